Source: an optimization exercise on an open RTL-to-GDS flow (aim: small area, a short achievable clock period and few clock cycles). Production flows keep margins and buffers that such runs may drop. At most, simulation tests tie the RTL to the original design; equivalence was not proved. Order is by start time. A run may have started before the one above it ended, and the first run may already hold edits. Some runs may be left out. An edit can pass the tests and still lose a function that they never use. No functional check of the RTL was part of runs 12 to 17, 27 and 28. The clock cells of runs 8 to 35 come from the design's own scripts or RTL, not from TritonCTS. The flow treats the clock pin as an ideal source. Dropping or thinning the clock tree relies on that and would not hold on a real chip. Power is estimated from default activity; no workload was simulated.

<file path="constraint.sdc">
create_clock -name core_clock -period 5.0 [get_ports {clk}]
set_input_delay 1.0000 -clock core_clock [delete_from_list [all_inputs] [get_ports {clk}]]
set_output_delay 1.0000 -clock core_clock [all_outputs]
set_load 0.01 [all_outputs]
</file>
<file path="design.v">
`timescale 1ns / 1ps
module bridge(
input clk,arvalid,res_n,
input [1:0]arburst,
input [3:0]arlen,
input [4:0]araddr,
output arready,
output reg [15:0]rdata,
output rresp,rlast,
input rready,
output rvalid,
output [2:0]PADDR,
input [15:0]PRDATA,
output PWRITE,PENABLE,PSEL1,PSEL2,PSEL3,PSEL4,
input PREADY
    );
    parameter IDLE = 3'b000,SETUP_M = 3'b001,SETUP_S = 3'b010,
              ACCESS_S = 3'b011,PREACCESS_M = 3'b100,ACCESS_M = 3'b101;
    reg [2:0]current_state;
    reg [1:0]burst;
    reg [3:0]lenS;           
    reg [3:0]lenM;           
    reg [4:0]addr;
    reg [15:0]DDATA[15:0];   
    reg [2:0]DADDR;
    reg [3:0]wi;             
    reg [3:0]ri;             
    reg last;
    always@(posedge clk,negedge res_n)
    begin
      if(!res_n)
        current_state <= IDLE;
      else
        case(current_state)
          IDLE : if(arvalid)
                   current_state <= SETUP_M;
          SETUP_M : current_state <= SETUP_S;
          SETUP_S : current_state <= ACCESS_S;
          ACCESS_S : if(PREADY)
                       current_state <= (lenS != 0) ? SETUP_S : PREACCESS_M;
          PREACCESS_M : current_state <= ACCESS_M;
          ACCESS_M : if(rready)
                       current_state <= last ? IDLE : PREACCESS_M;
          default : current_state <= IDLE;
        endcase
    end
    always@(posedge clk)
    begin
      case(current_state)
        SETUP_M : begin
                    addr <= araddr;
                    burst <= arburst;
                    lenS <= arlen;
                    lenM <= arlen;
                    DADDR <= araddr[2:0];
                    wi <= 4'd0;
                    ri <= 4'd0;
                  end
        ACCESS_S : if(PREADY)
                     begin
                       DDATA[wi] <= PRDATA;
                       if(lenS != 0)
                         begin
                           if(burst == 2'b01)
                             DADDR <= DADDR + 3'd1;
                           lenS <= lenS - 4'd1;
                           wi <= wi + 4'd1;
                         end
                     end
        PREACCESS_M : begin
                        rdata <= DDATA[ri];
                        last <= (lenM == 4'd0);
                      end
        ACCESS_M : if(rready && !last)
                     begin
                       ri <= ri + 4'd1;
                       lenM <= lenM - 4'd1;
                     end
        default : ;
      endcase
    end
    wire apb_phase = (current_state == SETUP_S || current_state == ACCESS_S);
    assign arready = (current_state == SETUP_M);
    assign PADDR = DADDR;
    assign PSEL1 = apb_phase && (addr[4:3] == 2'b00);
    assign PSEL2 = apb_phase && (addr[4:3] == 2'b01);
    assign PSEL3 = apb_phase && (addr[4:3] == 2'b10);
    assign PSEL4 = apb_phase && (addr[4:3] == 2'b11);
    assign PWRITE = 1'b0;
    assign PENABLE = (current_state == ACCESS_S);
    assign rvalid = (current_state == ACCESS_M);
    assign rresp = rvalid;
    assign rlast = (rvalid && last);
endmodule
</file>
<file path="config.mk">
export PLATFORM = sky130hd
export DESIGN_NAME = bridge
export DESIGN_NICKNAME = bridge
export VERILOG_FILES = /design/flow/design.v
export SDC_FILE = /design/flow/constraint.sdc
export NUM_CORES = 4
export LEC_CHECK = 0
export CAP_MARGIN = 20
export CORE_MARGIN = 2
export CORE_UTILIZATION = 40
export PLACE_DENSITY = 0.6
export SLEW_MARGIN = 20
</file>
<file path="run.sh">
#!/bin/bash
# synth_recipe.tcl (not shown) runs the flow's synth.tcl, then flattens the netlist and writes it again
# the make line also repeats each setting of config.mk as NAME=value (left out here)
make -C /OpenROAD-flow-scripts/flow DESIGN_CONFIG=/design/flow/config.mk WORK_HOME=/design/flow/orfs CLKGATE_MAP_FILE= SYNTH_SCRIPT=/design/flow/synth_recipe.tcl finish
</file>
==> results.json, run 1 <==
{
  "status": "complete, no violations",
  "cts_root_buffer": "clkbuf_16",
  "min_period_ps": 3566,
  "final_cell_area_sq_um": 13550,
  "grt_max_degree": 66,
  "rsz0062_at_grt": "no",
  "synth_warnings": 1,
  "cpPeakStageDelay_ps": 600,
  "synth_area_sq_um": 11580,
  "synth_xor_area_frac": 0.006806,
  "p_leak_nw": 4.312,
  "synth_adder_area_share": 0.008642,
  "cp-end-kind": "output pin",
  "final_antenna_net_count": 0,
  "die_h_um": 174.2,
  "grt_usage": 0.1631,
  "layout.nets": 674,
  "critPathKind": "reg2out",
  "core_area_sq_um": 28630,
  "hold_depth": 1,
  "top_usage_layer": "met2",
  "io_pins": 61,
  "required_ps": 4000,
  "nFillCells": 2385,
  "grt_use_met2": 0.2777,
  "clkTransAtPathRegs_ps": 60,
  "vias_per_cell": 5.311,
  "synth-seq-cells": 299,
  "synth_top_family_by_area": "multiplexers",
  "multi_input_area_sq_um": 2472,
  "synth_cell_types": 33,
  "dr_total_vias": 5529,
  "yosys.cell_count.top_type": "edfxtp_1",
  "cts-buffers-inserted": 30,
  "worstPathArrival_ps": 2570,
  "crit-reg2reg-launch": "current_state[1]",
  "drc": 0,
  "synth_area_per_cell_sq_um": 20.57,
  "final_core_util": 0.4733,
  "r2r-end": "DDATA[1][12]",
  "dp_hpwl_mm": 15.13,
  "yosysTopAreaCell": "edfxtp_1",
  "ys.flop_type": "edfxtp_1",
  "wl_mm": 24.19,
  "cts_sinks": 299,
  "finalHoldViolations": 0,
  "tns_ps": 0,
  "ir_drop_mv": 0.2570,
  "synth-compound-area-share": 0.02906,
  "syn-num-nets": 603,
  "grt_overflow": 0,
  "row_count": 62,
  "post_dp_cell_area_sq_um": 12610,
  "drive_above_1_share": 0.1933,
  "crit_slowest_cell": "clkdlybuf4s50_1",
  "pwr_density_cell_nw_per_um2": 454.3,
  "clockBufferDepth": 3,
  "synth_mux_area_frac": 0.1267,
  "whs_endpoint": "last",
  "async_flop_share": 0.01003,
  "tightest_slew_ps": 1063,
  "pre_cts_ws_ps": 1808,
  "gp_congestion": 0.8247,
  "grt_pass1_vias": 5876,
  "synth_common_cells": "edfxtp_1 (296), mux4_2 (57), nand2_1 (35), a22oi_1 (32), nor2_1 (24)",
  "maxSlewHeadroom": 0.2914,
  "clkLatencyLatePin_ps": 550,
  "cap_violations": 0,
  "tritoncts": "yes",
  "drv_slew": 0,
  "cts-hold-fix-buffers": 0,
  "drtIter0Drc": 387,
  "seq_area_sq_um": 8964,
  "synth_edf_count": 296,
  "antenna_found_initial": 0,
  "wl_per_cell_um": 23.24,
  "whs_ps": 605.0,
  "critPathLaunchType": "flop",
  "r2r_slack_ps": 2080,
  "die_width_um": 174.2,
  "drtPass1Iterations": 5,
  "cts_setup_buffers": 0,
  "syn_inst": 563,
  "met3_usage": 0.02800,
  "syn2layout_area_growth_pct": 16.97,
  "crit_chain": "nand3b_1 > inv_1 > clkdlybuf4s50_1",
  "path_max_fanout": 17,
  "grt_pass1_wl_mm": 36.97,
  "yosysSeqAreaShare": 0.7739,
  "ff2ff_path_depth": 5,
  "diodes": 0,
  "grtUsageMet1": 0.2236,
  "dieArea_sq_um": 30330,
  "place.port_buffers": 59,
  "ys_top_cells_by_area": "edfxtp_1 (77%), mux4_2 (11%), a22oi_1 (2.1%), mux4_1 (1.6%), nand2_1 (1.1%)",
  "start_util": 0.4046,
  "hold_class": "reg2reg",
  "worst-path-buf-inv": 2,
  "synth-simple-area-share": 0.03716,
  "period_share": 0.7132,
  "max_freq_mhz": 280.4,
  "fin_ws_ps": 1434,
  "fin_skew_ps": 11.35,
  "ctsResizeCount": 0,
  "finalSetupViolCount": 0,
  "yosys.area.top_type_share": 0.7674,
  "htree_num_levels": 1,
  "min_from": "lenM[3]",
  "path_delay_family": "buffers and inverters"
}
## worst max path at each step
stage / slack (ps) / cells past startpoint / endpoint / start
floorplan: 2320 / 2 / DDATA[3][0] / PREADY
global placement: 1870 / 3 / DDATA[8][8] / PREADY
detailed placement: 1810 / 3 / DDATA[14][3] / PREADY
CTS: 1430 / 3 / PENABLE / current_state[2]
global route: 1230 / 3 / PENABLE / current_state[1]
finish: 1430 / 3 / PENABLE / current_state[1]
## power by group
group          leakage [nW]  internal (mW)  switching (mW)
registers              2.71           3.03           0.118
logic                  1.14          0.350           0.530
clock network         0.458           1.24           0.890
## layer usage
metal / routed length (um) / up-vias
li1: - / 2433
met5: 0 / -
met4: 414 / 0
met3: 1255 / 28
met1: 10410 / 2892
met2: 12110 / 176
## final cells by class
class                      count  area share
clock buffer                  42     0.06031
clock inverter                13    0.008496
inverter                       9    0.002494
multi-input combinational    225      0.1825
sequential                   299      0.6616
tap                          384     0.03546
timing repair buffer          69     0.04913
## state kept, by name (all words and copies together), names as in the netlist
register,cells
DDATA,256
last,1
burst,2
rdata,16
ri,4
current_state,3
wi,4
DADDR,3
lenM,4
addr,2
lenS,4
## per-stage QoR
step                std cells  power, mW
floorplan                 563      3.727
global placement          986      4.046
detailed placement        986      4.090
CTS                      1041      6.209
global route             1041      6.414
finish                   1041      6.155
## cell families (layout without fill, tap and decap cells)
logic type,Yosys count,after routing
AND/OR/NAND/NOR,93,93
buffers and inverters,39,133
flip-flops,299,299
adder cells (fa/ha/maj),8,8
multiplexers,64,64
other,1,1
XOR/XNOR,9,9
AO/OA/AOI/OAI,50,50
## cells in the final DEF, fill, tap and decap left out, types with 3 or more instances in the layout
cell,n
edfxtp_1,296
clkdlybuf4s50_1,59
mux4_2,57
nand2_1,35
a22oi_1,32
clkbuf_16,31
nor2_1,12
nor2_2,12
o21ai_0,11
clkbuf_1,11
buf_4,10
inv_1,9
ha_1,8
clkinv_2,8
xnor2_1,7
mux4_1,7
and2_1,6
nand3_1,6
nand2b_1,4
nor3_2,4
a21oi_1,4
nor2b_1,3
nor3b_1,3
dfrtp_1,3
Testbench counts, summed over its fixed seeds: cycles 15,137.
==> inputs of run 2 (changes only) <==
==> design.v (replaced) <==
`timescale 1ns / 1ps
module bridge(
input clk,arvalid,res_n,
input [1:0]arburst,
input [3:0]arlen,
input [4:0]araddr,
output arready,
output reg [15:0]rdata,
output rresp,rlast,
input rready,
output rvalid,
output reg [2:0]PADDR,
input [15:0]PRDATA,
output PWRITE,PENABLE,PSEL1,PSEL2,PSEL3,PSEL4,
input PREADY
    );
    reg        empty;        
    reg [1:0]  sel;
    reg [2:0]  addr;         
    reg        incr;
    reg [3:0]  cnt;          
    reg        setup;        
    reg        enable;       
    reg [3:0]  psel;
    reg        tlast;        
    reg        valid;
    reg        rlast_q;
    reg        skid;
    reg [15:0] sdata;
    reg        slast;
    wire done  = enable & PREADY;               
    wire take  = valid & rready;                
    wire accept = arvalid & empty;
    wire room  = ~valid | (~skid & (~done | rready)) | (rready & ~done);
    wire free  = ~setup & (~enable | PREADY);
    wire issue = ~empty & free & room;
    always @(posedge clk, negedge res_n)
      if (!res_n) begin
        empty  <= 1'b1;
        setup  <= 1'b0;
        enable <= 1'b0;
        psel   <= 4'd0;
        valid  <= 1'b0;
        skid   <= 1'b0;
      end else begin
        if (accept)
          empty <= 1'b0;
        else if (issue && cnt == 4'd0)
          empty <= 1'b1;
        setup  <= issue;
        enable <= setup | (enable & ~PREADY);
        if (issue)
          psel <= 4'd1 << sel;
        else if (done)
          psel <= 4'd0;
        valid <= skid | done | (valid & ~rready);
        skid  <= (skid | (done & valid)) & ~rready;
      end
    always @(posedge clk) begin
      if (accept) begin
        sel  <= araddr[4:3];
        addr <= araddr[2:0];
        incr <= (arburst == 2'b01);
        cnt  <= arlen;
      end else if (issue) begin
        if (incr)
          addr <= addr + 3'd1;
        cnt <= cnt - 4'd1;
      end
      if (~setup & ~(enable & ~PREADY)) begin
        PADDR <= addr;
        tlast <= (cnt == 4'd0);
      end
      if (~valid | rready) begin
        rdata   <= skid ? sdata : PRDATA;
        rlast_q <= skid ? slast : tlast;
      end
      if (~skid) begin
        sdata <= PRDATA;
        slast <= tlast;
      end
    end
    assign arready = empty;
    assign PSEL1 = psel[0];
    assign PSEL2 = psel[1];
    assign PSEL3 = psel[2];
    assign PSEL4 = psel[3];
    assign PENABLE = enable;
    assign PWRITE = 1'b0;
    assign rvalid = valid;
    assign rresp = valid;
    assign rlast = rlast_q;
endmodule
==> run 2 against run 1 <==
  * Still clean on timing, DRC and antenna
  * Worst setup slack improved by 1100 ps
  * Synthesized area decreased by 82%
  * Register-to-register slack improved by 900 ps
  * Synthesized cell count decreased by 75%
  * Critical path depth increased by 1
  * Global-route usage decreased by 2.4 points
  * Cell area decreased by 79%
  * Utilization increased by 9.6 points
  * Highest routed layer unchanged
==> results.json, run 2 <==
{
  "yosys.area.top_type_share": 0.4455,
  "worstPathArrival_ps": 2480,
  "grt_pass1_wl_mm": 6.072,
  "fin_skew_ps": 6.135,
  "syn-num-nets": 173,
  "die_h_um": 76.28,
  "cts-hold-fix-buffers": 0,
  "core_area_sq_um": 5075,
  "dpl.cell_count": 262,
  "clkLatencyLatePin_ps": 320,
  "cts_setup_buffers": 0,
  "wl_mm": 3.691,
  "final_cell_mix": "clkdlybuf4s50_1 (59), edfxtp_1 (31), mux2_2 (18)",
  "finalSetupViolCount": 0,
  "yosysSeqAreaShare": 0.7168,
  "seq_area_sq_um": 1498,
  "clkTransAtPathRegs_ps": 60,
  "switchingPower_mw": 0.4513,
  "critPathKind": "in2reg",
  "drtIter0Drc": 39,
  "cap_violations": 0,
  "dp_hpwl_mm": 2.598,
  "die_width_um": 76.28,
  "diodes": 0,
  "reg_top3": "rdata (16), sdata (16)",
  "start_util": 0.4117,
  "final_common_cell": "clkdlybuf4s50_1",
  "drc": 0,
  "syn_inst": 138,
  "swShare": 0.2872,
  "period_share": 0.5008,
  "place.port_buffers": 59,
  "yosysTopAreaCell": "edfxtp_1",
  "ys.flop_type": "edfxtp_1",
  "vias_per_cell": 4.486,
  "dr_total_vias": 1247,
  "synth_cell_types": 26,
  "synth_common_cells": "edfxtp_1 (31), mux2_2 (18), dfxtp_1 (17), nand2_1 (10), nor2_1 (9)",
  "comb_power_share": 0.293,
  "grt_pass1_vias": 1330,
  "io_pins": 61,
  "min_period_ps": 2504,
  "grt_max_degree": 21,
  "synth_area_per_cell_sq_um": 15.14,
  "whs_ps": 466.4,
  "yosys.cell_count.top_type": "edfxtp_1",
  "pwr-share-seq": 0.489,
  "clockBufferDepth": 2,
  "required_ps": 4980,
  "dieArea_sq_um": 5818,
  "tritoncts": "yes",
  "synth_edf_count": 31,
  "drtPass1Iterations": 4,
  "syn2layout_area_growth_pct": 38.20,
  "rsz0062_at_grt": "no",
  "gp_congestion": 0.7807,
  "grt_usage": 0.1394,
  "wl_per_cell_um": 13.28,
  "cts_sinks": 57,
  "pwr_density_cell_nw_per_um2": 544.2,
  "critPathLaunchType": "input pin",
  "tns_ps": 0,
  "ys_top_cells_by_area": "edfxtp_1 (45%), dfxtp_1 (16%), mux2_2 (9.7%), dfrtp_1 (9.6%), mux2i_1 (1.9%)",
  "ctsResizeCount": 0,
  "async_flop_share": 0.1579,
  "cp-end-kind": "flop",
  "cts_root_buffer": "clkbuf_8",
  "clkPwrFrac": 0.218,
  "synth-seq-cells": 57,
  "hold_class": "reg2reg",
  "synth_warnings": 1,
  "cts-buffers-inserted": 9,
  "final_antenna_net_count": 0,
  "status": "complete, no violations",
  "tightest_slew_ps": 815.7,
  "nFillCells": 451,
  "ir_drop_mv": 0.2948,
  "antenna_found_initial": 0,
  "internal-power_mw": 1.120,
  "layout.nets": 238,
  "layout.cells.non_filler": 278,
  "row_count": 26,
  "finalHoldViolations": 0,
  "htree_num_levels": 3,
  "synth_area_sq_um": 2090,
  "drive_above_1_share": 0.1731,
  "p_leak_nw": 1.131,
  "grt_overflow": 0,
  "multi_input_area_sq_um": 526.8,
  "path_max_fanout": 19,
  "drv_slew": 0,
  "max_freq_mhz": 399.4,
  "maxSlewHeadroom": 0.4562
}
run 2: cell count changes in the layout (fill, tap and decap cells not counted), moves of 7 or more:
| cell | before | now |
|---|---|---|
| mux2_2 | 0 | 18 |
| clkbuf_16 | 31 | 0 |
| mux4_2 | 57 | 0 |
| nor2_2 | 12 | 0 |
| o21ai_0 | 11 | 1 |
| nand2_1 | 35 | 10 |
| dfxtp_1 | 0 | 17 |
| buf_4 | 10 | 0 |
| clkbuf_8 | 0 | 9 |
| mux4_1 | 7 | 0 |
| a22oi_1 | 32 | 0 |
| clkbuf_1 | 11 | 3 |
| edfxtp_1 | 296 | 31 |
run 2: cells by family (layout without fill, tap and decap cells):
group / after synthesis / in the layout / synth area share
buf+inv: 13 / 83 / 0.03114
other cells: 1 / 1 / 0.001795
mux: 22 / 22 / 0.1162
xor+xnor: 3 / 3 / 0.01258
compound gates: 11 / 11 / 0.03953
simple gates: 28 / 28 / 0.06407
fa+ha+maj: 3 / 3 / 0.01797
flops: 57 / 57 / 0.7168
run 2: final cells by class:
type                    instances  share of cell area
clock buffers                  12             0.04679
clock inverters                 4            0.006932
inverters                       8             0.01040
multi-input cells              68              0.1824
flip-flops and latches         57              0.5186
well taps                      70             0.03033
repair buffers                 59              0.2045
run 2: metal layers:
metal	share of wire	routed length [um]	up-vias	track usage
met3	0.073	269	6	0.05806
met2	0.51	1867	45	0.2274
met4	0.021	78	0	0.08182
met5	0	0	-	0
met1	0.40	1476	588	0.1522
li1	-	-	608	-
run 2: power groups by stage:
stage / clock network [mW] / logic, mW / registers, mW
floorplan: 0 / 0.226 / 0.789
global placement: 0 / 0.452 / 0.773
global route: 0.375 / 0.502 / 0.788
CTS: 0.354 / 0.469 / 0.773
detailed placement: 0 / 0.466 / 0.778
finish: 0.343 / 0.460 / 0.769
run 2: stage by stage:
step | util | power [mW] | setup WS, ps | cell area, sq um
floorplan | - | 1.015 | 2867 | 2090
global placement | 0.5385 | 1.226 | 2239 | 2733
detailed placement | 0.5385 | 1.244 | 2119 | 2733
CTS | 0.5690 | 1.596 | 2479 | 2888
global route | 0.5690 | 1.665 | 2393 | 2888
finish | 0.5690 | 1.571 | 2496 | 2888
run 2: path summary, 6_finish.rpt:
| kind | end | from | depth (start not counted) | slack, ps |
|---|---|---|---|---|
| worst max-delay path | addr[1] | rready | 4 | 2500 |
| worst min-delay path | PADDR[1] | addr[1] | 0 | 470 |
| worst max register to register | addr[1] | skid | 3 | 2980 |
| worst min register to register | PADDR[1] | addr[1] | 0 | 470 |
| max in group asynchronous | empty | res_n | 1 | 3710 |
| min in group asynchronous | psel[2] | res_n | 1 | 970 |
run 2: worst max-delay path, cell delays in order:
cell	delay [ps]
clkdlybuf4s50_1	480
nand2b_4	300
o2111ai_4	260
o21ai_0	440
Testbench counts for the RTL of run 2, summed over its fixed seeds: cycles 7,350.
==> inputs of run 3 (changes only) <==
==> flow/run.sh (new file) <==
#!/bin/bash
set -euo pipefail
export BUFFER_PORTS_ARGS="-buffer_cell sky130_fd_sc_hd__buf_1"
bash standard.sh finish > flow_standard.log 2>&1
==> standard.sh (new file) <==
#!/bin/bash
# synth_recipe.tcl (not shown) runs the flow's synth.tcl, then flattens the netlist and writes it again
# the make line also repeats each setting of config.mk as NAME=value (left out here)
make -C /OpenROAD-flow-scripts/flow DESIGN_CONFIG=/design/flow/config.mk WORK_HOME=/design/flow/orfs CLKGATE_MAP_FILE= SYNTH_SCRIPT=/design/flow/synth_recipe.tcl "${@:-finish}"
removed: run.sh
==> run 3 against run 2 <==
  * Still clean on timing, DRC and antenna
  * Via count shrank 0.96%
  * Non-clock buffer count is the same
  * Clock skew shrank 1.5 ps
  * Worst setup slack gained 380 ps
  * Cell area shrank 11%
  * Utilization shrank 6.2 points
  * Die area is the same
  * Critical path type unchanged
  * Highest routed layer unchanged
==> results.json, run 3 <==
{
  "status": "complete, no violations",
  "ys_top_cells_by_area": "edfxtp_1 (45%), dfxtp_1 (16%), mux2_2 (9.7%), dfrtp_1 (9.6%), mux2i_1 (1.9%)",
  "clkLatencyLatePin_ps": 320,
  "cts_setup_buffers": 0,
  "syn-num-nets": 173,
  "io_pins": 61,
  "cp-endpoint": "addr[1]",
  "cts-hold-fix-buffers": 0,
  "min_period_ps": 2127,
  "row_count": 26,
  "worstPathArrival_ps": 2090,
  "gp_congestion": 0.6859,
  "syn_inst": 138,
  "reg_top3": "rdata (16), sdata (16)",
  "r2r_slack_ps": 2960,
  "core_area_sq_um": 5075,
  "synth_common_cells": "edfxtp_1 (31), mux2_2 (18), dfxtp_1 (17), nand2_1 (10), nor2_1 (9)",
  "drive_above_1_share": 0.1827,
  "ir_drop_mv": 0.2884,
  "tns_ps": 0,
  "crit_chain": "buf_1 > nand2b_4 > o2111ai_4 > o21ai_0",
  "required_ps": 4960,
  "die_h_um": 76.28,
  "tightest_slew_ps": 809.4,
  "crit-reg2reg-launch": "skid",
  "max_freq_mhz": 470.2,
  "cpPeakStageDelay_ps": 460,
  "yosysSeqAreaShare": 0.7168,
  "final_cell_mix": "buf_1 (59), edfxtp_1 (31), mux2_2 (18)",
  "finalSetupViolCount": 0,
  "clkTransAtPathRegs_ps": 60,
  "place.port_buffers": 59,
  "ff2ff_path_depth": 3,
  "maxSlewHeadroom": 0.4604,
  "async_flop_share": 0.1579,
  "cts_root_buffer": "clkbuf_8",
  "yosysTopAreaCell": "edfxtp_1",
  "final_core_util": 0.5072,
  "final_antenna_net_count": 0,
  "wl_per_cell_um": 12.09,
  "tritoncts": "yes",
  "drc": 0,
  "crit_path_start": "rready",
  "htree_num_levels": 3,
  "grt_pass1_vias": 1294,
  "antenna_found_initial": 0,
  "yosys.cell_count.top_type": "edfxtp_1",
  "rsz0062_at_grt": "no",
  "cp-end-kind": "flop",
  "drtPass1Iterations": 4,
  "min_from": "addr[1]",
  "ctsResizeCount": 0,
  "synth-seq-cells": 57,
  "drtIter0Drc": 42,
  "crit_slowest_cell": "o21ai_0",
  "ys.flop_type": "edfxtp_1",
  "cts_sinks": 57,
  "p_leak_nw": 0.9937,
  "grt_overflow": 0,
  "layout.nets": 238,
  "vias_per_cell": 4.442,
  "grt_usage": 0.1259,
  "finalHoldViolations": 0,
  "synth_edf_count": 31,
  "whs_ps": 450.6,
  "final_common_cell": "buf_1",
  "fin_skew_ps": 4.593,
  "dp_hpwl_mm": 2.450,
  "synth_cell_types": 26,
  "synth_warnings": 1,
  "diodes": 0,
  "synth_area_sq_um": 2090,
  "syn2layout_area_growth_pct": 23.17,
  "path_max_fanout": 19,
  "path_delay_family": "compound AO/OA/AOI/OAI gates",
  "cts-buffers-inserted": 9,
  "dieArea_sq_um": 5818,
  "start_util": 0.4117,
  "cp.depth": 4,
  "die_width_um": 76.28,
  "critPathLaunchType": "input pin",
  "wl_mm": 3.362,
  "critPathKind": "in2reg",
  "pwr_density_cell_nw_per_um2": 606.3,
  "grt_pass1_wl_mm": 5.485,
  "worst-path-buf-inv": 1,
  "hold_class": "reg2reg",
  "r2r-end": "addr[1]",
  "cap_violations": 0,
  "dr_total_vias": 1235,
  "period_share": 0.4254,
  "drv_slew": 0,
  "clockBufferDepth": 2,
  "synth_area_per_cell_sq_um": 15.14,
  "yosys.area.top_type_share": 0.4455,
  "grt_max_degree": 21
}
[run 3: cell counts after synthesis]
Identical to the previous run, type by type.
[run 3: cell families (layout without fill, tap and decap cells)]
kind of cell             after synthesis  count (layout)  share of synthesized area
flip-flops                            57              57                     0.7168
AND/OR/NAND/NOR                       28              28                    0.06407
multiplexers                          22              22                     0.1162
buffers and inverters                 13              83                    0.03114
AO/OA/AOI/OAI                         11              11                    0.03953
adder cells (fa/ha/maj)                3               3                    0.01797
XOR/XNOR                               3               3                    0.01258
other                                  1               1                   0.001795
[run 3: power by group]
group	switching [mW]	internal, mW
logic	0.199	0.148
clock network	0.170	0.278
registers	0.0817	0.684
[run 3: worst min-delay path by stage]
stage | slack (ps) | end | depth (start not counted)
after floorplan | 430 | PADDR[1] | 0
after global placement | 450 | PADDR[1] | 0
after detailed placement | 440 | PADDR[1] | 0
after CTS | 450 | PADDR[1] | 0
after global routing | 470 | PADDR[1] | 0
final | 450 | PADDR[1] | 0
[run 3: cell type report]
type                       instances  area, sq um
fill                             491         2501
multi-input combinational         68        526.8
inverter                           8        30.03
clock inverter                     6        82.58
sequential                        57         1498
timing repair buffer              59        221.5
clock buffer                      10        127.6
tap                               70        87.58
[run 3: metrics by stage]
| stage | area [sq um] | worst slack [ps] | std cells | power [mW] |
|---|---|---|---|---|
| 2_1_floorplan | 2090 | 2867 | 138 | 1.015 |
| 3_3_place_gp | 2364 | 2629 | 262 | 1.112 |
| 3_5_place_dp | 2364 | 2526 | 262 | 1.132 |
| 4_1_cts | 2574 | 2878 | 278 | 1.589 |
| 5_1_grt | 2574 | 2780 | 278 | 1.654 |
| 6_report | 2574 | 2873 | 278 | 1.560 |
[run 3: metal layers]
metal,global-route usage,part of all wire,up-vias
li1,-,-,612
met1,0.1208,0.39,572
met2,0.2230,0.53,46
met3,0.04621,0.068,5
met4,0.08545,0.012,0
met5,0,0,-
==> inputs of run 4 (changes only) <==
--- a/design.v
+++ b/design.v
@@ -28,12 +28,11 @@
     reg        skid;
     reg [15:0] sdata;
     reg        slast;
-    wire done  = enable & PREADY;               
-    wire take  = valid & rready;                
+    wire done   = enable & PREADY;              
     wire accept = arvalid & empty;
-    wire room  = ~valid | (~skid & (~done | rready)) | (rready & ~done);
-    wire free  = ~setup & (~enable | PREADY);
-    wire issue = ~empty & free & room;
+    wire idle   = ~setup & ~enable;
+    wire issue  = ~empty & ((idle & (~skid | rready)) |
+                            (done & (~valid | (~skid & rready))));
     always @(posedge clk, negedge res_n)
       if (!res_n) begin
         empty  <= 1'b1;
@@ -62,7 +61,7 @@
         addr <= araddr[2:0];
         incr <= (arburst == 2'b01);
         cnt  <= arlen;
-      end else if (issue) begin
+      end else if (setup) begin
         if (incr)
           addr <= addr + 3'd1;
         cnt <= cnt - 4'd1;
==> run 4 against run 3 <==
  * First-iteration DRC count is 48% lower
  * Count of clock-buffer cells in the layout is 2 higher
  * Sequential share of layout area is 0.085 points higher
  * Global-route usage is 0.68 points higher
==> results.json, run 4 <==
{
  "dpl.cell_count": 264,
  "clockBufferDepth": 2,
  "seq_area_sq_um": 1498,
  "power_mw": 1.551,
  "yosysSeqAreaShare": 0.7151,
  "cpPeakStageDelay_ps": 540,
  "layout.nets": 240,
  "grt_pass1_vias": 1358,
  "synth_area_per_cell_sq_um": 14.96,
  "syn-num-nets": 175,
  "ys.flop_type": "edfxtp_1",
  "dp_hpwl_mm": 2.673,
  "ys_top_cells_by_area": "edfxtp_1 (44%), dfxtp_1 (16%), dfrtp_1 (9.6%), mux2_2 (5.4%), mux2_1 (4.3%)",
  "cts_setup_buffers": 0,
  "pwr_density_cell_nw_per_um2": 603.6,
  "critPathLaunchType": "flop",
  "wl_mm": 3.596,
  "p_leak_nw": 0.9932,
  "yosys.cell_count.top_type": "edfxtp_1",
  "drv_slew": 0,
  "die_h_um": 76.36,
  "status": "complete, no violations",
  "drtIter0Drc": 22,
  "antenna_found_initial": 0,
  "synth_warnings": 1,
  "wl_per_cell_um": 12.89,
  "dr_total_vias": 1268,
  "tightest_slew_ps": 801.0,
  "synth_xor_area_frac": 0.01254,
  "grt_max_degree": 21,
  "synth_edf_count": 31,
  "ctsResizeCount": 0,
  "cts_root_buffer": "clkbuf_8",
  "synth-simple-area-share": 0.06631,
  "layout.cells.non_filler": 279,
  "core_area_sq_um": 5075,
  "worst-path-buf-inv": 1,
  "cts-hold-fix-buffers": 0,
  "vias_per_cell": 4.545,
  "io_pins": 61,
  "drc": 0,
  "synth-seq-cells": 57,
  "synth_cell_types": 33,
  "synth_mux_area_frac": 0.1159,
  "synth-compound-area-share": 0.04241,
  "tritoncts": "yes",
  "nFillCells": 466,
  "ff2ff_path_depth": 3,
  "fin_ws_ps": 2995,
  "period_share": 0.4009,
  "synth_common_cells": "edfxtp_1 (31), dfxtp_1 (17), nand2_1 (11), mux2_2 (10)",
  "synth_top_family_by_area": "multiplexers",
  "syn_inst": 140,
  "dieArea_sq_um": 5831,
  "synth_adder_area_share": 0.01792,
  "path_max_fanout": 3,
  "crit_slowest_cell": "dfstp_2",
  "worstPathArrival_ps": 1000,
  "cap_violations": 0,
  "final_common_cell": "buf_1",
  "drive_above_1_share": 0.1531,
  "gp_congestion": 0.6915,
  "hold_depth": 0,
  "finalSetupViolCount": 0,
  "cp-end-kind": "output pin",
  "hold_class": "reg2reg",
  "final_cell_mix": "buf_1 (59), edfxtp_1 (31), dfxtp_1 (17)",
  "grt_overflow": 0,
  "syn2layout_area_growth_pct": 22.70,
  "cts_sinks": 57,
  "crit_chain": "buf_1",
  "clkLatencyLatePin_ps": 320,
  "rsz0062_at_grt": "no",
  "pre_cts_ws_ps": 2821,
  "die_width_um": 76.36,
  "async_flop_share": 0.1579,
  "finalHoldViolations": 0,
  "maxSlewHeadroom": 0.4660,
  "cts-buffers-inserted": 9,
  "place.port_buffers": 59,
  "required_ps": 4000,
  "row_count": 26,
  "grt_usage": 0.1327,
  "final_antenna_net_count": 0,
  "fin_skew_ps": 5.421,
  "cp.depth": 1,
  "drtPass1Iterations": 4,
  "grt_pass1_wl_mm": 5.934,
  "htree_num_levels": 3,
  "path_delay_family": "flip-flops",
  "max_freq_mhz": 498.8,
  "start_util": 0.4127,
  "min_period_ps": 2005,
  "critPathKind": "reg2out",
  "synth_area_sq_um": 2095,
  "yosys.area.top_type_share": 0.4444,
  "clkTransAtPathRegs_ps": 60,
  "reg_top3": "rdata (16), sdata (16)",
  "yosysTopAreaCell": "edfxtp_1",
  "multi_input_area_sq_um": 538.0,
  "ir_drop_mv": 0.2659,
  "tns_ps": 0,
  "diodes": 0
}
run 4: worst paths after layout:
| kind | endpoint | from | slack (ps) |
|---|---|---|---|
| hold / removal | PADDR[1] | addr[1] | 460 |
| max in group asynchronous | empty | res_n | 3990 |
| setup / recovery | arready | empty | 3000 |
| setup reg to reg | psel[0] | skid | 3410 |
| min in group asynchronous | psel[1] | res_n | 640 |
| hold reg to reg | PADDR[1] | addr[1] | 460 |
run 4: power breakdown:
part / switching, mW / internal [mW]
sequential: 0.0818 / 0.684
clock: 0.164 / 0.253
combinational: 0.211 / 0.158
total: 0.456 / 1.09
run 4: cell type report:
class,count,area share
tap,70,0.03408
timing repair buffer,59,0.08617
clock inverter,3,0.01558
clock buffer,12,0.06037
inverter,8,0.01168
sequential,57,0.5828
multi-input combinational,70,0.2093
run 4: per-stage QoR:
step / hold slack [ps] / utilization / area [sq um]
5_1_grt: 479.2 / 0.5064 / 2570
4_1_cts: 461.9 / 0.5064 / 2570
6_report: 461.2 / 0.5064 / 2570
2_1_floorplan: 430.7 / - / 2095
3_5_place_dp: 448.7 / 0.4679 / 2375
3_3_place_gp: 441.9 / 0.4679 / 2375
run 4: worst reg2reg max path, cell delays in order (launching register included):
cell and delay (ps):
dfrtp_1 860, a21oi_2 110, o21ai_4 290, mux2i_1 240
run 4: cell families after synthesis:
group                    Yosys count
flip-flops                        57
AND/OR/NAND/NOR                   29
multiplexers                      22
buffers and inverters             13
AO/OA/AOI/OAI                     12
adder cells (fa/ha/maj)            3
XOR/XNOR                           3
other                              1
run 4: routing by layer:
| layer | track usage | share of wire |
|---|---|---|
| met1 | 0.1370 | 0.40 |
| met2 | 0.2221 | 0.51 |
| met3 | 0.04384 | 0.064 |
| met4 | 0.1018 | 0.032 |
| met5 | 0 | 0 |
Testbench counts for the RTL of run 4, summed over its fixed seeds: cycles 7,350.
==> inputs of run 5 (changes only) <==
==> flow/run.sh (replaced) <==
#!/bin/bash
set -euo pipefail
export BUFFER_PORTS_ARGS="-buffer_cell sky130_fd_sc_hd__buf_1"
export CTS_ARGS="-sink_clustering_enable -repair_clock_nets -dont_use_dummy_load -buf_list sky130_fd_sc_hd__clkbuf_4 -root_buf sky130_fd_sc_hd__clkbuf_4"
bash standard.sh finish > flow_standard.log 2>&1
==> run 5 against run 4 <==
  * Synthesized area unchanged
  * Critical path depth unchanged
  * Routed wire length decreased by 0.86%
  * Clock skew increased by 15 ps
  * Critical endpoint unchanged
  * Largest power group unchanged
  * Highest routed layer unchanged
==> results.json, run 5 <==
{
  "die_h_um": 76.36,
  "drv_slew": 0,
  "cts_root_buffer": "clkbuf_4",
  "final_cell_mix": "buf_1 (59), edfxtp_1 (31), dfxtp_1 (17)",
  "layout.cells.non_filler": 273,
  "layout.nets": 240,
  "dp_hpwl_mm": 2.673,
  "hold_class": "reg2reg",
  "antenna_found_initial": 0,
  "cts-hold-fix-buffers": 0,
  "grt_overflow": 0,
  "core_area_sq_um": 5075,
  "crit_chain": "buf_1",
  "drc": 0,
  "grt_pass1_wl_mm": 5.830,
  "synth_area_per_cell_sq_um": 14.96,
  "final_core_util": 0.4813,
  "die_width_um": 76.36,
  "synth_edf_count": 31,
  "critPathKind": "reg2out",
  "wl_mm": 3.565,
  "tightest_slew_ps": 797.7,
  "min_from": "addr[1]",
  "max_freq_mhz": 485.3,
  "drtPass1Iterations": 4,
  "cts-buffers-inserted": 9,
  "p_leak_nw": 0.9324,
  "dr_total_vias": 1262,
  "drtIter0Drc": 24,
  "syn2layout_area_growth_pct": 16.61,
  "yosysSeqAreaShare": 0.7151,
  "hold_depth": 0,
  "seq_area_sq_um": 1498,
  "maxSlewHeadroom": 0.4682,
  "whs_ps": 462.3,
  "grt_max_degree": 21,
  "wl_per_cell_um": 13.06,
  "path_max_fanout": 3,
  "htree_num_levels": 3,
  "finalHoldViolations": 0,
  "ff2ff_path_depth": 3,
  "cts_setup_buffers": 0,
  "yosys.area.top_type_share": 0.4444,
  "synth_area_sq_um": 2095,
  "ys.flop_type": "edfxtp_1",
  "cpPeakStageDelay_ps": 550,
  "crit_path_start": "empty",
  "r2r_slack_ps": 3410,
  "cts_sinks": 57,
  "ys_top_cells_by_area": "edfxtp_1 (44%), dfxtp_1 (16%), dfrtp_1 (9.6%), mux2_2 (5.4%), mux2_1 (4.3%)",
  "dieArea_sq_um": 5831,
  "reg_top3": "rdata (16), sdata (16)",
  "pwr_density_cell_nw_per_um2": 553.4,
  "ir_drop_mv": 0.2029,
  "vias_per_cell": 4.623,
  "place.port_buffers": 59,
  "whs_endpoint": "PADDR[1]",
  "power_mw": 1.352,
  "clockBufferDepth": 2,
  "tns_ps": 0,
  "synth_warnings": 1,
  "worstPathArrival_ps": 1060,
  "grt_pass1_vias": 1345,
  "drive_above_1_share": 0.1330,
  "period_share": 0.4122,
  "clkLatencyLatePin_ps": 380,
  "yosys.cell_count.top_type": "edfxtp_1",
  "nFillCells": 478,
  "critPathLaunchType": "flop",
  "worst-path-buf-inv": 1,
  "cp-end-kind": "output pin",
  "crit-reg2reg-launch": "skid",
  "synth-seq-cells": 57,
  "syn-num-nets": 175,
  "status": "complete, no violations",
  "gp_congestion": 0.6915,
  "syn_inst": 140,
  "rsz0062_at_grt": "no",
  "tritoncts": "yes",
  "min_period_ps": 2061,
  "grt_usage": 0.1324,
  "clkTransAtPathRegs_ps": 80,
  "start_util": 0.4127,
  "required_ps": 4000,
  "ctsResizeCount": 0,
  "yosysTopAreaCell": "edfxtp_1",
  "synth_common_cells": "edfxtp_1 (31), dfxtp_1 (17), nand2_1 (11), mux2_2 (10)",
  "crit_slowest_cell": "dfstp_2",
  "final_common_cell": "buf_1",
  "cap_violations": 0,
  "synth_cell_types": 33,
  "diodes": 0,
  "final_antenna_net_count": 0,
  "row_count": 26,
  "dpl.cell_count": 264,
  "finalSetupViolCount": 0,
  "fin_skew_ps": 20.55,
  "io_pins": 61,
  "multi_input_area_sq_um": 538.0,
  "r2r-end": "psel[0]",
  "path_delay_family": "flip-flops",
  "async_flop_share": 0.1579
}
-- run 5: per-stage QoR --
stage	setup slack [ps]	area (sq um)
3_3_place_gp	2887	2375
5_1_grt	2875	2442
3_5_place_dp	2821	2375
4_1_cts	2898	2442
2_1_floorplan	3160	2095
6_report	2939	2442
-- run 5: cell families (layout without fill, tap and decap cells) --
family,after synthesis,count (layout),synth area share
mux,22,22,0.1159
flops,57,57,0.7151
xor+xnor,3,3,0.01255
buf+inv,13,76,0.02807
fa+ha+maj,3,3,0.01792
other cells,1,1,0.001790
simple gates,29,29,0.06631
compound gates,12,12,0.04242
-- run 5: cell type report --
class	instances	area share
clock buffers	9	0.02766
repair buffers	59	0.09068
well taps	70	0.03586
flip-flops and latches	57	0.6132
multi-input cells	70	0.2203
inverters	8	0.01230
-- run 5: per-layer routing --
layer,up-vias,global-route usage,share of wire
li1,613,-,-
met2,46,0.2195,0.52
met1,595,0.1339,0.39
met4,0,0.1073,0.024
met3,8,0.04739,0.072
met5,-,0,0
-- run 5: how the worst max path moves through the flow --
stage                      endpoint  slack [ps]  depth (start not counted)
after floorplan             addr[0]        3160                          3
after global placement    rdata[10]        2890                          3
after detailed placement   rdata[6]        2820                          3
after CTS                   arready        2900                          1
after global routing        arready        2880                          1
final                       arready        2940                          1
-- run 5: where the power goes --
group          switching, mW  internal, mW
combinational          0.211         0.158
sequential            0.0826         0.683
clock                  0.134        0.0835
==> inputs of run 6 (changes only) <==
==> flow/run.sh (replaced) <==
#!/bin/bash
set -euo pipefail
export BUFFER_PORTS_ARGS="-buffer_cell sky130_fd_sc_hd__buf_1"
export CTS_ARGS="-sink_clustering_enable -repair_clock_nets -dont_use_dummy_load -buf_list sky130_fd_sc_hd__clkbuf_16 -root_buf sky130_fd_sc_hd__clkbuf_16 -sink_clustering_size 64 -sink_clustering_max_diameter 500"
bash standard.sh finish > flow_standard.log 2>&1
==> run 6 against run 5 <==
  * Still clean
  * Worst setup slack improved by 71 ps
  * Utilization increased by 3.1 points
  * Clock power increased by 120%
  * Via count decreased by 0.71%
  * Routed wire length about the same
  * Sequential power about the same
==> results.json, run 6 <==
{
  "syn2layout_area_growth_pct": 24.13,
  "nFillCells": 454,
  "ctsResizeCount": 0,
  "grt_overflow": 0,
  "wl_mm": 3.563,
  "fin_skew_ps": 7.132,
  "dr_total_vias": 1253,
  "period_share": 0.3979,
  "yosysTopAreaCell": "edfxtp_1",
  "final_antenna_net_count": 0,
  "min_period_ps": 1990,
  "drc": 0,
  "drv_slew": 0,
  "dieArea_sq_um": 5831,
  "critPathKind": "reg2out",
  "cts_root_buffer": "clkbuf_16",
  "grt_usage": 0.1342,
  "crit_slowest_cell": "dfstp_2",
  "cp.depth": 1,
  "required_ps": 4000,
  "dpl.cell_count": 264,
  "synth_area_sq_um": 2095,
  "synth-seq-cells": 57,
  "drtPass1Iterations": 4,
  "final_cell_area_sq_um": 2600,
  "path_max_fanout": 3,
  "die_width_um": 76.36,
  "drive_above_1_share": 0.1330,
  "whs_ps": 459.3,
  "die_h_um": 76.36,
  "clkTransAtPathRegs_ps": 40,
  "antenna_found_initial": 0,
  "diodes": 0,
  "io_pins": 61,
  "syn_inst": 140,
  "rsz0062_at_grt": "no",
  "wl_met3_um": 233,
  "grt_max_degree": 21,
  "path_delay_family": "flip-flops",
  "tritoncts": "yes",
  "cap_violations": 0,
  "ys.flop_type": "edfxtp_1",
  "final_cell_mix": "buf_1 (59), edfxtp_1 (31), dfxtp_1 (17)",
  "met2_wirelength_mm": 1.867,
  "final_core_util": 0.5123,
  "syn-num-nets": 175,
  "clkLatencyLatePin_ps": 310,
  "status": "complete, no violations",
  "vias_per_cell": 4.590,
  "htree_num_levels": 3,
  "hold_depth": 0,
  "cts-hold-fix-buffers": 0,
  "start_util": 0.4127,
  "met1Wirelength_mm": 1.383,
  "cpPeakStageDelay_ps": 530,
  "wl_per_cell_um": 13.05,
  "tightest_slew_ps": 786.6,
  "drtIter0Drc": 35,
  "core_area_sq_um": 5075,
  "ir_drop_mv": 0.2406,
  "place.port_buffers": 59,
  "seq_area_sq_um": 1498,
  "clockBufferDepth": 2,
  "ys_top_cells_by_area": "edfxtp_1 (44%), dfxtp_1 (16%), dfrtp_1 (9.6%), mux2_2 (5.4%), mux2_1 (4.3%)",
  "grt_pass1_wl_mm": 5.899,
  "yosys.area.top_type_share": 0.4444,
  "highest_layer": "met4",
  "r2r_slack_ps": 3430,
  "finalSetupViolCount": 0,
  "synth_common_cells": "edfxtp_1 (31), dfxtp_1 (17), nand2_1 (11), mux2_2 (10)",
  "hold_class": "reg2reg",
  "row_count": 26,
  "cts_sinks": 57,
  "worstPathArrival_ps": 990,
  "synth_warnings": 1,
  "synth_edf_count": 31,
  "reg_top3": "rdata (16), sdata (16)",
  "crit_chain": "buf_1",
  "dp_hpwl_mm": 2.673,
  "ff2ff_path_depth": 3,
  "cts_setup_buffers": 0,
  "layout.nets": 240,
  "layout.cells.non_filler": 273,
  "yosys.cell_count.top_type": "edfxtp_1",
  "pwr_density_cell_nw_per_um2": 619.0,
  "worst-path-buf-inv": 1,
  "post_dp_cell_area_sq_um": 2375,
  "synth_cell_types": 33,
  "async_flop_share": 0.1579,
  "tns_ps": 0,
  "max_freq_mhz": 502.6,
  "critPathLaunchType": "flop",
  "p_leak_nw": 1.002,
  "finalHoldViolations": 0,
  "final_common_cell": "buf_1",
  "yosysSeqAreaShare": 0.7151,
  "grt_pass1_vias": 1339,
  "cp-end-kind": "output pin",
  "synth_area_per_cell_sq_um": 14.96,
  "gp_congestion": 0.6915,
  "cts-buffers-inserted": 9,
  "multi_input_area_sq_um": 538.0,
  "maxSlewHeadroom": 0.4756
}
## run 6: final cells by class
cell class / instances / share of cell area
tap: 70 / 0.03369
timing repair buffer: 59 / 0.08518
inverter: 8 / 0.01155
clock buffer: 9 / 0.08662
multi-input combinational: 70 / 0.2069
sequential: 57 / 0.5760
## run 6: worst reg2reg max path, cell delays in order (launching register included)
cell	delay, ps
dfrtp_1	850
a21oi_2	120
o21ai_4	290
mux2i_1	240
## run 6: power breakdown
group | switching, mW | total [mW] | internal (mW)
sequential | 0.0814 | 0.767 | 0.686
clock | 0.161 | 0.473 | 0.312
combinational | 0.211 | 0.370 | 0.158
total | 0.454 | 1.61 | 1.16
## run 6: kinds of logic (layout without fill, tap and decap cells)
| group | Yosys count | after routing | share of synthesized area |
|---|---|---|---|
| compound gates | 12 | 12 | 0.04242 |
| xor+xnor | 3 | 3 | 0.01255 |
| fa+ha+maj | 3 | 3 | 0.01792 |
| buf+inv | 13 | 76 | 0.02807 |
| flops | 57 | 57 | 0.7151 |
| mux | 22 | 22 | 0.1159 |
| other cells | 1 | 1 | 0.001790 |
| simple gates | 29 | 29 | 0.06631 |
## run 6: metrics by stage
stage          power, mW  setup WS, ps
2_1_floorplan      1.025          3160
3_3_place_gp       1.124          2887
3_5_place_dp       1.152          2821
4_1_cts            1.635          2988
5_1_grt            1.698          2968
6_report           1.609          3010
## run 6: worst paths after layout
path / from / endpoint
worst max-delay path: empty / arready
worst min-delay path: addr[1] / PADDR[1]
worst max register to register: skid / psel[0]
worst min register to register: addr[1] / PADDR[1]
max in group asynchronous: res_n / empty
min in group asynchronous: res_n / psel[1]
## run 6: per-layer routing
layer / GRT usage / up-vias
li1: - / 613
met1: 0.1369 / 591
met2: 0.2221 / 43
met3: 0.04739 / 6
met4: 0.1073 / 0
met5: 0 / -
==> inputs of run 7 (changes only) <==
==> flow/run.sh (replaced) <==
#!/bin/bash
set -euo pipefail
export BUFFER_PORTS_ARGS="-buffer_cell sky130_fd_sc_hd__buf_1"
export CTS_ARGS="-sink_clustering_enable -repair_clock_nets -dont_use_dummy_load -buf_list sky130_fd_sc_hd__clkbuf_8 -root_buf sky130_fd_sc_hd__clkbuf_8 -sink_clustering_size 64 -sink_clustering_max_diameter 500"
bash standard.sh finish > flow_standard.log 2>&1
==> run 7 against run 6 <==
  * Cell area fell by 3.9%
  * Power shrank 11%
  * Still clean on timing, DRC and antenna
  * Sequential share of layout area grew 2.3 points
  * Routed wire length down 0.11%
  * Largest cell class unchanged
  * Combinational power about the same
  * Count of clock-buffer cells in the layout unchanged
  * Cell count unchanged
  * Worst hold slack improved by 1.7 ps
  * Synthesized cell count did not move
  * First-iteration DRC count is 23% lower
  * Clock skew rose by 5.0 ps
==> results.json, run 7 <==
{
  "grt_overflow": 0,
  "cts-hold-fix-buffers": 0,
  "layout.nets": 240,
  "yosys.area.top_type_share": 0.4444,
  "critPathKind": "reg2out",
  "cp-end-kind": "output pin",
  "synth_area_sq_um": 2095,
  "dp_hpwl_mm": 2.673,
  "reg_top3": "rdata (16), sdata (16)",
  "critPathLaunchType": "flop",
  "syn2layout_area_growth_pct": 19.30,
  "synth_cell_types": 33,
  "required_ps": 4000,
  "dr_total_vias": 1254,
  "cap_violations": 0,
  "period_share": 0.4000,
  "yosys.cell_count.top_type": "edfxtp_1",
  "yosysSeqAreaShare": 0.7151,
  "p_leak_nw": 0.9557,
  "hold_depth": 0,
  "grt_pass1_wl_mm": 5.851,
  "status": "complete, no violations",
  "switchingPower_mw": 0.4337,
  "pwr-share-seq": 0.534,
  "cts_sinks": 57,
  "async_flop_share": 0.1579,
  "finalSetupViolCount": 0,
  "post_dp_cell_area_sq_um": 2375,
  "clkLatencyLatePin_ps": 310,
  "grt_usage": 0.1329,
  "cts_setup_buffers": 0,
  "wl_mm": 3.559,
  "syn_inst": 140,
  "ctsResizeCount": 0,
  "swShare": 0.3021,
  "synth_area_per_cell_sq_um": 14.96,
  "internal-power_mw": 1.002,
  "drc": 0,
  "drtIter0Drc": 27,
  "synth_warnings": 1,
  "dieArea_sq_um": 5831,
  "path_max_fanout": 3,
  "final_common_cell": "buf_1",
  "ys_top_cells_by_area": "edfxtp_1 (44%), dfxtp_1 (16%), dfrtp_1 (9.6%), mux2_2 (5.4%), mux2_1 (4.3%)",
  "drtPass1Iterations": 4,
  "vias_per_cell": 4.593,
  "crit-reg2reg-launch": "skid",
  "diodes": 0,
  "final_cell_area_sq_um": 2499,
  "crit_slowest_cell": "dfstp_2",
  "yosysTopAreaCell": "edfxtp_1",
  "whs_ps": 461.0,
  "maxSlewHeadroom": 0.4663,
  "final_cell_mix": "buf_1 (59), edfxtp_1 (31), dfxtp_1 (17)",
  "grt_max_degree": 21,
  "final_core_util": 0.4924,
  "start_util": 0.4127,
  "final_antenna_net_count": 0,
  "io_pins": 61,
  "gp_congestion": 0.6915,
  "tightest_slew_ps": 800.5,
  "die_h_um": 76.36,
  "synth-seq-cells": 57,
  "cpPeakStageDelay_ps": 540,
  "tritoncts": "yes",
  "syn-num-nets": 175,
  "htree_num_levels": 3,
  "min_period_ps": 2000,
  "cts-buffers-inserted": 9,
  "core_area_sq_um": 5075,
  "cts_root_buffer": "clkbuf_8",
  "r2r-end": "psel[0]",
  "fin_skew_ps": 12.12,
  "drv_slew": 0,
  "min_from": "addr[1]",
  "worstPathArrival_ps": 1000,
  "comb_power_share": 0.257,
  "antenna_found_initial": 0,
  "worst-path-buf-inv": 1,
  "finalHoldViolations": 0,
  "pwr_density_cell_nw_per_um2": 574.5,
  "hold_class": "reg2reg",
  "clkTransAtPathRegs_ps": 50,
  "ff2ff_path_depth": 3,
  "crit_chain": "buf_1",
  "clkPwrFrac": 0.209,
  "ir_drop_mv": 0.2037,
  "place.port_buffers": 59,
  "rsz0062_at_grt": "no",
  "synth_common_cells": "edfxtp_1 (31), dfxtp_1 (17), nand2_1 (11), mux2_2 (10)",
  "die_width_um": 76.36,
  "drive_above_1_share": 0.1330,
  "whs_endpoint": "PADDR[1]",
  "r2r_slack_ps": 3420,
  "clockBufferDepth": 2,
  "max_freq_mhz": 500.0,
  "path_delay_family": "flip-flops",
  "wl_per_cell_um": 13.04,
  "ys.flop_type": "edfxtp_1",
  "synth_edf_count": 31,
  "grt_pass1_vias": 1334,
  "row_count": 26,
  "tns_ps": 0
}
-- run 7: cell counts after synthesis --
No cell type changed its count.
-- run 7: how the worst max path moves through the flow --
stage	start	end	slack, ps	cells after the start
floorplan	arvalid	addr[0]	3160	3
global placement	rready	rdata[10]	2890	3
detailed placement	rready	rdata[6]	2820	3
CTS	empty	arready	2970	1
global route	empty	arready	2950	1
finish	empty	arready	3000	1
-- run 7: through the flow --
| stage | setup slack (ps) | std cells | total power [mW] |
|---|---|---|---|
| after CTS | 2973 | 273 | 1.460 |
| after floorplan | 3160 | 140 | 1.025 |
| after global placement | 2887 | 264 | 1.124 |
| final | 3000 | 273 | 1.435 |
| after global routing | 2948 | 273 | 1.521 |
| after detailed placement | 2821 | 264 | 1.152 |
-- run 7: final cells by class --
cell class	instances	area (sq um)
clock buffer	9	123.9
fill	469	2576
inverter	8	30.03
multi-input combinational	70	538.0
sequential	57	1498
tap	70	87.58
timing repair buffer	59	221.5
-- run 7: power groups by stage --
stage / sequential, mW / clock (mW) / combinational, mW
after floorplan: 0.787 / 0 / 0.238
after global placement: 0.768 / 0 / 0.356
after detailed placement: 0.777 / 0 / 0.374
after CTS: 0.769 / 0.314 / 0.376
after global routing: 0.784 / 0.330 / 0.408
final: 0.766 / 0.301 / 0.369
-- run 7: worst reg2reg max path: cells and delay by family, from the launching register on --
family             cells  cell delay, ps
muxes                  1             240
DFF                    1             860
AOI/OAI and AO/OA      2             410
-- run 7: cells by family after synthesis --
logic type                 Yosys count  synth area share
DFF                                 57            0.7151
and+or+nand+nor                     29           0.06631
muxes                               22            0.1159
buffers and inverters               13           0.02807
AOI/OAI and AO/OA                   12           0.04242
adders and majority gates            3           0.01792
xor gates and xnor gates             3           0.01255
other                                1          0.001790
-- run 7: per-layer routing --
| layer | vias up | share of wire | track usage |
|---|---|---|---|
| li1 | 607 | - | - |
| met1 | 590 | 0.39 | 0.1346 |
| met2 | 47 | 0.52 | 0.2204 |
| met3 | 10 | 0.066 | 0.05095 |
| met4 | 0 | 0.028 | 0.1018 |
| met5 | - | 0 | 0 |
==> inputs of run 8 (changes only) <==
==> flow/run.sh (replaced) <==
#!/bin/bash
set -euo pipefail
export BUFFER_PORTS_ARGS="-buffer_cell sky130_fd_sc_hd__buf_1"
export PRE_CTS_TCL="$PWD/flow/manclk.tcl"
bash standard.sh finish > flow_standard.log 2>&1
==> flow/manclk.tcl (new file) <==
# Clock distribution in place of the CTS H-tree: the clock port drives
# nbuf clock buffers, each driving the register clock pins of one vertical
# slice of the core, placed at that slice's centroid.
proc man_clock {bufmaster nbuf} {
  set db [ord::get_db]
  set block [ord::get_db_block]
  set clknet [$block findNet clk]
  set master [$db findMaster $bufmaster]
  set sinks {}
  foreach it [$clknet getITerms] {
    set loc [[$it getInst] getLocation]
    lappend sinks [list [lindex $loc 0] [lindex $loc 1] $it]
  }
  set sinks [lsort -integer -index 0 $sinks]
  set n [llength $sinks]
  for {set b 0} {$b < $nbuf} {incr b} {
    set lo [expr {$b * $n / $nbuf}]
    set hi [expr {($b + 1) * $n / $nbuf - 1}]
    set inst [odb::dbInst_create $block $master clkbuf_root_$b]
    set net [odb::dbNet_create $block clknet_root_$b]
    $net setSigType CLOCK
    set sx 0; set sy 0; set k 0
    foreach s [lrange $sinks $lo $hi] {
      set it [lindex $s 2]
      set sx [expr {$sx + [lindex $s 0]}]; set sy [expr {$sy + [lindex $s 1]}]; incr k
      $it disconnect
      $it connect $net
    }
    [$inst findITerm A] connect $clknet
    [$inst findITerm X] connect $net
    $inst setLocation [expr {$sx / $k}] [expr {$sy / $k}]
    $inst setPlacementStatus PLACED
    puts "man_clock: $k sinks on clknet_root_$b"
  }
}

# Sourced by ORFS's cts.tcl just before its clock_tree_synthesis call:
# replace that call with the distribution above.
rename clock_tree_synthesis orfs_clock_tree_synthesis
proc clock_tree_synthesis {args} {
  man_clock sky130_fd_sc_hd__clkbuf_8 4
}
==> run 8 against run 7 <==
  * Still clean on timing, DRC and antenna
  * Worst hold slack improved by 8.3 ps
  * Worst setup slack better by 5.3 ps
  * Clock skew about the same
  * Global-route usage down 1.8 points
  * Clock power down 41%
  * Critical endpoint is now rdata[4]
  * Largest cell class unchanged
  * Largest power group unchanged
==> results.json, run 8 <==
{
  "min_from": "sdata[10]",
  "drtPass1Iterations": 3,
  "p_leak_nw": 0.9198,
  "cts_setup_buffers": 0,
  "grt_pass1_wl_mm": 5.685,
  "synth_area_sq_um": 2095,
  "syn-num-nets": 175,
  "row_count": 26,
  "critPathLaunchType": "input pin",
  "hold_depth": 1,
  "layout.nets": 235,
  "required_ps": 4780,
  "final_cell_mix": "buf_1 (59), edfxtp_1 (31), dfxtp_1 (17)",
  "crit-reg2reg-launch": "skid",
  "dieArea_sq_um": 5831,
  "yosys.area.top_type_share": 0.4444,
  "clkLatencyLatePin_ps": 150,
  "maxSlewHeadroom": 0.4643,
  "clkTransAtPathRegs_ps": 80,
  "yosysTopAreaCell": "edfxtp_1",
  "rsz0062_at_grt": "no",
  "grt_overflow": 0,
  "multi_input_area_sq_um": 538.0,
  "whs_ps": 469.3,
  "tns_ps": 0,
  "die_h_um": 76.36,
  "yosysSeqAreaShare": 0.7151,
  "ir_drop_mv": 0.2476,
  "reg_top3": "rdata (16), sdata (16)",
  "hold_class": "reg2reg",
  "synth_warnings": 1,
  "cts-hold-fix-buffers": 0,
  "finalSetupViolCount": 0,
  "wl_mm": 3.421,
  "die_width_um": 76.36,
  "cp-end-kind": "flop",
  "nFillCells": 470,
  "cpPeakStageDelay_ps": 540,
  "yosys.cell_count.top_type": "edfxtp_1",
  "async_flop_share": 0.1579,
  "synth_edf_count": 31,
  "dr_total_vias": 1218,
  "ctsResizeCount": 0,
  "ys.flop_type": "edfxtp_1",
  "diodes": 0,
  "start_util": 0.4127,
  "drv_slew": 0,
  "critPathKind": "in2reg",
  "place.port_buffers": 59,
  "ff2ff_path_depth": 3,
  "max_freq_mhz": 501.3,
  "ys_top_cells_by_area": "edfxtp_1 (44%), dfxtp_1 (16%), dfrtp_1 (9.6%), mux2_2 (5.4%), mux2_1 (4.3%)",
  "drtIter0Drc": 17,
  "whs_endpoint": "sdata[10]",
  "cap_violations": 0,
  "gp_congestion": 0.6915,
  "crit_chain": "buf_1 > inv_1 > nand2_1",
  "synth_common_cells": "edfxtp_1 (31), dfxtp_1 (17), nand2_1 (11), mux2_2 (10)",
  "grt_max_degree": 21,
  "r2r_slack_ps": 3400,
  "drive_above_1_share": 0.1111,
  "fin_skew_ps": 11.63,
  "grt_usage": 0.1145,
  "synth_cell_types": 33,
  "core_area_sq_um": 5075,
  "dp_hpwl_mm": 2.673,
  "wl_per_cell_um": 12.76,
  "worstPathArrival_ps": 1770,
  "finalHoldViolations": 0,
  "status": "complete, no violations",
  "io_pins": 61,
  "min_period_ps": 1995,
  "drc": 0,
  "vias_per_cell": 4.545,
  "final_common_cell": "buf_1",
  "seq_area_sq_um": 1498,
  "final_antenna_net_count": 0,
  "synth-seq-cells": 57,
  "syn_inst": 140,
  "grt_pass1_vias": 1318,
  "crit_slowest_cell": "nand2_1",
  "synth_area_per_cell_sq_um": 14.96,
  "r2r-end": "psel[0]",
  "antenna_found_initial": 0,
  "syn2layout_area_growth_pct": 16.01,
  "period_share": 0.3989,
  "path_max_fanout": 18,
  "pwr_density_cell_nw_per_um2": 540.5,
  "tightest_slew_ps": 803.6
}
-- run 8: cell counts after synthesis --
Identical to the previous run, type by type.
-- run 8: worst max path at each step --
stage / end / depth (start not counted) / from
after floorplan: addr[0] / 3 / arvalid
after global placement: rdata[10] / 3 / rready
after detailed placement: rdata[6] / 3 / rready
after CTS: rdata[6] / 3 / rready
after global routing: rdata[4] / 3 / rready
final: rdata[4] / 3 / rready
-- run 8: cells by family after synthesis --
group	count (synthesis)	share of synthesized area
AO/OA/AOI/OAI	12	0.04242
buffers and inverters	13	0.02807
adder cells (fa/ha/maj)	3	0.01792
XOR/XNOR	3	0.01255
multiplexers	22	0.1159
AND/OR/NAND/NOR	29	0.06631
other	1	0.001790
flip-flops	57	0.7151
-- run 8: cell type report --
class / instances / share of cell area
sequential: 57 / 0.6164
multi-input combinational: 70 / 0.2214
tap: 70 / 0.03605
inverter: 8 / 0.01236
buffer: 4 / 0.02266
timing repair buffer: 59 / 0.09114
-- run 8: layer usage --
layer / wire [um] / track usage
met1: 1298 / 0.1213
met2: 1834 / 0.2327
met3: 224 / 0.02251
met4: 63 / 0.02000
met5: 0 / 0
-- run 8: critical path, delay by kind of cell --
| kind | cells | cell delay [ps] |
|---|---|---|
| buf+inv | 2 | 220 |
| simple gates | 1 | 540 |
-- run 8: stage by stage --
| stage | setup WS, ps | power, mW | instances | area (sq um) | util |
|---|---|---|---|---|---|
| floorplan | 3160 | 1.025 | 140 | 2095 | - |
| global placement | 2887 | 1.124 | 264 | 2375 | 0.4679 |
| detailed placement | 2821 | 1.152 | 264 | 2375 | 0.4679 |
| CTS | 2819 | 1.296 | 268 | 2430 | 0.4788 |
| global route | 2910 | 1.389 | 268 | 2430 | 0.4788 |
| finish | 3005 | 1.313 | 268 | 2430 | 0.4788 |
-- run 8: power by group --
| group | switching (mW) | total (mW) | internal (mW) |
|---|---|---|---|
| sequential | 0.0825 | 0.765 | 0.683 |
| clock | 0.106 | 0.179 | 0.0736 |
| combinational | 0.211 | 0.369 | 0.158 |
==> inputs of run 9 (changes only) <==
--- a/config.mk
+++ b/config.mk
@@ -9,4 +9,5 @@
 export CORE_MARGIN = 2
 export CORE_UTILIZATION = 40
 export PLACE_DENSITY = 0.6
+export SETUP_SLACK_MARGIN = 3.3
 export SLEW_MARGIN = 20
==> run 9 against run 8 <==
  * Power rose by 6.9%
  * Sequential share of layout area fell by 4.7 points
  * Clock skew is 5.8 ps lower
  * Largest power group unchanged
  * First-iteration DRC count increased by 29%
  * Critical endpoint is now arready
  * Via count rose by 4.7%
  * Largest cell class unchanged
  * Synthesized cell count stayed put
  * Synthesized area is the same
==> results.json, run 9 <==
{
  "worst-path-buf-inv": 1,
  "dieArea_sq_um": 5831,
  "grt_pass1_vias": 1329,
  "die_width_um": 76.36,
  "status": "complete, no violations",
  "clkTransAtPathRegs_ps": 90,
  "wl_met3_um": 217,
  "final_common_cell": "buf_1",
  "grt_pass1_wl_mm": 5.961,
  "row_count": 26,
  "wl_mm": 3.554,
  "drtIter0Drc": 22,
  "period_share": 0.3691,
  "required_ps": 4000,
  "yosysSeqAreaShare": 0.7151,
  "crit_chain": "buf_6",
  "io_pins": 61,
  "finalSetupViolCount": 0,
  "drive_above_1_share": 0.2816,
  "antenna_found_initial": 0,
  "core_area_sq_um": 5075,
  "finalHoldViolations": 0,
  "layout.nets": 243,
  "vias_per_cell": 4.620,
  "cp.depth": 1,
  "synth_area_sq_um": 2095,
  "dr_total_vias": 1275,
  "cpPeakStageDelay_ps": 590,
  "whs_ps": 469.2,
  "clkLatencyLatePin_ps": 150,
  "grt_overflow": 0,
  "synth-seq-cells": 57,
  "grt_usage": 0.1206,
  "cts-hold-fix-buffers": 0,
  "dp_hpwl_mm": 2.658,
  "multi_input_area_sq_um": 599.3,
  "drc": 0,
  "max_freq_mhz": 541.9,
  "yosysTopAreaCell": "edfxtp_1",
  "met2_wirelength_mm": 1.951,
  "synth_area_per_cell_sq_um": 14.96,
  "async_flop_share": 0.1579,
  "maxSlewHeadroom": 0.4340,
  "synth_cell_types": 33,
  "grt_max_degree": 21,
  "worstPathArrival_ps": 850,
  "drv_slew": 0,
  "synth_warnings": 1,
  "synth_edf_count": 31,
  "wl_per_cell_um": 12.88,
  "drtPass1Iterations": 2,
  "gp_congestion": 0.7321,
  "yosys.cell_count.top_type": "edfxtp_1",
  "final_antenna_net_count": 0,
  "path_max_fanout": 3,
  "start_util": 0.4127,
  "diodes": 0,
  "ys.flop_type": "edfxtp_1",
  "die_h_um": 76.36,
  "cap_violations": 0,
  "pwr_density_cell_nw_per_um2": 533.2,
  "final_cell_mix": "buf_1 (44), edfxtp_1 (31), dfxtp_1 (17)",
  "ff2ff_path_depth": 1,
  "place.port_buffers": 59,
  "critPathKind": "reg2out",
  "cp-end-kind": "output pin",
  "hold_depth": 1,
  "hold_class": "reg2reg",
  "met1Wirelength_mm": 1.339,
  "ys_top_cells_by_area": "edfxtp_1 (44%), dfxtp_1 (16%), dfrtp_1 (9.6%), mux2_2 (5.4%), mux2_1 (4.3%)",
  "tns_ps": 0,
  "path_delay_family": "flip-flops",
  "min_period_ps": 1845,
  "syn2layout_area_growth_pct": 25.69,
  "reg_top3": "rdata (16), sdata (16)",
  "highest_layer": "met4",
  "nFillCells": 467,
  "syn-num-nets": 175,
  "r2r_slack_ps": 3410,
  "synth_common_cells": "edfxtp_1 (31), dfxtp_1 (17), nand2_1 (11), mux2_2 (10)",
  "crit_slowest_cell": "dfstp_2",
  "seq_area_sq_um": 1500,
  "fin_skew_ps": 5.800,
  "tightest_slew_ps": 849.0,
  "p_leak_nw": 1.039,
  "ir_drop_mv": 0.2739,
  "yosys.area.top_type_share": 0.4444,
  "critPathLaunchType": "flop",
  "syn_inst": 140,
  "rsz0062_at_grt": "yes"
}
run 9: cell counts after synthesis:
No cell type changed its count.
run 9: area by class of cell:
cell class | count | share of cell area
inverter | 8 | 0.01236
multi-input combinational | 70 | 0.2277
timing repair buffer | 67 | 0.1359
tap | 70 | 0.03327
sequential | 57 | 0.5699
buffer | 4 | 0.02091
run 9: through the flow:
stage                     instances    util  worst slack, ps  power [mW]  cell area, sq um
after floorplan                 140       -             3308       1.038              2125
after global placement          264  0.4719             3062       1.137              2395
after detailed placement        264  0.4719             3036       1.158              2395
after CTS                       274  0.5086             3158       1.354              2581
after global routing            276  0.5187             3118       1.495              2633
final                           276  0.5187             3155       1.404              2633
run 9: path summary, 6_finish.rpt:
check / startpoint / endpoint
min: sdata[11] / sdata[11]
min in group asynchronous: res_n / skid
min reg2reg: sdata[11] / sdata[11]
max: empty / arready
max reg2reg: skid / rdata[3]
max in group asynchronous: res_n / valid
run 9: repair_timing:
item / CTS / global route
buffers inserted: 6 / 2
pin swaps: 4 / 1
resized for setup: 23 / 20
setup endpoints to repair: 45 / 17
cloned: 0 / 0
run 9: cell families (layout without fill, tap and decap cells):
family / Yosys count / after routing / synth area share
flops: 57 / 57 / 0.7151
simple gates: 29 / 29 / 0.06631
mux: 22 / 22 / 0.1159
buf+inv: 13 / 79 / 0.02807
compound gates: 12 / 12 / 0.04242
fa+ha+maj: 3 / 3 / 0.01792
xor+xnor: 3 / 3 / 0.01255
other cells: 1 / 1 / 0.001790
run 9: power by group:
group | total, mW | internal (mW) | leakage [nW] | switching (mW)
registers | 0.774 | 0.684 | 0.558 | 0.0903
logic | 0.450 | 0.227 | 0.452 | 0.224
clock network | 0.179 | 0.0736 | 0.0288 | 0.106
run 9: metal layers:
| layer | track usage | up-vias |
|---|---|---|
| met5 | 0 | - |
| met4 | 0.01636 | 0 |
| met3 | 0.02133 | 4 |
| met2 | 0.2451 | 42 |
| met1 | 0.1312 | 613 |
| li1 | - | 616 |
==> inputs of run 10 (changes only) <==
--- a/config.mk
+++ b/config.mk
@@ -9,5 +9,5 @@
 export CORE_MARGIN = 2
 export CORE_UTILIZATION = 40
 export PLACE_DENSITY = 0.6
-export SETUP_SLACK_MARGIN = 3.3
+export SETUP_SLACK_MARGIN = 3.2
 export SLEW_MARGIN = 20
==> run 10 against run 9 <==
  * Fmax rose by 2.6%
  * First-iteration DRC count grew 55%
  * Clock power rose by 3%
  * Worst setup slack better by 47 ps
  * Global-route usage fell by 0.36 points
  * Clock skew increased by 3.4 ps
  * Sequential cell count is the same
  * Worst hold slack worse by 1.7 ps
==> results.json, run 10 <==
{
  "final_cell_mix": "buf_1 (56), edfxtp_1 (31), dfxtp_1 (17)",
  "whs_ps": 467.5,
  "start_util": 0.4127,
  "cpPeakStageDelay_ps": 550,
  "crit_slowest_cell": "dfstp_2",
  "io_pins": 61,
  "ys.flop_type": "edfxtp_1",
  "synth_common_cells": "edfxtp_1 (31), dfxtp_1 (17), nand2_1 (11), mux2_2 (10)",
  "swShare": 0.3080,
  "die_h_um": 76.36,
  "grt_pass1_vias": 1344,
  "vias_per_cell": 4.604,
  "yosys.cell_count.top_type": "edfxtp_1",
  "status": "complete, no violations",
  "min_period_ps": 1799,
  "internal-power_mw": 0.9564,
  "finalHoldViolations": 0,
  "finalSetupViolCount": 0,
  "comb_power_share": 0.314,
  "path_delay_family": "flip-flops",
  "final_antenna_net_count": 0,
  "synth_edf_count": 31,
  "ys_top_cells_by_area": "edfxtp_1 (44%), dfxtp_1 (16%), dfrtp_1 (9.6%), mux2_2 (5.4%), mux2_1 (4.3%)",
  "drv_slew": 0,
  "drtIter0Drc": 34,
  "clkPwrFrac": 0.134,
  "critPathLaunchType": "flop",
  "diodes": 0,
  "synth_area_sq_um": 2095,
  "ir_drop_mv": 0.2824,
  "power_mw": 1.382,
  "fin_skew_ps": 9.244,
  "nFillCells": 457,
  "required_ps": 4000,
  "reg_top3": "rdata (16), sdata (16)",
  "worstPathArrival_ps": 800,
  "crit_chain": "buf_6",
  "yosysSeqAreaShare": 0.7151,
  "r2r-end": "rdata[15]",
  "critPathKind": "reg2out",
  "tightest_slew_ps": 871.8,
  "ff2ff_path_depth": 1,
  "multi_input_area_sq_um": 588.1,
  "min_from": "sdata[7]",
  "synth_cell_types": 33,
  "synth-seq-cells": 57,
  "clkTransAtPathRegs_ps": 90,
  "pwr-share-seq": 0.552,
  "grt_max_degree": 21,
  "hold_class": "reg2reg",
  "dr_total_vias": 1266,
  "cp-end-kind": "output pin",
  "grt_usage": 0.1169,
  "drive_above_1_share": 0.1902,
  "pre_cts_ws_ps": 2901,
  "synth_warnings": 1,
  "antenna_found_initial": 0,
  "drtPass1Iterations": 4,
  "syn_inst": 140,
  "layout.nets": 242,
  "p_leak_nw": 0.9864,
  "wl_mm": 3.528,
  "grt_overflow": 0,
  "dpl.cell_count": 264,
  "gp_congestion": 0.7237,
  "tns_ps": 0,
  "cp-endpoint": "arready",
  "cp.depth": 1,
  "core_area_sq_um": 5075,
  "grt_pass1_wl_mm": 5.865,
  "place.port_buffers": 59,
  "dp_hpwl_mm": 2.600,
  "synth_area_per_cell_sq_um": 14.96,
  "syn-num-nets": 175,
  "path_max_fanout": 2,
  "worst-path-buf-inv": 1,
  "cap_violations": 0,
  "rsz0062_at_grt": "yes",
  "yosys.area.top_type_share": 0.4444,
  "drc": 0,
  "switchingPower_mw": 0.4256,
  "max_freq_mhz": 556.0,
  "pwr_density_cell_nw_per_um2": 539.1,
  "die_width_um": 76.36,
  "period_share": 0.3597,
  "layout.cells.non_filler": 275,
  "seq_area_sq_um": 1500,
  "syn2layout_area_growth_pct": 22.40,
  "async_flop_share": 0.1579,
  "yosysTopAreaCell": "edfxtp_1",
  "final_common_cell": "buf_1",
  "r2r_slack_ps": 3410,
  "crit_path_start": "empty",
  "fin_ws_ps": 3201,
  "row_count": 26,
  "wl_per_cell_um": 12.83,
  "dieArea_sq_um": 5831,
  "clkLatencyLatePin_ps": 150,
  "maxSlewHeadroom": 0.4188,
  "crit-reg2reg-launch": "skid"
}
-- run 10: logic make-up after synthesis --
kind of cell,after synthesis,synth area share
xor+xnor,3,0.01255
compound gates,12,0.04242
other cells,1,0.001790
mux,22,0.1159
fa+ha+maj,3,0.01792
flops,57,0.7151
buf+inv,13,0.02807
simple gates,29,0.06631
-- run 10: timing repair --
action | 4_1_cts | 5_1_grt
buffers inserted | 2 | 5
pin swaps | 4 | 0
hold buffers | 0 | 0
endpoints found under the setup margin | 45 | 4
resized for setup | 17 | 5
-- run 10: power groups by stage --
stage                     Sequential [mW]  Combinational [mW]  Clock [mW]
after floorplan                     0.787               0.239           0
after global placement              0.768               0.355           0
after detailed placement            0.776               0.370           0
after CTS                           0.786               0.396       0.141
after global routing                0.780               0.475       0.208
final                               0.764               0.433       0.185
-- run 10: layer usage --
metal | global-route usage | vias up | part of all wire
li1 | - | 611 | -
met1 | 0.1247 | 600 | 0.38
met2 | 0.2327 | 46 | 0.52
met3 | 0.02014 | 9 | 0.062
met4 | 0.03273 | 0 | 0.029
met5 | 0 | - | 0
-- run 10: cell type report --
| type | count | area share |
|---|---|---|
| multi-input combinational | 70 | 0.2294 |
| sequential | 57 | 0.5852 |
| buffer | 4 | 0.02147 |
| tap | 70 | 0.03416 |
| timing repair buffer | 66 | 0.1171 |
| inverter | 8 | 0.01269 |
-- run 10: per-stage QoR --
stage	util	area [sq um]
2_1_floorplan	-	2098
3_3_place_gp	0.4684	2377
3_5_place_dp	0.4684	2377
4_1_cts	0.4958	2516
5_1_grt	0.5052	2564
6_report	0.5052	2564
-- run 10: worst min path at each step --
stage | cells past startpoint | slack (ps) | end
after floorplan | 0 | 430 | PADDR[1]
after global placement | 1 | 440 | sdata[14]
after detailed placement | 1 | 450 | sdata[11]
after CTS | 1 | 450 | sdata[11]
after global routing | 0 | 490 | PADDR[1]
final | 1 | 470 | sdata[7]
==> inputs of run 11 (changes only) <==
--- a/config.mk
+++ b/config.mk
@@ -9,5 +9,5 @@
 export CORE_MARGIN = 2
 export CORE_UTILIZATION = 40
 export PLACE_DENSITY = 0.6
-export SETUP_SLACK_MARGIN = 3.2
+export SETUP_SLACK_MARGIN = 3.1
 export SLEW_MARGIN = 20
==> run 11 against run 10 <==
  * Still clean on timing, DRC and antenna
  * Synthesized cell count unchanged
  * Sequential power grew 0.5%
  * Via count fell by 2.3%
  * Largest cell class unchanged
  * Synthesized area stayed put
==> results.json, run 11 <==
{
  "clkTransAtPathRegs_ps": 90,
  "cpPeakStageDelay_ps": 490,
  "critPathKind": "reg2out",
  "synth_warnings": 1,
  "ir_drop_mv": 0.2556,
  "grt_overflow": 0,
  "vias_per_cell": 4.565,
  "synth-seq-cells": 57,
  "yosysTopAreaCell": "edfxtp_1",
  "gp_congestion": 0.6915,
  "cp-end-kind": "output pin",
  "finalHoldViolations": 0,
  "yosysSeqAreaShare": 0.7151,
  "crit_slowest_cell": "dfrtp_1",
  "syn2layout_area_growth_pct": 18.46,
  "die_width_um": 76.36,
  "wl_per_cell_um": 12.81,
  "final_core_util": 0.4889,
  "dieArea_sq_um": 5831,
  "antenna_found_initial": 0,
  "critPathLaunchType": "flop",
  "final_cell_area_sq_um": 2481,
  "max_freq_mhz": 545.1,
  "ys.flop_type": "edfxtp_1",
  "tns_ps": 0,
  "drive_above_1_share": 0.1592,
  "maxSlewHeadroom": 0.4715,
  "tightest_slew_ps": 792.7,
  "start_util": 0.4127,
  "reg_top3": "rdata (16), sdata (16)",
  "finalSetupViolCount": 0,
  "synth_area_per_cell_sq_um": 14.96,
  "drtPass1Iterations": 4,
  "synth_area_sq_um": 2095,
  "min_period_ps": 1834,
  "multi_input_area_sq_um": 563.0,
  "rsz0062_at_grt": "no",
  "syn_inst": 140,
  "path_delay_family": "flip-flops",
  "hold_class": "reg2reg",
  "post_dp_cell_area_sq_um": 2375,
  "syn-num-nets": 175,
  "required_ps": 4000,
  "pre_cts_ws_ps": 2821,
  "p_leak_nw": 0.9552,
  "dr_total_vias": 1237,
  "final_common_cell": "buf_1",
  "status": "complete, no violations",
  "die_h_um": 76.36,
  "crit_chain": "buf_1",
  "cap_violations": 0,
  "seq_area_sq_um": 1498,
  "met1Wirelength_mm": 1.334,
  "core_area_sq_um": 5075,
  "wl_met3_um": 224,
  "yosys.cell_count.top_type": "edfxtp_1",
  "ys_top_cells_by_area": "edfxtp_1 (44%), dfxtp_1 (16%), dfrtp_1 (9.6%), mux2_2 (5.4%), mux2_1 (4.3%)",
  "synth_cell_types": 33,
  "met2_wirelength_mm": 1.849,
  "final_antenna_net_count": 0,
  "place.port_buffers": 59,
  "wl_mm": 3.472,
  "row_count": 26,
  "fin_ws_ps": 3166,
  "drtIter0Drc": 15,
  "clkLatencyLatePin_ps": 150,
  "grt_usage": 0.1158,
  "grt_max_degree": 21,
  "drv_slew": 0,
  "period_share": 0.3669,
  "worst-path-buf-inv": 1,
  "highest_layer": "met4",
  "diodes": 0,
  "final_cell_mix": "buf_1 (56), edfxtp_1 (31), dfxtp_1 (17)",
  "pwr_density_cell_nw_per_um2": 541.2,
  "layout.nets": 238,
  "dp_hpwl_mm": 2.673,
  "io_pins": 61,
  "fin_skew_ps": 8.096,
  "drc": 0,
  "async_flop_share": 0.1579,
  "grt_pass1_wl_mm": 5.761,
  "grt_pass1_vias": 1320,
  "worstPathArrival_ps": 830,
  "synth_common_cells": "edfxtp_1 (31), dfxtp_1 (17), nand2_1 (11), mux2_2 (10)",
  "nFillCells": 465,
  "path_max_fanout": 6,
  "yosys.area.top_type_share": 0.4444,
  "synth_edf_count": 31
}
[run 11: per-stage QoR]
step | hold WS (ps) | std cells | power, mW
2_1_floorplan | 430.7 | 140 | 1.025
6_report | 469.4 | 271 | 1.343
5_1_grt | 489.3 | 271 | 1.420
4_1_cts | 448.7 | 270 | 1.322
3_5_place_dp | 448.7 | 264 | 1.152
3_3_place_gp | 441.9 | 264 | 1.124
[run 11: layout make-up]
type	instances	area share
flip-flops and latches	57	0.6036
plain buffers	4	0.02219
inverters	8	0.01210
multi-input cells	70	0.2269
well taps	70	0.03530
repair buffers	62	0.09985
[run 11: worst paths after layout]
check	to	from	slack, ps	cells after the start
worst max-delay path	PENABLE	enable	3170	1
worst min-delay path	sdata[10]	sdata[10]	470	1
worst max register to register	psel[0]	skid	3450	3
worst min register to register	sdata[10]	sdata[10]	470	1
max in group asynchronous	empty	res_n	3850	1
min in group asynchronous	enable	res_n	790	1
[run 11: per-layer routing]
layer	vias up	global-route usage
met1	586	0.1252
met5	-	0
met3	5	0.02133
met2	41	0.2345
li1	605	-
met4	0	0.01818
[run 11: logic make-up (layout without fill, tap and decap cells)]
| group | Yosys count | count (layout) | synth area share |
|---|---|---|---|
| other cells | 1 | 1 | 0.001790 |
| mux | 22 | 22 | 0.1159 |
| fa+ha+maj | 3 | 3 | 0.01792 |
| xor+xnor | 3 | 3 | 0.01255 |
| simple gates | 29 | 29 | 0.06631 |
| flops | 57 | 57 | 0.7151 |
| compound gates | 12 | 12 | 0.04242 |
| buf+inv | 13 | 74 | 0.02807 |
[run 11: where the power goes]
group / total [mW] / leakage [nW] / internal [mW] / switching, mW
logic: 0.398 / 0.367 / 0.178 / 0.220
clock network: 0.178 / 0.0288 / 0.0735 / 0.104
registers: 0.768 / 0.560 / 0.682 / 0.0856
total: 1.34 / 0.955 / 0.933 / 0.410
[run 11: repair_timing]
action                                  in CTS  in global routing
cloned                                       0                  0
hold buffers                                 0                  0
pin swaps                                    3                  0
endpoints found under the setup margin      37                  1
gates resized for setup                      9                  1
setup buffers                                2                  1
==> inputs of run 12 (changes only) <==
--- a/design.v
+++ b/design.v
@@ -56,7 +56,7 @@
         skid  <= (skid | (done & valid)) & ~rready;
       end
     always @(posedge clk) begin
-      if (accept) begin
+      if (empty) begin
         sel  <= araddr[4:3];
         addr <= araddr[2:0];
         incr <= (arburst == 2'b01);
==> run 12 against run 11 <==
  * Worst hold slack improved by 9.6 ps
  * Sequential cell count stayed put
  * Register-to-register slack got worse by 180 ps
  * Routed wire length is 5.6% higher
  * Largest power group unchanged
==> results.json, run 12 <==
{
  "status": "complete, no violations",
  "start_util": 0.4093,
  "drv_slew": 0,
  "synth_warnings": 1,
  "yosys.area.top_type_share": 0.4482,
  "yosys.cell_count.top_type": "edfxtp_1",
  "ys.flop_type": "edfxtp_1",
  "clkTransAtPathRegs_ps": 90,
  "drive_above_1_share": 0.2233,
  "cts-hold-fix-buffers": 0,
  "reg_top3": "rdata (16), sdata (16)",
  "final_antenna_net_count": 0,
  "place.port_buffers": 59,
  "die_width_um": 76.06,
  "cpPeakStageDelay_ps": 660,
  "dp_hpwl_mm": 2.584,
  "vias_per_cell": 4.529,
  "drtPass1Iterations": 3,
  "row_count": 26,
  "synth_area_per_cell_sq_um": 15.16,
  "drc": 0,
  "hold_class": "reg2reg",
  "dr_total_vias": 1250,
  "tns_ps": 0,
  "grt_pass1_vias": 1308,
  "period_share": 0.3836,
  "io_pins": 61,
  "ir_drop_mv": 0.3183,
  "drtIter0Drc": 14,
  "ys_top_cells_by_area": "edfxtp_1 (45%), dfxtp_1 (16%), mux2_2 (10%), dfrtp_1 (9.6%), nand2_1 (2.7%)",
  "final_cell_mix": "buf_1 (57), edfxtp_1 (31), mux2_2 (19)",
  "finalSetupViolCount": 0,
  "synth_common_cells": "edfxtp_1 (31), mux2_2 (19), dfxtp_1 (17), nand2_1 (15), dfrtp_1 (8)",
  "grt_overflow": 0,
  "synth-seq-cells": 57,
  "p_leak_nw": 0.9680,
  "finalHoldViolations": 0,
  "grt_max_degree": 23,
  "syn_inst": 137,
  "grt_usage": 0.1178,
  "gp_congestion": 0.7604,
  "synth_cell_types": 30,
  "yosysTopAreaCell": "edfxtp_1",
  "worstPathArrival_ps": 920,
  "syn-num-nets": 172,
  "dieArea_sq_um": 5785,
  "maxSlewHeadroom": 0.4079,
  "diodes": 0,
  "rsz0062_at_grt": "yes",
  "required_ps": 4000,
  "wl_mm": 3.668,
  "critPathKind": "reg2out",
  "core_area_sq_um": 5075,
  "synth_edf_count": 31,
  "die_h_um": 76.06,
  "cp-end-kind": "output pin",
  "critPathLaunchType": "flop",
  "synth_area_sq_um": 2077,
  "grt_pass1_wl_mm": 5.837,
  "max_freq_mhz": 521.3,
  "tightest_slew_ps": 888.1,
  "fin_skew_ps": 3.104,
  "clkLatencyLatePin_ps": 150,
  "crit_chain": "buf_6",
  "layout.cells.non_filler": 276,
  "path_delay_family": "flip-flops",
  "final_common_cell": "buf_1",
  "pwr_density_cell_nw_per_um2": 550.6,
  "wl_per_cell_um": 13.29,
  "dpl.cell_count": 261,
  "worst-path-buf-inv": 1,
  "path_max_fanout": 6,
  "cap_violations": 0,
  "yosysSeqAreaShare": 0.7211,
  "syn2layout_area_growth_pct": 21.63,
  "crit_slowest_cell": "dfstp_4",
  "layout.nets": 243,
  "antenna_found_initial": 0,
  "min_period_ps": 1918,
  "async_flop_share": 0.1579
}
[run 12: cell types whose count changed in the layout (fill, tap and decap cells not counted), moves of 2 or more]
| cell | previous run | this run |
|---|---|---|
| mux2_2 | 10 | 19 |
| mux2_1 | 8 | 0 |
| a21oi_1 | 6 | 0 |
| buf_4 | 3 | 9 |
| nor2_1 | 8 | 2 |
| nand2_1 | 8 | 13 |
| o21ai_0 | 0 | 5 |
| buf_6 | 0 | 2 |
| inv_2 | 2 | 0 |
| or2b_1 | 2 | 0 |
[run 12: cells by family (layout without fill, tap and decap cells)]
kind of cell,count (synthesis),in the layout,share of synthesized area
muxes,23,23,0.1223
xor gates and xnor gates,3,3,0.01265
adders and majority gates,3,3,0.01807
and+or+nand+nor,25,25,0.05663
DFF,57,57,0.7211
other,1,1,0.001805
buffers and inverters,12,81,0.02650
AOI/OAI and AO/OA,13,13,0.04097
[run 12: cell type report]
class	instances	area, sq um
tap	70	87.58
timing repair buffer	70	314.1
fill	470	2549
sequential	57	1503
multi-input combinational	68	538.0
buffer	4	55.05
inverter	7	28.78
[run 12: final timing paths]
kind / depth (start not counted) / startpoint / slack (ps) / end
worst max-delay path: 1 / empty / 3080 / arready
worst min-delay path: 1 / sdata[6] / 480 / sdata[6]
worst max register to register: 4 / skid / 3270 / psel[3]
worst min register to register: 1 / sdata[6] / 480 / sdata[6]
max in group asynchronous: 1 / res_n / 3860 / enable
min in group asynchronous: 1 / res_n / 780 / setup
[run 12: stage by stage]
stage | cell area [sq um] | setup slack (ps) | util | power (mW) | hold WS (ps)
3_3_place_gp | 2357 | 2883 | 0.4645 | 1.144 | 441.9
3_5_place_dp | 2357 | 2823 | 0.4645 | 1.169 | 459.5
4_1_cts | 2467 | 3094 | 0.4862 | 1.341 | 462.3
6_report | 2526 | 3082 | 0.4978 | 1.391 | 479.1
2_1_floorplan | 2077 | 3170 | - | 1.038 | 430.7
5_1_grt | 2526 | 3050 | 0.4978 | 1.483 | 494.1
[run 12: what timing repair did]
item	CTS	global route
pin swaps	2	0
gates resized for setup	10	4
buffers inserted	4	7
setup endpoints to repair	24	2
hold endpoints to repair	0	0
[run 12: report_power, final]
group	internal [mW]	total (mW)	leakage (nW)	switching, mW
clock	0.0737	0.182	0.0288	0.108
combinational	0.198	0.420	0.378	0.222
sequential	0.696	0.789	0.562	0.0930
total	0.967	1.39	0.968	0.424
[run 12: layer usage]
layer | global-route usage | part of all wire
met1 | 0.1357 | 0.42
met2 | 0.2357 | 0.52
met3 | 0.01659 | 0.057
met4 | 0.01455 | 0.011
met5 | 0 | 0
==> inputs of run 13 (changes only) <==
--- a/config.mk
+++ b/config.mk
@@ -9,5 +9,5 @@
 export CORE_MARGIN = 2
 export CORE_UTILIZATION = 40
 export PLACE_DENSITY = 0.6
-export SETUP_SLACK_MARGIN = 3.1
+export SETUP_SLACK_MARGIN = 3.0
 export SLEW_MARGIN = 20
==> run 13 against run 12 <==
  * Critical endpoint unchanged
  * Fmax down 2.0%
  * Clock skew is 0.94 ps higher
  * Sequential power fell by 0.5%
  * Via count down 1.3%
==> results.json, run 13 <==
{
  "status": "complete, no violations",
  "final_core_util": 0.4879,
  "grt_pass1_vias": 1281,
  "swShare": 0.3033,
  "max_freq_mhz": 510.8,
  "drive_above_1_share": 0.1823,
  "rsz0062_at_grt": "no",
  "yosys.cell_count.top_type": "edfxtp_1",
  "grt_max_degree": 23,
  "synth-seq-cells": 57,
  "synth_area_per_cell_sq_um": 15.16,
  "path_max_fanout": 6,
  "grt_overflow": 0,
  "yosysSeqAreaShare": 0.7211,
  "syn_inst": 137,
  "p_leak_nw": 0.9413,
  "row_count": 26,
  "worstPathArrival_ps": 960,
  "required_ps": 4000,
  "period_share": 0.3915,
  "place.port_buffers": 59,
  "finalHoldViolations": 0,
  "synth_cell_types": 30,
  "crit_chain": "buf_1",
  "vias_per_cell": 4.520,
  "dpl.cell_count": 261,
  "start_util": 0.4093,
  "critPathKind": "reg2out",
  "final_common_cell": "buf_1",
  "tns_ps": 0,
  "pre_cts_ws_ps": 2823,
  "nFillCells": 471,
  "diodes": 0,
  "cap_violations": 0,
  "core_area_sq_um": 5075,
  "syn2layout_area_growth_pct": 19.22,
  "antenna_found_initial": 0,
  "drtIter0Drc": 20,
  "hold_class": "reg2reg",
  "grt_pass1_wl_mm": 5.671,
  "async_flop_share": 0.1579,
  "ir_drop_mv": 0.3210,
  "fin_skew_ps": 4.049,
  "clkTransAtPathRegs_ps": 90,
  "drtPass1Iterations": 4,
  "layout.nets": 240,
  "crit_slowest_cell": "dfstp_4",
  "final_cell_mix": "buf_1 (59), edfxtp_1 (31), mux2_2 (19)",
  "yosys.area.top_type_share": 0.4482,
  "comb_power_share": 0.291,
  "grt_usage": 0.1134,
  "wl_mm": 3.566,
  "cts-hold-fix-buffers": 0,
  "synth_edf_count": 31,
  "clkLatencyLatePin_ps": 150,
  "io_pins": 61,
  "whs_ps": 479.3,
  "final_antenna_net_count": 0,
  "maxSlewHeadroom": 0.4308,
  "cp-end-kind": "output pin",
  "dr_total_vias": 1234,
  "die_h_um": 76.06,
  "synth_area_sq_um": 2077,
  "pwr_density_cell_nw_per_um2": 551.2,
  "clkPwrFrac": 0.134,
  "yosysTopAreaCell": "edfxtp_1",
  "switchingPower_mw": 0.4140,
  "gp_congestion": 0.7604,
  "internal-power_mw": 0.9509,
  "syn-num-nets": 172,
  "worst-path-buf-inv": 1,
  "dieArea_sq_um": 5785,
  "ys.flop_type": "edfxtp_1",
  "pwr-share-seq": 0.575,
  "ys_top_cells_by_area": "edfxtp_1 (45%), dfxtp_1 (16%), mux2_2 (10%), dfrtp_1 (9.6%), nand2_1 (2.7%)",
  "die_width_um": 76.06,
  "tightest_slew_ps": 853.8,
  "critPathLaunchType": "flop",
  "finalSetupViolCount": 0,
  "layout.cells.non_filler": 273,
  "drv_slew": 0,
  "reg_top3": "rdata (16), sdata (16)",
  "synth_warnings": 1,
  "synth_common_cells": "edfxtp_1 (31), mux2_2 (19), dfxtp_1 (17), nand2_1 (15), dfrtp_1 (8)",
  "path_delay_family": "flip-flops",
  "min_period_ps": 1958,
  "cpPeakStageDelay_ps": 660,
  "wl_per_cell_um": 13.06,
  "dp_hpwl_mm": 2.584,
  "drc": 0,
  "fin_ws_ps": 3042
}
[run 13: power by group through the flow]
stage	Combinational, mW	Sequential (mW)	Clock (mW)
floorplan	0.231	0.807	0
global placement	0.349	0.795	0
detailed placement	0.365	0.804	0
CTS	0.375	0.805	0.141
global route	0.445	0.804	0.206
finish	0.397	0.785	0.182
[run 13: routing by layer]
metal	track usage	part of all wire	vias to the layer above	wire length (um)
met1	0.1334	0.42	580	1492
met2	0.2232	0.51	42	1820
li1	-	-	608	-
met3	0.01659	0.059	4	212
met4	0.01455	0.011	0	41
met5	0	0	-	0
[run 13: kinds of logic after synthesis]
kind of cell / synth area share
xor+xnor: 0.01265
simple gates: 0.05663
mux: 0.1223
buf+inv: 0.02650
fa+ha+maj: 0.01807
flops: 0.7211
compound gates: 0.04097
other cells: 0.001805
[run 13: repair_timing]
item | CTS | global route
setup buffers | 1 | 7
gates resized for setup | 2 | 1
pin swaps | 1 | 0
gates cloned | 0 | 0
setup endpoints to repair | 22 | 1
[run 13: cell type report]
type	instances	area, sq um	share of cell area
Multi-Input combinational cell	68	526.8	0.2127
Buffer	4	55.05	0.02223
Tap cell	70	87.58	0.03537
Sequential cell	57	1501	0.6064
Inverter	7	26.28	0.01061
Timing Repair Buffer	67	279.0	0.1127
[run 13: through the flow]
step | power, mW | area [sq um]
after global placement | 1.144 | 2357
after floorplan | 1.038 | 2077
after CTS | 1.321 | 2422
final | 1.365 | 2476
after detailed placement | 1.169 | 2357
after global routing | 1.455 | 2476
[run 13: final timing paths]
check                               from  endpoint  slack [ps]  cells after the start
max in group asynchronous          res_n     empty        3870                      1
worst max-delay path               empty   arready        3040                      1
worst max register to register      skid   psel[3]        3290                      4
min in group asynchronous          res_n     setup         780                      1
worst min register to register  sdata[9]  sdata[9]         480                      1
worst min-delay path            sdata[9]  sdata[9]         480                      1
[run 13: worst register-to-register path, delay by kind of cell (launching register included)]
kind            cells  cell delay [ps]
compound gates      2              370
buf+inv             1              160
flops               1              900
mux                 1              200
==> inputs of run 14 (changes only) <==
--- a/design.v
+++ b/design.v
@@ -14,7 +14,7 @@
 output PWRITE,PENABLE,PSEL1,PSEL2,PSEL3,PSEL4,
 input PREADY
     );
-    reg        empty;        
+    reg        full;         
     reg [1:0]  sel;
     reg [2:0]  addr;         
     reg        incr;
@@ -29,13 +29,14 @@
     reg [15:0] sdata;
     reg        slast;
     wire done   = enable & PREADY;              
+    wire empty  = ~full;
     wire accept = arvalid & empty;
     wire idle   = ~setup & ~enable;
-    wire issue  = ~empty & ((idle & (~skid | rready)) |
+    wire issue  = full & ((idle & (~skid | rready)) |
                             (done & (~valid | (~skid & rready))));
     always @(posedge clk, negedge res_n)
       if (!res_n) begin
-        empty  <= 1'b1;
+        full   <= 1'b0;
         setup  <= 1'b0;
         enable <= 1'b0;
         psel   <= 4'd0;
@@ -43,9 +44,9 @@
         skid   <= 1'b0;
       end else begin
         if (accept)
-          empty <= 1'b0;
+          full <= 1'b1;
         else if (issue && cnt == 4'd0)
-          empty <= 1'b1;
+          full <= 1'b0;
         setup  <= issue;
         enable <= setup | (enable & ~PREADY);
         if (issue)
--- a/config.mk
+++ b/config.mk
@@ -9,5 +9,5 @@
 export CORE_MARGIN = 2
 export CORE_UTILIZATION = 40
 export PLACE_DENSITY = 0.6
-export SETUP_SLACK_MARGIN = 3.0
+export SETUP_SLACK_MARGIN = 3.2
 export SLEW_MARGIN = 20
==> run 14 against run 13 <==
  * Routed wire length fell by 4.1%
  * Clock power barely moved
  * Fmax rose by 6.1%
  * Worst hold slack got worse by 12 ps
  * Via count rose by 0.16%
  * Sequential power fell by 0.8%
  * Critical path depth rose by 1
  * Largest cell class unchanged
  * Highest routed layer unchanged
==> results.json, run 14 <==
{
  "status": "complete, no violations",
  "async_flop_share": 0.1579,
  "grt_pass1_vias": 1234,
  "drc": 0,
  "layout.nets": 240,
  "worst-path-buf-inv": 2,
  "final_antenna_net_count": 0,
  "tightest_slew_ps": 508.1,
  "hold_class": "reg2reg",
  "cpPeakStageDelay_ps": 450,
  "drv_slew": 0,
  "row_count": 26,
  "ys.flop_type": "edfxtp_1",
  "finalHoldViolations": 0,
  "core_area_sq_um": 5075,
  "drive_above_1_share": 0.2414,
  "wl_per_cell_um": 12.53,
  "period_share": 0.3689,
  "cap_violations": 0,
  "cp-end-kind": "output pin",
  "yosys.area.top_type_share": 0.4458,
  "synth_cell_types": 26,
  "rsz0062_at_grt": "yes",
  "seq_area_sq_um": 1501,
  "dieArea_sq_um": 5815,
  "io_pins": 61,
  "dr_total_vias": 1236,
  "synth_common_cells": "edfxtp_1 (31), mux2_2 (19), dfxtp_1 (17), nand2_1 (12), dfrtp_1 (9)",
  "dp_hpwl_mm": 2.480,
  "worstPathArrival_ps": 840,
  "synth_warnings": 1,
  "crit_slowest_cell": "dfrtp_2",
  "path_max_fanout": 6,
  "synth_area_sq_um": 2088,
  "grt_max_degree": 22,
  "min_period_ps": 1844,
  "clkLatencyLatePin_ps": 150,
  "synth-seq-cells": 57,
  "nFillCells": 461,
  "drtIter0Drc": 34,
  "whs_ps": 467.6,
  "grt_usage": 0.1154,
  "crit_chain": "clkinvlp_4 > clkbuf_2",
  "vias_per_cell": 4.527,
  "tns_ps": 0,
  "syn_inst": 135,
  "fin_skew_ps": 4.649,
  "p_leak_nw": 0.9585,
  "start_util": 0.4115,
  "final_cell_mix": "buf_1 (56), edfxtp_1 (31), mux2_2 (19)",
  "die_width_um": 76.26,
  "maxSlewHeadroom": 0.6613,
  "max_freq_mhz": 542.2,
  "syn2layout_area_growth_pct": 21.69,
  "required_ps": 4000,
  "critPathLaunchType": "flop",
  "cts-hold-fix-buffers": 0,
  "ys_top_cells_by_area": "edfxtp_1 (45%), dfxtp_1 (16%), dfrtp_1 (11%), mux2_2 (10%), nand2_1 (2.2%)",
  "place.port_buffers": 59,
  "multi_input_area_sq_um": 545.5,
  "synth_edf_count": 31,
  "finalSetupViolCount": 0,
  "critPathKind": "reg2out",
  "yosysSeqAreaShare": 0.7166,
  "ir_drop_mv": 0.2460,
  "syn-num-nets": 170,
  "path_delay_family": "flip-flops",
  "die_h_um": 76.26,
  "reg_top3": "rdata (16), sdata (16)",
  "r2r_slack_ps": 3520,
  "antenna_found_initial": 0,
  "synth_area_per_cell_sq_um": 15.47,
  "pwr_density_cell_nw_per_um2": 544.4,
  "drtPass1Iterations": 4,
  "diodes": 0,
  "grt_overflow": 0,
  "grt_pass1_wl_mm": 5.775,
  "wl_mm": 3.421,
  "yosys.cell_count.top_type": "edfxtp_1",
  "yosysTopAreaCell": "edfxtp_1",
  "final_common_cell": "buf_1",
  "gp_congestion": 0.7340,
  "clkTransAtPathRegs_ps": 90
}
==> run 14: cell count changes in the layout (fill, tap and decap cells not counted), sizes merged, moves of 2 or more <==
| cell | before | now |
|---|---|---|
| o21ai | 6 | 3 |
| nor2 | 2 | 5 |
| nand2 | 15 | 12 |
| a21oi | 1 | 3 |
==> run 14: cell families after synthesis <==
group / count (synthesis) / synth area share
AO/OA/AOI/OAI: 11 / 0.04434
adder cells (fa/ha/maj): 3 / 0.01798
multiplexers: 23 / 0.1216
other: 1 / 0.001796
XOR/XNOR: 3 / 0.01258
flip-flops: 57 / 0.7166
buffers and inverters: 13 / 0.03236
AND/OR/NAND/NOR: 24 / 0.05273
==> run 14: power by group <==
| group | switching (mW) | total, mW | internal (mW) | leakage [nW] |
|---|---|---|---|---|
| Clock | 0.107 | 0.181 | 0.0736 | 0.0288 |
| Combinational | 0.224 | 0.423 | 0.199 | 0.373 |
| Sequential | 0.0870 | 0.779 | 0.692 | 0.556 |
| Total | 0.419 | 1.38 | 0.965 | 0.958 |
==> run 14: layout make-up <==
type,instances,area share
timing repair buffer,69,0.1221
tap,70,0.03447
sequential,57,0.5908
multi-input combinational,65,0.2147
inverter,8,0.01625
buffer,4,0.02166
==> run 14: routing by layer <==
| layer | global-route usage | share of wire | vias up |
|---|---|---|---|
| met5 | 0 | 0 | - |
| met4 | 0.01091 | 0.0099 | 0 |
| met3 | 0.01777 | 0.060 | 5 |
| met2 | 0.2035 | 0.50 | 40 |
| met1 | 0.1569 | 0.43 | 588 |
| li1 | - | - | 603 |
==> run 14: worst paths after layout <==
| path | from | end | cells past startpoint |
|---|---|---|---|
| setup / recovery | full | arready | 2 |
| hold / removal | addr[1] | PADDR[1] | 0 |
| setup reg to reg | skid | psel[0] | 3 |
| hold reg to reg | addr[1] | PADDR[1] | 0 |
| max in group asynchronous | res_n | enable | 1 |
| min in group asynchronous | res_n | psel[2] | 1 |
==> run 14: through the flow <==
stage	power (mW)	cell area [sq um]	cells	worst slack, ps	util
2_1_floorplan	1.043	2091	135	3208	-
3_3_place_gp	1.140	2362	259	3002	0.4655
3_5_place_dp	1.163	2362	259	2967	0.4655
4_1_cts	1.327	2469	264	3094	0.4864
5_1_grt	1.483	2541	273	3115	0.5007
6_report	1.383	2541	273	3156	0.5007
==> run 14: repair_timing <==
item                                    CTS  global route
setup buffers                             1             9
pin swaps                                 2             1
gates cloned                              0             0
gates resized for setup                  14             4
endpoints found under the setup margin   29             9
==> inputs of run 15 (changes only) <==
--- a/config.mk
+++ b/config.mk
@@ -9,5 +9,5 @@
 export CORE_MARGIN = 2
 export CORE_UTILIZATION = 40
 export PLACE_DENSITY = 0.6
-export SETUP_SLACK_MARGIN = 3.2
+export SETUP_SLACK_MARGIN = 3.1
 export SLEW_MARGIN = 20
==> run 15 against run 14 <==
  * Synthesized area did not move
  * Global-route usage grew 0.31 points
  * Fmax decreased by 1.6%
  * Clock power barely moved
  * Worst setup slack lost 29 ps
  * Cell count is 1.5% lower
==> results.json, run 15 <==
{
  "io_pins": 61,
  "cp-end-kind": "output pin",
  "reg_top3": "rdata (16), sdata (16)",
  "worstPathArrival_ps": 870,
  "ys_top_cells_by_area": "edfxtp_1 (45%), dfxtp_1 (16%), dfrtp_1 (11%), mux2_2 (10%), nand2_1 (2.2%)",
  "fin_skew_ps": 5.443,
  "drv_slew": 0,
  "final_antenna_net_count": 0,
  "row_count": 26,
  "crit-reg2reg-launch": "full",
  "required_ps": 4000,
  "layout.cells.non_filler": 269,
  "critPathKind": "reg2out",
  "min_from": "addr[1]",
  "tns_ps": 0,
  "final_common_cell": "buf_1",
  "syn-num-nets": 170,
  "crit_slowest_cell": "dfrtp_2",
  "finalHoldViolations": 0,
  "period_share": 0.3748,
  "crit_path_start": "full",
  "dpl.cell_count": 259,
  "synth_area_sq_um": 2088,
  "yosysTopAreaCell": "edfxtp_1",
  "async_flop_share": 0.1579,
  "clkTransAtPathRegs_ps": 90,
  "synth_cell_types": 26,
  "dr_total_vias": 1202,
  "synth_edf_count": 31,
  "grt_max_degree": 22,
  "drtPass1Iterations": 4,
  "synth_area_per_cell_sq_um": 15.47,
  "vias_per_cell": 4.468,
  "grt_use_met2": 0.2292,
  "start_util": 0.4115,
  "maxSlewHeadroom": 0.6571,
  "layout.nets": 236,
  "top_usage_layer": "met2",
  "tightest_slew_ps": 514.3,
  "drc": 0,
  "antenna_found_initial": 0,
  "final_cell_mix": "buf_1 (58), edfxtp_1 (31), mux2_2 (19)",
  "rsz0062_at_grt": "yes",
  "grtUsageMet1": 0.1430,
  "drtIter0Drc": 15,
  "cts-hold-fix-buffers": 0,
  "cap_violations": 0,
  "wl_per_cell_um": 13.09,
  "place.port_buffers": 59,
  "syn2layout_area_growth_pct": 19.71,
  "yosysSeqAreaShare": 0.7166,
  "cpPeakStageDelay_ps": 480,
  "syn_inst": 135,
  "ir_drop_mv": 0.3299,
  "finalSetupViolCount": 0,
  "whs_ps": 472.5,
  "gp_congestion": 0.7348,
  "path_max_fanout": 8,
  "status": "complete, no violations",
  "core_area_sq_um": 5075,
  "die_width_um": 76.26,
  "synth-seq-cells": 57,
  "yosys.cell_count.top_type": "edfxtp_1",
  "yosys.area.top_type_share": 0.4458,
  "path_delay_family": "flip-flops",
  "grt_usage": 0.1185,
  "grt_pass1_wl_mm": 5.844,
  "grt_overflow": 0,
  "crit_chain": "clkinvlp_4 > buf_1",
  "die_h_um": 76.26,
  "synth_common_cells": "edfxtp_1 (31), mux2_2 (19), dfxtp_1 (17), nand2_1 (12), dfrtp_1 (9)",
  "min_period_ps": 1874,
  "drive_above_1_share": 0.2060,
  "hold_class": "reg2reg",
  "wl_mm": 3.522,
  "p_leak_nw": 0.9342,
  "dp_hpwl_mm": 2.647,
  "pwr_density_cell_nw_per_um2": 545.0,
  "clkLatencyLatePin_ps": 150,
  "synth_warnings": 1,
  "ys.flop_type": "edfxtp_1",
  "diodes": 0,
  "worst-path-buf-inv": 2,
  "dieArea_sq_um": 5815,
  "grt_pass1_vias": 1239,
  "critPathLaunchType": "flop",
  "max_freq_mhz": 533.7,
  "met3_usage": 0.01896
}
[run 15: changes by cell type in the layout (fill, tap and decap cells not counted), sizes merged]
cell / before / now
clkbuf: 5 / 4
buf: 68 / 65
[run 15: logic make-up (layout without fill, tap and decap cells)]
group           count (synthesis)  after routing  share of synthesized area
buf+inv                        13             77                    0.03236
fa+ha+maj                       3              3                    0.01798
simple gates                   24             24                    0.05273
compound gates                 11             11                    0.04434
xor+xnor                        3              3                    0.01258
mux                            23             23                     0.1216
flops                          57             57                     0.7166
other cells                     1              1                   0.001796
[run 15: worst paths after layout]
kind,slack (ps),cells after the start,endpoint
worst max-delay path,3130,2,arready
worst min-delay path,470,0,PADDR[1]
worst max register to register,3470,5,psel[2]
worst min register to register,470,0,PADDR[1]
max in group asynchronous,3840,1,enable
min in group asynchronous,790,1,psel[2]
[run 15: what timing repair did]
| action | in CTS | in global routing |
|---|---|---|
| setup endpoints to repair | 24 | 3 |
| pin swaps | 2 | 0 |
| setup buffers | 1 | 5 |
| hold endpoints to repair | 0 | 0 |
| gates resized for setup | 12 | 2 |
[run 15: layer usage]
| metal | part of all wire | vias up |
|---|---|---|
| li1 | - | 593 |
| met3 | 0.062 | 5 |
| met2 | 0.53 | 40 |
| met1 | 0.40 | 564 |
| met5 | 0 | - |
| met4 | 0.0097 | 0 |
[run 15: metrics by stage]
step	util	worst slack [ps]	power, mW	instance area [sq um]
after floorplan	-	3178	1.042	2088
after global placement	0.4650	2892	1.137	2360
after detailed placement	0.4650	2856	1.167	2360
after CTS	0.4847	3045	1.328	2460
after global routing	0.4926	3076	1.450	2500
final	0.4926	3126	1.362	2500
[run 15: area by class of cell]
class                   count  area [sq um]
multi-input cells          65         538.0
flip-flops and latches     57          1500
plain buffers               4         55.05
fillers                   488          2575
inverters                   8         41.29
well taps                  70         87.58
repair buffers             65         277.8
[run 15: power by group]
group | total, mW | internal (mW) | switching [mW]
clock | 0.180 | 0.0736 | 0.106
sequential | 0.783 | 0.691 | 0.0917
combinational | 0.400 | 0.180 | 0.219
total | 1.36 | 0.945 | 0.417
==> inputs of run 16 (changes only) <==
--- a/design.v
+++ b/design.v
@@ -49,10 +49,7 @@
           full <= 1'b0;
         setup  <= issue;
         enable <= setup | (enable & ~PREADY);
-        if (issue)
-          psel <= 4'd1 << sel;
-        else if (done)
-          psel <= 4'd0;
+        psel <= ({4{issue}} & (4'd1 << sel)) | (psel & {4{~done}});
         valid <= skid | done | (valid & ~rready);
         skid  <= (skid | (done & valid)) & ~rready;
       end
@@ -67,7 +64,7 @@
           addr <= addr + 3'd1;
         cnt <= cnt - 4'd1;
       end
-      if (~setup & ~(enable & ~PREADY)) begin
+      if (~enable | PREADY) begin
         PADDR <= addr;
         tlast <= (cnt == 4'd0);
       end
==> run 16 against run 15 <==
  * Still clean
  * Critical path depth unchanged
  * Sequential share of layout area grew 1.5 points
  * Worst hold slack improved by 3.7 ps
  * Register-to-register slack worse by 60 ps
  * Power fell by 0.61%
  * First-iteration DRC count rose to 4.1 times the previous value
  * Clock skew rose by 1.6 ps
  * Cell area shrank 2.6%
  * Utilization down 0.95 points
  * Fmax hardly changed
  * Synthesized cell count fell by 3.0%
  * Sequential power rose by 0.6%
  * Largest power group unchanged
==> results.json, run 16 <==
{
  "cap_violations": 0,
  "rsz0062_at_grt": "yes",
  "ff2ff_path_depth": 1,
  "antenna_found_initial": 0,
  "final_core_util": 0.4831,
  "drtIter0Drc": 61,
  "fin_skew_ps": 7.093,
  "p_leak_nw": 0.8920,
  "synth_warnings": 1,
  "drtPass1Iterations": 4,
  "die_width_um": 75.60,
  "required_ps": 4000,
  "start_util": 0.4067,
  "hold_depth": 1,
  "dieArea_sq_um": 5715,
  "row_count": 26,
  "critPathLaunchType": "flop",
  "core_area_sq_um": 5042,
  "clkLatencyLatePin_ps": 150,
  "drive_above_1_share": 0.1947,
  "maxSlewHeadroom": 0.4357,
  "synth_area_sq_um": 2051,
  "final_antenna_net_count": 0,
  "dr_total_vias": 1203,
  "finalSetupViolCount": 0,
  "tightest_slew_ps": 846.5,
  "vias_per_cell": 4.627,
  "io_pins": 61,
  "cts-hold-fix-buffers": 0,
  "finalHoldViolations": 0,
  "max_freq_mhz": 533.5,
  "syn2layout_area_growth_pct": 18.79,
  "dp_hpwl_mm": 2.542,
  "grt_overflow": 0,
  "final_cell_mix": "buf_1 (57), edfxtp_1 (31), mux2_2 (18)",
  "tns_ps": 0,
  "cpPeakStageDelay_ps": 470,
  "period_share": 0.3749,
  "grt_usage": 0.1161,
  "wl_mm": 3.389,
  "crit_slowest_cell": "dfrtp_2",
  "pwr_density_cell_nw_per_um2": 555.8,
  "place.port_buffers": 59,
  "nFillCells": 452,
  "min_period_ps": 1875,
  "yosys.cell_count.top_type": "edfxtp_1",
  "syn-num-nets": 166,
  "drv_slew": 0,
  "synth_common_cells": "edfxtp_1 (31), mux2_2 (18), dfxtp_1 (17), dfrtp_1 (9), nor2_1 (8)",
  "wl_per_cell_um": 13.03,
  "die_h_um": 75.60,
  "path_max_fanout": 7,
  "gp_congestion": 0.6726,
  "async_flop_share": 0.1579,
  "ir_drop_mv": 0.2870,
  "grt_pass1_wl_mm": 5.292,
  "final_common_cell": "buf_1",
  "synth_edf_count": 31,
  "layout.nets": 227,
  "reg_top3": "rdata (16), sdata (16)",
  "synth_area_per_cell_sq_um": 15.65,
  "syn_inst": 131,
  "cp-end-kind": "output pin",
  "ys_top_cells_by_area": "edfxtp_1 (45%), dfxtp_1 (17%), dfrtp_1 (11%), mux2_2 (9.9%), ha_1 (1.8%)",
  "ys.flop_type": "edfxtp_1",
  "yosysTopAreaCell": "edfxtp_1",
  "yosys.area.top_type_share": 0.4539,
  "critPathKind": "reg2out",
  "drc": 0,
  "worstPathArrival_ps": 870,
  "grt_pass1_vias": 1122,
  "clkTransAtPathRegs_ps": 90,
  "diodes": 0,
  "status": "complete, no violations",
  "hold_class": "reg2reg",
  "synth-seq-cells": 57,
  "crit_chain": "inv_4 > buf_1",
  "yosysSeqAreaShare": 0.7297,
  "grt_max_degree": 21,
  "synth_cell_types": 27
}
==> run 16: final timing paths <==
kind	startpoint	endpoint	slack (ps)
worst min register to register	sdata[6]	sdata[6]	480
min in group asynchronous	res_n	psel[2]	770
max in group asynchronous	res_n	enable	3880
worst max register to register	skid	rdata[10]	3410
worst min-delay path	sdata[6]	sdata[6]	480
worst max-delay path	full	arready	3130
==> run 16: power breakdown <==
part	internal [mW]	leakage, nW	switching [mW]
clock network	0.0737	0.0288	0.110
registers	0.692	0.558	0.0962
logic	0.177	0.305	0.204
total	0.943	0.892	0.411
==> run 16: cell families (layout without fill, tap and decap cells) <==
kind of cell / count (synthesis) / in the layout / synth area share
other: 1 / 1 / 0.001829
buffers and inverters: 10 / 69 / 0.02562
AOI/OAI and AO/OA: 14 / 14 / 0.05064
and+or+nand+nor: 25 / 25 / 0.06224
xor gates and xnor gates: 3 / 3 / 0.01282
muxes: 18 / 18 / 0.09884
adders and majority gates: 3 / 3 / 0.01831
DFF: 57 / 57 / 0.7297
==> run 16: area by class of cell <==
cell class                      instances  area, sq um  share of cell area
Sequential cell                        57         1499              0.6153
Multi-Input combinational cell         64        538.0              0.2209
Timing Repair Buffer                   61        239.0             0.09810
Tap cell                               70        87.58             0.03595
Buffer                                  4        55.05             0.02260
Inverter                                4        17.52            0.007191
==> run 16: timing repair <==
action	4_1_cts	5_1_grt
setup endpoints to repair	25	2
pin swaps	4	0
buffers inserted	0	2
gates resized for setup	9	3
==> run 16: stage by stage <==
stage          area [sq um]  hold WS (ps)  power, mW  setup WS, ps  instances
2_1_floorplan          2051         430.7      1.032          3148        131
3_3_place_gp           2322         441.2      1.130          2812        254
3_5_place_dp           2322         458.8      1.157          2757        254
4_1_cts                2417         458.8      1.322          3090        258
5_1_grt                2436         498.7      1.451          3090        260
6_report               2436         476.2      1.354          3125        260
==> run 16: routing by layer <==
| metal | GRT usage | vias to the layer above | routed length (um) |
|---|---|---|---|
| li1 | - | 586 | - |
| met1 | 0.1463 | 572 | 1331 |
| met2 | 0.2261 | 43 | 1850 |
| met3 | 0.01058 | 2 | 187 |
| met4 | 0.005848 | 0 | 19 |
| met5 | 0 | - | 0 |
==> run 16: worst max-delay path: cells and delay by family (launching register included) <==
| family | cells | cell delay, ps |
|---|---|---|
| buffers and inverters | 2 | 250 |
| DFF | 1 | 470 |
==> inputs of run 17 (changes only) <==
--- a/config.mk
+++ b/config.mk
@@ -9,5 +9,5 @@
 export CORE_MARGIN = 2
 export CORE_UTILIZATION = 40
 export PLACE_DENSITY = 0.6
-export SETUP_SLACK_MARGIN = 3.1
+export SETUP_SLACK_MARGIN = 3.2
 export SLEW_MARGIN = 20
==> run 17 against run 16 <==
  * Worst hold slack got worse by 4.6 ps
  * Sequential cell count is the same
  * Die area stayed put
  * Global-route usage fell by 0.73 points
  * Largest power group unchanged
  * Largest cell class unchanged
  * First-iteration DRC count shrank 69%
  * Clock skew fell by 2.8 ps
==> results.json, run 17 <==
{
  "critPathKind": "reg2out",
  "gp_congestion": 0.6837,
  "period_share": 0.3588,
  "p_leak_nw": 0.9401,
  "maxSlewHeadroom": 0.4432,
  "grt_pass1_wl_mm": 4.954,
  "tightest_slew_ps": 835.3,
  "die_h_um": 75.60,
  "crit_chain": "inv_4 > buf_2",
  "syn_inst": 131,
  "power_mw": 1.384,
  "tns_ps": 0,
  "drv_slew": 0,
  "cts-hold-fix-buffers": 0,
  "r2r_slack_ps": 3430,
  "synth_cell_types": 27,
  "final_common_cell": "buf_1",
  "dieArea_sq_um": 5715,
  "synth-seq-cells": 57,
  "yosys.cell_count.top_type": "edfxtp_1",
  "finalHoldViolations": 0,
  "min_period_ps": 1794,
  "cap_violations": 0,
  "required_ps": 4000,
  "max_freq_mhz": 557.4,
  "hold_class": "reg2reg",
  "die_width_um": 75.60,
  "dp_hpwl_mm": 2.476,
  "drtPass1Iterations": 2,
  "ir_drop_mv": 0.2894,
  "wl_mm": 3.342,
  "clkTransAtPathRegs_ps": 90,
  "final_cell_mix": "buf_1 (56), edfxtp_1 (31), mux2_2 (18)",
  "syn2layout_area_growth_pct": 22.64,
  "start_util": 0.4067,
  "worstPathArrival_ps": 790,
  "ys_top_cells_by_area": "edfxtp_1 (45%), dfxtp_1 (17%), dfrtp_1 (11%), mux2_2 (9.9%), ha_1 (1.8%)",
  "place.port_buffers": 59,
  "row_count": 26,
  "diodes": 0,
  "grt_max_degree": 21,
  "cpPeakStageDelay_ps": 450,
  "rsz0062_at_grt": "yes",
  "drtIter0Drc": 19,
  "yosysSeqAreaShare": 0.7297,
  "layout.nets": 235,
  "grt_pass1_vias": 1194,
  "vias_per_cell": 4.567,
  "cp-end-kind": "output pin",
  "synth_area_per_cell_sq_um": 15.65,
  "status": "complete, no violations",
  "grt_overflow": 0,
  "worst-path-buf-inv": 2,
  "grt_usage": 0.1087,
  "core_area_sq_um": 5042,
  "finalSetupViolCount": 0,
  "syn-num-nets": 166,
  "yosys.area.top_type_share": 0.4539,
  "final_antenna_net_count": 0,
  "synth_common_cells": "edfxtp_1 (31), mux2_2 (18), dfxtp_1 (17), dfrtp_1 (9), nor2_1 (8)",
  "synth_area_sq_um": 2051,
  "drive_above_1_share": 0.2374,
  "drc": 0,
  "synth_warnings": 1,
  "path_max_fanout": 5,
  "antenna_found_initial": 0,
  "async_flop_share": 0.1579,
  "pwr_density_cell_nw_per_um2": 550.4,
  "reg_top3": "rdata (16), sdata (16)",
  "clkLatencyLatePin_ps": 150,
  "ys.flop_type": "edfxtp_1",
  "path_delay_family": "flip-flops",
  "dr_total_vias": 1224,
  "fin_skew_ps": 4.303,
  "wl_per_cell_um": 12.47,
  "io_pins": 61,
  "synth_edf_count": 31,
  "critPathLaunchType": "flop",
  "yosysTopAreaCell": "edfxtp_1",
  "crit_slowest_cell": "dfrtp_2"
}
run 17: path summary, 6_finish.rpt:
check | start | endpoint | cells past startpoint
min in group asynchronous | res_n | full | 1
setup reg to reg | skid | rdata[11] | 1
hold reg to reg | addr[1] | PADDR[1] | 0
max in group asynchronous | res_n | valid | 1
setup / recovery | full | arready | 2
hold / removal | addr[1] | PADDR[1] | 0
run 17: per-stage QoR:
step	instances	area (sq um)	setup slack, ps	hold WS [ps]	util
5_1_grt	268	2515	3170	492.0	0.4988
3_3_place_gp	254	2325	2968	442.3	0.4610
6_report	268	2515	3206	471.6	0.4988
4_1_cts	258	2434	3162	451.3	0.4826
3_5_place_dp	254	2325	2902	451.3	0.4610
2_1_floorplan	131	2053	3285	430.7	-
run 17: where the power goes:
part	switching, mW	internal, mW
Clock	0.107	0.0736
Sequential	0.0874	0.693
Combinational	0.216	0.207
run 17: layout make-up:
class                   count  area [sq um]
plain buffers               4         55.05
fillers                   473          2527
inverters                   4         17.52
multi-input cells          64         538.0
flip-flops and latches     57          1500
well taps                  70         87.58
repair buffers             69         316.6
run 17: cell families (layout without fill, tap and decap cells):
family          Yosys count  count (layout)  synth area share
compound gates           14              14           0.05064
other cells               1               1          0.001829
flops                    57              57            0.7297
fa+ha+maj                 3               3           0.01831
xor+xnor                  3               3           0.01282
simple gates             25              25           0.06224
buf+inv                  10              77           0.02562
mux                      18              18           0.09884
run 17: repair_timing:
| item | CTS | global route |
|---|---|---|
| hold endpoints to repair | 0 | 0 |
| gates resized for setup | 14 | 5 |
| buffers inserted | 0 | 10 |
| pin swaps | 5 | 0 |
| endpoints found under the setup margin | 25 | 4 |
run 17: metal layers:
metal / share of wire / track usage / vias to the layer above / wire length [um]
met2: 0.54 / 0.2348 / 40 / 1819
li1: - / - / 600 / -
met5: 0 / 0 / - / 0
met1: 0.39 / 0.1159 / 582 / 1306
met3: 0.059 / 0.009259 / 2 / 196
met4: 0.0057 / 0.007797 / 0 / 19
==> inputs of run 18 (changes only) <==
--- a/design.v
+++ b/design.v
@@ -15,6 +15,7 @@
 input PREADY
     );
     reg        full;         
+    reg        ready;        
     reg [1:0]  sel;
     reg [2:0]  addr;         
     reg        incr;
@@ -30,23 +31,28 @@
     reg        slast;
     wire done   = enable & PREADY;              
     wire empty  = ~full;
-    wire accept = arvalid & empty;
+    wire accept = arvalid & ready;
     wire idle   = ~setup & ~enable;
     wire issue  = full & ((idle & (~skid | rready)) |
                             (done & (~valid | (~skid & rready))));
     always @(posedge clk, negedge res_n)
       if (!res_n) begin
         full   <= 1'b0;
+        ready  <= 1'b0;
         setup  <= 1'b0;
         enable <= 1'b0;
         psel   <= 4'd0;
         valid  <= 1'b0;
         skid   <= 1'b0;
       end else begin
-        if (accept)
-          full <= 1'b1;
-        else if (issue && cnt == 4'd0)
-          full <= 1'b0;
+        if (accept) begin
+          full  <= 1'b1;
+          ready <= 1'b0;
+        end else if (issue && cnt == 4'd0) begin
+          full  <= 1'b0;
+          ready <= 1'b1;
+        end else
+          ready <= ~full;
         setup  <= issue;
         enable <= setup | (enable & ~PREADY);
         psel <= ({4{issue}} & (4'd1 << sel)) | (psel & {4{~done}});
@@ -77,7 +83,7 @@
         slast <= tlast;
       end
     end
-    assign arready = empty;
+    assign arready = ready;
     assign PSEL1 = psel[0];
     assign PSEL2 = psel[1];
     assign PSEL3 = psel[2];
==> run 18 against run 17 <==
  * Fmax is 0.54% higher
  * Die area is 2.4% higher
  * Sequential share of layout area grew 1.4 points
  * Power decreased by 1.1%
  * Register-to-register slack worse by 50 ps
  * Synthesized cell count up 4.6%
  * Largest cell class unchanged
  * Largest power group unchanged
==> results.json, run 18 <==
{
  "status": "complete, no violations",
  "yosysTopAreaCell": "edfxtp_1",
  "required_ps": 4000,
  "cts-hold-fix-buffers": 0,
  "pwr-share-seq": 0.596,
  "p_leak_nw": 0.9080,
  "vias_per_cell": 4.620,
  "cap_violations": 0,
  "drtIter0Drc": 28,
  "gp_congestion": 0.7696,
  "comb_power_share": 0.274,
  "pwr_density_cell_nw_per_um2": 548.2,
  "critPathLaunchType": "flop",
  "die_h_um": 76.52,
  "drv_slew": 0,
  "maxSlewHeadroom": 0.6098,
  "clkLatencyLatePin_ps": 150,
  "grt_max_degree": 22,
  "worstPathArrival_ps": 780,
  "r2r_slack_ps": 3380,
  "place.port_buffers": 59,
  "ys.flop_type": "edfxtp_1",
  "syn2layout_area_growth_pct": 18.74,
  "fin_skew_ps": 8.569,
  "antenna_found_initial": 0,
  "path_delay_family": "flip-flops",
  "switchingPower_mw": 0.4229,
  "layout.nets": 233,
  "finalSetupViolCount": 0,
  "grt_overflow": 0,
  "internal-power_mw": 0.9461,
  "wl_per_cell_um": 13.35,
  "hold_class": "reg2reg",
  "rsz0062_at_grt": "yes",
  "min_period_ps": 1785,
  "drc": 0,
  "cp-end-kind": "output pin",
  "final_core_util": 0.4921,
  "grt_usage": 0.1194,
  "synth_cell_types": 32,
  "synth-seq-cells": 58,
  "diodes": 0,
  "clkPwrFrac": 0.130,
  "cp-endpoint": "PENABLE",
  "dp_hpwl_mm": 2.657,
  "synth_edf_count": 31,
  "dr_total_vias": 1229,
  "clkTransAtPathRegs_ps": 90,
  "r2r-end": "psel[0]",
  "start_util": 0.4144,
  "row_count": 26,
  "tightest_slew_ps": 585.3,
  "yosys.cell_count.top_type": "edfxtp_1",
  "crit_chain": "buf_1",
  "ff2ff_path_depth": 2,
  "synth_area_per_cell_sq_um": 15.35,
  "crit_path_start": "enable",
  "dieArea_sq_um": 5855,
  "final_cell_mix": "buf_1 (56), edfxtp_1 (31), mux2_2 (18)",
  "syn-num-nets": 172,
  "die_width_um": 76.52,
  "syn_inst": 137,
  "core_area_sq_um": 5075,
  "finalHoldViolations": 0,
  "reg_top3": "rdata (16), sdata (16)",
  "crit-reg2reg-launch": "full",
  "async_flop_share": 0.1724,
  "ys_top_cells_by_area": "edfxtp_1 (44%), dfxtp_1 (16%), dfrtp_1 (12%), mux2_2 (9.6%), buf_4 (1.8%)",
  "wl_mm": 3.550,
  "swShare": 0.3089,
  "period_share": 0.3569,
  "critPathKind": "reg2out",
  "synth_area_sq_um": 2103,
  "yosysSeqAreaShare": 0.7234,
  "cp.depth": 1,
  "tns_ps": 0,
  "synth_common_cells": "edfxtp_1 (31), mux2_2 (18), dfxtp_1 (17), dfrtp_1 (10), nand2_1 (10)",
  "grt_pass1_wl_mm": 5.892,
  "yosys.area.top_type_share": 0.4426,
  "crit_slowest_cell": "dfrtp_2",
  "final_antenna_net_count": 0,
  "synth_warnings": 1,
  "io_pins": 61,
  "drtPass1Iterations": 4,
  "ir_drop_mv": 0.2904,
  "drive_above_1_share": 0.1939,
  "cpPeakStageDelay_ps": 460,
  "max_freq_mhz": 560.3,
  "final_common_cell": "buf_1",
  "worst-path-buf-inv": 1,
  "grt_pass1_vias": 1311,
  "path_max_fanout": 6
}
run 18: changes by cell type in the layout (fill, tap and decap cells not counted), moves of 2 or more:
| cell | previous run | this run |
|---|---|---|
| buf_4 | 10 | 2 |
| o21ai_0 | 1 | 4 |
| a22o_2 | 2 | 0 |
| a32o_1 | 2 | 0 |
| and3_1 | 2 | 0 |
| nand2_1 | 4 | 9 |
run 18: cell families after synthesis:
logic type | synth area share
xor+xnor | 0.01249
compound gates | 0.05236
fa+ha+maj | 0.01785
buf+inv | 0.02736
other cells | 0.001783
simple gates | 0.06842
mux | 0.09637
flops | 0.7234
run 18: how the worst min path moves through the flow:
| stage | start | endpoint | cells past startpoint |
|---|---|---|---|
| floorplan | addr[1] | PADDR[1] | 0 |
| global placement | sdata[5] | sdata[5] | 1 |
| detailed placement | sdata[0] | sdata[0] | 1 |
| CTS | sdata[0] | sdata[0] | 1 |
| global route | sdata[9] | sdata[9] | 1 |
| finish | sdata[5] | sdata[5] | 1 |
run 18: power by group through the flow:
stage	Combinational (mW)	Clock, mW	Sequential, mW
after floorplan	0.236	0	0.812
after global placement	0.335	0	0.812
after detailed placement	0.356	0	0.820
after CTS	0.380	0.142	0.827
after global routing	0.420	0.201	0.836
final	0.375	0.178	0.816
run 18: layout make-up:
class,count,area [sq um]
multi-input cells,69,551.8
well taps,70,87.58
plain buffers,4,55.05
repair buffers,61,256.5
fillers,477,2577
inverters,4,21.27
flip-flops and latches,58,1525
run 18: repair_timing:
action,4_1_cts,5_1_grt
pin swaps,5,0
gates resized for setup,12,5
endpoints found under the setup margin,25,6
buffers inserted,2,0
gates cloned,0,0
run 18: layer usage:
metal  up-vias  part of all wire  track usage
met3         4             0.050      0.02014
met4         0             0.010      0.01818
li1        603                 -            -
met5         -                 0            0
met1       581              0.41       0.1339
met2        41              0.53       0.2381
run 18: per-stage QoR:
stage,hold WS (ps),cell area [sq um],setup WS [ps],power [mW],instances
final,474.3,2497,3215,1.369,266
after global routing,488.8,2497,3182,1.457,266
after global placement,450.9,2372,3038,1.147,260
after CTS,459.1,2489,3132,1.350,266
after detailed placement,459.1,2372,3031,1.176,260
after floorplan,430.7,2106,3233,1.048,137
Testbench counts for the RTL of run 18, summed over its fixed seeds: cycles 7,352.
==> inputs of run 19 (changes only) <==
--- a/config.mk
+++ b/config.mk
@@ -9,5 +9,5 @@
 export CORE_MARGIN = 2
 export CORE_UTILIZATION = 40
 export PLACE_DENSITY = 0.6
-export SETUP_SLACK_MARGIN = 3.2
+export SETUP_SLACK_MARGIN = 3.3
 export SLEW_MARGIN = 20
==> run 19 against run 18 <==
  * Highest routed layer unchanged
  * Clock power barely moved
  * Cell area rose by 1.1%
  * Worst hold slack improved by 3.4 ps
  * Sequential share of layout area fell by 0.59 points
  * Critical path depth did not move
  * Sequential cell count did not move
  * Synthesized cell count did not move
  * Critical endpoint is now rvalid
  * Sequential power fell by 2%
  * Still clean on timing, DRC and antenna
  * Die area did not move
==> results.json, run 19 <==
{
  "crit-reg2reg-launch": "skid",
  "ff2ff_path_depth": 4,
  "wl_per_cell_um": 13.51,
  "final_common_cell": "buf_1",
  "final_antenna_net_count": 0,
  "worstPathArrival_ps": 740,
  "period_share": 0.3472,
  "drtPass1Iterations": 4,
  "hold_depth": 1,
  "status": "complete, no violations",
  "yosys.area.top_type_share": 0.4426,
  "rsz0062_at_grt": "yes",
  "required_ps": 4000,
  "min_from": "sdata[5]",
  "drtIter0Drc": 26,
  "gp_congestion": 0.7269,
  "reg_top3": "rdata (16), sdata (16)",
  "post_dp_cell_area_sq_um": 2380,
  "r2r_slack_ps": 3500,
  "row_count": 26,
  "tns_ps": 0,
  "grt_pass1_vias": 1394,
  "r2r-end": "full",
  "maxSlewHeadroom": 0.6387,
  "syn2layout_area_growth_pct": 19.99,
  "clkTransAtPathRegs_ps": 90,
  "met3_usage": 0.01896,
  "async_flop_share": 0.1724,
  "crit_chain": "clkbuf_2",
  "whs_endpoint": "sdata[5]",
  "min_period_ps": 1736,
  "die_width_um": 76.52,
  "yosys.cell_count.top_type": "edfxtp_1",
  "layout.cells.non_filler": 267,
  "ys.flop_type": "edfxtp_1",
  "critPathKind": "reg2out",
  "grt_use_met2": 0.2566,
  "grt_overflow": 0,
  "ir_drop_mv": 0.3369,
  "synth_common_cells": "edfxtp_1 (31), mux2_2 (18), dfxtp_1 (17), dfrtp_1 (10), nand2_1 (10)",
  "pre_cts_ws_ps": 2932,
  "grtUsageMet1": 0.1305,
  "layout.nets": 234,
  "synth_warnings": 1,
  "fin_ws_ps": 3264,
  "hold_class": "reg2reg",
  "critPathLaunchType": "flop",
  "fin_skew_ps": 6.615,
  "drive_above_1_share": 0.2437,
  "yosysTopAreaCell": "edfxtp_1",
  "antenna_found_initial": 0,
  "cts-hold-fix-buffers": 0,
  "dp_hpwl_mm": 2.778,
  "syn-num-nets": 172,
  "crit_slowest_cell": "dfrtp_2",
  "path_delay_family": "flip-flops",
  "synth_edf_count": 31,
  "drc": 0,
  "finalSetupViolCount": 0,
  "grt_max_degree": 22,
  "clkLatencyLatePin_ps": 150,
  "pwr_density_cell_nw_per_um2": 549.0,
  "crit_path_start": "valid",
  "core_area_sq_um": 5075,
  "die_h_um": 76.52,
  "grt_pass1_wl_mm": 6.147,
  "io_pins": 61,
  "dr_total_vias": 1275,
  "drv_slew": 0,
  "synth-seq-cells": 58,
  "diodes": 0,
  "dpl.cell_count": 260,
  "final_cell_area_sq_um": 2524,
  "p_leak_nw": 0.9404,
  "wl_mm": 3.608,
  "max_freq_mhz": 576.1,
  "start_util": 0.4144,
  "vias_per_cell": 4.775,
  "finalHoldViolations": 0,
  "yosysSeqAreaShare": 0.7234,
  "synth_area_sq_um": 2103,
  "path_max_fanout": 5,
  "final_cell_mix": "buf_1 (48), edfxtp_1 (31), mux2_2 (18)",
  "dieArea_sq_um": 5855,
  "syn_inst": 137,
  "cap_violations": 0,
  "grt_usage": 0.1234,
  "cpPeakStageDelay_ps": 450,
  "worst-path-buf-inv": 1,
  "synth_cell_types": 32,
  "cp-end-kind": "output pin",
  "ys_top_cells_by_area": "edfxtp_1 (44%), dfxtp_1 (16%), dfrtp_1 (12%), mux2_2 (9.6%), buf_4 (1.8%)",
  "tightest_slew_ps": 542.0,
  "synth_area_per_cell_sq_um": 15.35,
  "place.port_buffers": 59,
  "top_usage_layer": "met2"
}
[run 19: changes by cell type in the layout (fill, tap and decap cells not counted), sizes merged]
cell | before | now
buf | 60 | 54
clkbuf | 5 | 12
[run 19: routing by layer]
metal,vias to the layer above,share of wire
li1,604,-
met2,46,0.57
met5,-,0
met4,0,0.012
met3,4,0.060
met1,621,0.36
[run 19: through the flow]
step / hold slack (ps) / power, mW / utilization
2_1_floorplan: 430.7 / 1.048 / -
3_3_place_gp: 441.0 / 1.143 / 0.4689
3_5_place_dp: 458.4 / 1.174 / 0.4689
4_1_cts: 459.5 / 1.339 / 0.4877
5_1_grt: 501.0 / 1.474 / 0.4973
6_report: 477.7 / 1.386 / 0.4973
[run 19: worst max path at each step]
stage	to	cells past startpoint
after global placement	full	5
after floorplan	full	4
final	rvalid	1
after detailed placement	full	5
after CTS	full	5
after global routing	rvalid	1
[run 19: final cells by class]
type	instances	area, sq um
Timing Repair Buffer	62	276.5
Sequential cell	58	1526
Tap cell	70	87.58
Multi-Input combinational cell	69	551.8
Buffer	4	55.05
Inverter	4	26.28
Fill cell	484	2551
[run 19: power breakdown]
group / switching (mW) / internal (mW)
registers: 0.0979 / 0.704
clock network: 0.107 / 0.0736
logic: 0.220 / 0.183
total: 0.425 / 0.961
[run 19: kinds of logic (layout without fill, tap and decap cells)]
kind of cell | after synthesis | count (layout) | synth area share
flops | 58 | 58 | 0.7234
simple gates | 29 | 29 | 0.06842
mux | 18 | 18 | 0.09637
compound gates | 15 | 15 | 0.05236
buf+inv | 10 | 70 | 0.02736
fa+ha+maj | 3 | 3 | 0.01785
xor+xnor | 3 | 3 | 0.01249
other cells | 1 | 1 | 0.001783
[run 19: what timing repair did]
item	CTS	global route
hold endpoints to repair	0	0
buffers inserted	0	3
endpoints found under the setup margin	29	19
pin swaps	6	4
gates resized for setup	10	16
==> inputs of run 20 (changes only) <==
--- a/config.mk
+++ b/config.mk
@@ -9,5 +9,5 @@
 export CORE_MARGIN = 2
 export CORE_UTILIZATION = 40
 export PLACE_DENSITY = 0.6
-export SETUP_SLACK_MARGIN = 3.3
+export SETUP_SLACK_MARGIN = 3.5
 export SLEW_MARGIN = 20
==> run 20 against run 19 <==
  * Cell count rose by 2.2%
  * Synthesized cell count did not move
  * Still clean
  * Critical path type unchanged
  * Sequential share of layout area fell by 4.4 points
  * Critical endpoint is now rresp
  * Largest cell class unchanged
  * Largest power group unchanged
  * Utilization rose by 4.0 points
  * Worst setup slack got worse by 54 ps
==> results.json, run 20 <==
{
  "status": "complete, no violations",
  "wl_mm": 3.821,
  "hold_class": "reg2reg",
  "ys.flop_type": "edfxtp_1",
  "ys_top_cells_by_area": "edfxtp_1 (44%), dfxtp_1 (16%), dfrtp_1 (12%), mux2_2 (9.6%), buf_4 (1.8%)",
  "p_leak_nw": 1.050,
  "final_core_util": 0.5375,
  "drtIter0Drc": 33,
  "finalHoldViolations": 0,
  "place.port_buffers": 59,
  "tightest_slew_ps": 571.7,
  "path_max_fanout": 3,
  "synth_area_sq_um": 2103,
  "synth-seq-cells": 58,
  "core_area_sq_um": 5075,
  "row_count": 26,
  "critPathKind": "reg2out",
  "synth_xor_area_frac": 0.01249,
  "worst-path-buf-inv": 1,
  "synth_area_per_cell_sq_um": 15.35,
  "dpl.cell_count": 260,
  "power_mw": 1.503,
  "synth_mux_area_frac": 0.09637,
  "drc": 0,
  "die_width_um": 76.52,
  "synth_adder_area_share": 0.01785,
  "wl_per_cell_um": 14.00,
  "async_flop_share": 0.1724,
  "io_pins": 61,
  "maxSlewHeadroom": 0.6189,
  "drtPass1Iterations": 4,
  "gp_congestion": 0.7670,
  "fin_ws_ps": 3210,
  "synth_warnings": 1,
  "crit_path_start": "valid",
  "cts-hold-fix-buffers": 0,
  "yosysTopAreaCell": "edfxtp_1",
  "cp-end-kind": "output pin",
  "min_from": "addr[1]",
  "cpPeakStageDelay_ps": 510,
  "reg_top3": "rdata (16), sdata (16)",
  "dp_hpwl_mm": 2.531,
  "min_period_ps": 1790,
  "post_dp_cell_area_sq_um": 2381,
  "start_util": 0.4144,
  "synth-simple-area-share": 0.06841,
  "synth_cell_types": 32,
  "antenna_found_initial": 0,
  "syn_inst": 137,
  "rsz0062_at_grt": "yes",
  "whs_ps": 468.6,
  "period_share": 0.3580,
  "pwr_density_cell_nw_per_um2": 551.1,
  "vias_per_cell": 4.626,
  "grt_pass1_vias": 1308,
  "required_ps": 4000,
  "crit_slowest_cell": "dfrtp_4",
  "synth_edf_count": 31,
  "pre_cts_ws_ps": 2955,
  "crit_chain": "buf_6",
  "nFillCells": 443,
  "final_common_cell": "buf_1",
  "syn2layout_area_growth_pct": 29.68,
  "grt_max_degree": 22,
  "fin_skew_ps": 11.19,
  "grt_pass1_wl_mm": 6.023,
  "layout.cells.non_filler": 273,
  "critPathLaunchType": "flop",
  "diodes": 0,
  "synth_top_family_by_area": "multiplexers",
  "drive_above_1_share": 0.3645,
  "tns_ps": 0,
  "final_antenna_net_count": 0,
  "grt_usage": 0.1238,
  "die_h_um": 76.52,
  "final_cell_area_sq_um": 2728,
  "yosysSeqAreaShare": 0.7234,
  "ir_drop_mv": 0.2679,
  "yosys.cell_count.top_type": "edfxtp_1",
  "finalSetupViolCount": 0,
  "yosys.area.top_type_share": 0.4426,
  "clkTransAtPathRegs_ps": 90,
  "crit-reg2reg-launch": "skid",
  "synth_common_cells": "edfxtp_1 (31), mux2_2 (18), dfxtp_1 (17), dfrtp_1 (10), nand2_1 (10)",
  "dr_total_vias": 1263,
  "final_cell_mix": "buf_1 (34), edfxtp_1 (31), clkbuf_2 (19)",
  "synth-compound-area-share": 0.05235,
  "dieArea_sq_um": 5855,
  "grt_overflow": 0,
  "max_freq_mhz": 558.7,
  "drv_slew": 0,
  "cap_violations": 0,
  "layout.nets": 240,
  "clkLatencyLatePin_ps": 150,
  "worstPathArrival_ps": 790,
  "syn-num-nets": 172,
  "path_delay_family": "flip-flops"
}
==> run 20: layout make-up <==
class | count | area (sq um) | area share
flip-flops and latches | 58 | 1529 | 0.5606
repair buffers | 65 | 365.4 | 0.1339
plain buffers | 4 | 55.05 | 0.02018
well taps | 70 | 87.58 | 0.03211
inverters | 4 | 23.77 | 0.008716
multi-input cells | 72 | 666.9 | 0.2445
==> run 20: final timing paths <==
check,endpoint,slack [ps],cells after the start
worst max-delay path,rresp,3210,1
worst min-delay path,PADDR[1],470,0
worst max register to register,psel[0],3470,5
worst min register to register,PADDR[1],470,0
max in group asynchronous,valid,3780,1
min in group asynchronous,valid,800,1
==> run 20: cells by family (layout without fill, tap and decap cells) <==
group / count (synthesis) / after routing
flip-flops: 58 / 58
other: 1 / 1
XOR/XNOR: 3 / 3
multiplexers: 18 / 18
AND/OR/NAND/NOR: 29 / 32
adder cells (fa/ha/maj): 3 / 3
AO/OA/AOI/OAI: 15 / 15
buffers and inverters: 10 / 73
==> run 20: what timing repair did <==
item	in CTS	in global routing
pin swaps	6	5
setup buffers	6	0
gates cloned	3	0
setup endpoints to repair	57	59
resized for setup	28	34
==> run 20: where the power goes <==
| group | switching, mW | total [mW] | internal (mW) |
|---|---|---|---|
| clock network | 0.110 | 0.183 | 0.0737 |
| logic | 0.265 | 0.513 | 0.248 |
| registers | 0.102 | 0.807 | 0.706 |
==> run 20: layer usage <==
layer  routed length (um)  vias up  part of all wire  track usage
li1                     -      624                 -            -
met1                 1488      595              0.39       0.1473
met2                 2089       41              0.55       0.2372
met3                  213        3             0.056      0.01896
met4                   31        0            0.0081      0.02182
met5                    0        -                 0            0
==> inputs of run 21 (changes only) <==
--- a/config.mk
+++ b/config.mk
@@ -7,7 +7,7 @@
 export LEC_CHECK = 0
 export CAP_MARGIN = 20
 export CORE_MARGIN = 2
-export CORE_UTILIZATION = 40
-export PLACE_DENSITY = 0.6
-export SETUP_SLACK_MARGIN = 3.5
+export CORE_UTILIZATION = 55
+export PLACE_DENSITY = 0.75
+export SETUP_SLACK_MARGIN = 3.3
 export SLEW_MARGIN = 20
==> run 21 against run 20 <==
  * Still clean on timing, DRC and antenna
  * Cell area is 4.9% lower
  * Via count is 2.3% higher
  * Worst setup slack better by 52 ps
  * Synthesized area stayed put
  * Synthesized cell count stayed put
  * Fmax is 3.0% higher
  * Largest cell class unchanged
  * Largest power group unchanged
==> results.json, run 21 <==
{
  "synth_edf_count": 31,
  "gp_congestion": 0.8025,
  "synth_common_cells": "edfxtp_1 (31), mux2_2 (18), dfxtp_1 (17), dfrtp_1 (10), nand2_1 (10)",
  "die_h_um": 65.84,
  "synth_warnings": 1,
  "grt_pass1_wl_mm": 5.637,
  "dr_total_vias": 1292,
  "vias_per_cell": 5.107,
  "fin_ws_ps": 3262,
  "path_max_fanout": 6,
  "internal-power_mw": 1.025,
  "required_ps": 5030,
  "yosysSeqAreaShare": 0.7234,
  "drtPass1Iterations": 4,
  "cts-hold-fix-buffers": 0,
  "tightest_slew_ps": 579.6,
  "wl_mm": 3.654,
  "yosys.cell_count.top_type": "edfxtp_1",
  "cap_violations": 0,
  "rsz0062_at_grt": "yes",
  "whs_ps": 477.5,
  "power_mw": 1.467,
  "worstPathArrival_ps": 1760,
  "comb_power_share": 0.331,
  "final_cell_mix": "buf_1 (49), edfxtp_1 (31), mux2_2 (18)",
  "tns_ps": 0,
  "switchingPower_mw": 0.4426,
  "ir_drop_mv": 0.3340,
  "ys_top_cells_by_area": "edfxtp_1 (44%), dfxtp_1 (16%), dfrtp_1 (12%), mux2_2 (9.6%), buf_4 (1.8%)",
  "final_antenna_net_count": 0,
  "grt_overflow": 0,
  "layout.nets": 242,
  "pwr_density_cell_nw_per_um2": 565.4,
  "grt_usage": 0.1641,
  "grt_max_degree": 22,
  "grt_pass1_vias": 1288,
  "drc": 0,
  "status": "complete, no violations",
  "crit_chain": "buf_8 > nand4b_1 > o21ai_4 > nor2_4 > buf_4 > o21ai_0",
  "async_flop_share": 0.1724,
  "finalHoldViolations": 0,
  "cpPeakStageDelay_ps": 200,
  "min_period_ps": 1738,
  "drtIter0Drc": 58,
  "period_share": 0.3476,
  "hold_class": "reg2reg",
  "start_util": 0.5745,
  "synth_cell_types": 32,
  "yosys.area.top_type_share": 0.4426,
  "ys.flop_type": "edfxtp_1",
  "maxSlewHeadroom": 0.6136,
  "finalSetupViolCount": 0,
  "core_area_sq_um": 3661,
  "synth_area_sq_um": 2103,
  "dp_hpwl_mm": 2.512,
  "dieArea_sq_um": 4335,
  "final_cell_area_sq_um": 2595,
  "ff2ff_path_depth": 6,
  "row_count": 22,
  "clkLatencyLatePin_ps": 150,
  "wl_per_cell_um": 14.44,
  "drv_slew": 0,
  "io_pins": 61,
  "antenna_found_initial": 0,
  "syn_inst": 137,
  "critPathLaunchType": "input pin",
  "synth-seq-cells": 58,
  "drive_above_1_share": 0.2780,
  "hold_depth": 1,
  "post_dp_cell_area_sq_um": 2352,
  "die_width_um": 65.84,
  "crit_slowest_cell": "nor2_4",
  "cp-end-kind": "flop",
  "place.port_buffers": 59,
  "final_common_cell": "buf_1",
  "p_leak_nw": 0.9874,
  "syn-num-nets": 172,
  "swShare": 0.3017,
  "max_freq_mhz": 575.4,
  "clkTransAtPathRegs_ps": 80,
  "reg_top3": "rdata (16), sdata (16)",
  "yosysTopAreaCell": "edfxtp_1",
  "syn2layout_area_growth_pct": 23.38,
  "diodes": 0,
  "pwr-share-seq": 0.549,
  "clkPwrFrac": 0.120,
  "pre_cts_ws_ps": 2918,
  "critPathKind": "in2reg",
  "synth_area_per_cell_sq_um": 15.35,
  "fin_skew_ps": 10.63
}
==> run 21: cell counts after synthesis <==
No cell type changed its count.
==> run 21: kinds of logic (layout without fill, tap and decap cells) <==
logic type	after synthesis	count (layout)	share of synthesized area
AO/OA/AOI/OAI	15	15	0.05236
XOR/XNOR	3	3	0.01249
adder cells (fa/ha/maj)	3	3	0.01785
buffers and inverters	10	78	0.02736
flip-flops	58	58	0.7234
multiplexers	18	18	0.09637
other	1	1	0.001783
AND/OR/NAND/NOR	29	29	0.06842
==> run 21: metrics by stage <==
stage | util | instances
CTS | 0.6794 | 246
global route | 0.7088 | 253
detailed placement | 0.6425 | 238
finish | 0.7088 | 253
global placement | 0.6425 | 238
floorplan | - | 137
==> run 21: what timing repair did <==
| item | CTS | global route |
|---|---|---|
| buffers inserted | 4 | 7 |
| endpoints found under the setup margin | 29 | 23 |
| pin swaps | 8 | 4 |
| hold endpoints to repair | 0 | 0 |
| gates resized for setup | 13 | 24 |
==> run 21: power by group through the flow <==
stage                     Combinational, mW  Clock (mW)  Sequential (mW)
final                                 0.486       0.176            0.805
after global routing                  0.541       0.203            0.827
after CTS                             0.407       0.142            0.820
after detailed placement              0.355           0            0.813
after global placement                0.334           0            0.803
after floorplan                       0.236           0            0.812
==> run 21: final timing paths <==
kind                           from  endpoint  slack, ps
max                          rready   psel[2]       3260
min reg2reg                sdata[4]  sdata[4]        480
max in group asynchronous     res_n    enable       3780
max reg2reg                  enable      full       3400
min in group asynchronous     res_n     ready        810
min                        sdata[4]  sdata[4]        480
==> run 21: final cells by class <==
class | count | area (sq um)
plain buffers | 4 | 55.05
fillers | 262 | 1066
flip-flops and latches | 58 | 1526
repair buffers | 70 | 366.6
inverters | 4 | 26.28
well taps | 48 | 60.06
multi-input cells | 69 | 560.5
==> run 21: layer usage <==
metal / routed length (um) / track usage
met1: 1346 / 0.1934
met2: 2045 / 0.3220
met3: 191 / 0.01704
met5: 0 / 0
met4: 70 / 0.02865
==> run 21: critical path, delay by kind of cell <==
family          cells  cell delay, ps
buf+inv             2             260
simple gates        2             340
compound gates      2             160
==> inputs of run 22 (changes only) <==
--- a/config.mk
+++ b/config.mk
@@ -7,7 +7,7 @@
 export LEC_CHECK = 0
 export CAP_MARGIN = 20
 export CORE_MARGIN = 2
-export CORE_UTILIZATION = 55
-export PLACE_DENSITY = 0.75
-export SETUP_SLACK_MARGIN = 3.3
+export CORE_UTILIZATION = 40
+export PLACE_DENSITY = 0.6
+export SETUP_SLACK_MARGIN = 3.25
 export SLEW_MARGIN = 20
==> run 22 against run 21 <==
  * Synthesized area unchanged
  * Cell count increased by 7.1%
  * Routed wire length increased by 1.1%
  * Clock power increased by 4%
  * Power decreased by 2.5%
  * Cell area decreased by 1.4%
  * Via count decreased by 2.2%
  * Synthesized cell count unchanged
  * First-iteration DRC count decreased by 43%
  * Sequential power increased by 0.6%
  * Fmax decreased by 0.78%
  * Highest routed layer unchanged
==> results.json, run 22 <==
{
  "status": "complete, no violations",
  "final_antenna_net_count": 0,
  "highest_layer": "met4",
  "drv_slew": 0,
  "crit_slowest_cell": "dfrtp_2",
  "nFillCells": 464,
  "maxSlewHeadroom": 0.6372,
  "tns_ps": 0,
  "drive_above_1_share": 0.2289,
  "synth_common_cells": "edfxtp_1 (31), mux2_2 (18), dfxtp_1 (17), dfrtp_1 (10), nand2_1 (10)",
  "critPathLaunchType": "flop",
  "p_leak_nw": 0.9411,
  "ys_top_cells_by_area": "edfxtp_1 (44%), dfxtp_1 (16%), dfrtp_1 (12%), mux2_2 (9.6%), buf_4 (1.8%)",
  "synth_edf_count": 31,
  "dieArea_sq_um": 5855,
  "worstPathArrival_ps": 750,
  "grt_usage": 0.1204,
  "final_cell_mix": "buf_1 (55), edfxtp_1 (31), mux2_2 (18)",
  "final_common_cell": "buf_1",
  "gp_congestion": 0.8185,
  "finalHoldViolations": 0,
  "critPathKind": "reg2out",
  "pwr_density_cell_nw_per_um2": 559.3,
  "required_ps": 4000,
  "grt_overflow": 0,
  "grt_max_degree": 22,
  "grt_pass1_wl_mm": 5.954,
  "ys.flop_type": "edfxtp_1",
  "start_util": 0.4144,
  "antenna_found_initial": 0,
  "path_delay_family": "flip-flops",
  "vias_per_cell": 4.664,
  "whs_ps": 467.3,
  "synth_cell_types": 32,
  "drtPass1Iterations": 4,
  "yosys.cell_count.top_type": "edfxtp_1",
  "synth_area_sq_um": 2103,
  "path_max_fanout": 5,
  "drtIter0Drc": 33,
  "crit_chain": "buf_6",
  "drc": 0,
  "place.port_buffers": 59,
  "diodes": 0,
  "die_width_um": 76.52,
  "syn-num-nets": 172,
  "yosysTopAreaCell": "edfxtp_1",
  "worst-path-buf-inv": 1,
  "period_share": 0.3503,
  "ir_drop_mv": 0.2514,
  "tightest_slew_ps": 544.2,
  "hold_class": "reg2reg",
  "clkTransAtPathRegs_ps": 90,
  "row_count": 26,
  "reg_top3": "rdata (16), sdata (16)",
  "async_flop_share": 0.1724,
  "clkLatencyLatePin_ps": 150,
  "cp-end-kind": "output pin",
  "yosysSeqAreaShare": 0.7234,
  "finalSetupViolCount": 0,
  "die_h_um": 76.52,
  "met2_wirelength_mm": 1.962,
  "synth-seq-cells": 58,
  "min_period_ps": 1752,
  "met1Wirelength_mm": 1.529,
  "grt_pass1_vias": 1313,
  "cap_violations": 0,
  "synth_area_per_cell_sq_um": 15.35,
  "wl_per_cell_um": 13.64,
  "dr_total_vias": 1264,
  "seq_area_sq_um": 1526,
  "fin_skew_ps": 9.107,
  "wl_met3_um": 173,
  "synth_warnings": 1,
  "syn2layout_area_growth_pct": 21.59,
  "syn_inst": 137,
  "yosys.area.top_type_share": 0.4426,
  "rsz0062_at_grt": "yes",
  "layout.nets": 238,
  "wl_mm": 3.696,
  "io_pins": 61,
  "max_freq_mhz": 570.9,
  "core_area_sq_um": 5075,
  "multi_input_area_sq_um": 555.5,
  "cpPeakStageDelay_ps": 460,
  "dp_hpwl_mm": 2.627
}
[run 22: layout make-up]
class,count,area share
buffer,4,0.02153
sequential,58,0.5969
timing repair buffer,66,0.1218
multi-input combinational,69,0.2172
tap,70,0.03425
inverter,4,0.008317
[run 22: power by group]
group	leakage [nW]	switching, mW	internal [mW]	total, mW
sequential	0.570	0.105	0.705	0.810
combinational	0.342	0.226	0.212	0.438
clock	0.0288	0.109	0.0737	0.183
[run 22: cells by family (layout without fill, tap and decap cells)]
group,Yosys count,after routing,synth area share
AO/OA/AOI/OAI,15,15,0.05236
XOR/XNOR,3,3,0.01249
adder cells (fa/ha/maj),3,3,0.01785
buffers and inverters,10,74,0.02736
flip-flops,58,58,0.7234
multiplexers,18,18,0.09637
other,1,1,0.001783
AND/OR/NAND/NOR,29,29,0.06842
[run 22: worst paths after layout]
check / start / depth (start not counted) / to / slack (ps)
max reg2reg: skid / 5 / psel[0] / 3500
max in group asynchronous: res_n / 1 / enable / 3810
min: addr[1] / 0 / PADDR[1] / 470
max: valid / 1 / rvalid / 3250
min in group asynchronous: res_n / 1 / setup / 790
min reg2reg: addr[1] / 0 / PADDR[1] / 470
[run 22: what timing repair did]
item / in CTS / in global routing
endpoints found under the setup margin: 29 / 11
gates resized for setup: 12 / 15
pin swaps: 5 / 4
setup buffers: 2 / 5
hold buffers: 0 / 0
[run 22: metrics by stage]
step,total power [mW],instance area (sq um),cells,utilization,setup slack [ps]
after detailed placement,1.171,2372,260,0.4675,3032
after global routing,1.516,2557,271,0.5039,3220
final,1.430,2557,271,0.5039,3248
after CTS,1.351,2485,266,0.4896,3083
after global placement,1.147,2372,260,0.4675,3073
after floorplan,1.048,2106,137,-,3274
[run 22: per-layer routing]
metal,track usage,up-vias
li1,-,610
met1,0.1448,608
met2,0.2310,41
met3,0.01659,5
met4,0.02000,0
met5,0,-
==> inputs of run 23 (changes only) <==
--- a/config.mk
+++ b/config.mk
@@ -9,5 +9,5 @@
 export CORE_MARGIN = 2
 export CORE_UTILIZATION = 40
 export PLACE_DENSITY = 0.6
-export SETUP_SLACK_MARGIN = 3.25
+export SETUP_SLACK_MARGIN = 3.35
 export SLEW_MARGIN = 20
==> run 23 against run 22 <==
  * Sequential cell count did not move
  * Utilization fell by 0.22 points
  * Power fell by 2.1%
  * Global-route usage rose by 0.30 points
  * Sequential share of layout area rose by 0.21 points
  * Critical path depth rose by 4
  * Sequential power fell by 1%
  * Fmax rose by 0.97%
  * Cell count fell by 1.5%
  * Largest cell class unchanged
==> results.json, run 23 <==
{
  "finalHoldViolations": 0,
  "tightest_slew_ps": 567.2,
  "wl_mm": 3.619,
  "maxSlewHeadroom": 0.6219,
  "required_ps": 5040,
  "cap_violations": 0,
  "finalSetupViolCount": 0,
  "reg_top3": "rdata (16), sdata (16)",
  "yosysTopAreaCell": "edfxtp_1",
  "path_max_fanout": 7,
  "fin_skew_ps": 6.187,
  "gp_congestion": 0.7269,
  "drtPass1Iterations": 4,
  "die_h_um": 76.52,
  "ys.flop_type": "edfxtp_1",
  "final_common_cell": "buf_1",
  "antenna_found_initial": 0,
  "drv_slew": 0,
  "min_period_ps": 1735,
  "grt_overflow": 0,
  "highest_layer": "met4",
  "whs_ps": 477.8,
  "grt_max_degree": 22,
  "comb_power_share": 0.298,
  "row_count": 26,
  "grt_usage": 0.1234,
  "synth_common_cells": "edfxtp_1 (31), mux2_2 (18), dfxtp_1 (17), dfrtp_1 (10), nand2_1 (10)",
  "met2_wirelength_mm": 2.060,
  "synth_area_sq_um": 2103,
  "p_leak_nw": 0.9847,
  "place.port_buffers": 59,
  "final_cell_mix": "buf_1 (37), edfxtp_1 (31), clkbuf_2 (19)",
  "layout.nets": 234,
  "ir_drop_mv": 0.3402,
  "wl_met3_um": 202,
  "die_width_um": 76.52,
  "dp_hpwl_mm": 2.778,
  "clkLatencyLatePin_ps": 150,
  "synth_cell_types": 32,
  "start_util": 0.4144,
  "status": "complete, no violations",
  "core_area_sq_um": 5075,
  "drc": 0,
  "synth_warnings": 1,
  "syn-num-nets": 172,
  "drtIter0Drc": 26,
  "power_mw": 1.400,
  "grt_pass1_vias": 1394,
  "swShare": 0.3064,
  "switchingPower_mw": 0.4288,
  "yosysSeqAreaShare": 0.7234,
  "pwr_density_cell_nw_per_um2": 549.7,
  "critPathKind": "in2reg",
  "synth_edf_count": 31,
  "synth_area_per_cell_sq_um": 15.35,
  "cp-end-kind": "flop",
  "period_share": 0.3469,
  "diodes": 0,
  "dr_total_vias": 1277,
  "clkPwrFrac": 0.129,
  "syn_inst": 137,
  "rsz0062_at_grt": "yes",
  "syn2layout_area_growth_pct": 21.06,
  "cts-hold-fix-buffers": 0,
  "yosys.area.top_type_share": 0.4426,
  "vias_per_cell": 4.783,
  "synth-seq-cells": 58,
  "pwr-share-seq": 0.573,
  "ys_top_cells_by_area": "edfxtp_1 (44%), dfxtp_1 (16%), dfrtp_1 (12%), mux2_2 (9.6%), buf_4 (1.8%)",
  "grt_pass1_wl_mm": 6.147,
  "dieArea_sq_um": 5855,
  "internal-power_mw": 0.9707,
  "hold_class": "reg2reg",
  "io_pins": 61,
  "async_flop_share": 0.1724,
  "critPathLaunchType": "input pin",
  "worstPathArrival_ps": 1770,
  "clkTransAtPathRegs_ps": 90,
  "met1Wirelength_mm": 1.313,
  "max_freq_mhz": 576.5,
  "yosys.cell_count.top_type": "edfxtp_1",
  "drive_above_1_share": 0.3046,
  "final_antenna_net_count": 0,
  "tns_ps": 0,
  "wl_per_cell_um": 13.55
}
## run 23: final cells by class
type / instances / area, sq um
fillers: 476 / 2529
flip-flops and latches: 58 / 1525
multi-input cells: 69 / 560.5
repair buffers: 62 / 294.0
well taps: 70 / 87.58
plain buffers: 4 / 55.05
inverters: 4 / 23.77
## run 23: path summary, 6_finish.rpt
path                           from        to  slack, ps  cells after the start
max                          rready      full       3270                      5
min                        sdata[4]  sdata[4]        480                      1
max reg2reg                    full   psel[0]       3440                      2
min reg2reg                sdata[4]  sdata[4]        480                      1
max in group asynchronous     res_n      skid       3820                      1
min in group asynchronous     res_n      full        800                      1
## run 23: metrics by stage
step | setup slack (ps) | cell area [sq um] | cells | util
floorplan | 3285 | 2113 | 137 | -
global placement | 2980 | 2380 | 260 | 0.4689
detailed placement | 2932 | 2380 | 260 | 0.4689
CTS | 3096 | 2477 | 264 | 0.4882
global route | 3239 | 2546 | 267 | 0.5017
finish | 3265 | 2546 | 267 | 0.5017
## run 23: per-layer routing
layer,vias up,global-route usage
met5,-,0
met4,0,0.01818
met3,4,0.01896
met2,42,0.2566
met1,627,0.1305
li1,604,-
## run 23: cells by family after synthesis
kind of cell | synth area share
other | 0.001783
DFF | 0.7234
AOI/OAI and AO/OA | 0.05236
muxes | 0.09637
and+or+nand+nor | 0.06842
xor gates and xnor gates | 0.01249
adders and majority gates | 0.01785
buffers and inverters | 0.02736
## run 23: power groups by stage
| stage | logic, mW | clock network, mW | registers (mW) |
|---|---|---|---|
| 2_1_floorplan | 0.236 | 0 | 0.812 |
| 3_3_place_gp | 0.338 | 0 | 0.805 |
| 3_5_place_dp | 0.358 | 0 | 0.816 |
| 4_1_cts | 0.373 | 0.142 | 0.825 |
| 5_1_grt | 0.463 | 0.207 | 0.819 |
| 6_report | 0.417 | 0.181 | 0.802 |
## run 23: critical path, stage by stage
cell and delay, ps:
buf_8 90, inv_8 30, a211oi_4 260, nor2_4 90, a221o_1 300
## run 23: what timing repair did
item	CTS	global route
gates resized for setup	12	29
buffers inserted	0	3
endpoints found under the setup margin	31	65
pin swaps	6	4
==> inputs of run 24 (changes only) <==
--- a/config.mk
+++ b/config.mk
@@ -9,5 +9,5 @@
 export CORE_MARGIN = 2
 export CORE_UTILIZATION = 40
 export PLACE_DENSITY = 0.6
-export SETUP_SLACK_MARGIN = 3.35
+export SETUP_SLACK_MARGIN = 3.4
 export SLEW_MARGIN = 20
==> run 24 against run 23 <==
  * Utilization rose by 0.81 points
  * Fmax down 0.42%
  * Global-route usage up 0.14 points
  * Worst setup slack lost 7.3 ps
  * Still clean on timing, DRC and antenna
  * Sequential power rose by 0.9%
  * Critical path type is now reg2out
  * Cell area is 1.6% higher
  * Clock skew about the same
  * Synthesized area is the same
  * Die area stayed put
  * Combinational power is 5.5% higher
  * Sequential cell count is the same
  * Via count fell by 0.47%
==> results.json, run 24 <==
{
  "required_ps": 4000,
  "finalHoldViolations": 0,
  "cp-end-kind": "output pin",
  "rsz0062_at_grt": "yes",
  "synth_warnings": 1,
  "grt_pass1_wl_mm": 6.175,
  "worst-path-buf-inv": 1,
  "ir_drop_mv": 0.2820,
  "drtIter0Drc": 31,
  "path_max_fanout": 5,
  "drive_above_1_share": 0.3266,
  "die_width_um": 76.52,
  "final_common_cell": "buf_1",
  "final_antenna_net_count": 0,
  "yosysSeqAreaShare": 0.7234,
  "io_pins": 61,
  "syn-num-nets": 172,
  "layout.nets": 236,
  "max_freq_mhz": 574.0,
  "cpPeakStageDelay_ps": 460,
  "syn2layout_area_growth_pct": 23.02,
  "synth-seq-cells": 58,
  "critPathLaunchType": "flop",
  "cts-hold-fix-buffers": 0,
  "yosysTopAreaCell": "edfxtp_1",
  "period_share": 0.3484,
  "reg_top3": "rdata (16), sdata (16)",
  "pwr_density_cell_nw_per_um2": 551.8,
  "syn_inst": 137,
  "maxSlewHeadroom": 0.6404,
  "gp_congestion": 0.6919,
  "drc": 0,
  "synth_common_cells": "edfxtp_1 (31), mux2_2 (18), dfxtp_1 (17), dfrtp_1 (10), nand2_1 (10)",
  "tns_ps": 0,
  "start_util": 0.4144,
  "grt_pass1_vias": 1323,
  "drtPass1Iterations": 4,
  "wl_mm": 3.665,
  "crit_slowest_cell": "dfrtp_2",
  "die_h_um": 76.52,
  "synth_cell_types": 32,
  "place.port_buffers": 59,
  "synth_edf_count": 31,
  "row_count": 26,
  "finalSetupViolCount": 0,
  "p_leak_nw": 1.011,
  "dp_hpwl_mm": 2.644,
  "ys.flop_type": "edfxtp_1",
  "grt_overflow": 0,
  "path_delay_family": "flip-flops",
  "clkLatencyLatePin_ps": 150,
  "vias_per_cell": 4.725,
  "critPathKind": "reg2out",
  "dieArea_sq_um": 5855,
  "diodes": 0,
  "yosys.cell_count.top_type": "edfxtp_1",
  "grt_max_degree": 22,
  "antenna_found_initial": 0,
  "clkTransAtPathRegs_ps": 90,
  "async_flop_share": 0.1724,
  "synth_area_sq_um": 2103,
  "core_area_sq_um": 5075,
  "wl_per_cell_um": 13.62,
  "worstPathArrival_ps": 740,
  "ys_top_cells_by_area": "edfxtp_1 (44%), dfxtp_1 (16%), dfrtp_1 (12%), mux2_2 (9.6%), buf_4 (1.8%)",
  "final_core_util": 0.5099,
  "synth_area_per_cell_sq_um": 15.35,
  "nFillCells": 462,
  "tightest_slew_ps": 539.5,
  "status": "complete, no violations",
  "final_cell_mix": "buf_1 (34), edfxtp_1 (31), clkbuf_2 (19)",
  "crit_chain": "buf_6",
  "hold_class": "reg2reg",
  "grt_usage": 0.1248,
  "fin_skew_ps": 6.208,
  "whs_ps": 469.7,
  "dr_total_vias": 1271,
  "min_period_ps": 1742,
  "drv_slew": 0,
  "yosys.area.top_type_share": 0.4426,
  "cap_violations": 0
}
## run 24: logic make-up (layout without fill, tap and decap cells)
kind of cell	after synthesis	in the layout	synth area share
buffers and inverters	10	72	0.02736
AOI/OAI and AO/OA	15	15	0.05236
other	1	1	0.001783
adders and majority gates	3	3	0.01785
xor gates and xnor gates	3	3	0.01249
and+or+nand+nor	29	29	0.06842
DFF	58	58	0.7234
muxes	18	18	0.09637
## run 24: per-layer routing
metal	vias up	share of wire	track usage
li1	610	-	-
met5	-	0	0
met3	8	0.058	0.02014
met2	49	0.51	0.2336
met4	0	0.028	0.03091
met1	604	0.40	0.1488
## run 24: path summary, 6_finish.rpt
kind,from,endpoint,slack (ps),cells after the start
setup / recovery,enable,PENABLE,3260,1
hold / removal,addr[1],PADDR[1],470,0
setup reg to reg,skid,full,3480,4
hold reg to reg,addr[1],PADDR[1],470,0
max in group asynchronous,res_n,full,3820,1
min in group asynchronous,res_n,setup,800,1
## run 24: area by class of cell
| type | count | area [sq um] | area share |
|---|---|---|---|
| Buffer | 4 | 55.05 | 0.02128 |
| Inverter | 4 | 23.77 | 0.009188 |
| Multi-Input combinational cell | 69 | 563.0 | 0.2176 |
| Sequential cell | 58 | 1526 | 0.5899 |
| Tap cell | 70 | 87.58 | 0.03385 |
| Timing Repair Buffer | 64 | 331.6 | 0.1281 |
## run 24: power by group
part / switching, mW / internal [mW] / leakage, nW / total (mW)
sequential: 0.105 / 0.704 / 0.570 / 0.809
combinational: 0.224 / 0.216 / 0.412 / 0.440
clock: 0.105 / 0.0736 / 0.0288 / 0.179
total: 0.434 / 0.994 / 1.01 / 1.43
## run 24: what timing repair did
action / 4_1_cts / 5_1_grt
setup endpoints to repair: 42 / 72
pin swaps: 7 / 4
endpoints found under the hold margin: 0 / 0
gates resized for setup: 15 / 34
buffers inserted: 0 / 5
## run 24: metrics by stage
step	power (mW)	area (sq um)	std cells	worst slack, ps
global placement	1.150	2380	260	2965
detailed placement	1.175	2380	260	2942
CTS	1.348	2486	264	3105
global route	1.522	2587	269	3231
finish	1.428	2587	269	3258
floorplan	1.048	2113	137	3285
==> inputs of run 25 (changes only) <==
--- a/config.mk
+++ b/config.mk
@@ -7,7 +7,7 @@
 export LEC_CHECK = 0
 export CAP_MARGIN = 20
 export CORE_MARGIN = 2
-export CORE_UTILIZATION = 40
-export PLACE_DENSITY = 0.6
-export SETUP_SLACK_MARGIN = 3.4
+export CORE_UTILIZATION = 30
+export PLACE_DENSITY = 0.5
+export SETUP_SLACK_MARGIN = 3.3
 export SLEW_MARGIN = 20
==> run 25 against run 24 <==
  * Critical path depth stayed put
  * Sequential share of layout area decreased by 0.54 points
  * Power hardly changed
  * Largest cell class unchanged
==> results.json, run 25 <==
{
  "final_core_util": 0.3843,
  "finalHoldViolations": 0,
  "switchingPower_mw": 0.4368,
  "async_flop_share": 0.1724,
  "final_antenna_net_count": 0,
  "finalSetupViolCount": 0,
  "yosysTopAreaCell": "edfxtp_1",
  "drive_above_1_share": 0.2871,
  "worst-path-buf-inv": 1,
  "clkPwrFrac": 0.130,
  "pwr-share-seq": 0.564,
  "synth_edf_count": 31,
  "fin_ws_ps": 3265,
  "internal-power_mw": 0.9917,
  "antenna_found_initial": 0,
  "core_area_sq_um": 6794,
  "grt_pass1_wl_mm": 5.871,
  "reg_top3": "rdata (16), sdata (16)",
  "row_count": 30,
  "crit_chain": "buf_1",
  "path_delay_family": "flip-flops",
  "ys.flop_type": "edfxtp_1",
  "pre_cts_ws_ps": 2939,
  "synth_area_sq_um": 2103,
  "place.port_buffers": 59,
  "final_cell_mix": "buf_1 (45), edfxtp_1 (31), mux2_2 (18)",
  "die_width_um": 87.73,
  "die_h_um": 87.73,
  "critPathLaunchType": "flop",
  "period_share": 0.3470,
  "clkTransAtPathRegs_ps": 90,
  "synth_area_per_cell_sq_um": 15.35,
  "ys_top_cells_by_area": "edfxtp_1 (44%), dfxtp_1 (16%), dfrtp_1 (12%), mux2_2 (9.6%), buf_4 (1.8%)",
  "yosys.area.top_type_share": 0.4426,
  "synth-seq-cells": 58,
  "worstPathArrival_ps": 730,
  "drv_slew": 0,
  "comb_power_share": 0.306,
  "synth_cell_types": 32,
  "path_max_fanout": 5,
  "max_freq_mhz": 576.4,
  "start_util": 0.3096,
  "ir_drop_mv": 0.2649,
  "drtPass1Iterations": 4,
  "syn_inst": 137,
  "swShare": 0.3058,
  "yosysSeqAreaShare": 0.7234,
  "wl_mm": 3.636,
  "grt_overflow": 0,
  "p_leak_nw": 0.9809,
  "layout.nets": 239,
  "syn-num-nets": 172,
  "drc": 0,
  "rsz0062_at_grt": "yes",
  "grt_pass1_vias": 1266,
  "cap_violations": 0,
  "final_common_cell": "buf_1",
  "hold_class": "reg2reg",
  "syn2layout_area_growth_pct": 24.15,
  "cp-end-kind": "output pin",
  "pwr_density_cell_nw_per_um2": 547.1,
  "grt_max_degree": 22,
  "power_mw": 1.429,
  "required_ps": 4000,
  "vias_per_cell": 4.205,
  "status": "complete, no violations",
  "maxSlewHeadroom": 0.6274,
  "diodes": 0,
  "crit_slowest_cell": "dfrtp_2",
  "fin_skew_ps": 8.799,
  "dr_total_vias": 1253,
  "gp_congestion": 0.6850,
  "synth_common_cells": "edfxtp_1 (31), mux2_2 (18), dfxtp_1 (17), dfrtp_1 (10), nand2_1 (10)",
  "min_period_ps": 1735,
  "yosys.cell_count.top_type": "edfxtp_1",
  "drtIter0Drc": 26,
  "io_pins": 61,
  "critPathKind": "reg2out",
  "dp_hpwl_mm": 2.579,
  "synth_warnings": 1,
  "cpPeakStageDelay_ps": 450,
  "dieArea_sq_um": 7697,
  "tns_ps": 0,
  "clkLatencyLatePin_ps": 150,
  "wl_per_cell_um": 12.20,
  "grt_usage": 0.09260,
  "tightest_slew_ps": 558.9
}
run 25: worst paths after layout:
check                           startpoint  endpoint  slack [ps]  cells after the start
worst min register to register    sdata[0]  sdata[0]         480                      1
worst max register to register        skid      full        3500                      4
worst max-delay path                enable   PENABLE        3270                      1
worst min-delay path              sdata[0]  sdata[0]         480                      1
max in group asynchronous            res_n      skid        3800                      1
min in group asynchronous            res_n     ready         800                      1
run 25: logic make-up after synthesis:
family	after synthesis	synth area share
multiplexers	18	0.09637
adder cells (fa/ha/maj)	3	0.01785
AND/OR/NAND/NOR	29	0.06842
XOR/XNOR	3	0.01249
other	1	0.001783
AO/OA/AOI/OAI	15	0.05236
buffers and inverters	10	0.02736
flip-flops	58	0.7234
run 25: repair_timing:
item | 4_1_cts | 5_1_grt
resized for setup | 11 | 23
hold buffers | 0 | 0
endpoints found under the setup margin | 29 | 40
buffers inserted | 2 | 6
pin swaps | 6 | 3
run 25: metrics by stage:
stage,hold WS [ps],instance area [sq um],cells
2_1_floorplan,430.7,2113,137
3_3_place_gp,441.1,2412,286
3_5_place_dp,458.1,2412,286
4_1_cts,458.7,2522,292
5_1_grt,489.3,2611,298
6_report,477.7,2611,298
run 25: area by class of cell:
class,instances,area (sq um)
inverter,4,26.28
tap,96,120.1
buffer,4,55.05
multi-input combinational,69,564.3
sequential,58,1526
fill,676,4183
timing repair buffer,67,319.1
run 25: layer usage:
metal	share of wire	track usage	vias to the layer above	wire (um)
met3	0.071	0.01697	3	257
met4	0.0066	0.006993	0	24
met1	0.41	0.1162	592	1490
met5	0	0	-	0
li1	-	-	615	-
met2	0.51	0.1729	43	1863
run 25: power groups by stage:
stage               Clock, mW  Sequential [mW]  Combinational (mW)
floorplan                   0            0.812               0.236
global placement            0            0.819               0.346
detailed placement          0            0.820               0.352
CTS                     0.142            0.827               0.381
global route            0.212            0.825               0.493
finish                  0.186            0.806               0.437
==> inputs of run 26 (changes only) <==
--- a/design.v
+++ b/design.v
@@ -20,9 +20,9 @@
     reg [2:0]  addr;         
     reg        incr;
     reg [3:0]  cnt;          
-    reg        setup;        
     reg        enable;       
     reg [3:0]  psel;
+    wire       setup = (psel != 4'd0) & ~enable;    
     reg        tlast;        
     reg        valid;
     reg        rlast_q;
@@ -32,14 +32,13 @@
     wire done   = enable & PREADY;              
     wire empty  = ~full;
     wire accept = arvalid & ready;
-    wire idle   = ~setup & ~enable;
+    wire idle   = (psel == 4'd0);
     wire issue  = full & ((idle & (~skid | rready)) |
                             (done & (~valid | (~skid & rready))));
     always @(posedge clk, negedge res_n)
       if (!res_n) begin
         full   <= 1'b0;
         ready  <= 1'b0;
-        setup  <= 1'b0;
         enable <= 1'b0;
         psel   <= 4'd0;
         valid  <= 1'b0;
@@ -53,7 +52,6 @@
           ready <= 1'b1;
         end else
           ready <= ~full;
-        setup  <= issue;
         enable <= setup | (enable & ~PREADY);
         psel <= ({4{issue}} & (4'd1 << sel)) | (psel & {4{~done}});
         valid <= skid | done | (valid & ~rready);
--- a/config.mk
+++ b/config.mk
@@ -7,7 +7,7 @@
 export LEC_CHECK = 0
 export CAP_MARGIN = 20
 export CORE_MARGIN = 2
-export CORE_UTILIZATION = 30
-export PLACE_DENSITY = 0.5
+export CORE_UTILIZATION = 40
+export PLACE_DENSITY = 0.6
 export SETUP_SLACK_MARGIN = 3.3
 export SLEW_MARGIN = 20
==> run 26 against run 25 <==
  * Largest cell class unchanged
  * Clock skew shrank 0.70 ps
  * Sequential cell count decreased by 1
  * Worst hold slack got worse by 14 ps
  * First-iteration DRC count grew 27%
  * Cell area fell by 1.5%
  * Global-route usage rose by 3.6 points
  * Still clean on timing, DRC and antenna
  * Routed wire length up 5.1%
  * Register-to-register slack lost 90 ps
==> results.json, run 26 <==
{
  "status": "complete, no violations",
  "critPathKind": "reg2out",
  "path_delay_family": "flip-flops",
  "drive_above_1_share": 0.3054,
  "worstPathArrival_ps": 760,
  "rsz0062_at_grt": "yes",
  "io_pins": 61,
  "drc": 0,
  "hold_class": "reg2reg",
  "dp_hpwl_mm": 2.664,
  "dieArea_sq_um": 5781,
  "wl_met3_um": 234,
  "core_area_sq_um": 5042,
  "tightest_slew_ps": 567.3,
  "synth_area_sq_um": 2076,
  "multi_input_area_sq_um": 589.3,
  "seq_area_sq_um": 1500,
  "whs_ps": 463.9,
  "reg_top3": "rdata (16), sdata (16)",
  "start_util": 0.4117,
  "syn2layout_area_growth_pct": 23.93,
  "synth_cell_types": 26,
  "grt_pass1_vias": 1308,
  "ir_drop_mv": 0.3502,
  "cpPeakStageDelay_ps": 460,
  "fin_skew_ps": 8.095,
  "synth_warnings": 1,
  "critPathLaunchType": "flop",
  "dr_total_vias": 1263,
  "final_antenna_net_count": 0,
  "power_mw": 1.439,
  "max_freq_mhz": 569.3,
  "clkTransAtPathRegs_ps": 90,
  "wl_per_cell_um": 13.99,
  "die_width_um": 76.04,
  "layout.nets": 240,
  "clkLatencyLatePin_ps": 150,
  "yosys.area.top_type_share": 0.4485,
  "grt_pass1_wl_mm": 6.230,
  "place.port_buffers": 59,
  "synth_edf_count": 31,
  "synth-seq-cells": 57,
  "path_max_fanout": 6,
  "min_period_ps": 1757,
  "finalSetupViolCount": 0,
  "period_share": 0.3513,
  "synth_area_per_cell_sq_um": 15.38,
  "drtIter0Drc": 33,
  "drtPass1Iterations": 4,
  "die_h_um": 76.04,
  "async_flop_share": 0.1579,
  "wl_mm": 3.820,
  "met1Wirelength_mm": 1.530,
  "diodes": 0,
  "final_cell_mix": "buf_1 (45), edfxtp_1 (31), mux2_2 (19)",
  "vias_per_cell": 4.626,
  "required_ps": 4000,
  "yosysSeqAreaShare": 0.7209,
  "syn-num-nets": 170,
  "syn_inst": 135,
  "tns_ps": 0,
  "cap_violations": 0,
  "row_count": 26,
  "pwr_density_cell_nw_per_um2": 559.5,
  "antenna_found_initial": 0,
  "cp-end-kind": "output pin",
  "drv_slew": 0,
  "ys_top_cells_by_area": "edfxtp_1 (45%), dfxtp_1 (16%), dfrtp_1 (11%), mux2_2 (10%), o21ai_0 (1.9%)",
  "finalHoldViolations": 0,
  "grt_usage": 0.1287,
  "crit_slowest_cell": "dfrtp_2",
  "ys.flop_type": "edfxtp_1",
  "maxSlewHeadroom": 0.6178,
  "met2_wirelength_mm": 2.010,
  "synth_common_cells": "edfxtp_1 (31), mux2_2 (19), dfxtp_1 (17), nand2_1 (10), dfrtp_1 (9)",
  "p_leak_nw": 0.9761,
  "crit_chain": "clkbuf_2",
  "yosys.cell_count.top_type": "edfxtp_1",
  "gp_congestion": 0.8937,
  "nFillCells": 446,
  "worst-path-buf-inv": 1,
  "final_common_cell": "buf_1",
  "highest_layer": "met4",
  "grt_overflow": 0,
  "yosysTopAreaCell": "edfxtp_1",
  "grt_max_degree": 22
}
## run 26: changes by cell type in the layout (fill, tap and decap cells not counted), sizes merged, moves of 2 or more
| cell | delta |
|---|---|
| o21ai | +3 |
| buf | +3 |
| nand2b | +3 |
| clkbuf | -2 |
| a21oi | +2 |
| nor2 | -3 |
## run 26: final timing paths
check,startpoint,to,slack [ps],cells after the start
max in group asynchronous,res_n,enable,3860,1
min,addr[1],PADDR[1],460,0
max reg2reg,psel[0],cnt[1],3410,3
max,valid,rresp,3240,1
min reg2reg,addr[1],PADDR[1],460,0
min in group asynchronous,res_n,skid,780,1
## run 26: cell type report
cell class / count / share of cell area
Buffer: 4 / 0.02140
Sequential cell: 57 / 0.5832
Timing Repair Buffer: 68 / 0.1279
Multi-Input combinational cell: 71 / 0.2291
Tap cell: 70 / 0.03405
Inverter: 3 / 0.004377
## run 26: cells by family after synthesis
group / after synthesis / share of synthesized area
flops: 57 / 0.7209
simple gates: 27 / 0.07173
mux: 19 / 0.1031
compound gates: 17 / 0.05064
buf+inv: 8 / 0.02110
fa+ha+maj: 3 / 0.01809
xor+xnor: 3 / 0.01266
other cells: 1 / 0.001807
## run 26: what timing repair did
action	4_1_cts	5_1_grt
resized for setup	16	19
endpoints found under the setup margin	24	29
cloned	1	0
buffers inserted	1	8
hold buffers	0	0
hold endpoints to repair	0	0
pin swaps	7	0
## run 26: layer usage
metal	track usage	up-vias
met2	0.2455	47
met1	0.1622	594
met3	0.01659	4
met5	0	-
met4	0.01091	0
li1	-	618
## run 26: through the flow
stage               utilization  setup slack [ps]  area, sq um  std cells
floorplan                     -              3342         2078        135
global placement         0.4670              3083         2355        259
detailed placement       0.4670              3029         2355        259
CTS                      0.4923              3288         2482        265
global route             0.5102              3208         2572        273
finish                   0.5102              3243         2572        273
## run 26: power by group
group	internal, mW	leakage (nW)	total, mW	switching [mW]
clock	0.0738	0.0288	0.187	0.114
combinational	0.221	0.388	0.459	0.238
sequential	0.694	0.559	0.793	0.0987
total	0.989	0.976	1.44	0.451
Testbench counts for the RTL of run 26, summed over its fixed seeds: cycles 7,352.
==> inputs of run 27 (changes only) <==
--- a/design.v
+++ b/design.v
@@ -20,11 +20,12 @@
     reg [2:0]  addr;         
     reg        incr;
     reg [3:0]  cnt;          
+    reg        setup;        
     reg        enable;       
     reg [3:0]  psel;
-    wire       setup = (psel != 4'd0) & ~enable;    
     reg        tlast;        
     reg        valid;
+    reg        rv;           
     reg        rlast_q;
     reg        skid;
     reg [15:0] sdata;
@@ -32,16 +33,18 @@
     wire done   = enable & PREADY;              
     wire empty  = ~full;
     wire accept = arvalid & ready;
-    wire idle   = (psel == 4'd0);
+    wire idle   = ~setup & ~enable;
     wire issue  = full & ((idle & (~skid | rready)) |
                             (done & (~valid | (~skid & rready))));
     always @(posedge clk, negedge res_n)
       if (!res_n) begin
         full   <= 1'b0;
         ready  <= 1'b0;
+        setup  <= 1'b0;
         enable <= 1'b0;
         psel   <= 4'd0;
         valid  <= 1'b0;
+        rv     <= 1'b0;
         skid   <= 1'b0;
       end else begin
         if (accept) begin
@@ -52,9 +55,11 @@
           ready <= 1'b1;
         end else
           ready <= ~full;
+        setup  <= issue;
         enable <= setup | (enable & ~PREADY);
         psel <= ({4{issue}} & (4'd1 << sel)) | (psel & {4{~done}});
         valid <= skid | done | (valid & ~rready);
+        rv    <= skid | done | (rv & ~rready);
         skid  <= (skid | (done & valid)) & ~rready;
       end
     always @(posedge clk) begin
@@ -88,7 +93,7 @@
     assign PSEL4 = psel[3];
     assign PENABLE = enable;
     assign PWRITE = 1'b0;
-    assign rvalid = valid;
-    assign rresp = valid;
+    assign rvalid = rv;
+    assign rresp = rv;
     assign rlast = rlast_q;
 endmodule
--- a/config.mk
+++ b/config.mk
@@ -9,5 +9,5 @@
 export CORE_MARGIN = 2
 export CORE_UTILIZATION = 40
 export PLACE_DENSITY = 0.6
-export SETUP_SLACK_MARGIN = 3.3
+export SETUP_SLACK_MARGIN = 3.35
 export SLEW_MARGIN = 20
==> run 27 against run 26 <==
  * Fmax is 1.7% higher
  * Worst hold slack better by 5.5 ps
  * Synthesized area is 2.8% higher
  * Routed wire length is 5.8% lower
  * Worst setup slack better by 29 ps
  * First-iteration DRC count is 9.1% higher
  * Synthesized cell count is 4.4% higher
  * Power is 0.89% higher
  * Largest power group unchanged
==> results.json, run 27 <==
{
  "finalSetupViolCount": 0,
  "yosys.cell_count.top_type": "edfxtp_1",
  "syn-num-nets": 176,
  "clkLatencyLatePin_ps": 150,
  "cap_violations": 0,
  "grt_pass1_vias": 1278,
  "tns_ps": 0,
  "reg_top3": "rdata (16), sdata (16)",
  "crit_slowest_cell": "dfrtp_2",
  "cp-end-kind": "output pin",
  "finalHoldViolations": 0,
  "switchingPower_mw": 0.4416,
  "final_core_util": 0.5134,
  "synth_cell_types": 33,
  "internal-power_mw": 1.010,
  "syn_inst": 141,
  "ff2ff_path_depth": 4,
  "synth_edf_count": 31,
  "cpPeakStageDelay_ps": 450,
  "synth_top_family_by_area": "multiplexers",
  "drtIter0Drc": 36,
  "grt_overflow": 0,
  "synth_mux_area_frac": 0.09496,
  "whs_ps": 469.4,
  "pwr-share-seq": 0.565,
  "yosysSeqAreaShare": 0.7245,
  "worstPathArrival_ps": 730,
  "p_leak_nw": 1.042,
  "worst-path-buf-inv": 1,
  "drv_slew": 0,
  "die_h_um": 77.05,
  "wl_mm": 3.599,
  "synth_xor_area_frac": 0.01231,
  "crit-reg2reg-launch": "skid",
  "critPathLaunchType": "flop",
  "async_flop_share": 0.1864,
  "core_area_sq_um": 5140,
  "drc": 0,
  "synth-seq-cells": 59,
  "ys_top_cells_by_area": "edfxtp_1 (44%), dfxtp_1 (16%), dfrtp_1 (13%), mux2_2 (9.5%), nand2_1 (1.9%)",
  "grt_max_degree": 22,
  "min_from": "addr[1]",
  "vias_per_cell": 4.661,
  "r2r_slack_ps": 3510,
  "post_dp_cell_area_sq_um": 2415,
  "maxSlewHeadroom": 0.6100,
  "dieArea_sq_um": 5937,
  "diodes": 0,
  "pwr_density_cell_nw_per_um2": 550.3,
  "power_mw": 1.452,
  "fin_skew_ps": 8.571,
  "clkTransAtPathRegs_ps": 90,
  "yosysTopAreaCell": "edfxtp_1",
  "synth-simple-area-share": 0.06565,
  "r2r-end": "full",
  "status": "complete, no violations",
  "dr_total_vias": 1277,
  "yosys.area.top_type_share": 0.4361,
  "rsz0062_at_grt": "yes",
  "drive_above_1_share": 0.3480,
  "final_antenna_net_count": 0,
  "critPathKind": "reg2out",
  "gp_congestion": 0.7570,
  "final_cell_area_sq_um": 2639,
  "antenna_found_initial": 0,
  "synth_area_per_cell_sq_um": 15.14,
  "layout.nets": 241,
  "min_period_ps": 1727,
  "required_ps": 4000,
  "row_count": 26,
  "synth_adder_area_share": 0.01758,
  "comb_power_share": 0.310,
  "fin_ws_ps": 3273,
  "crit_chain": "buf_6",
  "tightest_slew_ps": 585.0,
  "final_cell_mix": "edfxtp_1 (31), buf_1 (30), clkbuf_2 (26)",
  "whs_endpoint": "PADDR[1]",
  "grt_usage": 0.1185,
  "hold_depth": 0,
  "place.port_buffers": 59,
  "syn2layout_area_growth_pct": 23.62,
  "final_common_cell": "edfxtp_1",
  "wl_per_cell_um": 13.14,
  "start_util": 0.4153,
  "dp_hpwl_mm": 2.701,
  "ir_drop_mv": 0.3647,
  "die_width_um": 77.05,
  "synth-compound-area-share": 0.05627,
  "io_pins": 61,
  "grt_pass1_wl_mm": 5.899,
  "synth_area_sq_um": 2135,
  "pre_cts_ws_ps": 2929,
  "period_share": 0.3454,
  "clkPwrFrac": 0.125,
  "hold_class": "reg2reg",
  "synth_common_cells": "edfxtp_1 (31), mux2_2 (18), dfxtp_1 (17), dfrtp_1 (11), nand2_1 (11)",
  "path_max_fanout": 5,
  "path_delay_family": "flip-flops",
  "drtPass1Iterations": 3,
  "dpl.cell_count": 264,
  "swShare": 0.3041,
  "layout.cells.non_filler": 274,
  "max_freq_mhz": 579.0,
  "ys.flop_type": "edfxtp_1",
  "synth_warnings": 1
}
[run 27: cell types whose count changed after synthesis, sizes merged, moves of 2 or more]
cell	previous run	this run
nor2	5	8
dfrtp	9	11
nand2	10	12
nand2b	4	2
nand3b	3	1
o21ai	8	6
[run 27: routing by layer]
metal / global-route usage / routed length (um)
met1: 0.1411 / 1427
met2: 0.2307 / 1902
met3: 0.01882 / 240
met4: 0.01250 / 29
met5: 0 / 0
[run 27: logic make-up after synthesis]
kind of cell	after synthesis
flops	59
simple gates	29
mux	18
compound gates	17
buf+inv	11
fa+ha+maj	3
xor+xnor	3
other cells	1
[run 27: power by group through the flow]
stage / sequential [mW] / combinational [mW] / clock, mW
5_1_grt: 0.844 / 0.500 / 0.208
6_report: 0.821 / 0.450 / 0.181
2_1_floorplan: 0.825 / 0.237 / 0
4_1_cts: 0.837 / 0.376 / 0.144
3_3_place_gp: 0.823 / 0.343 / 0
3_5_place_dp: 0.830 / 0.359 / 0
[run 27: how the worst max path moves through the flow]
stage,endpoint,cells after the start,startpoint,slack (ps)
after detailed placement,full,5,rready,2930
after floorplan,full,4,rready,3290
final,PENABLE,1,enable,3270
after global placement,full,5,rready,2950
after global routing,PENABLE,1,enable,3250
after CTS,full,5,rready,3100
[run 27: cell type report]
class | instances | area, sq um
multi-input cells | 71 | 583.1
fillers | 471 | 2501
flip-flops and latches | 59 | 1550
inverters | 5 | 30.03
repair buffers | 65 | 332.8
plain buffers | 4 | 55.05
well taps | 70 | 87.58
[run 27: repair_timing]
action | CTS | global route
gates cloned | 0 | 0
endpoints found under the setup margin | 30 | 66
buffers inserted | 0 | 6
resized for setup | 12 | 41
pin swaps | 6 | 3
hold buffers | 0 | 0
[run 27: worst register-to-register path, cell delays in order, from the launching register on]
cell      delay (ps)
dfrtp_2          590
nand4b_1         300
o21ai_4          100
nor2_4            90
a221o_1          290
==> inputs of run 28 (changes only) <==
--- a/config.mk
+++ b/config.mk
@@ -9,5 +9,5 @@
 export CORE_MARGIN = 2
 export CORE_UTILIZATION = 40
 export PLACE_DENSITY = 0.6
-export SETUP_SLACK_MARGIN = 3.35
+export SETUP_SLACK_MARGIN = 3.3
 export SLEW_MARGIN = 20
==> run 28 against run 27 <==
  * Sequential power barely moved
  * Routed wire length fell by 0.89%
  * Worst setup slack improved by 0.66 ps
  * Power fell by 3.1%
  * Synthesized area did not move
  * Largest power group unchanged
==> results.json, run 28 <==
{
  "power_mw": 1.406,
  "tightest_slew_ps": 598.2,
  "gp_congestion": 0.7570,
  "clkTransAtPathRegs_ps": 90,
  "final_common_cell": "buf_1",
  "yosysTopAreaCell": "edfxtp_1",
  "path_max_fanout": 5,
  "synth_cell_types": 33,
  "synth_common_cells": "edfxtp_1 (31), mux2_2 (18), dfxtp_1 (17), dfrtp_1 (11), nand2_1 (11)",
  "final_core_util": 0.5002,
  "rsz0062_at_grt": "yes",
  "dp_hpwl_mm": 2.701,
  "synth_mux_area_frac": 0.09496,
  "cp-end-kind": "output pin",
  "critPathKind": "reg2out",
  "syn2layout_area_growth_pct": 20.46,
  "wl_per_cell_um": 13.07,
  "grt_max_degree": 22,
  "async_flop_share": 0.1864,
  "cap_violations": 0,
  "critPathLaunchType": "flop",
  "place.port_buffers": 59,
  "nFillCells": 485,
  "yosys.area.top_type_share": 0.4361,
  "pwr-share-seq": 0.582,
  "yosysSeqAreaShare": 0.7245,
  "drc": 0,
  "clkLatencyLatePin_ps": 150,
  "die_width_um": 77.05,
  "die_h_um": 77.05,
  "syn_inst": 141,
  "synth_area_per_cell_sq_um": 15.14,
  "clkPwrFrac": 0.129,
  "yosys.cell_count.top_type": "edfxtp_1",
  "layout.nets": 240,
  "ys.flop_type": "edfxtp_1",
  "pwr_density_cell_nw_per_um2": 547.0,
  "syn-num-nets": 176,
  "row_count": 26,
  "vias_per_cell": 4.615,
  "fin_skew_ps": 9.188,
  "diodes": 0,
  "grt_pass1_vias": 1278,
  "crit_slowest_cell": "dfrtp_2",
  "path_delay_family": "flip-flops",
  "synth_xor_area_frac": 0.01231,
  "comb_power_share": 0.290,
  "crit_chain": "buf_1",
  "dieArea_sq_um": 5937,
  "synth-compound-area-share": 0.05627,
  "whs_ps": 469.2,
  "synth-seq-cells": 59,
  "core_area_sq_um": 5140,
  "grt_pass1_wl_mm": 5.899,
  "drive_above_1_share": 0.2512,
  "required_ps": 4000,
  "drv_slew": 0,
  "worstPathArrival_ps": 730,
  "final_antenna_net_count": 0,
  "start_util": 0.4153,
  "synth_area_sq_um": 2135,
  "status": "complete, no violations",
  "grt_overflow": 0,
  "synth_edf_count": 31,
  "switchingPower_mw": 0.4269,
  "ir_drop_mv": 0.3155,
  "period_share": 0.3453,
  "synth_warnings": 1,
  "multi_input_area_sq_um": 561.8,
  "reg_top3": "rdata (16), sdata (16)",
  "worst-path-buf-inv": 1,
  "internal-power_mw": 0.9795,
  "finalSetupViolCount": 0,
  "synth_top_family_by_area": "multiplexers",
  "maxSlewHeadroom": 0.6012,
  "synth_adder_area_share": 0.01758,
  "antenna_found_initial": 0,
  "swShare": 0.3035,
  "drtIter0Drc": 37,
  "synth-simple-area-share": 0.06565,
  "seq_area_sq_um": 1550,
  "io_pins": 61,
  "p_leak_nw": 0.9736,
  "grt_usage": 0.1185,
  "wl_mm": 3.567,
  "cpPeakStageDelay_ps": 440,
  "max_freq_mhz": 579.2,
  "ys_top_cells_by_area": "edfxtp_1 (44%), dfxtp_1 (16%), dfrtp_1 (13%), mux2_2 (9.5%), nand2_1 (1.9%)",
  "final_cell_mix": "buf_1 (47), edfxtp_1 (31), mux2_2 (18)",
  "finalHoldViolations": 0,
  "min_period_ps": 1727,
  "tns_ps": 0,
  "drtPass1Iterations": 3,
  "hold_class": "reg2reg",
  "dr_total_vias": 1260
}
## run 28: logic make-up (layout without fill, tap and decap cells)
family                   after synthesis  after routing
flip-flops                            59             59
AND/OR/NAND/NOR                       29             29
multiplexers                          18             18
AO/OA/AOI/OAI                         17             17
buffers and inverters                 11             73
adder cells (fa/ha/maj)                3              3
XOR/XNOR                               3              3
other                                  1              1
## run 28: metrics by stage
step / cell area [sq um] / instances / setup slack, ps
2_1_floorplan: 2145 / 141 / 3285
5_1_grt: 2571 / 273 / 3249
3_5_place_dp: 2415 / 264 / 2929
3_3_place_gp: 2415 / 264 / 2946
4_1_cts: 2514 / 268 / 3103
6_report: 2571 / 273 / 3273
## run 28: routing by layer
layer / share of wire / vias to the layer above / track usage
met4: 0.0078 / 0 / 0.01250
li1: - / 620 / -
met2: 0.53 / 43 / 0.2307
met1: 0.40 / 595 / 0.1411
met5: 0 / - / 0
met3: 0.066 / 2 / 0.01882
## run 28: power by group through the flow
stage	Clock (mW)	Combinational [mW]	Sequential, mW
after CTS	0.144	0.376	0.837
after detailed placement	0	0.359	0.830
after global routing	0.209	0.457	0.840
after global placement	0	0.343	0.823
after floorplan	0	0.237	0.825
final	0.181	0.408	0.818
## run 28: cell type report
cell class	instances	share of cell area
buffer	4	0.02141
inverter	5	0.01168
tap	70	0.03406
sequential	59	0.6029
multi-input combinational	71	0.2185
timing repair buffer	64	0.1114
## run 28: repair_timing
item / 4_1_cts / 5_1_grt
setup buffers: 0 / 5
hold buffers: 0 / 0
hold endpoints to repair: 0 / 0
setup endpoints to repair: 29 / 21
resized for setup: 11 / 14
pin swaps: 6 / 3
## run 28: worst paths after layout
check,start,end,slack [ps],cells after the start
setup / recovery,enable,PENABLE,3270,1
hold reg to reg,addr[1],PADDR[1],470,0
max in group asynchronous,res_n,full,3760,1
hold / removal,addr[1],PADDR[1],470,0
setup reg to reg,skid,full,3530,4
min in group asynchronous,res_n,rv,820,1
==> inputs of run 29 (changes only) <==
--- a/design.v
+++ b/design.v
@@ -25,7 +25,6 @@
     reg [3:0]  psel;
     reg        tlast;        
     reg        valid;
-    reg        rv;           
     reg        rlast_q;
     reg        skid;
     reg [15:0] sdata;
@@ -44,7 +43,6 @@
         enable <= 1'b0;
         psel   <= 4'd0;
         valid  <= 1'b0;
-        rv     <= 1'b0;
         skid   <= 1'b0;
       end else begin
         if (accept) begin
@@ -59,7 +57,6 @@
         enable <= setup | (enable & ~PREADY);
         psel <= ({4{issue}} & (4'd1 << sel)) | (psel & {4{~done}});
         valid <= skid | done | (valid & ~rready);
-        rv    <= skid | done | (rv & ~rready);
         skid  <= (skid | (done & valid)) & ~rready;
       end
     always @(posedge clk) begin
@@ -93,7 +90,7 @@
     assign PSEL4 = psel[3];
     assign PENABLE = enable;
     assign PWRITE = 1'b0;
-    assign rvalid = rv;
-    assign rresp = rv;
+    assign rvalid = valid;
+    assign rresp = valid;
     assign rlast = rlast_q;
 endmodule
--- a/config.mk
+++ b/config.mk
@@ -8,6 +8,7 @@
 export CAP_MARGIN = 20
 export CORE_MARGIN = 2
 export CORE_UTILIZATION = 40
+export GPL_TIMING_DRIVEN = 0
 export PLACE_DENSITY = 0.6
 export SETUP_SLACK_MARGIN = 3.3
 export SLEW_MARGIN = 20
==> run 29 against run 28 <==
  * Worst hold slack better by 6.3 ps
  * Sequential power down 5.4%
  * Via count down 0.79%
  * Combinational power up 18%
  * Synthesized area down 1.5%
  * Critical path type unchanged
==> results.json, run 29 <==
{
  "ir_drop_mv": 0.2969,
  "multi_input_area_sq_um": 566.8,
  "syn_inst": 137,
  "yosysSeqAreaShare": 0.7234,
  "required_ps": 4000,
  "grt_pass1_wl_mm": 6.141,
  "finalSetupViolCount": 0,
  "dp_hpwl_mm": 2.712,
  "dieArea_sq_um": 5855,
  "diodes": 0,
  "synth-seq-cells": 58,
  "p_leak_nw": 0.9936,
  "critPathKind": "reg2out",
  "die_width_um": 76.52,
  "hold_class": "reg2reg",
  "final_antenna_net_count": 0,
  "drc": 0,
  "yosys.cell_count.top_type": "edfxtp_1",
  "top_usage_layer": "met2",
  "met3_usage": 0.01659,
  "drtIter0Drc": 25,
  "wl_mm": 3.596,
  "nFillCells": 461,
  "syn2layout_area_growth_pct": 23.91,
  "synth_warnings": 1,
  "cap_violations": 0,
  "maxSlewHeadroom": 0.6116,
  "max_freq_mhz": 554.2,
  "final_cell_mix": "buf_1 (47), edfxtp_1 (31), mux2_2 (18)",
  "path_max_fanout": 3,
  "die_h_um": 76.52,
  "pwr_density_cell_nw_per_um2": 552.8,
  "syn-num-nets": 172,
  "core_area_sq_um": 5075,
  "dr_total_vias": 1250,
  "synth_cell_types": 32,
  "synth_common_cells": "edfxtp_1 (31), mux2_2 (18), dfxtp_1 (17), dfrtp_1 (10), nand2_1 (10)",
  "grtUsageMet1": 0.1396,
  "tightest_slew_ps": 582.6,
  "layout.cells.non_filler": 275,
  "row_count": 26,
  "final_common_cell": "buf_1",
  "async_flop_share": 0.1724,
  "yosysTopAreaCell": "edfxtp_1",
  "grt_pass1_vias": 1386,
  "seq_area_sq_um": 1524,
  "period_share": 0.3609,
  "drv_slew": 0,
  "ys.flop_type": "edfxtp_1",
  "clkTransAtPathRegs_ps": 90,
  "layout.nets": 242,
  "synth_area_sq_um": 2103,
  "drtPass1Iterations": 4,
  "fin_skew_ps": 9.176,
  "finalHoldViolations": 0,
  "tns_ps": 0,
  "ys_top_cells_by_area": "edfxtp_1 (44%), dfxtp_1 (16%), dfrtp_1 (12%), mux2_2 (9.6%), buf_4 (1.8%)",
  "antenna_found_initial": 0,
  "ff2ff_path_depth": 5,
  "vias_per_cell": 4.545,
  "cts-hold-fix-buffers": 0,
  "grt_usage": 0.1236,
  "rsz0062_at_grt": "yes",
  "synth_edf_count": 31,
  "worstPathArrival_ps": 800,
  "io_pins": 61,
  "status": "complete, no violations",
  "grt_overflow": 0,
  "grt_max_degree": 19,
  "drive_above_1_share": 0.2780,
  "cp-end-kind": "output pin",
  "grt_use_met2": 0.2504,
  "place.port_buffers": 59,
  "clkLatencyLatePin_ps": 150,
  "start_util": 0.4144,
  "synth_area_per_cell_sq_um": 15.35,
  "dpl.cell_count": 266,
  "wl_per_cell_um": 13.08,
  "min_period_ps": 1804,
  "gp_congestion": 0.6874,
  "yosys.area.top_type_share": 0.4426,
  "hold_depth": 1,
  "critPathLaunchType": "flop",
  "reg_top3": "rdata (16), sdata (16)"
}
-- run 29: layer usage --
| layer | up-vias | share of wire |
|---|---|---|
| met5 | - | 0 |
| met2 | 36 | 0.54 |
| li1 | 621 | - |
| met1 | 590 | 0.40 |
| met4 | 0 | 0.0097 |
| met3 | 3 | 0.048 |
-- run 29: cell families after synthesis --
| group | count (synthesis) | synth area share |
|---|---|---|
| buf+inv | 10 | 0.02736 |
| flops | 58 | 0.7234 |
| other cells | 1 | 0.001783 |
| mux | 18 | 0.09637 |
| compound gates | 15 | 0.05236 |
| simple gates | 29 | 0.06842 |
| fa+ha+maj | 3 | 0.01785 |
| xor+xnor | 3 | 0.01249 |
-- run 29: where the power goes --
part           switching, mW  total, mW  internal (mW)  leakage, nW
clock network          0.110      0.183         0.0737       0.0288
registers             0.0707      0.774          0.704        0.572
logic                  0.261      0.483          0.222        0.393
total                  0.441       1.44          0.999        0.994
-- run 29: final timing paths --
check	from	to	slack [ps]
setup / recovery	valid	rvalid	3200
hold / removal	slast	slast	480
setup reg to reg	cnt[0]	full	3550
hold reg to reg	slast	slast	480
max in group asynchronous	res_n	enable	3780
min in group asynchronous	res_n	full	810
-- run 29: timing repair --
action | CTS | global route
endpoints found under the setup margin | 30 | 16
pin swaps | 4 | 2
setup buffers | 2 | 3
gates resized for setup | 12 | 19
-- run 29: layout make-up --
class | instances | share of cell area
well taps | 70 | 0.03361
flip-flops and latches | 58 | 0.5847
plain buffers | 10 | 0.03889
multi-input cells | 69 | 0.2175
repair buffers | 64 | 0.1167
inverters | 4 | 0.008641
-- run 29: metrics by stage --
stage	instance area (sq um)	hold slack (ps)	util	setup slack, ps	power, mW
finish	2606	475.5	0.5136	3196	1.441
CTS	2534	458.6	0.4993	3081	1.369
detailed placement	2422	458.6	0.4773	2917	1.188
global placement	2422	440.1	0.4773	2972	1.159
global route	2606	492.5	0.5136	3164	1.534
floorplan	2113	430.7	-	3285	1.048
-- run 29: worst max-delay path: stages, from the launching register on --
cell and delay, ps:
dfrtp_2 430, buf_6 120, buf_6 110
Testbench counts for the RTL of run 29, summed over its fixed seeds: cycles 7,352.
==> inputs of run 30 (changes only) <==
--- a/config.mk
+++ b/config.mk
@@ -5,10 +5,10 @@
 export SDC_FILE = /design/flow/constraint.sdc
 export NUM_CORES = 4
 export LEC_CHECK = 0
+export ABC_AREA = 1
 export CAP_MARGIN = 20
 export CORE_MARGIN = 2
 export CORE_UTILIZATION = 40
-export GPL_TIMING_DRIVEN = 0
 export PLACE_DENSITY = 0.6
 export SETUP_SLACK_MARGIN = 3.3
 export SLEW_MARGIN = 20
==> run 30 against run 29 <==
  * Cell count grew 17%
  * Global-route usage shrank 0.38 points
  * Largest cell class unchanged
  * Via count grew 10%
  * Die area grew 3.3%
  * Critical endpoint unchanged
  * Sequential power grew 6.2%
  * Routed wire length shrank 3.5%
  * Critical path type unchanged
  * Cell area shrank 2.2%
==> results.json, run 30 <==
{
  "synth-seq-cells": 58,
  "crit_chain": "clkbuf_2",
  "synth_mux_area_frac": 0,
  "crit_slowest_cell": "dfrtp_2",
  "fin_skew_ps": 10.09,
  "cts-hold-fix-buffers": 0,
  "synth_top_family_by_area": "simple AND/OR/NAND/NOR gates",
  "grt_max_degree": 21,
  "dr_total_vias": 1377,
  "critPathLaunchType": "flop",
  "synth_area_per_cell_sq_um": 11.34,
  "yosysSeqAreaShare": 0.6989,
  "grt_overflow": 0,
  "start_util": 0.4209,
  "dp_hpwl_mm": 2.535,
  "wl_per_cell_um": 10.81,
  "cap_violations": 0,
  "p_leak_nw": 1.120,
  "hold_class": "reg2reg",
  "synth_cell_types": 23,
  "synth_adder_area_share": 0.01724,
  "critPathKind": "reg2out",
  "status": "complete, no violations",
  "cp.depth": 1,
  "max_freq_mhz": 572.1,
  "drtIter0Drc": 38,
  "dpl.cell_count": 313,
  "synth_edf_count": 31,
  "worstPathArrival_ps": 750,
  "drive_above_1_share": 0.1434,
  "dieArea_sq_um": 6049,
  "pwr_density_cell_nw_per_um2": 569.2,
  "place.port_buffers": 59,
  "crit-reg2reg-launch": "skid",
  "yosysTopAreaCell": "edfxtp_1",
  "die_h_um": 77.78,
  "synth-simple-area-share": 0.1730,
  "diodes": 0,
  "maxSlewHeadroom": 0.6367,
  "synth_xor_area_frac": 0.008046,
  "layout.nets": 288,
  "synth-compound-area-share": 0.04080,
  "path_delay_family": "flip-flops",
  "tns_ps": 0,
  "rsz0062_at_grt": "yes",
  "finalHoldViolations": 0,
  "io_pins": 61,
  "grt_usage": 0.1198,
  "row_count": 26,
  "worst-path-buf-inv": 1,
  "layout.cells.non_filler": 321,
  "syn2layout_area_growth_pct": 17.07,
  "drtPass1Iterations": 4,
  "drv_slew": 0,
  "clkTransAtPathRegs_ps": 90,
  "yosys.cell_count.top_type": "nand2_1",
  "ys_top_cells_by_area": "edfxtp_1 (43%), dfxtp_1 (16%), nand2_1 (14%), dfrtp_1 (11%), buf_6 (2.1%)",
  "vias_per_cell": 4.290,
  "drc": 0,
  "syn-num-nets": 227,
  "r2r-end": "psel[0]",
  "final_antenna_net_count": 0,
  "final_common_cell": "nand2_1",
  "period_share": 0.3496,
  "synth_warnings": 1,
  "reg_top3": "rdata (16), sdata (16)",
  "ir_drop_mv": 0.3220,
  "syn_inst": 192,
  "grt_pass1_wl_mm": 6.147,
  "grt_pass1_vias": 1355,
  "die_width_um": 77.78,
  "async_flop_share": 0.1724,
  "gp_congestion": 0.6729,
  "cp-end-kind": "output pin",
  "ys.flop_type": "edfxtp_1",
  "cp-endpoint": "rvalid",
  "finalSetupViolCount": 0,
  "antenna_found_initial": 0,
  "core_area_sq_um": 5172,
  "synth_common_cells": "nand2_1 (80), edfxtp_1 (31), dfxtp_1 (17), inv_1 (12), dfrtp_1 (10)",
  "wl_mm": 3.469,
  "ff2ff_path_depth": 5,
  "required_ps": 4000,
  "power_mw": 1.451,
  "tightest_slew_ps": 544.9,
  "synth_area_sq_um": 2177,
  "yosys.area.top_type_share": 0.4276,
  "r2r_slack_ps": 3710,
  "min_period_ps": 1748,
  "final_cell_mix": "nand2_1 (80), buf_1 (47), edfxtp_1 (31)",
  "cpPeakStageDelay_ps": 450,
  "clkLatencyLatePin_ps": 150,
  "crit_path_start": "valid",
  "path_max_fanout": 4
}
[run 30: repair_timing]
item                                    in CTS  in global routing
resized for setup                            6                 12
setup buffers                                2                  1
cloned                                       1                  0
endpoints found under the setup margin      26                 18
pin swaps                                    2                  0
endpoints found under the hold margin        0                  0
[run 30: power breakdown]
part / switching [mW] / internal [mW] / leakage, nW / total (mW)
clock network: 0.109 / 0.0737 / 0.0288 / 0.183
logic: 0.279 / 0.167 / 0.514 / 0.446
registers: 0.0925 / 0.730 / 0.578 / 0.822
[run 30: cell families (layout without fill, tap and decap cells)]
group	after synthesis	after routing
and+or+nand+nor	92	93
DFF	58	58
buffers and inverters	23	81
AOI/OAI and AO/OA	13	13
adders and majority gates	3	3
xor gates and xnor gates	2	2
other	1	1
[run 30: per-stage QoR]
stage | setup slack [ps] | instance area (sq um) | hold slack (ps) | utilization
final | 3252 | 2549 | 451.5 | 0.4927
after global routing | 3230 | 2549 | 483.1 | 0.4927
after CTS | 3303 | 2526 | 434.7 | 0.4884
after detailed placement | 3029 | 2414 | 434.7 | 0.4666
after floorplan | 3352 | 2177 | 414.3 | -
after global placement | 3055 | 2414 | 425.3 | 0.4666
[run 30: worst min path at each step]
stage | start | to | cells past startpoint
detailed placement | sdata[4] | sdata[4] | 2
finish | sdata[12] | sdata[12] | 2
global placement | sdata[14] | sdata[14] | 2
CTS | sdata[4] | sdata[4] | 2
floorplan | sdata[14] | sdata[14] | 2
global route | sdata[3] | sdata[3] | 2
[run 30: final cells by class]
cell class / instances / area [sq um]
sequential: 58 / 1524
inverter: 15 / 63.81
fill: 481 / 2624
tap: 70 / 87.58
timing repair buffer: 62 / 274.0
multi-input combinational: 112 / 544.3
buffer: 4 / 55.05
[run 30: metal layers]
| layer | wire [um] | track usage | vias up |
|---|---|---|---|
| li1 | - | - | 726 |
| met1 | 1508 | 0.1519 | 612 |
| met2 | 1750 | 0.2267 | 37 |
| met3 | 180 | 0.01279 | 2 |
| met4 | 29 | 0.01071 | 0 |
| met5 | 0 | 0 | - |
==> inputs of run 31 (changes only) <==
--- a/config.mk
+++ b/config.mk
@@ -5,7 +5,7 @@
 export SDC_FILE = /design/flow/constraint.sdc
 export NUM_CORES = 4
 export LEC_CHECK = 0
-export ABC_AREA = 1
+export ABC_CLOCK_PERIOD_IN_PS = 1700
 export CAP_MARGIN = 20
 export CORE_MARGIN = 2
 export CORE_UTILIZATION = 40
==> run 31 against run 30 <==
  * Still clean
  * Worst setup slack better by 12 ps
  * Sequential share of layout area up 0.69 points
  * Sequential cell count unchanged
  * Cell area down 0.98%
  * First-iteration DRC count down 32%
  * Critical path type unchanged
  * Highest routed layer unchanged
==> results.json, run 31 <==
{
  "crit_slowest_cell": "dfrtp_2",
  "drive_above_1_share": 0.2437,
  "synth_area_per_cell_sq_um": 15.35,
  "synth_area_sq_um": 2103,
  "die_h_um": 76.52,
  "required_ps": 4000,
  "layout.nets": 234,
  "grt_overflow": 0,
  "start_util": 0.4144,
  "max_freq_mhz": 576.1,
  "grt_pass1_wl_mm": 6.147,
  "clkTransAtPathRegs_ps": 90,
  "post_dp_cell_area_sq_um": 2380,
  "drtPass1Iterations": 4,
  "dieArea_sq_um": 5855,
  "final_cell_mix": "buf_1 (48), edfxtp_1 (31), mux2_2 (18)",
  "yosysSeqAreaShare": 0.7234,
  "cap_violations": 0,
  "core_area_sq_um": 5075,
  "path_delay_family": "flip-flops",
  "synth-seq-cells": 58,
  "nFillCells": 484,
  "final_cell_area_sq_um": 2524,
  "critPathKind": "reg2out",
  "vias_per_cell": 4.775,
  "wl_per_cell_um": 13.51,
  "worstPathArrival_ps": 740,
  "worst-path-buf-inv": 1,
  "place.port_buffers": 59,
  "p_leak_nw": 0.9404,
  "finalHoldViolations": 0,
  "drv_slew": 0,
  "drtIter0Drc": 26,
  "yosysTopAreaCell": "edfxtp_1",
  "syn_inst": 137,
  "period_share": 0.3472,
  "wl_mm": 3.608,
  "io_pins": 61,
  "status": "complete, no violations",
  "crit_chain": "clkbuf_2",
  "cp-end-kind": "output pin",
  "dpl.cell_count": 260,
  "yosys.area.top_type_share": 0.4426,
  "maxSlewHeadroom": 0.6387,
  "min_period_ps": 1736,
  "path_max_fanout": 5,
  "layout.cells.non_filler": 267,
  "tns_ps": 0,
  "ys.flop_type": "edfxtp_1",
  "synth_warnings": 1,
  "syn2layout_area_growth_pct": 19.99,
  "async_flop_share": 0.1724,
  "finalSetupViolCount": 0,
  "fin_skew_ps": 6.615,
  "yosys.cell_count.top_type": "edfxtp_1",
  "synth_common_cells": "edfxtp_1 (31), mux2_2 (18), dfxtp_1 (17), dfrtp_1 (10), nand2_1 (10)",
  "final_core_util": 0.4973,
  "hold_class": "reg2reg",
  "synth_cell_types": 32,
  "row_count": 26,
  "rsz0062_at_grt": "yes",
  "synth_edf_count": 31,
  "die_width_um": 76.52,
  "cts-hold-fix-buffers": 0,
  "dr_total_vias": 1275,
  "cpPeakStageDelay_ps": 450,
  "ir_drop_mv": 0.3369,
  "power_mw": 1.386,
  "ys_top_cells_by_area": "edfxtp_1 (44%), dfxtp_1 (16%), dfrtp_1 (12%), mux2_2 (9.6%), buf_4 (1.8%)",
  "final_antenna_net_count": 0,
  "gp_congestion": 0.7269,
  "clkLatencyLatePin_ps": 150,
  "critPathLaunchType": "flop",
  "grt_max_degree": 22,
  "diodes": 0,
  "final_common_cell": "buf_1",
  "grt_usage": 0.1234,
  "reg_top3": "rdata (16), sdata (16)",
  "antenna_found_initial": 0,
  "syn-num-nets": 172,
  "grt_pass1_vias": 1394,
  "drc": 0,
  "dp_hpwl_mm": 2.778,
  "tightest_slew_ps": 542.0,
  "pwr_density_cell_nw_per_um2": 549.0
}
-- run 31: changes by cell type in the layout (fill, tap and decap cells not counted), moves of 3 or more --
| cell | delta |
|---|---|
| a21oi_1 | +4 |
| clkbuf_2 | -3 |
| inv_1 | -10 |
| mux2_2 | +18 |
| nand2_1 | -71 |
| nor2_1 | +3 |
| o21ai_2 | -5 |
-- run 31: metal layers --
layer | vias up | track usage | part of all wire | wire length, um
li1 | 604 | - | - | -
met1 | 621 | 0.1305 | 0.36 | 1303
met2 | 46 | 0.2566 | 0.57 | 2047
met3 | 4 | 0.01896 | 0.060 | 215
met4 | 0 | 0.01818 | 0.012 | 42
met5 | - | 0 | 0 | 0
-- run 31: final cells by class --
class                           instances  area [sq um]  area share
Buffer                                  4         55.05     0.02181
Sequential cell                        58          1526      0.6049
Timing Repair Buffer                   62         276.5      0.1096
Multi-Input combinational cell         69         551.8      0.2186
Inverter                                4         26.28     0.01041
Tap cell                               70         87.58     0.03471
-- run 31: cells by family after synthesis --
kind of cell,share of synthesized area
other,0.001783
AOI/OAI and AO/OA,0.05236
buffers and inverters,0.02736
muxes,0.09637
adders and majority gates,0.01785
xor gates and xnor gates,0.01249
and+or+nand+nor,0.06842
DFF,0.7234
-- run 31: what timing repair did --
action / 4_1_cts / 5_1_grt
pin swaps: 6 / 4
setup endpoints to repair: 29 / 19
buffers inserted: 0 / 3
resized for setup: 10 / 16
-- run 31: power breakdown --
part           total (mW)  internal (mW)  switching (mW)
sequential          0.802          0.704          0.0979
combinational       0.402          0.183           0.220
clock               0.181         0.0736           0.107
-- run 31: worst paths after layout --
kind | start | to | slack (ps) | depth (start not counted)
setup reg to reg | skid | full | 3500 | 4
hold reg to reg | sdata[5] | sdata[5] | 480 | 1
max in group asynchronous | res_n | skid | 3820 | 1
min in group asynchronous | res_n | setup | 800 | 1
hold / removal | sdata[5] | sdata[5] | 480 | 1
setup / recovery | valid | rvalid | 3260 | 1
-- run 31: metrics by stage --
step / hold WS (ps) / setup slack [ps]
2_1_floorplan: 430.7 / 3285
3_3_place_gp: 441.0 / 2980
3_5_place_dp: 458.4 / 2932
4_1_cts: 459.5 / 3095
5_1_grt: 501.0 / 3232
6_report: 477.7 / 3264
==> inputs of run 32 (changes only) <==
--- a/config.mk
+++ b/config.mk
@@ -5,10 +5,10 @@
 export SDC_FILE = /design/flow/constraint.sdc
 export NUM_CORES = 4
 export LEC_CHECK = 0
-export ABC_CLOCK_PERIOD_IN_PS = 1700
 export CAP_MARGIN = 20
 export CORE_MARGIN = 2
 export CORE_UTILIZATION = 40
 export PLACE_DENSITY = 0.6
 export SETUP_SLACK_MARGIN = 3.3
 export SLEW_MARGIN = 20
+export TNS_END_PERCENT = 100
==> run 32 against run 31 <==
  * Sequential cell count is the same
  * Worst hold slack unchanged
  * Via count is the same
  * Clock power about the same
  * Synthesized cell count did not move
  * Power unchanged
  * Sequential power about the same
  * Synthesized area is the same
  * Global-route usage stayed put
  * Fmax unchanged
  * Utilization unchanged
  * Critical path type unchanged
  * Critical endpoint unchanged
==> results.json, run 32 <==
{
  "status": "complete, no violations",
  "max_freq_mhz": 576.1,
  "synth_common_cells": "edfxtp_1 (31), mux2_2 (18), dfxtp_1 (17), dfrtp_1 (10), nand2_1 (10)",
  "worst-path-buf-inv": 1,
  "synth_area_per_cell_sq_um": 15.35,
  "synth-seq-cells": 58,
  "worstPathArrival_ps": 740,
  "cpPeakStageDelay_ps": 450,
  "clkPwrFrac": 0.131,
  "gp_congestion": 0.7269,
  "yosys.area.top_type_share": 0.4426,
  "clkLatencyLatePin_ps": 150,
  "final_antenna_net_count": 0,
  "crit_slowest_cell": "dfrtp_2",
  "synth_warnings": 1,
  "pwr_density_cell_nw_per_um2": 549.0,
  "finalHoldViolations": 0,
  "dr_total_vias": 1275,
  "async_flop_share": 0.1724,
  "drc": 0,
  "die_h_um": 76.52,
  "grt_max_degree": 22,
  "layout.nets": 234,
  "finalSetupViolCount": 0,
  "diodes": 0,
  "synth_edf_count": 31,
  "cap_violations": 0,
  "maxSlewHeadroom": 0.6387,
  "wl_mm": 3.608,
  "start_util": 0.4144,
  "crit_chain": "clkbuf_2",
  "syn-num-nets": 172,
  "final_cell_mix": "buf_1 (48), edfxtp_1 (31), mux2_2 (18)",
  "comb_power_share": 0.290,
  "min_period_ps": 1736,
  "grt_usage": 0.1234,
  "ys_top_cells_by_area": "edfxtp_1 (44%), dfxtp_1 (16%), dfrtp_1 (12%), mux2_2 (9.6%), buf_4 (1.8%)",
  "fin_ws_ps": 3264,
  "cp-end-kind": "output pin",
  "yosysSeqAreaShare": 0.7234,
  "synth_area_sq_um": 2103,
  "path_max_fanout": 5,
  "rsz0062_at_grt": "yes",
  "grt_pass1_vias": 1394,
  "p_leak_nw": 0.9404,
  "drtIter0Drc": 26,
  "drv_slew": 0,
  "clkTransAtPathRegs_ps": 90,
  "required_ps": 4000,
  "vias_per_cell": 4.775,
  "final_core_util": 0.4973,
  "antenna_found_initial": 0,
  "pre_cts_ws_ps": 2932,
  "tightest_slew_ps": 542.0,
  "tns_ps": 0,
  "reg_top3": "rdata (16), sdata (16)",
  "grt_overflow": 0,
  "dp_hpwl_mm": 2.778,
  "nFillCells": 484,
  "hold_class": "reg2reg",
  "critPathLaunchType": "flop",
  "place.port_buffers": 59,
  "drtPass1Iterations": 4,
  "yosysTopAreaCell": "edfxtp_1",
  "yosys.cell_count.top_type": "edfxtp_1",
  "pwr-share-seq": 0.579,
  "final_common_cell": "buf_1",
  "internal-power_mw": 0.9607,
  "switchingPower_mw": 0.4249,
  "fin_skew_ps": 6.615,
  "path_delay_family": "flip-flops",
  "row_count": 26,
  "die_width_um": 76.52,
  "critPathKind": "reg2out",
  "grt_pass1_wl_mm": 6.147,
  "whs_ps": 477.7,
  "period_share": 0.3472,
  "syn2layout_area_growth_pct": 19.99,
  "ir_drop_mv": 0.3369,
  "io_pins": 61,
  "ys.flop_type": "edfxtp_1",
  "dieArea_sq_um": 5855,
  "cts-hold-fix-buffers": 0,
  "core_area_sq_um": 5075,
  "drive_above_1_share": 0.2437,
  "syn_inst": 137,
  "swShare": 0.3066,
  "synth_cell_types": 32,
  "wl_per_cell_um": 13.51
}
## run 32: cell counts in the layout (fill, tap and decap cells not counted)
No cell type changed its count.
## run 32: worst paths after layout
path / startpoint / to / slack [ps] / cells past startpoint
min reg2reg: sdata[5] / sdata[5] / 480 / 1
min in group asynchronous: res_n / setup / 800 / 1
max reg2reg: skid / full / 3500 / 4
max in group asynchronous: res_n / skid / 3820 / 1
min: sdata[5] / sdata[5] / 480 / 1
max: valid / rvalid / 3260 / 1
## run 32: power by group through the flow
| stage | clock, mW | combinational, mW | sequential, mW |
|---|---|---|---|
| global route | 0.207 | 0.447 | 0.820 |
| finish | 0.181 | 0.402 | 0.802 |
| floorplan | 0 | 0.236 | 0.812 |
| global placement | 0 | 0.338 | 0.805 |
| detailed placement | 0 | 0.358 | 0.816 |
| CTS | 0.142 | 0.373 | 0.824 |
## run 32: cell type report
class	instances	area (sq um)	share of cell area
multi-input combinational	69	551.8	0.2186
tap	70	87.58	0.03471
inverter	4	26.28	0.01041
sequential	58	1526	0.6049
timing repair buffer	62	276.5	0.1096
buffer	4	55.05	0.02181
## run 32: cells by family (layout without fill, tap and decap cells)
kind of cell,count (synthesis),in the layout,synth area share
flops,58,58,0.7234
simple gates,29,29,0.06842
mux,18,18,0.09637
compound gates,15,15,0.05236
buf+inv,10,70,0.02736
fa+ha+maj,3,3,0.01785
xor+xnor,3,3,0.01249
other cells,1,1,0.001783
## run 32: what timing repair did
item	CTS	global route
pin swaps	6	4
setup buffers	0	3
gates resized for setup	10	16
setup endpoints to repair	29	19
## run 32: routing by layer
metal,vias to the layer above,GRT usage,wire [um]
met4,0,0.01818,42
met3,4,0.01896,215
li1,604,-,-
met5,-,0,0
met2,46,0.2566,2047
met1,621,0.1305,1303
## run 32: through the flow
stage / instance area (sq um) / std cells / total power, mW
finish: 2524 / 267 / 1.386
global route: 2524 / 267 / 1.474
CTS: 2475 / 264 / 1.339
detailed placement: 2380 / 260 / 1.174
global placement: 2380 / 260 / 1.143
floorplan: 2113 / 137 / 1.048
==> inputs of run 33 (changes only) <==
--- a/design.v
+++ b/design.v
@@ -20,9 +20,9 @@
     reg [2:0]  addr;         
     reg        incr;
     reg [3:0]  cnt;          
-    reg        setup;        
     reg        enable;       
     reg [3:0]  psel;
+    wire       setup = (psel != 4'd0) & ~enable;    
     reg        tlast;        
     reg        valid;
     reg        rlast_q;
@@ -32,14 +32,13 @@
     wire done   = enable & PREADY;              
     wire empty  = ~full;
     wire accept = arvalid & ready;
-    wire idle   = ~setup & ~enable;
+    wire idle   = (psel == 4'd0);
     wire issue  = full & ((idle & (~skid | rready)) |
                             (done & (~valid | (~skid & rready))));
     always @(posedge clk, negedge res_n)
       if (!res_n) begin
         full   <= 1'b0;
         ready  <= 1'b0;
-        setup  <= 1'b0;
         enable <= 1'b0;
         psel   <= 4'd0;
         valid  <= 1'b0;
@@ -53,7 +52,6 @@
           ready <= 1'b1;
         end else
           ready <= ~full;
-        setup  <= issue;
         enable <= setup | (enable & ~PREADY);
         psel <= ({4{issue}} & (4'd1 << sel)) | (psel & {4{~done}});
         valid <= skid | done | (valid & ~rready);
--- a/config.mk
+++ b/config.mk
@@ -9,6 +9,5 @@
 export CORE_MARGIN = 2
 export CORE_UTILIZATION = 40
 export PLACE_DENSITY = 0.6
-export SETUP_SLACK_MARGIN = 3.3
+export SETUP_SLACK_MARGIN = 3.2
 export SLEW_MARGIN = 20
-export TNS_END_PERCENT = 100
==> run 33 against run 32 <==
  * Via count decreased by 2.8%
  * Cell area shrank 2.1%
  * Fmax is 1.2% lower
  * Synthesized area is 1.3% lower
  * Cell count is 0.37% higher
  * Synthesized cell count decreased by 1.5%
  * Largest power group unchanged
==> results.json, run 33 <==
{
  "status": "complete, no violations",
  "io_pins": 61,
  "dpl.cell_count": 259,
  "ys_top_cells_by_area": "edfxtp_1 (45%), dfxtp_1 (16%), dfrtp_1 (11%), mux2_2 (10%), o21ai_0 (1.9%)",
  "synth-seq-cells": 57,
  "cap_violations": 0,
  "start_util": 0.4117,
  "pre_cts_ws_ps": 3029,
  "critPathKind": "reg2out",
  "drtIter0Drc": 47,
  "cpPeakStageDelay_ps": 430,
  "min_period_ps": 1756,
  "fin_skew_ps": 8.363,
  "grt_usage": 0.1258,
  "dr_total_vias": 1239,
  "pwr_density_cell_nw_per_um2": 558.4,
  "ir_drop_mv": 0.3369,
  "hold_class": "reg2reg",
  "vias_per_cell": 4.623,
  "final_cell_area_sq_um": 2471,
  "worst-path-buf-inv": 1,
  "gp_congestion": 0.8937,
  "syn_inst": 135,
  "syn-num-nets": 170,
  "post_dp_cell_area_sq_um": 2355,
  "clkLatencyLatePin_ps": 150,
  "die_h_um": 76.04,
  "die_width_um": 76.04,
  "grt_pass1_vias": 1291,
  "dp_hpwl_mm": 2.664,
  "critPathLaunchType": "flop",
  "nFillCells": 448,
  "finalHoldViolations": 0,
  "wl_per_cell_um": 13.59,
  "grt_pass1_wl_mm": 6.106,
  "dieArea_sq_um": 5781,
  "fin_ws_ps": 3244,
  "layout.cells.non_filler": 268,
  "rsz0062_at_grt": "no",
  "tns_ps": 0,
  "synth_cell_types": 26,
  "wl_mm": 3.641,
  "path_max_fanout": 3,
  "yosysSeqAreaShare": 0.7209,
  "ys.flop_type": "edfxtp_1",
  "yosys.cell_count.top_type": "edfxtp_1",
  "yosys.area.top_type_share": 0.4485,
  "reg_top3": "rdata (16), sdata (16)",
  "p_leak_nw": 0.9021,
  "crit_slowest_cell": "dfrtp_1",
  "final_common_cell": "buf_1",
  "synth_edf_count": 31,
  "cts-hold-fix-buffers": 0,
  "yosysTopAreaCell": "edfxtp_1",
  "grt_max_degree": 22,
  "synth_area_per_cell_sq_um": 15.38,
  "finalSetupViolCount": 0,
  "r2r_slack_ps": 3390,
  "final_antenna_net_count": 0,
  "required_ps": 4000,
  "synth_area_sq_um": 2076,
  "worstPathArrival_ps": 760,
  "path_delay_family": "flip-flops",
  "async_flop_share": 0.1579,
  "diodes": 0,
  "clkTransAtPathRegs_ps": 90,
  "row_count": 26,
  "place.port_buffers": 59,
  "cp-end-kind": "output pin",
  "antenna_found_initial": 0,
  "synth_common_cells": "edfxtp_1 (31), mux2_2 (19), dfxtp_1 (17), nand2_1 (10), dfrtp_1 (9)",
  "drv_slew": 0,
  "synth_warnings": 1,
  "core_area_sq_um": 5042,
  "maxSlewHeadroom": 0.4543,
  "drtPass1Iterations": 4,
  "layout.nets": 235,
  "drc": 0,
  "drive_above_1_share": 0.2020,
  "final_cell_mix": "buf_1 (57), edfxtp_1 (31), mux2_2 (19)",
  "grt_overflow": 0,
  "max_freq_mhz": 569.4,
  "crit_chain": "buf_1",
  "tightest_slew_ps": 818.5,
  "period_share": 0.3513,
  "syn2layout_area_growth_pct": 19.05
}
[run 33: changes by cell type after synthesis, sizes merged, moves of 2 or more]
cell    previous run  this run
a21oi              4         6
o21ai              5         8
nand2b             2         4
nor2               8         5
[run 33: cells by family after synthesis]
group                      Yosys count  synth area share
adders and majority gates            3           0.01809
AOI/OAI and AO/OA                   17           0.05064
buffers and inverters                8           0.02110
other                                1          0.001807
muxes                               19            0.1031
DFF                                 57            0.7209
and+or+nand+nor                     27           0.07173
xor gates and xnor gates             3           0.01266
[run 33: metal layers]
layer / track usage / up-vias / wire [um]
met5: 0 / - / 0
met3: 0.01659 / 2 / 209
met4: 0.01091 / 0 / 22
met2: 0.2455 / 46 / 1921
met1: 0.1535 / 585 / 1487
li1: - / 606 / -
[run 33: stage by stage]
step           total power, mW  hold slack [ps]    util
4_1_cts                  1.332            444.9  0.4834
3_3_place_gp             1.148            442.7  0.4670
2_1_floorplan            1.044            430.7       -
6_report                 1.380            463.6  0.4901
3_5_place_dp             1.174            444.9  0.4670
5_1_grt                  1.477            479.6  0.4901
[run 33: power breakdown]
group	internal, mW	switching [mW]	total (mW)
Clock	0.0737	0.111	0.185
Sequential	0.694	0.0981	0.792
Combinational	0.182	0.221	0.403
[run 33: worst paths after layout]
kind,start,to,cells past startpoint
worst max register to register,skid,ready,4
max in group asynchronous,res_n,enable,1
worst min-delay path,addr[1],PADDR[1],0
worst min register to register,addr[1],PADDR[1],0
min in group asynchronous,res_n,skid,1
worst max-delay path,psel[1],PSEL2,1
[run 33: cell type report]
type,instances,area (sq um),share of cell area
repair buffers,64,261.5,0.1058
flip-flops and latches,57,1499,0.6066
plain buffers,4,55.05,0.02228
multi-input cells,70,556.8,0.2253
inverters,3,11.26,0.004557
well taps,70,87.58,0.03544
[run 33: repair_timing]
item                       in CTS  in global routing
resized for setup               5                  3
setup endpoints to repair      24                  5
pin swaps                       2                  0
setup buffers                   1                  4
Testbench counts for the RTL of run 33, summed over its fixed seeds: cycles 7,352.
==> inputs of run 34 (changes only) <==
--- a/flow/manclk.tcl
+++ b/flow/manclk.tcl
@@ -38,5 +38,5 @@
 # replace that call with the distribution above.
 rename clock_tree_synthesis orfs_clock_tree_synthesis
 proc clock_tree_synthesis {args} {
-  man_clock sky130_fd_sc_hd__clkbuf_8 4
+  man_clock sky130_fd_sc_hd__clkbuf_16 2
 }
==> run 34 against run 33 <==
  * Via count rose by 0.56%
  * Critical path depth did not move
  * Cell area rose by 0.41%
  * Sequential power fell by 0.5%
  * Highest routed layer unchanged
  * Worst setup slack got worse by 13 ps
  * Global-route usage fell by 0.26 points
  * Worst hold slack improved by 7.0 ps
  * Synthesized area did not move
  * Power rose by 0.90%
  * Routed wire length rose by 0.19%
  * First-iteration DRC count fell by 17%
  * Cell count did not move
==> results.json, run 34 <==
{
  "yosys.area.top_type_share": 0.4485,
  "critPathLaunchType": "flop",
  "die_width_um": 76.04,
  "cap_violations": 0,
  "worstPathArrival_ps": 770,
  "start_util": 0.4117,
  "dieArea_sq_um": 5781,
  "ys_top_cells_by_area": "edfxtp_1 (45%), dfxtp_1 (16%), dfrtp_1 (11%), mux2_2 (10%), o21ai_0 (1.9%)",
  "vias_per_cell": 4.649,
  "async_flop_share": 0.1579,
  "drtIter0Drc": 39,
  "drive_above_1_share": 0.2020,
  "rsz0062_at_grt": "yes",
  "nFillCells": 446,
  "seq_area_sq_um": 1499,
  "cpPeakStageDelay_ps": 440,
  "io_pins": 61,
  "whs_ps": 470.7,
  "p_leak_nw": 0.9085,
  "synth_top_family_by_area": "multiplexers",
  "synth_warnings": 1,
  "synth_adder_area_share": 0.01808,
  "yosys.cell_count.top_type": "edfxtp_1",
  "final_cell_mix": "buf_1 (57), edfxtp_1 (31), mux2_2 (19)",
  "synth_area_per_cell_sq_um": 15.38,
  "final_core_util": 0.4921,
  "synth_common_cells": "edfxtp_1 (31), mux2_2 (19), dfxtp_1 (17), nand2_1 (10), dfrtp_1 (9)",
  "fin_skew_ps": 5.616,
  "place.port_buffers": 59,
  "synth-compound-area-share": 0.05063,
  "dr_total_vias": 1246,
  "synth_mux_area_frac": 0.1031,
  "pwr_density_cell_nw_per_um2": 561.1,
  "wl_mm": 3.648,
  "tightest_slew_ps": 822.2,
  "synth-simple-area-share": 0.07173,
  "synth-seq-cells": 57,
  "status": "complete, no violations",
  "crit_chain": "buf_2",
  "grt_usage": 0.1233,
  "final_common_cell": "buf_1",
  "drv_slew": 0,
  "final_antenna_net_count": 0,
  "reg_top3": "rdata (16), sdata (16)",
  "grt_overflow": 0,
  "ys.flop_type": "edfxtp_1",
  "synth_edf_count": 31,
  "grt_pass1_wl_mm": 5.989,
  "tns_ps": 0,
  "grt_max_degree": 30,
  "finalHoldViolations": 0,
  "clkLatencyLatePin_ps": 160,
  "hold_class": "reg2reg",
  "diodes": 0,
  "synth_area_sq_um": 2076,
  "maxSlewHeadroom": 0.4519,
  "required_ps": 4000,
  "synth_cell_types": 26,
  "drtPass1Iterations": 3,
  "antenna_found_initial": 0,
  "path_delay_family": "flip-flops",
  "period_share": 0.3539,
  "path_max_fanout": 3,
  "grt_pass1_vias": 1254,
  "critPathKind": "reg2out",
  "yosysTopAreaCell": "edfxtp_1",
  "worst-path-buf-inv": 1,
  "ir_drop_mv": 0.2770,
  "row_count": 26,
  "cts-hold-fix-buffers": 0,
  "synth_xor_area_frac": 0.01266,
  "syn2layout_area_growth_pct": 19.53,
  "crit_slowest_cell": "dfrtp_1",
  "multi_input_area_sq_um": 556.8,
  "yosysSeqAreaShare": 0.7209,
  "max_freq_mhz": 565.1,
  "wl_per_cell_um": 13.61,
  "clkTransAtPathRegs_ps": 100,
  "core_area_sq_um": 5042,
  "die_h_um": 76.04,
  "gp_congestion": 0.8937,
  "syn_inst": 135,
  "layout.nets": 235,
  "dp_hpwl_mm": 2.664,
  "drc": 0,
  "syn-num-nets": 170,
  "min_period_ps": 1770,
  "cp-end-kind": "output pin",
  "finalSetupViolCount": 0
}
## run 34: cell types whose count changed in the layout (fill, tap and decap cells not counted), sizes merged
| cell | before | now |
|---|---|---|
| buf | 63 | 66 |
| clkbuf | 5 | 2 |
## run 34: cell families (layout without fill, tap and decap cells)
| kind of cell | Yosys count | in the layout |
|---|---|---|
| buffers and inverters | 8 | 71 |
| other | 1 | 1 |
| adders and majority gates | 3 | 3 |
| DFF | 57 | 57 |
| AOI/OAI and AO/OA | 17 | 17 |
| muxes | 19 | 19 |
| xor gates and xnor gates | 3 | 3 |
| and+or+nand+nor | 27 | 27 |
## run 34: per-stage QoR
step / power (mW) / worst slack (ps) / area (sq um) / instances
final: 1.392 / 3230 / 2481 / 268
after global routing: 1.482 / 3201 / 2481 / 268
after CTS: 1.332 / 3206 / 2432 / 262
after detailed placement: 1.174 / 3029 / 2355 / 259
after global placement: 1.148 / 3083 / 2355 / 259
after floorplan: 1.044 / 3342 / 2078 / 135
## run 34: repair_timing
| action | CTS | global route |
|---|---|---|
| setup buffers | 1 | 6 |
| pin swaps | 2 | 0 |
| gates resized for setup | 5 | 4 |
| cloned | 0 | 0 |
| endpoints found under the setup margin | 24 | 7 |
| hold endpoints to repair | 0 | 0 |
## run 34: final cells by class
cell class | count | area share
flip-flops and latches | 57 | 0.6041
multi-input cells | 70 | 0.2244
repair buffers | 66 | 0.1114
well taps | 70 | 0.03530
plain buffers | 2 | 0.02017
inverters | 3 | 0.004539
## run 34: per-layer routing
| layer | global-route usage | up-vias | share of wire |
|---|---|---|---|
| li1 | - | 606 | - |
| met1 | 0.1567 | 592 | 0.42 |
| met2 | 0.2366 | 46 | 0.52 |
| met3 | 0.01540 | 2 | 0.055 |
| met4 | 0.005455 | 0 | 0.0055 |
| met5 | 0 | - | 0 |
## run 34: path summary, 6_finish.rpt
check | start | to | slack, ps | cells past startpoint
worst min register to register | addr[1] | PADDR[1] | 470 | 0
worst max register to register | skid | ready | 3380 | 4
max in group asynchronous | res_n | enable | 3880 | 1
worst max-delay path | psel[3] | PSEL4 | 3230 | 1
min in group asynchronous | res_n | skid | 760 | 1
worst min-delay path | addr[1] | PADDR[1] | 470 | 0
## run 34: report_power, final
group          leakage, nW  total [mW]  internal, mW  switching (mW)
Combinational        0.323       0.419         0.190           0.229
Clock               0.0246       0.185        0.0741           0.111
Sequential           0.561       0.788         0.694          0.0944
Total                0.908        1.39         0.958           0.434
==> inputs of run 35 (changes only) <==
--- a/flow/manclk.tcl
+++ b/flow/manclk.tcl
@@ -38,5 +38,5 @@
 # replace that call with the distribution above.
 rename clock_tree_synthesis orfs_clock_tree_synthesis
 proc clock_tree_synthesis {args} {
-  man_clock sky130_fd_sc_hd__clkbuf_16 2
+  man_clock sky130_fd_sc_hd__clkbuf_8 3
 }
==> run 35 against run 34 <==
  * Routed wire length rose by 0.74%
  * Cell area fell by 0.91%
  * Sequential cell count did not move
  * Clock skew rose by 4.6 ps
  * Register-to-register slack barely moved
  * Fmax fell by 1.5%
  * Die area did not move
  * Clock power fell by about 10%
  * Power fell by 2.1%
  * Largest cell class unchanged
==> results.json, run 35 <==
{
  "async_flop_share": 0.1579,
  "met1Wirelength_mm": 1.567,
  "drive_above_1_share": 0.2030,
  "highest_layer": "met4",
  "start_util": 0.4117,
  "synth_area_per_cell_sq_um": 15.38,
  "gp_congestion": 0.8937,
  "synth_mux_area_frac": 0.1031,
  "yosysSeqAreaShare": 0.7209,
  "worstPathArrival_ps": 800,
  "grt_usage": 0.1235,
  "layout.nets": 234,
  "period_share": 0.3594,
  "synth_warnings": 1,
  "nFillCells": 453,
  "yosys.area.top_type_share": 0.4485,
  "clkLatencyLatePin_ps": 170,
  "core_area_sq_um": 5042,
  "ys.flop_type": "edfxtp_1",
  "synth-compound-area-share": 0.05063,
  "synth_area_sq_um": 2076,
  "cts-hold-fix-buffers": 0,
  "tns_ps": 0,
  "tightest_slew_ps": 827.2,
  "synth_edf_count": 31,
  "rsz0062_at_grt": "yes",
  "seq_area_sq_um": 1499,
  "drc": 0,
  "crit_chain": "buf_1",
  "finalSetupViolCount": 0,
  "synth_cell_types": 26,
  "vias_per_cell": 4.558,
  "grt_max_degree": 22,
  "maxSlewHeadroom": 0.4485,
  "dieArea_sq_um": 5781,
  "yosysTopAreaCell": "edfxtp_1",
  "synth-seq-cells": 57,
  "crit_slowest_cell": "dfrtp_2",
  "multi_input_area_sq_um": 556.8,
  "dp_hpwl_mm": 2.664,
  "syn_inst": 135,
  "clkTransAtPathRegs_ps": 110,
  "die_width_um": 76.04,
  "grt_pass1_wl_mm": 5.996,
  "path_max_fanout": 7,
  "critPathKind": "reg2out",
  "wl_met3_um": 192,
  "syn-num-nets": 170,
  "synth-simple-area-share": 0.07173,
  "synth_common_cells": "edfxtp_1 (31), mux2_2 (19), dfxtp_1 (17), nand2_1 (10), dfrtp_1 (9)",
  "ir_drop_mv": 0.2927,
  "synth_top_family_by_area": "multiplexers",
  "p_leak_nw": 0.8985,
  "cp-end-kind": "output pin",
  "synth_adder_area_share": 0.01808,
  "row_count": 26,
  "grt_pass1_vias": 1251,
  "whs_ps": 465.3,
  "worst-path-buf-inv": 1,
  "drtIter0Drc": 38,
  "drv_slew": 0,
  "diodes": 0,
  "final_antenna_net_count": 0,
  "finalHoldViolations": 0,
  "required_ps": 4000,
  "reg_top3": "rdata (16), sdata (16)",
  "final_common_cell": "buf_1",
  "drtPass1Iterations": 4,
  "wl_mm": 3.675,
  "min_period_ps": 1797,
  "max_freq_mhz": 556.5,
  "synth_xor_area_frac": 0.01266,
  "antenna_found_initial": 0,
  "die_h_um": 76.04,
  "fin_skew_ps": 10.18,
  "status": "complete, no violations",
  "ys_top_cells_by_area": "edfxtp_1 (45%), dfxtp_1 (16%), dfrtp_1 (11%), mux2_2 (10%), o21ai_0 (1.9%)",
  "critPathLaunchType": "flop",
  "dr_total_vias": 1217,
  "pwr_density_cell_nw_per_um2": 554.2,
  "final_cell_mix": "buf_1 (56), edfxtp_1 (31), mux2_2 (19)",
  "yosys.cell_count.top_type": "edfxtp_1",
  "wl_per_cell_um": 13.76,
  "met2_wirelength_mm": 1.884,
  "cap_violations": 0,
  "syn2layout_area_growth_pct": 18.44,
  "place.port_buffers": 59,
  "grt_overflow": 0,
  "path_delay_family": "flip-flops",
  "hold_class": "reg2reg",
  "cpPeakStageDelay_ps": 450,
  "io_pins": 61
}
-- run 35: cell counts after synthesis --
Identical to the previous run, type by type.
-- run 35: layer usage --
metal  up-vias  global-route usage
li1        602                   -
met1       571              0.1535
met2        40              0.2375
met3         4             0.01659
met4         0             0.01091
met5         -                   0
-- run 35: cell families after synthesis --
kind of cell,Yosys count
buf+inv,8
fa+ha+maj,3
other cells,1
compound gates,17
mux,19
xor+xnor,3
simple gates,27
flops,57
-- run 35: final timing paths --
check | start | endpoint | slack [ps] | cells past startpoint
hold / removal | addr[1] | PADDR[1] | 470 | 0
min in group asynchronous | res_n | skid | 750 | 1
max in group asynchronous | res_n | valid | 3890 | 1
setup / recovery | enable | PENABLE | 3200 | 1
setup reg to reg | skid | ready | 3380 | 4
hold reg to reg | addr[1] | PADDR[1] | 470 | 0
-- run 35: where the power goes --
group	leakage (nW)	internal (mW)	switching, mW	total (mW)
logic	0.316	0.182	0.222	0.404
registers	0.561	0.693	0.0998	0.793
clock network	0.0216	0.0561	0.110	0.166
total	0.899	0.932	0.431	1.36
-- run 35: stage by stage --
stage                     instances  area, sq um    util  power (mW)  worst slack, ps
final                           267         2459  0.4876       1.363             3203
after global routing            267         2459  0.4876       1.454             3149
after CTS                       263         2424  0.4806       1.315             3206
after detailed placement        259         2355  0.4670       1.174             3029
after global placement          259         2355  0.4670       1.148             3083
after floorplan                 135         2078       -       1.044             3342
-- run 35: area by class of cell --
type / instances / area share
plain buffers: 3 / 0.01679
inverters: 3 / 0.004580
well taps: 70 / 0.03562
flip-flops and latches: 57 / 0.6097
repair buffers: 64 / 0.1069
multi-input cells: 70 / 0.2265
-- run 35: timing repair --
action	4_1_cts	5_1_grt
endpoints found under the hold margin	0	0
pin swaps	2	0
endpoints found under the setup margin	24	7
buffers inserted	1	4
gates resized for setup	5	5
gates cloned	0	0

## static timing again, ports no longer ideal
The results above use ideal ports. As a check the final layouts listed here were re-extracted and re-timed, cells and wires unchanged. Step 1: set_driving_cell puts a clkbuf_16 on clk and a buf_2 on each other input, an assumption about the parent block. Step 2 adds t to the input delays and takes it off the output delays; t is the mean of the earliest and latest rising clock arrival at the registers after step 1. Input paths then give back, and output paths get back, about the clock's delay inside the block. Slacks: no drivers / after step 1 / after step 2; pairs: no drivers / after step 1.
| run | t, ns | setup slack, ns | latest minus earliest clock arrival (ns) | worst data-port slew with drivers (ns) | pins driven straight from the clock port |
|---|---|---|---|---|---|
| run 1 | 0.589 | 1.434 / 1.385 / 1.781 | 0.013 / 0.013 | 0.04 | 1 |
| run 2 | 0.348 | 2.496 / 2.486 / 2.138 | 0.007 / 0.008 | 0.05 | 1 |
| run 3 | 0.343 | 2.873 / 2.872 / 2.529 | 0.005 / 0.005 | 0.03 | 1 |
| run 4 | 0.342 | 2.995 / 2.968 / 2.826 | 0.006 / 0.006 | 0.03 | 1 |
| run 5 | 0.391 | 2.939 / 2.915 / 2.827 | 0.021 / 0.021 | 0.03 | 1 |
| run 6 | 0.336 | 3.010 / 2.979 / 2.827 | 0.008 / 0.008 | 0.03 | 1 |
| run 7 | 0.335 | 3.000 / 2.973 / 2.833 | 0.012 / 0.012 | 0.04 | 1 |
| run 8 | 0.194 | 3.005 / 3.032 / 2.839 | 0.013 / 0.013 | 0.04 | 4 |
| run 9 | 0.192 | 3.155 / 3.106 / 3.135 | 0.007 / 0.006 | 0.06 | 4 |
| run 10 | 0.195 | 3.201 / 3.154 / 3.100 | 0.010 / 0.010 | 0.06 | 4 |
| run 11 | 0.193 | 3.166 / 3.115 / 3.098 | 0.009 / 0.009 | 0.03 | 4 |
| run 12 | 0.193 | 3.082 / 3.033 / 3.064 | 0.003 / 0.004 | 0.03 | 4 |
| run 13 | 0.192 | 3.042 / 2.994 / 3.013 | 0.004 / 0.004 | 0.03 | 4 |
| run 14 | 0.194 | 3.156 / 3.105 / 3.087 | 0.006 / 0.006 | 0.06 | 4 |
| run 15 | 0.192 | 3.126 / 3.077 / 3.072 | 0.006 / 0.006 | 0.05 | 4 |
| run 16 | 0.192 | 3.125 / 3.079 / 3.117 | 0.013 / 0.013 | 0.04 | 4 |
| run 17 | 0.190 | 3.206 / 3.160 / 3.141 | 0.006 / 0.005 | 0.05 | 4 |
| run 18 | 0.191 | 3.215 / 3.167 / 3.102 | 0.009 / 0.009 | 0.06 | 4 |
| run 19 | 0.192 | 3.264 / 3.217 / 3.082 | 0.008 / 0.008 | 0.07 | 4 |
| run 20 | 0.195 | 3.210 / 3.162 / 3.088 | 0.011 / 0.011 | 0.06 | 4 |
| run 21 | 0.190 | 3.262 / 3.217 / 3.061 | 0.011 / 0.011 | 0.07 | 4 |
| run 22 | 0.197 | 3.248 / 3.198 / 3.096 | 0.010 / 0.010 | 0.06 | 4 |
| run 23 | 0.192 | 3.265 / 3.223 / 3.046 | 0.008 / 0.007 | 0.07 | 4 |
| run 24 | 0.193 | 3.258 / 3.209 / 3.063 | 0.007 / 0.006 | 0.06 | 4 |
| run 25 | 0.195 | 3.265 / 3.217 / 3.099 | 0.012 / 0.011 | 0.06 | 4 |
| run 26 | 0.195 | 3.243 / 3.195 / 3.254 | 0.009 / 0.009 | 0.06 | 4 |
| run 27 | 0.194 | 3.273 / 3.223 / 3.099 | 0.009 / 0.009 | 0.05 | 4 |
| run 28 | 0.194 | 3.273 / 3.224 / 3.114 | 0.010 / 0.010 | 0.05 | 4 |
| run 29 | 0.197 | 3.196 / 3.145 / 3.082 | 0.010 / 0.009 | 0.06 | 4 |
| run 30 | 0.194 | 3.252 / 3.203 / 3.310 | 0.011 / 0.011 | 0.04 | 4 |
| run 31 | 0.192 | 3.264 / 3.217 / 3.082 | 0.008 / 0.008 | 0.07 | 4 |
| run 32 | 0.192 | 3.264 / 3.217 / 3.082 | 0.008 / 0.008 | 0.07 | 4 |
| run 33 | 0.195 | 3.244 / 3.195 / 3.167 | 0.009 / 0.009 | 0.04 | 4 |
| run 34 | 0.206 | 3.230 / 3.186 / 3.170 | 0.006 / 0.006 | 0.03 | 2 |
| run 35 | 0.205 | 3.203 / 3.159 / 3.165 | 0.011 / 0.011 | 0.04 | 3 |
After both steps every run listed still meets setup and hold. The setup slack of run 2, which loses most, moves by -0.010 ns with the drivers and by -0.358 ns with both steps.
